Background: an optimization exercise with open tools, aiming at a short achievable clock period and few clock cycles. Do not read the settings as production practice. RTL that was checked went through simulation tests only; none was proved equivalent to the original. Order is by start time. A run may have started before the one above it ended, and the first run may already hold edits. Not every run is shown, and edits may drop behaviour that the tests do not exercise. Only the layout flow was run in runs 4, 7, 9, 11 to 15, 19 to 22 and 24; the RTL was not checked for function there. Power is estimated from default activity; no workload was simulated.

$ cat flow/design.v
module pc(
    input clk,
    input reset,
    input pcwrite,
    input [7:0] next_pc,
    output reg [7:0] pc
);
    always @ (posedge clk or posedge reset) begin
        if (reset) begin
            pc <= 8'b0;
        end
        else if (pcwrite) begin
            pc <= next_pc;
        end
    end
endmodule
module IF_ID (
    input clk,
    input reset,
    input [18:0] IF_instruction,
    input IF_IDwrite,
    input [7:0] IF_pc_plus_one,
    output reg [7:0] ID_pc_plus_one,
    output reg [18:0] ID_instruction,
    output reg ID_valid
);
    always @(posedge clk or posedge reset) begin
        if (reset) begin
            ID_valid <= 1'b0;
        end
        else if (IF_IDwrite) begin
            ID_valid <= 1'b1;
        end
    end
    always @(posedge clk) begin
        if (IF_IDwrite) begin
            ID_instruction <= IF_instruction;
            ID_pc_plus_one <= IF_pc_plus_one;
        end
    end
endmodule
module control(
    input [4:0] opcode,
    input hazard,
    output reg ID_branch,
    output reg ID_regwrite,
    output reg ID_memtoreg,
    output reg ID_memread,
    output reg ID_memwrite,
    output reg ID_alusrc,
    output reg ID_aluop,
    output reg ID_regdist,
    output reg ID_branchtype,
    output reg ID_push,
    output reg ID_pop,
    output reg ID_ret,
    output reg ID_jump
);
    always @(*) begin
        ID_branch = 1'b0;
        ID_regwrite = 1'b0;
        ID_memtoreg = 1'b0;
        ID_memread = 1'b0;
        ID_memwrite = 1'b0;
        ID_alusrc = 1'b0;
        ID_aluop = 1'b0;
        ID_regdist = 1'b0;
        ID_branchtype = 1'b0;
        ID_push = 1'b0;
        ID_pop = 1'b0;
        ID_ret = 1'b0;
        ID_jump = 1'b0;
        if (!hazard) begin
            case (opcode)
                5'd0: begin
                    ID_regdist = 1'b1;
                    ID_regwrite = 1'b1;
                end
                5'd1: begin
                    ID_regdist = 1'b1;
                    ID_regwrite = 1'b1;
                end
                5'd2: begin
                    ID_jump = 1'b1;
                end
                5'd3: begin
                    ID_branch = 1'b1;
                    ID_branchtype = 1'b0;
                end
                5'd4: begin
                    ID_branch = 1'b1;
                    ID_branchtype = 1'b1;
                end
                5'd5: begin
                    ID_push = 1'b1;
                    ID_jump = 1'b1;
                    ID_regdist = 1'b1;
                    ID_regwrite = 1'b1;
                    ID_alusrc = 1'b1;
                end
                5'd6: begin
                    ID_pop = 1'b1;
                    ID_ret = 1'b1;
                    ID_regdist = 1'b1;
                    ID_regwrite = 1'b1;
                    ID_alusrc = 1'b1;
                end
                5'd7: begin
                    ID_memread = 1'b1;
                    ID_memtoreg = 1'b1;
                    ID_regwrite = 1'b1;
                    ID_alusrc = 1'b1;
                end
                5'd8: begin
                    ID_memwrite = 1'b1;
                    ID_alusrc = 1'b1;
                end
                5'd9: begin
                    ID_regwrite = 1'b1;
                end
                5'd10: begin
                    ID_regwrite = 1'b1;
                    ID_alusrc = 1'b1;
                end
                default: begin
                end
            endcase
        end
    end
endmodule
module reg_file(
    input clk,
    input reset,
    input WB_regwrite,
    input ID_push,
    input ID_pop,
    input [2:0] rs1,
    input [2:0] rs2,
    input [2:0] ws,
    input [18:0] wd,
    output reg [18:0] ID_rd1,
    output reg [18:0] ID_rd2,
    output [2:0] sp
);
    integer i;
    reg [2:0] SP;
    reg [18:0] register_file[0:7];
    assign sp = SP;
    always @(*) begin
        if (WB_regwrite && (ws == rs1))
            ID_rd1 = wd;
        else
            ID_rd1 = register_file[rs1];
        if (WB_regwrite && (ws == rs2))
            ID_rd2 = wd;
        else
            ID_rd2 = register_file[rs2];
    end
    always @(posedge clk or posedge reset) begin
        if (reset) begin
            for (i=0;i<8;i=i+1) begin
                register_file[i] <= 19'd0;
            end
            SP <= 3'd7;
        end else begin
            if (WB_regwrite) begin
                register_file[ws] <= wd;
            end
            if (ID_push) begin
                SP <= SP - 3'd1;
            end
            else if (ID_pop) begin
                SP <= SP + 3'd1;
            end
        end
    end
endmodule
module comparator (
    input [18:0] ID_rd1,
    input [18:0] ID_rd2,
    output reg zero
);
    always @(*) begin
        if (ID_rd1 == ID_rd2) begin
            zero = 1'b1;
        end
        else begin
            zero = 1'b0;
        end
    end
endmodule
module ID_EX(
    input clk,
    input reset,
    input [4:0] ID_opcode,
    input ID_regwrite,
    input ID_memtoreg,
    input ID_memread,
    input ID_memwrite,
    input ID_alusrc,
    input ID_aluop,
    input ID_regdist,
    input [7:0] ID_immediate,
    input [2:0] ID_rs,
    input [2:0] ID_rt,
    input [2:0] ID_rd,
    input [18:0] ID_rd1,
    input [18:0] ID_rd2,
    output reg [4:0] EX_opcode,
    output reg EX_regwrite,
    output reg EX_memtoreg,
    output reg EX_memread,
    output reg EX_memwrite,
    output reg EX_alusrc,
    output reg EX_aluop,
    output reg EX_regdist,
    output reg [7:0] EX_immediate,
    output reg [2:0] EX_rs,
    output reg [2:0] EX_rt,
    output reg [2:0] EX_rd,
    output reg [18:0] EX_rd1,
    output reg [18:0] EX_rd2
);
    always @(posedge clk or posedge reset) begin
        if (reset) begin
            EX_regwrite <= 1'b0;
            EX_memread <= 1'b0;
            EX_memwrite <= 1'b0;
        end
        else begin
            EX_regwrite <= ID_regwrite;
            EX_memread <= ID_memread;
            EX_memwrite <= ID_memwrite;
        end
    end
    always @(posedge clk) begin
        EX_opcode <= ID_opcode;
        EX_memtoreg <= ID_memtoreg;
        EX_alusrc <= ID_alusrc;
        EX_aluop <= ID_aluop;
        EX_regdist <= ID_regdist;
        EX_immediate <= ID_immediate;
        EX_rs <= ID_rs;
        EX_rt <= ID_rt;
        EX_rd <= ID_rd;
        EX_rd1 <= ID_rd1;
        EX_rd2 <= ID_rd2;
    end
endmodule
module alu_mux(
    input [1:0] sel,
    input [18:0] EX_data,
    input [18:0] MEM_data,
    input [18:0] WB_data,
    output reg [18:0] in
);
    always @(*) begin
        case (sel)
            2'b00 : in = EX_data;
            2'b01 : in = MEM_data;
            2'b10 : in = WB_data;
            default: in = 19'd0;
        endcase
    end
endmodule
module alu_control (
    input [4:0] opcode,
    input [4:0] funct,
    output reg [4:0] operation
);
    always @(*) begin
        case (opcode)
            5'd0: operation = funct;
            5'd1: operation = funct;
            5'd9: operation = funct;
            5'd10: operation = 5'd12;
            5'd8: operation = 5'd12;
            5'd7: operation = 5'd12;
            5'd5: operation = 5'd12;
            5'd6: operation = 5'd12;
            default: operation = 5'd0;
        endcase
    end
endmodule
module alu (
    input [18:0] in1,
    input [18:0] in2,
    input [4:0] alu_ctrl,
    output reg [18:0] EX_out
);
    always @(*) begin
        case (alu_ctrl)
            5'd0: EX_out = in1 + in2;
            5'd1: EX_out = in1 - in2;
            5'd2: EX_out = in1 * in2;
            5'd3: EX_out = (in2 == 19'd0) ? 19'd0 : in1 / in2;
            5'd4: EX_out = in1 + 1;
            5'd5: EX_out = in1 - 1;
            5'd6: EX_out = in1 & in2;
            5'd7: EX_out = in1 | in2;
            5'd8: EX_out = in1 ^ in2;
            5'd9: EX_out = ~in1;
            5'd10: EX_out = in1 ^ 19'b0011001010111010110;  
            5'd11: EX_out = in1 ^ 19'b0011001010111010110;
            5'd12: EX_out = in2;
            default: EX_out = 19'd0;
        endcase
    end
endmodule
module EX_MEM (
    input clk,
    input reset,
    input EX_regwrite,
    input EX_memtoreg,
    input EX_memread,
    input EX_memwrite,
    input [18:0] EX_out,
    input [18:0] EX_wdata,
    input [2:0] EX_rd,
    output reg MEM_regwrite,
    output reg MEM_memtoreg,
    output reg MEM_memread,
    output reg MEM_memwrite,
    output reg [18:0] MEM_out,
    output reg [18:0] MEM_wdata,
    output reg [2:0] MEM_rd
);
    always @(posedge clk or posedge reset) begin
        if (reset) begin
            MEM_regwrite <= 1'b0;
            MEM_memread <= 1'b0;
            MEM_memwrite <= 1'b0;
        end
        else begin
            MEM_regwrite <= EX_regwrite;
            MEM_memread <= EX_memread;
            MEM_memwrite <= EX_memwrite;
        end
    end
    always @(posedge clk) begin
        MEM_memtoreg <= EX_memtoreg;
        MEM_out <= EX_out;
        MEM_wdata <= EX_wdata;
        MEM_rd <= EX_rd;
    end
endmodule
module MEM_WB (
    input clk,
    input reset,
    input MEM_regwrite,
    input MEM_memtoreg,
    input [18:0] MEM_rdata,
    input [18:0] MEM_out,
    input [2:0] MEM_rd,
    output reg WB_regwrite,
    output reg WB_memtoreg,
    output reg [18:0] WB_rdata,
    output reg [18:0] WB_out,
    output reg [2:0] WB_rd
);
always @(posedge clk or posedge reset) begin
    if (reset) begin
        WB_regwrite <= 1'b0;
    end
    else begin
        WB_regwrite <= MEM_regwrite;
    end
end
always @(posedge clk) begin
    WB_memtoreg <= MEM_memtoreg;
    WB_rdata <= MEM_rdata;
    WB_out <= MEM_out;
    WB_rd <= MEM_rd;
end
endmodule
module forwarding_unit (
    input [2:0] EX_rs,
	input [2:0] EX_rt,
	input [2:0] MEM_rd,
	input [2:0] WB_rd,
	input MEM_regwrite,
	input WB_regwrite,
	output reg [1:0] mux_in1,
	output reg [1:0] mux_in2
);
    always @ (*) begin
	    mux_in1 = 2'b00;
		mux_in2 = 2'b00;
		if ((MEM_rd == EX_rs) && (MEM_regwrite)) begin
		    mux_in1 =2'b01;
		end
		if ((MEM_rd == EX_rt) && (MEM_regwrite)) begin
		    mux_in2 =2'b01;
		end
		if (((WB_rd == EX_rs) && (WB_regwrite)) && ~((MEM_rd == EX_rs) && (MEM_regwrite))) begin
            mux_in1 = 2'b10;
        end
		if (((WB_rd == EX_rt) && (WB_regwrite)) && ~((MEM_rd == EX_rt) && (MEM_regwrite))) begin
            mux_in2 = 2'b10;
        end
	end 
endmodule
module hazard_detection(
    input reset,
    input EX_memread,
    input [2:0] EX_rt,
    input [2:0] ID_rt,
    input [2:0] ID_rs,
    input ID_reads_early,
    input [2:0] ID_ra1,
    input [2:0] ID_ra2,
    input EX_regwrite,
    input [2:0] EX_dest,
    input MEM_regwrite,
    input [2:0] MEM_rd,
    output reg hazard,
    output reg IF_IDwrite,
    output reg PCwrite
);
    wire early_hazard;
    assign early_hazard = ID_reads_early &&
        ((EX_regwrite && ((EX_dest == ID_ra1) || (EX_dest == ID_ra2))) ||
         (MEM_regwrite && ((MEM_rd == ID_ra1) || (MEM_rd == ID_ra2))));
    always @ (*) begin
        if (reset) begin
            hazard = 1'b0;
            IF_IDwrite = 1'b1;
            PCwrite = 1'b1;
        end
        else if ((EX_memread && ((EX_rt == ID_rt) || (EX_rt == ID_rs))) || early_hazard) begin
            hazard = 1'b1;
            IF_IDwrite = 1'b0;
            PCwrite = 1'b0;
        end
        else begin
            hazard = 1'b0;
            IF_IDwrite = 1'b1;
            PCwrite = 1'b1;
        end
    end
endmodule
module cpu(
    input clk,
    input reset,
    output [7:0] imem_addr,
    input [18:0] imem_data,
    output [7:0] dmem_addr,
    output [18:0] dmem_wdata,
    output dmem_we,
    input [18:0] dmem_rdata,
    output rf_we,
    output [2:0] rf_waddr,
    output [18:0] rf_wdata
);
    wire [7:0] ret_mux_pc;
    wire [7:0] pc;
    wire pcwrite;
    wire IF_IDwrite;
    wire hazard;
    wire WB_regwrite;
    pc pc_cpu (
        .clk(clk),
        .reset(reset),
        .pcwrite(pcwrite),
        .next_pc(ret_mux_pc),
        .pc(pc)
    );
    wire [18:0] IF_instruction;
    assign imem_addr = pc;
    assign IF_instruction = imem_data;
    wire [7:0] IF_pc_plus_one;
    assign IF_pc_plus_one = pc + 8'd1;
    wire [7:0] ID_pc_plus_one;
    wire [18:0] ID_instruction;
    wire ID_valid;
    wire branch_signal;
    IF_ID IF_ID_cpu (
        .clk(clk),
        .reset(reset),
        .IF_instruction(IF_instruction),
        .IF_IDwrite(IF_IDwrite),
        .IF_pc_plus_one(IF_pc_plus_one),
        .ID_pc_plus_one(ID_pc_plus_one),
        .ID_instruction(ID_instruction),
        .ID_valid(ID_valid)
    );
    wire ID_branch, ID_regwrite, ID_memtoreg, ID_memread, ID_memwrite, ID_alusrc, ID_aluop;
    wire ID_regdist, ID_branchtype, ID_push, ID_pop, ID_ret, ID_jump;
    control control_cpu(
        .opcode(ID_instruction[18:14]),
        .hazard(hazard | ~ID_valid),
        .ID_branch(ID_branch),
        .ID_regwrite(ID_regwrite),
        .ID_memtoreg(ID_memtoreg),
        .ID_memread(ID_memread),
        .ID_memwrite(ID_memwrite),
        .ID_alusrc(ID_alusrc),
        .ID_aluop(ID_aluop),
        .ID_regdist(ID_regdist),
        .ID_branchtype(ID_branchtype),
        .ID_push(ID_push),
        .ID_pop(ID_pop),
        .ID_ret(ID_ret),
        .ID_jump(ID_jump)
    );
    wire [18:0] wd;
    wire [18:0] ID_rd1, ID_rd2;
    wire [2:0] ws;
    wire [2:0] sp;
    wire ID_is_ret = (ID_instruction[18:14] == 5'd6);
    wire ID_is_call = (ID_instruction[18:14] == 5'd5);
    wire [2:0] ID_ra1 = ID_is_ret ? (sp + 3'd1) : ID_instruction[13:11];
    wire [2:0] ID_ra2 = ID_instruction[10:8];
    reg_file reg_file_cpu(
        .clk(clk),
        .reset(reset),
        .WB_regwrite(WB_regwrite),
        .ID_push(ID_push),
        .ID_pop(ID_pop),
        .rs1(ID_ra1),
        .rs2(ID_ra2),
        .ws(ws),
        .wd(wd),
        .ID_rd1(ID_rd1),
        .ID_rd2(ID_rd2),
        .sp(sp)
    );
    wire zero;
    comparator comparator_cpu(
        .ID_rd1(ID_rd1),
        .ID_rd2(ID_rd2),
        .zero(zero)
    );
    wire zero_flag;
    assign zero_flag = (ID_branchtype) ? ~zero : zero;
    assign branch_signal = ID_branch && zero_flag;
    wire [7:0] branch_mux_pc;
    assign branch_mux_pc = (branch_signal) ? ID_instruction[7:0] : IF_pc_plus_one;
    wire [7:0] jump_mux_pc;
    assign jump_mux_pc = (ID_jump) ? ID_instruction[7:0] : branch_mux_pc;
    assign ret_mux_pc = (ID_ret) ? ID_rd1[7:0] : jump_mux_pc;
    wire [7:0] ID_immediate = ID_is_call ? ID_pc_plus_one :
                              (ID_is_ret ? 8'd0 : ID_instruction[7:0]);
    wire [2:0] ID_rd = ID_is_call ? sp :
                       (ID_is_ret ? (sp + 3'd1) : ID_instruction[7:5]);
    wire EX_regwrite, EX_memtoreg, EX_memread, EX_memwrite, EX_alusrc, EX_aluop, EX_regdist;
    wire [7:0] EX_immediate;
    wire [2:0] EX_rs, EX_rt, EX_rd;
    wire [18:0] EX_rd1, EX_rd2;
    wire [4:0] EX_opcode;
    ID_EX ID_EX_cpu(
        .clk(clk),
        .reset(reset),
        .ID_opcode(ID_instruction[18:14]),
        .ID_regwrite(ID_regwrite),
        .ID_memtoreg(ID_memtoreg),
        .ID_memread(ID_memread),
        .ID_memwrite(ID_memwrite),
        .ID_alusrc(ID_alusrc),
        .ID_aluop(ID_aluop),
        .ID_regdist(ID_regdist),
        .ID_immediate(ID_immediate),
        .ID_rs(ID_instruction[13:11]),
        .ID_rt(ID_instruction[10:8]),
        .ID_rd(ID_rd),
        .ID_rd1(ID_rd1),
        .ID_rd2(ID_rd2),
        .EX_opcode(EX_opcode),
        .EX_regwrite(EX_regwrite),
        .EX_memtoreg(EX_memtoreg),
        .EX_memread(EX_memread),
        .EX_memwrite(EX_memwrite),
        .EX_alusrc(EX_alusrc),
        .EX_aluop(EX_aluop),
        .EX_regdist(EX_regdist),
        .EX_immediate(EX_immediate),
        .EX_rs(EX_rs),
        .EX_rt(EX_rt),
        .EX_rd(EX_rd),
        .EX_rd1(EX_rd1),
        .EX_rd2(EX_rd2)
    );
    wire [1:0] sel1, sel2;
    wire [18:0] in1, EX_in2_mux, in2;
    wire [18:0] MEM_out;
    alu_mux alu_mux_in1(
        .sel(sel1),
        .EX_data(EX_rd1),
        .MEM_data(MEM_out),
        .WB_data(wd),
        .in(in1)
    );
    alu_mux alu_mux_in2(
        .sel(sel2),
        .EX_data(EX_rd2),
        .MEM_data(MEM_out),
        .WB_data(wd),
        .in(EX_in2_mux)
    );
    wire [18:0] extended_EX_immediate;
    assign extended_EX_immediate = { 11'b0, EX_immediate};
    assign in2 = (EX_alusrc) ? extended_EX_immediate : EX_in2_mux;
    wire [4:0] alu_ctrl;
    alu_control alu_control_cpu(
        .opcode(EX_opcode),
        .funct(EX_immediate[4:0]),
        .operation(alu_ctrl)
    );
    wire [18:0] EX_out;
    alu alu_cpu(
        .in1(in1),
        .in2(in2),
        .alu_ctrl(alu_ctrl),
        .EX_out(EX_out)
    );
    wire [2:0] EX_rd_muxed;
    assign EX_rd_muxed = (EX_regdist) ? EX_rd : EX_rt;
    wire MEM_regwrite, MEM_memtoreg, MEM_memread, MEM_memwrite;
    wire [18:0] MEM_wdata;
    wire [2:0] MEM_rd;
    EX_MEM EX_MEM_cpu (
        .clk(clk),
        .reset(reset),
        .EX_regwrite(EX_regwrite),
        .EX_memtoreg(EX_memtoreg),
        .EX_memread(EX_memread),
        .EX_memwrite(EX_memwrite),
        .EX_out(EX_out),
        .EX_wdata(EX_in2_mux),
        .EX_rd(EX_rd_muxed),
        .MEM_regwrite(MEM_regwrite),
        .MEM_memtoreg(MEM_memtoreg),
        .MEM_memread(MEM_memread),
        .MEM_memwrite(MEM_memwrite),
        .MEM_out(MEM_out),
        .MEM_wdata(MEM_wdata),
        .MEM_rd(MEM_rd)
    );
    wire [18:0] MEM_rdata;
    assign dmem_addr = MEM_out[7:0];
    assign dmem_wdata = MEM_wdata;
    assign dmem_we = MEM_memwrite;
    assign MEM_rdata = dmem_rdata;
    wire WB_memtoreg;
    wire [18:0] WB_rdata, WB_out;
    wire [2:0] WB_rd;
    MEM_WB MEM_WB_cpu(
        .clk(clk),
        .reset(reset),
        .MEM_regwrite(MEM_regwrite),
        .MEM_memtoreg(MEM_memtoreg),
        .MEM_rdata(MEM_rdata),
        .MEM_out(MEM_out),
        .MEM_rd(MEM_rd),
        .WB_regwrite(WB_regwrite),
        .WB_memtoreg(WB_memtoreg),
        .WB_rdata(WB_rdata),
        .WB_out(WB_out),
        .WB_rd(WB_rd)
    );
    assign ws = WB_rd;
    assign wd = (WB_memtoreg) ? WB_rdata : WB_out;
    assign rf_we = WB_regwrite;
    assign rf_waddr = WB_rd;
    assign rf_wdata = wd;
    forwarding_unit forwarding_unit_cpu(
        .EX_rs(EX_rs),
        .EX_rt(EX_rt),
        .MEM_rd(MEM_rd),
        .WB_rd(WB_rd),
        .MEM_regwrite(MEM_regwrite),
        .WB_regwrite(WB_regwrite),
        .mux_in1(sel1),
        .mux_in2(sel2)
    );
    wire ID_reads_early = ID_valid && ((ID_instruction[18:14] == 5'd3) ||
                          (ID_instruction[18:14] == 5'd4) || ID_is_ret);
    hazard_detection hazard_detection_cpu(
        .reset(reset),
        .EX_memread(EX_memread),
        .EX_rt(EX_rt),
        .ID_rs(ID_instruction[13:11]),
        .ID_rt(ID_instruction[10:8]),
        .ID_reads_early(ID_reads_early),
        .ID_ra1(ID_ra1),
        .ID_ra2(ID_ra2),
        .EX_regwrite(EX_regwrite),
        .EX_dest(EX_rd_muxed),
        .MEM_regwrite(MEM_regwrite),
        .MEM_rd(MEM_rd),
        .hazard(hazard),
        .IF_IDwrite(IF_IDwrite),
        .PCwrite(pcwrite)
    );
endmodule
$ cat flow/run.sh
#!/bin/bash
# synth_recipe.tcl (not shown) runs the flow's synth.tcl, then flattens the netlist and writes it again
# the make line also repeats each setting of config.mk as NAME=value (left out here)
make -C /OpenROAD-flow-scripts/flow DESIGN_CONFIG=/design/flow/config.mk WORK_HOME=/design/flow/orfs CLKGATE_MAP_FILE= SYNTH_SCRIPT=/design/flow/synth_recipe.tcl finish
$ cat flow/config.mk
export PLATFORM = sky130hd
export DESIGN_NAME = cpu
export DESIGN_NICKNAME = cpu
export VERILOG_FILES = /design/flow/design.v
export SDC_FILE = /design/flow/constraint.sdc
export NUM_CORES = 4
export LEC_CHECK = 0
export CAP_MARGIN = 20
export CORE_MARGIN = 2
export CORE_UTILIZATION = 40
export SLEW_MARGIN = 20
$ cat flow/constraint.sdc
create_clock -name core_clock -period 38.0 [get_ports {clk}]
set_input_delay 7.6000 -clock core_clock [delete_from_list [all_inputs] [get_ports {clk}]]
set_output_delay 7.6000 -clock core_clock [all_outputs]
set_load 0.01 [all_outputs]
==> results_dict.tcl, run 1 <==
set metrics [dict create \
    async_reset_ff_share_pct 48.0 \
    area.sequential_sq_mm 0.00824 \
    wire_per_inst_um 24.0 \
    rrSetupSlack_ps 1640 \
    die_area_sq_mm 0.0863 \
    crit_top_cell "o21a_1" \
    cts_tree "done" \
    path_clk_slew_ps 80 \
    synth_edf_count 27 \
    r2r-start "MEM_WB_cpu.WB_rd[2]" \
    path_class "reg2reg" \
    max_slew_margin_pct 26.2 \
    critPathRequiredTime_ps 38450 \
    multi_input_area_sq_mm 0.0242 \
    synth_area_per_cell_sq_um 8.13 \
    worstMarginPinSlew_ps 1110 \
    num_vias 32600 \
    first_global_vias 31200 \
    first_iter_violations 3053 \
    critPathSlowestCell "dfxtp_4" \
    period_share_pct 95.7 \
    firstDrtPassIters 8 \
    grt_remaining_overflow 0 \
    port_buffers 98 \
    setup_viol 0 \
    antennaDiodeCount 0 \
    synth_area_sq_mm 0.0336 \
    num-fill-cells 8115 \
    synth_top_area_share_pct 12.4 \
    final_max_slew_viol_count 0 \
    drtAntennaViolNets 0 \
    worstSkewPairLatency_ps 600 \
    crit_path_max_fanout 8 \
    grt_pass1_wl_um 195000 \
    finClkSkew_ps 32.3 \
    design.core.area_sq_mm 0.0834 \
    ys.flop_type "dfrtp_1" \
    final_nets 4830 \
    synth_common_cells "nor2_1 (439), nand2_1 (394), inv_1 (331), ha_1 (319), o21ai_0 (309)" \
    critPathLaunch "MEM_WB_cpu.WB_rd[2]" \
    dp_hpwl_um 96000 \
    cts_buffers 41 \
    ys_warn_count 14 \
    reg2regPathDepth 189 \
    gp_congestion 0.995 \
    chipWidth_um 294 \
    rows 106 \
    startpoint_type "flip-flop" \
    clockBufferDepth 3 \
    cp-endpoint "EX_MEM_cpu.MEM_out[0]" \
    arrival_ps 36810 \
    grt_max_degree 77 \
    status "finished clean" \
    cp_slowest_stage_delay_ps 370 \
    area_delta_synth_final_pct 18.5 \
    synth.most_common_cell "nor2_1" \
    max_freq_mhz 27.5 \
    yosysSeqAreaShare_pct 24.5 \
    end_kind "flip-flop" \
    layout-drive-gt1-share_pct 15.2 \
    clock-sinks 354 \
    viasPerCell 5.97 \
    cap_violations 0 \
    synth.distinct_cells 98 \
    syn_inst 4131 \
    finalHoldViolCount 0 \
    worstHoldPathType "reg2reg" \
    synth-seq-cells 354 \
    antenna_found_initial 9 \
    synthTopCellsByArea "dfrtp_1 (12%), ha_1 (12%), dfxtp_1 (9.4%), fa_1 (7.4%), nor2_1 (4.9%)" \
    reg2reg_to "EX_MEM_cpu.MEM_out[0]" \
    grtUsageTotal_pct 29.5 \
    tns_ps 0 \
    synth_top_area_cell "dfrtp_1" \
    initial_core_util_pct 40.2 \
    ios 99 \
    drt_wl_total_um 131000 \
    clock-root-buffer "clkbuf_16" \
    die_y_um 294 \
    drc 0 \
    finalCriticalPeriod_ps 36360 \
    cts_max_level 2 \
]
final cells by class:
class | instances | area share [%]
Multi-Input combinational cell | 3213 | 60.8
Sequential cell | 354 | 20.7
Timing Repair Buffer | 397 | 8.41
Tap cell | 1080 | 3.40
Inverter | 340 | 3.22
Clock buffer | 55 | 2.91
Clock inverter | 21 | 0.538
per-layer routing:
metal,vias up,track usage [%],wire length [um]
li1,15100,-,-
met3,357,5.28,10700
met2,1467,48.4,60600
met5,-,0,44
met1,15700,37.7,53300
met4,6,13.7,6670
timing repair:
action                     4_1_cts  5_1_grt
cloned                           0        2
pin swaps                        9      135
setup endpoints to repair        1        2
setup buffers                    5       78
gates resized for setup         37      195
hold buffers                     0        0
per-stage QoR:
| stage | setup WS [ps] | instances | utilization [%] | hold slack, ps | cell area (sq um) |
|---|---|---|---|---|---|
| after global routing | -414 | 5460 | 47.7 | 332 | 39800 |
| after floorplan | 34.9 | 4131 | - | 310 | 33700 |
| after CTS | 10.5 | 5379 | 46.0 | 326 | 38400 |
| final | 1640 | 5460 | 47.7 | 327 | 39800 |
| after global placement | 120 | 5298 | 44.1 | 312 | 36800 |
| after detailed placement | -758 | 5298 | 44.1 | 312 | 36800 |
sequential cells by signal (all words and copies together), names as in the netlist, 5 cells and up, named ones only:
register,count
EX_MEM_cpu.MEM_out,19
EX_MEM_cpu.MEM_wdata,19
ID_EX_cpu.EX_immediate,8
ID_EX_cpu.EX_opcode,5
ID_EX_cpu.EX_rd1,19
ID_EX_cpu.EX_rd2,19
IF_ID_cpu.ID_instruction,19
IF_ID_cpu.ID_pc_plus_one,8
MEM_WB_cpu.WB_out,19
MEM_WB_cpu.WB_rdata,19
pc_cpu.pc,8
reg_file_cpu.register_file,152
cell families after synthesis:
group,count (synthesis),share of synthesized area (%)
simple gates,1301,17.5
fa+ha+maj,443,19.3
compound gates,1129,22.0
xor+xnor,189,5.03
mux,151,5.29
buf+inv,564,6.48
flops,354,24.5
worst min-delay path by stage:
stage | startpoint | to | slack (ps) | depth (start not counted)
2_1_floorplan | ID_EX_cpu.EX_memtoreg | EX_MEM_cpu.MEM_memtoreg | 310 | 0
3_3_place_gp | ID_EX_cpu.EX_memtoreg | EX_MEM_cpu.MEM_memtoreg | 310 | 0
3_5_place_dp | ID_EX_cpu.EX_memtoreg | EX_MEM_cpu.MEM_memtoreg | 310 | 0
4_1_cts | ID_EX_cpu.EX_memtoreg | EX_MEM_cpu.MEM_memtoreg | 330 | 0
5_1_grt | ID_EX_cpu.EX_memtoreg | EX_MEM_cpu.MEM_memtoreg | 330 | 0
6_report | EX_MEM_cpu.MEM_memtoreg | MEM_WB_cpu.WB_memtoreg | 330 | 0
placed cells by master, fill, tap and decap left out, types with 140 or more instances in the layout:
cell,synthesis,routed
xnor2_1,142,140
inv_1,331,326
dfxtp_1,157,148
ha_1,319,307
buf_4,11,281
dfrtp_1,167,167
a21oi_1,250,231
o21ai_0,309,273
nor2_1,439,430
nand2_1,394,392
critical path, delay by kind of cell, from the launching register on:
kind / cells / cell delay (ps)
adder cells (fa/ha/maj): 18 / 5110
AND/OR/NAND/NOR: 31 / 5040
XOR/XNOR: 1 / 210
AO/OA/AOI/OAI: 121 / 22190
flip-flops: 1 / 370
buffers and inverters: 9 / 1170
multiplexers: 9 / 2030
Testbench counts, summed over its fixed seeds: cycles 12,611.
Power of run 1 is left out: the tool's default activity adds up to more than one toggle a clock period on the data nets, which glitch-free logic cannot reach.
==> inputs of run 2 (changes only) <==
==> flow/design.v (replaced) <==
module cpu(
    input clk,
    input reset,
    output [7:0] imem_addr,
    input [18:0] imem_data,
    output [7:0] dmem_addr,
    output [18:0] dmem_wdata,
    output dmem_we,
    input [18:0] dmem_rdata,
    output rf_we,
    output [2:0] rf_waddr,
    output [18:0] rf_wdata
);
    localparam [18:0] KEY = 19'b0011001010111010110;
    reg [7:0] pc;
    reg [18:0] ir;
    reg ir_valid;
    reg [7:0] ir_pcp1;
    reg [2:0] sp;
    reg [18:0] rf [0:7];
    reg x_we, x_ld, x_st, x_div;
    reg [2:0] x_rd;
    reg [7:0] x_imm;
    reg [18:0] x_a, x_b, x_sd;
    reg x_fa, x_fb;
    reg [11:0] x_sel;      
    reg [1:0] dv_ph;
    reg [18:0] dv_r;
    reg w_we;
    reg [2:0] w_rd;
    reg [18:0] w_data;
    assign imem_addr = pc;
    assign dmem_addr = x_imm;
    assign dmem_we = x_st;
    assign dmem_wdata = x_sd;
    assign rf_we = w_we;
    assign rf_waddr = w_rd;
    assign rf_wdata = w_data;
    wire [18:0] a = x_fa ? w_data : x_a;
    wire [18:0] b = x_fb ? w_data : x_b;
    wire [22:0] bm [0:15];
    assign bm[0] = 23'd0;
    genvar g;
    generate
        for (g = 1; g < 16; g = g + 1) begin : g_mult
            assign bm[g] = b * g;
        end
    endgenerate
    wire b_zero = (b == 19'd0);
    wire lt1 = {4'd0, a} < {b, 4'd0};
    wire lt2 = {8'd0, a} < {b, 8'd0};
    wire lt3 = {12'd0, a} < {b, 12'd0};
    wire lt4 = {16'd0, a} < {b, 16'd0};
    wire [2:0] d0_top = b_zero ? 3'd0 : lt1 ? 3'd0 : lt2 ? 3'd1 : lt3 ? 3'd2 : lt4 ? 3'd3 : 3'd4;
    wire [18:0] d0_r = (d0_top == 3'd0) ? a : (d0_top == 3'd1) ? {4'd0, a[18:4]} :
                       (d0_top == 3'd2) ? {8'd0, a[18:8]} : (d0_top == 3'd3) ? {12'd0, a[18:12]} :
                       {16'd0, a[18:16]};
    reg [22:0] dm [1:15];       
    reg [18:0] dv_a;            
    reg [2:0] dv_i;             
    reg [18:0] dv_q;            
    function [22:0] dstep;      
        input [22:0] r;
        input [22:0] m1, m2, m3, m4, m5, m6, m7, m8, m9, m10, m11, m12, m13, m14, m15;
        reg [23:0] t [1:15];
        reg [15:0] ge;
        reg [3:0] dig;
        reg [18:0] rem;
        integer j;
        begin
            t[1] = {1'b0, r} - {1'b0, m1};   t[2] = {1'b0, r} - {1'b0, m2};
            t[3] = {1'b0, r} - {1'b0, m3};   t[4] = {1'b0, r} - {1'b0, m4};
            t[5] = {1'b0, r} - {1'b0, m5};   t[6] = {1'b0, r} - {1'b0, m6};
            t[7] = {1'b0, r} - {1'b0, m7};   t[8] = {1'b0, r} - {1'b0, m8};
            t[9] = {1'b0, r} - {1'b0, m9};   t[10] = {1'b0, r} - {1'b0, m10};
            t[11] = {1'b0, r} - {1'b0, m11}; t[12] = {1'b0, r} - {1'b0, m12};
            t[13] = {1'b0, r} - {1'b0, m13}; t[14] = {1'b0, r} - {1'b0, m14};
            t[15] = {1'b0, r} - {1'b0, m15};
            ge[0] = 1'b1;
            for (j = 1; j < 16; j = j + 1) ge[j] = !t[j][23];
            ge[0] = 1'b1;
            dig = 4'd0;
            rem = (ge[1] ? 19'd0 : r[18:0]);
            for (j = 1; j < 15; j = j + 1) begin
                dig = dig | ((ge[j] && !ge[j+1]) ? j[3:0] : 4'd0);
                rem = rem | ((ge[j] && !ge[j+1]) ? t[j][18:0] : 19'd0);
            end
            dig = dig | (ge[15] ? 4'd15 : 4'd0);
            rem = rem | (ge[15] ? t[15][18:0] : 19'd0);
            dstep = {dig, rem};
        end
    endfunction
    wire [22:0] s0 = dstep({4'd0, d0_r}, bm[1], bm[2], bm[3], bm[4], bm[5], bm[6], bm[7], bm[8],
                           bm[9], bm[10], bm[11], bm[12], bm[13], bm[14], bm[15]);
    reg [3:0] nib1, nib2;
    always @(*) begin
        case (dv_i)
            3'd0: nib1 = dv_a[3:0];
            3'd1: nib1 = dv_a[7:4];
            3'd2: nib1 = dv_a[11:8];
            default: nib1 = dv_a[15:12];
        endcase
        case (dv_i)
            3'd1: nib2 = dv_a[3:0];
            3'd2: nib2 = dv_a[7:4];
            default: nib2 = dv_a[11:8];
        endcase
    end
    wire [22:0] s1 = dstep({dv_r, nib1}, dm[1], dm[2], dm[3], dm[4], dm[5], dm[6], dm[7], dm[8],
                           dm[9], dm[10], dm[11], dm[12], dm[13], dm[14], dm[15]);
    wire [22:0] s2 = dstep({s1[18:0], nib2}, dm[1], dm[2], dm[3], dm[4], dm[5], dm[6], dm[7], dm[8],
                           dm[9], dm[10], dm[11], dm[12], dm[13], dm[14], dm[15]);
    wire dv_first = (dv_ph == 2'd0);
    wire dv_last = dv_first ? (d0_top == 3'd0) : (dv_i <= 3'd1);
    wire [18:0] div_res = dv_first ? (b_zero ? 19'd0 : {15'd0, s0[22:19]}) :
                          (dv_i == 3'd0) ? {dv_q[14:0], s1[22:19]} :
                          {dv_q[10:0], s1[22:19], s2[22:19]};
    wire x_hold = x_div && !dv_last;
    always @(posedge clk or posedge reset) begin
        if (reset) begin
            dv_ph <= 2'd0;
        end else if (x_div) begin
            dv_ph <= dv_last ? 2'd0 : 2'd1;
        end
    end
    integer mi;
    always @(posedge clk) begin
        if (x_div) begin
            if (dv_first) begin
                for (mi = 1; mi < 16; mi = mi + 1) dm[mi] <= bm[mi];
                dv_a <= a;
                dv_i <= d0_top - 3'd1;
                dv_r <= s0[18:0];
                dv_q <= {15'd0, s0[22:19]};
            end else begin
                dv_i <= dv_i - 3'd2;
                dv_r <= s2[18:0];
                dv_q <= {dv_q[10:0], s1[22:19], s2[22:19]};
            end
        end
    end
    wire [18:0] r_add = a + b;
    wire [18:0] r_sub = a - b;
    wire [18:0] r_mul = a * b;
    wire [18:0] r_inc = a + 19'd1;
    wire [18:0] r_dec = a - 19'd1;
    wire [18:0] x_fast =
        ({19{x_sel[0]}} & r_add) |
        ({19{x_sel[1]}} & r_sub) |
        ({19{x_sel[4]}} & r_inc) |
        ({19{x_sel[5]}} & r_dec) |
        ({19{x_sel[6]}} & (a & b)) |
        ({19{x_sel[7]}} & (a | b)) |
        ({19{x_sel[8]}} & (a ^ b)) |
        ({19{x_sel[9]}} & (~a)) |
        ({19{x_sel[10]}} & (a ^ KEY)) |
        ({19{x_sel[11]}} & b);
    wire [18:0] x_res = x_fast | ({19{x_sel[2]}} & r_mul);
    wire [4:0] op = ir[18:14];
    wire [2:0] f_rs = ir[13:11];
    wire [2:0] f_rt = ir[10:8];
    wire [7:0] f_imm = ir[7:0];
    wire [2:0] f_rd = ir[7:5];
    wire [4:0] f_fn = ir[4:0];
    wire d_art = ir_valid && (op == 5'd0 || op == 5'd1);
    wire d_cry = ir_valid && (op == 5'd9);
    wire d_jmp = ir_valid && (op == 5'd2);
    wire d_beq = ir_valid && (op == 5'd3);
    wire d_bne = ir_valid && (op == 5'd4);
    wire d_call = ir_valid && (op == 5'd5);
    wire d_ret = ir_valid && (op == 5'd6);
    wire d_ld = ir_valid && (op == 5'd7);
    wire d_st = ir_valid && (op == 5'd8);
    wire d_imm = ir_valid && (op == 5'd10);
    wire d_alu = d_art || d_cry;
    wire [2:0] sp1 = sp + 3'd1;
    wire [2:0] ra = d_ret ? sp1 : f_rs;
    wire [2:0] rb = f_rt;
    wire [18:0] rfa = (w_we && w_rd == ra) ? w_data : rf[ra];
    wire [18:0] rfb = (w_we && w_rd == rb) ? w_data : rf[rb];
    wire xa_hit = x_we && x_rd == ra;
    wire xb_hit = x_we && x_rd == rb;
    wire x_slow = x_ld || x_div || x_sel[2];    
    wire [18:0] va = xa_hit ? x_fast : rfa;
    wire [18:0] vb = xb_hit ? x_fast : rfb;
    wire use_a_early = d_beq || d_bne || d_ret;
    wire use_b_early = d_beq || d_bne || d_st;
    wire stall = x_hold || (x_slow && ((use_a_early && xa_hit) || (use_b_early && xb_hit)));
    wire eq = (va == vb);
    wire taken = d_jmp || d_call || (d_beq && eq) || (d_bne && !eq);
    wire [7:0] pcp1 = pc + 8'd1;
    wire [7:0] next_pc = d_ret ? va[7:0] : (taken ? f_imm : pcp1);
    wire d_we = d_alu || d_call || d_ret || d_ld || d_imm;
    wire [2:0] d_rd = d_call ? sp : (d_ret ? sp1 : (d_art ? f_rd : f_rt));
    wire d_useimm = !d_alu;
    wire [18:0] d_bval = d_call ? {11'd0, ir_pcp1} : (d_ret ? 19'd0 : {11'd0, f_imm});
    reg [11:0] d_sel;
    always @(*) begin
        d_sel = 12'd0;
        if (d_alu) begin
            case (f_fn)
                5'd0: d_sel[0] = 1'b1;
                5'd1: d_sel[1] = 1'b1;
                5'd2: d_sel[2] = 1'b1;
                5'd3: d_sel[3] = 1'b1;
                5'd4: d_sel[4] = 1'b1;
                5'd5: d_sel[5] = 1'b1;
                5'd6: d_sel[6] = 1'b1;
                5'd7: d_sel[7] = 1'b1;
                5'd8: d_sel[8] = 1'b1;
                5'd9: d_sel[9] = 1'b1;
                5'd10: d_sel[10] = 1'b1;
                5'd11: d_sel[10] = 1'b1;
                5'd12: d_sel[11] = 1'b1;
                default: d_sel = 12'd0;
            endcase
        end else if (d_imm || d_call || d_ret) begin
            d_sel[11] = 1'b1;
        end
    end
    integer i;
    always @(posedge clk or posedge reset) begin
        if (reset) begin
            pc <= 8'd0;
            ir_valid <= 1'b0;
            sp <= 3'd7;
            x_we <= 1'b0; x_ld <= 1'b0; x_st <= 1'b0; x_div <= 1'b0;
            w_we <= 1'b0;
            for (i = 0; i < 8; i = i + 1) rf[i] <= 19'd0;
        end else begin
            if (w_we) rf[w_rd] <= w_data;
            w_we <= x_we && !x_hold;
            if (!x_hold) begin
                x_we <= d_we && !stall;
                x_ld <= d_ld && !stall;
                x_st <= d_st && !stall;
                x_div <= d_alu && (f_fn == 5'd3) && !stall;
            end
            if (!stall) begin
                pc <= next_pc;
                ir_valid <= 1'b1;
                if (d_call) sp <= sp - 3'd1;
                else if (d_ret) sp <= sp1;
            end
        end
    end
    always @(posedge clk) begin
        w_rd <= x_rd;
        w_data <= x_ld ? dmem_rdata : (x_div ? div_res : x_res);
        if (!x_hold) begin
            x_rd <= d_rd;
            x_imm <= f_imm;
            x_a <= rfa;
            x_b <= d_useimm ? d_bval : rfb;
            x_fa <= xa_hit && d_alu;
            x_fb <= xb_hit && d_alu;
            x_sd <= vb;
            x_sel <= d_sel;
        end
        if (!stall) begin
            ir <= imem_data;
            ir_pcp1 <= pcp1;
        end
    end
endmodule
==> results_dict.tcl, run 2 <==
set metrics [dict create \
    wire_per_inst_um 34.6 \
    path_class "reg2reg" \
    status "finished clean" \
    finClkSkew_ps 66.1 \
    first_global_vias 83800 \
    path_clk_slew_ps 70 \
    p_per_area_mw_per_mm2 86.7 \
    grt_use_met2_pct 65.2 \
    ys_warn_count 6 \
    ios 99 \
    final_nets 11800 \
    switching_share_pct 57.9 \
    ys.flop_type "edfxtp_1" \
    worstMarginPinSlew_ps 1250 \
    synth_area_sq_mm 0.0840 \
    synth.most_common_cell "ha_1" \
    drtAntennaViolNets 0 \
    startpoint_type "flip-flop" \
    die_y_um 462 \
    critPathSlowestCell "o31ai_1" \
    p_switching_mw 4.64 \
    final_cell_mix "ha_1 (1203), inv_1 (915), a21oi_1 (751)" \
    syn_inst 10200 \
    design.core.area_sq_mm 0.209 \
    final_max_slew_viol_count 0 \
    synth_top_area_share_pct 17.9 \
    finalHoldViolCount 0 \
    grt_remaining_overflow 0 \
    synth_edf_count 320 \
    port_buffers 98 \
    post-cts-setup-buffers 0 \
    dp_hpwl_um 372000 \
    p_leak_nw 41.7 \
    num-fill-cells 20800 \
    cts_tree "done" \
    setup_viol 0 \
    viasPerCell 6.54 \
    peakVddDrop_mv 0.0934 \
    seq_power_share_pct 10.5 \
    largest-register "dm" \
    synth_top_area_cell "ha_1" \
    placed_cell_area_sq_mm 0.0903 \
    cap_violations 0 \
    top_usage_layer "met2" \
    grt_util_met3_pct 9.61 \
    crit_path_max_fanout 12 \
    end_kind "flip-flop" \
    num_vias 86700 \
    cp_slowest_stage_delay_ps 830 \
    finish.instance_area_sq_mm 0.0925 \
    grt_use_met1_pct 48.6 \
    grtUsageTotal_pct 41.2 \
    finalCriticalPeriod_ps 12360 \
    rsz0062_at_grt "false" \
    first_iter_violations 9470 \
    final_common_cell "ha_1" \
    critPathRequiredTime_ps 38420 \
    antenna_found_initial 35 \
    rrSetupSlack_ps 25640 \
    tns_ps 0 \
    firstDrtPassIters 8 \
    cts_buffers 59 \
    max_slew_margin_pct 16.1 \
    drc 0 \
    comb_power_share_pct 81.5 \
    rows 168 \
    arrival_ps 12780 \
    clockBufferDepth 3 \
    hold_buffers 0 \
    synthTopCellsByArea "ha_1 (18%), edfxtp_1 (11%), xnor2_1 (5.7%), fa_1 (5.6%), dfrtp_1 (5.0%)" \
    crit_top_cell "nor2_1" \
    period_share_pct 32.5 \
    max_freq_mhz 80.9 \
    chipWidth_um 462 \
    cts_resized 0 \
    gp_congestion 1.06 \
    layout-drive-gt1-share_pct 7.67 \
    worstSkewPairLatency_ps 750 \
    synth.distinct_cells 117 \
    yosysSeqAreaShare_pct 17.3 \
    internal_power_mw 3.38 \
    grt_max_degree 72 \
    die_area_sq_mm 0.214 \
    drt_wl_total_um 459000 \
    synth_area_per_cell_sq_um 8.27 \
    initial_core_util_pct 40.2 \
    cts_max_level 2 \
    clock-root-buffer "clkbuf_16" \
    area_delta_synth_final_pct 10.1 \
    synth-seq-cells 523 \
    clock-sinks 523 \
    worstHoldPathType "reg2reg" \
    largest_reg_flops 159 \
    synth_common_cells "ha_1 (1203), inv_1 (916), a21oi_1 (753), nand2_1 (711), nor2_1 (695)" \
    power_frac_clock_pct 8.1 \
    async_reset_ff_share_pct 32.5 \
    reg_top3 "dm (159), rf (152)" \
    grt_pass1_wl_um 633000 \
]
-- run 2: cell count changes after synthesis, sizes merged, moves of 292 or more --
cell,before,now
xnor2,142,549
a21o,60,352
a21oi,250,753
nand2,394,711
ha,319,1203
edfxtp,27,320
inv,334,917
-- run 2: per-layer routing --
metal	part of all wire, %	vias to the layer above	wire length, um
li1	-	37900	-
met1	37	42500	172000
met2	44	4870	202000
met3	9.5	1349	43600
met4	8.9	22	40900
met5	0.030	-	136
-- run 2: worst paths after layout --
check	from	to	cells after the start
worst max-delay path	dv_i[0]	dv_r[16]	34
worst min-delay path	x_rd[0]	w_rd[0]	0
worst max register to register	dv_i[0]	dv_r[16]	34
worst min register to register	x_rd[0]	w_rd[0]	0
max in group asynchronous	reset	dv_ph[0]	4
min in group asynchronous	reset	rf[2][12]	2
-- run 2: final cells by class --
cell class | instances | area [sq um] | share of cell area, %
antenna | 20 | 50.0 | 0.0541
clock buffer | 62 | 1520 | 1.64
clock inverter | 50 | 619 | 0.670
inverter | 930 | 3500 | 3.78
multi-input combinational | 8422 | 65300 | 70.6
sequential | 523 | 14500 | 15.7
tap | 2805 | 3510 | 3.79
timing repair buffer | 431 | 3480 | 3.76
-- run 2: cell families (layout without fill, tap and decap cells) --
family	Yosys count	in the layout	share of synthesized area, %
multiplexers	288	288	3.80
XOR/XNOR	813	813	8.47
adder cells (fa/ha/maj)	1438	1438	23.5
flip-flops	523	523	17.3
other	0	20	0
buffers and inverters	1218	1473	5.51
AO/OA/AOI/OAI	3241	3241	26.0
AND/OR/NAND/NOR	2642	2642	15.4
-- run 2: power groups by stage --
stage / Clock, mW / Combinational (mW) / Sequential, mW
3_3_place_gp: 0 / 6.25 / 0.842
5_1_grt: 0.670 / 6.89 / 0.846
2_1_floorplan: 0 / 3.93 / 0.809
3_5_place_dp: 0 / 6.28 / 0.844
6_report: 0.648 / 6.53 / 0.839
4_1_cts: 0.653 / 6.32 / 0.834
-- run 2: per-stage QoR --
step	util [%]	total power, mW	instances	worst slack [ps]	hold slack [ps]
floorplan	-	4.74	10200	25800	433
global placement	43.2	7.09	13100	25920	472
detailed placement	43.2	7.12	13100	25910	476
CTS	44.2	7.81	13200	25850	492
global route	44.2	8.41	13200	25320	512
finish	44.2	8.02	13200	25640	501
-- run 2: worst max-delay path, delay by kind of cell (launching register included) --
kind / cells / cell delay (ps)
AOI/OAI and AO/OA: 17 / 5920
and+or+nand+nor: 9 / 2860
buffers and inverters: 6 / 2040
DFF: 1 / 600
adders and majority gates: 2 / 580
Testbench counts for the RTL of run 2, summed over its fixed seeds: cycles 12,128.
==> inputs of run 3 (changes only) <==
==> flow/flow/run.sh (new file) <==
#!/bin/bash
# The standard layout (standard.sh), with timing repair asked to leave
# a setup margin, so that it sizes and buffers the critical paths.
set -euo pipefail
bash standard.sh SETUP_SLACK_MARGIN=28 TNS_END_PERCENT=100 finish > standard_flow.log 2>&1
==> flow/standard.sh (new file) <==
#!/bin/bash
# synth_recipe.tcl (not shown) runs the flow's synth.tcl, then flattens the netlist and writes it again
# the make line also repeats each setting of config.mk as NAME=value (left out here)
make -C /OpenROAD-flow-scripts/flow DESIGN_CONFIG=/design/flow/config.mk WORK_HOME=/design/flow/orfs CLKGATE_MAP_FILE= SYNTH_SCRIPT=/design/flow/synth_recipe.tcl "${@:-finish}"
removed: flow/run.sh
==> results_dict.tcl, run 3 <==
set metrics [dict create \
    status "finished clean" \
    finalCriticalPeriod_ps 9970 \
    gp_congestion 1.05 \
    critPathRequiredTime_ps 38460 \
    startpoint_type "flip-flop" \
    rsz0062_at_grt "true" \
    total_power_mw 8.21 \
    ys_warn_count 6 \
    viasPerCell 6.56 \
    hold_end "w_rd[1]" \
    finalHoldViolCount 0 \
    peakVddDrop_mv 0.0766 \
    synth_area_sq_mm 0.0840 \
    wire_per_inst_um 34.9 \
    holdCritStartpoint "x_rd[1]" \
    layout-drive-gt1-share_pct 8.75 \
    path_clk_slew_ps 70 \
    first_iter_violations 10100 \
    drtAntennaViolNets 0 \
    tns_ps 0 \
    chipWidth_um 462 \
    synthXorXnorAreaFrac_pct 8.47 \
    final_max_slew_viol_count 0 \
    setup_viol 0 \
    max_freq_mhz 100 \
    num_vias 87100 \
    cts_max_level 2 \
    worstSkewPairLatency_ps 760 \
    rrSetupSlack_ps 28030 \
    port_buffers 98 \
    cts_buffers 60 \
    crit_path_max_fanout 18 \
    internal_power_mw 3.45 \
    reg2regPathDepth 33 \
    holdPathStages 0 \
    final_nets 11900 \
    clock-root-buffer "clkbuf_16" \
    switching_share_pct 57.9 \
    path_class "reg2reg" \
    max_slew_margin_pct 15.8 \
    first_global_vias 84700 \
    drc 0 \
    largest_reg_flops 159 \
    async_reset_ff_share_pct 32.5 \
    ios 99 \
    comb_power_share_pct 81.9 \
    initial_core_util_pct 40.2 \
    ys.flop_type "edfxtp_1" \
    synth_top_area_share_pct 17.9 \
    synth-seq-cells 523 \
    syn_inst 10200 \
    synth_edf_count 320 \
    num-fill-cells 20700 \
    cap_violations 0 \
    p_leak_nw 42.0 \
    p_switching_mw 4.76 \
    firstDrtPassIters 9 \
    synth_compound_area_share_pct 26.0 \
    synthMuxAreaShare_pct 3.80 \
    r2r-start "x_fb" \
    p_per_area_mw_per_mm2 87.9 \
    post-route-util_pct 44.7 \
    rows 168 \
    grt_pass1_wl_um 638000 \
    die_area_sq_mm 0.214 \
    end_kind "flip-flop" \
    synth_simple_gate_area_share_pct 15.4 \
    synth_common_cells "ha_1 (1203), inv_1 (916), a21oi_1 (753), nand2_1 (711), nor2_1 (695)" \
    synthTopCellsByArea "ha_1 (18%), edfxtp_1 (11%), xnor2_1 (5.7%), fa_1 (5.6%), dfrtp_1 (5.0%)" \
    largest-register "dm" \
    seq_power_share_pct 10.1 \
    synth-adder-area-share_pct 23.5 \
    synth_top_area_cell "ha_1" \
    worstHoldPathType "reg2reg" \
    reg_top3 "dm (159), rf (152)" \
    synth_area_per_cell_sq_um 8.27 \
    power_frac_clock_pct 8.0 \
    grt_max_degree 149 \
    grtUsageTotal_pct 41.6 \
    worstMarginPinSlew_ps 1260 \
    area_delta_synth_final_pct 11.1 \
    die_y_um 462 \
    yosysSeqAreaShare_pct 17.3 \
    period_share_pct 26.2 \
    design.core.area_sq_mm 0.209 \
    drt_wl_total_um 464000 \
    antenna_found_initial 41 \
    synth.most_common_cell "ha_1" \
    clockBufferDepth 3 \
    cts_tree "done" \
    synth_top_family_by_area "compound AO/OA/AOI/OAI gates" \
    arrival_ps 10440 \
    critPathSlowestCell "xnor2_2" \
    crit_top_cell "buf_4" \
    clock-sinks 523 \
    dp_hpwl_um 373000 \
    synth.distinct_cells 117 \
    final_cell_mix "ha_1 (1202), inv_1 (906), a21oi_1 (746)" \
    finClkSkew_ps 58.6 \
    reg2reg_to "dv_r[17]" \
    grt_remaining_overflow 0 \
    cp_slowest_stage_delay_ps 590 \
    final_common_cell "ha_1" \
]
-- run 3: how the worst max path moves through the flow --
stage,endpoint,start
global route,dv_r[10],x_fa
global placement,dv_r[0],dv_i[0]
floorplan,dv_ph[0],reset
CTS,dv_r[10],x_fb
finish,dv_r[17],x_fb
detailed placement,dv_r[14],x_fa
-- run 3: logic make-up (layout without fill, tap and decap cells) --
group / Yosys count / in the layout
compound gates: 3241 / 3241
simple gates: 2642 / 2642
fa+ha+maj: 1438 / 1438
buf+inv: 1218 / 1512
xor+xnor: 813 / 813
flops: 523 / 523
mux: 288 / 288
other cells: 0 / 16
-- run 3: timing repair --
| action | CTS | global route |
|---|---|---|
| hold buffers | 0 | 0 |
| pin swaps | 6 | 6 |
| gates resized for setup | 67 | 71 |
| setup endpoints to repair | 27 | 28 |
| buffers inserted | 22 | 13 |
-- run 3: per-layer routing --
| layer | share of wire [%] | GRT usage, % | vias up |
|---|---|---|---|
| met5 | 0.043 | 0 | - |
| met4 | 9.4 | 32.1 | 30 |
| met3 | 9.7 | 10.0 | 1519 |
| met2 | 44 | 65.9 | 5015 |
| met1 | 37 | 48.4 | 42500 |
| li1 | - | - | 38000 |
-- run 3: worst max-delay path: cells and delay by family, from the launching register on --
| family | cells | cell delay [ps] |
|---|---|---|
| compound gates | 15 | 3960 |
| buf+inv | 8 | 1830 |
| fa+ha+maj | 4 | 1770 |
| simple gates | 4 | 880 |
| xor+xnor | 1 | 590 |
| flops | 1 | 460 |
| mux | 1 | 130 |
-- run 3: cell type report --
class                           instances  area [sq um]  share of cell area (%)
Sequential cell                       523         14500                    15.6
Antenna cell                           16          40.0                  0.0429
Inverter                              930          3530                    3.78
Timing Repair Buffer                  468          3800                    4.07
Multi-Input combinational cell       8422         65800                    70.5
Clock inverter                         41           532                   0.569
Clock buffer                           73          1610                    1.73
Tap cell                             2805          3510                    3.76
-- run 3: through the flow --
stage / setup WS, ps / std cells / cell area, sq um / hold WS (ps)
finish: 28030 / 13300 / 93400 / 485
global route: 27970 / 13300 / 93400 / 504
CTS: 28010 / 13200 / 92900 / 479
detailed placement: 26030 / 13100 / 90300 / 467
global placement: 25700 / 13100 / 90300 / 476
floorplan: 28230 / 10200 / 84000 / 433
-- run 3: power groups by stage --
stage	Clock, mW	Sequential (mW)	Combinational (mW)
final	0.655	0.830	6.73
after global placement	0	0.832	6.31
after global routing	0.676	0.837	7.07
after floorplan	0	0.809	3.93
after CTS	0.660	0.825	6.42
after detailed placement	0	0.834	6.33
==> inputs of run 4 (changes only) <==
==> flow/design.v (replaced) <==
module cpu(
    input clk,
    input reset,
    output [7:0] imem_addr,
    input [18:0] imem_data,
    output [7:0] dmem_addr,
    output [18:0] dmem_wdata,
    output dmem_we,
    input [18:0] dmem_rdata,
    output rf_we,
    output [2:0] rf_waddr,
    output [18:0] rf_wdata
);
    localparam [18:0] KEY = 19'b0011001010111010110;
    reg [7:0] pc;           
    reg [7:0] pcn;          
    reg [18:0] ir;
    reg ir_valid;
    reg [7:0] ir_pcp1;
    reg [2:0] sp;
    reg [18:0] rf [0:7];
    reg [7:0] rz;           
    reg x_we, x_ld, x_st, x_div;
    reg [2:0] x_rd;
    reg [7:0] x_imm;
    reg [18:0] x_a, x_b, x_sd;
    reg x_fa, x_fb;
    reg [11:0] x_sel;       
    reg x_mul;
    reg [7:0] w_oh;         
    reg [18:0] w_data;
    reg o_we;
    reg [2:0] o_rd;
    reg [18:0] o_data;
    assign imem_addr = pc;
    assign dmem_addr = x_imm;
    assign dmem_we = x_st;
    assign dmem_wdata = x_sd;
    assign rf_we = o_we;
    assign rf_waddr = o_rd;
    assign rf_wdata = o_data;
    wire [18:0] a = x_fa ? w_data : x_a;
    wire [18:0] b = x_fb ? w_data : x_b;
    reg dv_busy;                
    reg [18:0] dv_a, dv_b, dv_r, dv_q;
    reg [20:0] dv_b3;
    reg [3:0] dv_i;             
    function [20:0] dstep;      
        input [20:0] r;
        input [18:0] d;
        input [20:0] d3;
        reg [21:0] t1, t2, t3;
        begin
            t1 = {1'b0, r} - {3'b0, d};
            t2 = {1'b0, r} - {2'b0, d, 1'b0};
            t3 = {1'b0, r} - {1'b0, d3};
            if (!t3[21]) dstep = {2'd3, t3[18:0]};
            else if (!t2[21]) dstep = {2'd2, t2[18:0]};
            else if (!t1[21]) dstep = {2'd1, t1[18:0]};
            else dstep = {2'd0, r[18:0]};
        end
    endfunction
    wire b_zero = (b == 19'd0);
    wire [20:0] b3 = {2'b0, b} + {1'b0, b, 1'b0};
    wire [9:1] lt;
    genvar g;
    generate
        for (g = 1; g < 10; g = g + 1) begin : g_lt
            assign lt[g] = {{(2*g){1'b0}}, a} < {b, {(2*g){1'b0}}};
        end
    endgenerate
    wire dv_fast = b_zero || lt[1];
    wire [20:0] f0 = dstep({2'b0, a}, b, b3);
    wire [18:0] q_fast = b_zero ? 19'd0 : {17'd0, f0[20:19]};
    reg [3:0] nd;               
    always @(*) begin
        nd = 4'd9;
        if (lt[9]) nd = 4'd8;
        if (lt[8]) nd = 4'd7;
        if (lt[7]) nd = 4'd6;
        if (lt[6]) nd = 4'd5;
        if (lt[5]) nd = 4'd4;
        if (lt[4]) nd = 4'd3;
        if (lt[3]) nd = 4'd2;
        if (lt[2]) nd = 4'd1;
    end
    wire [18:0] a_top = a >> {nd, 1'b0};
    wire [20:0] s0 = dstep({2'b0, a_top}, b, b3);
    wire [18:0] dv_sh = dv_a >> {dv_i, 1'b0};
    wire [20:0] s1 = dstep({dv_r, dv_sh[1:0]}, dv_b, dv_b3);
    wire [18:0] dv_sh2 = dv_a >> {dv_i - 4'd1, 1'b0};
    wire [20:0] s2 = dstep({s1[18:0], dv_sh2[1:0]}, dv_b, dv_b3);
    wire dv_last = (dv_i <= 4'd1);
    wire [18:0] q_slow = (dv_i == 4'd0) ? {dv_q[16:0], s1[20:19]} : {dv_q[14:0], s1[20:19], s2[20:19]};
    wire [18:0] div_res = dv_busy ? q_slow : q_fast;
    wire x_hold = x_div && (dv_busy ? !dv_last : !dv_fast);
    always @(posedge clk or posedge reset) begin
        if (reset) begin
            dv_busy <= 1'b0;
        end else begin
            dv_busy <= x_hold;
        end
    end
    always @(posedge clk) begin
        if (!dv_busy) begin
            dv_a <= a;
            dv_b <= b;
            dv_b3 <= b3;
            dv_i <= nd - 4'd1;
            dv_r <= s0[18:0];
            dv_q <= {17'd0, s0[20:19]};
        end else begin
            dv_i <= dv_i - 4'd2;
            dv_r <= s2[18:0];
            dv_q <= {dv_q[14:0], s1[20:19], s2[20:19]};
        end
    end
    wire [18:0] r_mul = a * b;
    wire [18:0] x_fast =
        ({19{x_sel[0]}} & (a + b)) |
        ({19{x_sel[1]}} & (a - b)) |
        ({19{x_sel[4]}} & (a + 19'd1)) |
        ({19{x_sel[5]}} & (a - 19'd1)) |
        ({19{x_sel[6]}} & (a & b)) |
        ({19{x_sel[7]}} & (a | b)) |
        ({19{x_sel[8]}} & (a ^ b)) |
        ({19{x_sel[9]}} & (~a)) |
        ({19{x_sel[10]}} & (a ^ KEY)) |
        ({19{x_sel[11]}} & b);
    wire [18:0] x_out = x_ld ? dmem_rdata :
                        x_div ? div_res :
                        (x_fast | ({19{x_sel[2]}} & r_mul));
    wire x_wr = x_we && !x_hold;
    wire [4:0] op = ir[18:14];
    wire [2:0] f_rs = ir[13:11];
    wire [2:0] f_rt = ir[10:8];
    wire [7:0] f_imm = ir[7:0];
    wire [2:0] f_rd = ir[7:5];
    wire [4:0] f_fn = ir[4:0];
    wire d_art = ir_valid && (op == 5'd0 || op == 5'd1);
    wire d_cry = ir_valid && (op == 5'd9);
    wire d_jmp = ir_valid && (op == 5'd2);
    wire d_beq = ir_valid && (op == 5'd3);
    wire d_bne = ir_valid && (op == 5'd4);
    wire d_call = ir_valid && (op == 5'd5);
    wire d_ret = ir_valid && (op == 5'd6);
    wire d_ld = ir_valid && (op == 5'd7);
    wire d_st = ir_valid && (op == 5'd8);
    wire d_imm = ir_valid && (op == 5'd10);
    wire d_alu = d_art || d_cry;
    wire [2:0] sp1 = sp + 3'd1;
    wire [2:0] ra = d_ret ? sp1 : f_rs;
    wire [2:0] rb = f_rt;
    wire [18:0] rfa = w_oh[ra] ? w_data : (rz[ra] ? 19'd0 : rf[ra]);
    wire [18:0] rfb = w_oh[rb] ? w_data : (rz[rb] ? 19'd0 : rf[rb]);
    wire xa_hit = x_we && x_rd == ra;
    wire xb_hit = x_we && x_rd == rb;
    wire x_slow = x_ld || x_div || x_mul;
    wire [18:0] va = xa_hit ? x_fast : rfa;
    wire [18:0] vb = xb_hit ? x_fast : rfb;
    wire use_a_early = d_beq || d_bne || d_ret;
    wire use_b_early = d_beq || d_bne || d_st;
    wire stall = x_hold || (x_slow && ((use_a_early && xa_hit) || (use_b_early && xb_hit)));
    wire eq = (va == vb);
    wire taken = d_jmp || d_call || (d_beq && eq) || (d_bne && !eq);
    wire [7:0] next_pc = d_ret ? va[7:0] : (taken ? f_imm : pcn);
    wire [7:0] next_pcn = d_ret ? va[7:0] + 8'd1 : (taken ? f_imm + 8'd1 : pcn + 8'd1);
    wire d_we = d_alu || d_call || d_ret || d_ld || d_imm;
    wire [2:0] d_rd = d_call ? sp : (d_ret ? sp1 : (d_art ? f_rd : f_rt));
    wire d_useimm = !d_alu;
    wire [18:0] d_bval = d_call ? {11'd0, ir_pcp1} : (d_ret ? 19'd0 : {11'd0, f_imm});
    reg [11:0] d_sel;
    always @(*) begin
        d_sel = 12'd0;
        if (d_alu) begin
            case (f_fn)
                5'd0: d_sel[0] = 1'b1;
                5'd1: d_sel[1] = 1'b1;
                5'd2: d_sel[2] = 1'b1;
                5'd3: d_sel[3] = 1'b1;
                5'd4: d_sel[4] = 1'b1;
                5'd5: d_sel[5] = 1'b1;
                5'd6: d_sel[6] = 1'b1;
                5'd7: d_sel[7] = 1'b1;
                5'd8: d_sel[8] = 1'b1;
                5'd9: d_sel[9] = 1'b1;
                5'd10: d_sel[10] = 1'b1;
                5'd11: d_sel[10] = 1'b1;
                5'd12: d_sel[11] = 1'b1;
                default: d_sel = 12'd0;
            endcase
        end else if (d_imm || d_call || d_ret) begin
            d_sel[11] = 1'b1;
        end
    end
    integer i;
    always @(posedge clk or posedge reset) begin
        if (reset) begin
            pc <= 8'd0;
            pcn <= 8'd1;
            ir_valid <= 1'b0;
            sp <= 3'd7;
            rz <= 8'hff;
            x_we <= 1'b0; x_ld <= 1'b0; x_st <= 1'b0; x_div <= 1'b0;
            w_oh <= 8'd0;
            o_we <= 1'b0;
        end else begin
            rz <= rz & ~w_oh;
            w_oh <= x_wr ? (8'd1 << x_rd) : 8'd0;
            o_we <= x_wr;
            if (!x_hold) begin
                x_we <= d_we && !stall;
                x_ld <= d_ld && !stall;
                x_st <= d_st && !stall;
                x_div <= d_alu && (f_fn == 5'd3) && !stall;
            end
            if (!stall) begin
                pc <= next_pc;
                pcn <= next_pcn;
                ir_valid <= 1'b1;
                if (d_call) sp <= sp - 3'd1;
                else if (d_ret) sp <= sp1;
            end
        end
    end
    always @(posedge clk) begin
        for (i = 0; i < 8; i = i + 1)
            if (w_oh[i]) rf[i] <= w_data;
        w_data <= x_out;
        if (x_wr) begin
            o_rd <= x_rd;
            o_data <= x_out;
        end
        if (!x_hold) begin
            x_rd <= d_rd;
            x_imm <= f_imm;
            x_a <= rfa;
            x_b <= d_useimm ? d_bval : rfb;
            x_fa <= xa_hit && d_alu;
            x_fb <= xb_hit && d_alu;
            x_sd <= vb;
            x_sel <= d_sel;
            x_mul <= d_alu && (f_fn == 5'd2);
        end
        if (!stall) begin
            ir <= imem_data;
            ir_pcp1 <= pcn;
        end
    end
endmodule
==> flow/flow/run.sh (replaced) <==
#!/bin/bash
# The standard layout (standard.sh), with timing repair asked to leave
# a setup margin, so that it sizes and buffers the critical paths.
set -euo pipefail
bash standard.sh SETUP_SLACK_MARGIN=29.5 TNS_END_PERCENT=100 finish > standard_flow.log 2>&1
==> results_dict.tcl, run 4 <==
set metrics [dict create \
    status "finished clean" \
    peakVddDrop_mv 0.0849 \
    cts_max_level 2 \
    final_nets 5659 \
    synth_top_area_share_pct 23.8 \
    die_y_um 333 \
    path_class "reg2out" \
    grt_remaining_overflow 0 \
    synth-seq-cells 453 \
    grt_use_met1_pct 42.4 \
    drt_wl_total_um 170000 \
    rsz0062_at_grt "true" \
    rrSetupSlack_ps 29570 \
    synthMuxAreaShare_pct 4.97 \
    synth_simple_gate_area_share_pct 14.2 \
    reg_top3 "rf (152), dv_b3 (21)" \
    clock-root-buffer "clkbuf_16" \
    critPathRequiredTime_ps 30400 \
    synth-adder-area-share_pct 20.4 \
    synth_common_cells "ha_1 (489), inv_1 (422), nand2_1 (404), nor2_1 (402), edfxtp_1 (342)" \
    largest-register "rf" \
    num_vias 39500 \
    final_cell_mix "ha_1 (481), inv_1 (416), nand2_1 (401)" \
    synthXorXnorAreaFrac_pct 5.24 \
    finalHoldViolCount 0 \
    initial_core_util_pct 40.3 \
    cp_slowest_stage_delay_ps 550 \
    wire_per_inst_um 26.4 \
    largest_reg_flops 152 \
    finClkSkew_ps 42.3 \
    ys_warn_count 2 \
    worstHoldPathType "reg2reg" \
    setup_viol 0 \
    grt_pass1_wl_um 246000 \
    tns_ps 0 \
    max_freq_mhz 111 \
    drtAntennaViolNets 0 \
    max_slew_margin_pct 24.8 \
    holdCritStartpoint "pcn[5]" \
    grt_max_degree 73 \
    finish.instance_area_sq_mm 0.0501 \
    clockBufferDepth 3 \
    synth_edf_count 342 \
    hold_buffers 0 \
    cpLargestDelayFamily "flip-flops" \
    async_reset_ff_share_pct 9.27 \
    layout-drive-gt1-share_pct 14.3 \
    final_common_cell "ha_1" \
    grt_util_met3_pct 5.01 \
    die_area_sq_mm 0.111 \
    drc 0 \
    worstSkewPairLatency_ps 690 \
    path_cells "buf_2" \
    period_share_pct 23.7 \
    critPathSlowestCell "edfxtp_1" \
    cts_tree "done" \
    final_max_slew_viol_count 0 \
    firstDrtPassIters 7 \
    antenna_found_initial 7 \
    worstMarginPinSlew_ps 1110 \
    port_buffers 98 \
    first_iter_violations 5136 \
    synth_compound_area_share_pct 19.9 \
    crit_path_max_fanout 1 \
    synth_area_per_cell_sq_um 9.10 \
    placed_cells_incl_taps 6191 \
    cap_violations 0 \
    synth_area_sq_mm 0.0432 \
    fin_cells 6450 \
    finalCriticalPeriod_ps 9010 \
    synth_top_area_cell "edfxtp_1" \
    end_kind "output port" \
    placed_cell_area_sq_mm 0.0463 \
    ys.flop_type "edfxtp_1" \
    p_leak_nw 21.0 \
    r2r-start "dv_i[0]" \
    cp.buffers_inverters 1 \
    grt_use_met2_pct 43.4 \
    yosysSeqAreaShare_pct 29.4 \
    syn_inst 4750 \
    dp_hpwl_um 121000 \
    rows 120 \
    p_per_area_mw_per_mm2 89.3 \
    cts_buffers 53 \
    synth.distinct_cells 102 \
    synth_top_family_by_area "adder cells" \
    clock-sinks 453 \
    arrival_ps 1410 \
    ios 99 \
    top_usage_layer "met2" \
    critPathLaunch "x_sd[17]" \
    path_clk_slew_ps 60 \
    synth.most_common_cell "ha_1" \
    first_global_vias 37200 \
    design.core.area_sq_mm 0.107 \
    startpoint_type "flip-flop" \
    synthTopCellsByArea "edfxtp_1 (24%), ha_1 (14%), fa_1 (6.3%), xnor2_1 (4.0%), inv_1 (3.7%)" \
    viasPerCell 6.12 \
    chipWidth_um 333 \
    area_delta_synth_final_pct 15.8 \
    gp_congestion 0.970 \
    grtUsageTotal_pct 29.5 \
]
==> run 4: cell count changes in the layout (fill, tap and decap cells not counted), moves of 135 or more <==
cell and change:
nand2_1 -307, dfrtp_1 -135, xnor2_1 -351, inv_1 -490
ha_1 -721, xor2_1 -204, nor2_1 -296, o21ai_0 -366
a21o_1 -288, a21oi_1 -468
==> run 4: per-stage QoR <==
step	hold slack, ps	power [mW]	utilization (%)	worst slack, ps
2_1_floorplan	424	2.59	-	29520
3_3_place_gp	454	3.28	43.2	27920
3_5_place_dp	455	3.28	43.2	27800
4_1_cts	470	4.07	45.4	28990
5_1_grt	494	4.77	46.7	28950
6_report	472	4.47	46.7	28990
==> run 4: path summary, 6_finish.rpt <==
kind | cells past startpoint | endpoint
hold / removal | 0 | ir_pcp1[5]
min in group asynchronous | 2 | pc[0]
hold reg to reg | 0 | ir_pcp1[5]
setup / recovery | 1 | dmem_wdata[17]
max in group asynchronous | 3 | rz[5]
setup reg to reg | 43 | w_data[0]
==> run 4: repair_timing <==
action,CTS,global route
gates cloned,1,8
setup endpoints to repair,96,94
pin swaps,16,77
buffers inserted,60,82
resized for setup,332,183
==> run 4: layer usage <==
layer	part of all wire (%)	wire, um	vias to the layer above
li1	-	-	17700
met1	43	72900	19100
met2	42	71400	2290
met3	10	17700	425
met4	4.9	8300	0
met5	0	0	-
==> run 4: layout make-up <==
type | instances | area (sq um)
clock inverters | 26 | 294
fillers | 10200 | 57100
flip-flops and latches | 453 | 12700
inverters | 442 | 1690
diodes | 7 | 17.5
repair buffers | 384 | 3140
multi-input cells | 3661 | 28900
well taps | 1403 | 1760
clock buffers | 74 | 1580
==> run 4: cell families (layout without fill, tap and decap cells) <==
logic type                 after synthesis  count (layout)
AOI/OAI and AO/OA                     1283            1285
other                                    1              13
DFF                                    453             453
adders and majority gates              624             624
buffers and inverters                  643             926
muxes                                  182             182
xor gates and xnor gates               257             257
and+or+nand+nor                       1307            1307
==> run 4: where the power goes <==
part / total (mW) / internal [mW] / switching (mW) / leakage (nW)
clock: 0.548 / 0.316 / 0.233 / 0.916
combinational: 3.25 / 1.42 / 1.84 / 15.5
sequential: 0.670 / 0.604 / 0.0664 / 4.59
==> inputs of run 5 (changes only) <==
--- a/flow/design.v
+++ b/flow/design.v
@@ -26,3 +26,2 @@
     reg [18:0] x_a, x_b, x_sd;
-    reg x_fa, x_fb;
     reg [11:0] x_sel;       
@@ -41,4 +40,4 @@
     assign rf_wdata = o_data;
-    wire [18:0] a = x_fa ? w_data : x_a;
-    wire [18:0] b = x_fb ? w_data : x_b;
+    wire [18:0] a = x_a;
+    wire [18:0] b = x_b;
     reg dv_busy;                
@@ -228,15 +227,11 @@
             if (w_oh[i]) rf[i] <= w_data;
-        w_data <= x_out;
-        if (x_wr) begin
-            o_rd <= x_rd;
-            o_data <= x_out;
-        end
+        if (x_wr) w_data <= x_out;
+        o_rd <= x_rd;
+        o_data <= x_out;
+        x_imm <= f_imm;
+        x_sd <= vb;
         if (!x_hold) begin
             x_rd <= d_rd;
-            x_imm <= f_imm;
-            x_a <= rfa;
-            x_b <= d_useimm ? d_bval : rfb;
-            x_fa <= xa_hit && d_alu;
-            x_fb <= xb_hit && d_alu;
-            x_sd <= vb;
+            x_a <= xa_hit ? x_out : rfa;
+            x_b <= d_useimm ? d_bval : (xb_hit ? x_out : rfb);
             x_sel <= d_sel;
==> results_dict.tcl, run 5 <==
set metrics [dict create \
    status "finished clean" \
    synth.distinct_cells 112 \
    synth_area_per_cell_sq_um 9.00 \
    path_clk_slew_ps 60 \
    largest_reg_flops 152 \
    firstDrtPassIters 8 \
    synth-seq-cells 451 \
    fin_cells 6351 \
    final_common_cell "ha_1" \
    synth_top_area_cell "edfxtp_1" \
    finalCriticalPeriod_ps 8830 \
    largest-register "rf" \
    arrival_ps 1230 \
    syn_inst 4771 \
    worstMarginPinSlew_ps 1080 \
    startpoint_type "flip-flop" \
    synth_area_sq_mm 0.0429 \
    cpLargestDelayFamily "flip-flops" \
    yosysSeqAreaShare_pct 28.8 \
    grt_max_degree 58 \
    first_iter_violations 3911 \
    async_reset_ff_share_pct 9.31 \
    cp.buffers_inverters 1 \
    die_area_sq_mm 0.110 \
    cap_violations 0 \
    cts_max_level 2 \
    setup_viol 0 \
    viasPerCell 6.03 \
    final_cell_mix "ha_1 (484), inv_1 (434), nor2_1 (377)" \
    grtUsageTotal_pct 29.0 \
    initial_core_util_pct 40.2 \
    port_buffers 98 \
    cts_buffers 53 \
    critPathSlowestCell "dfrtp_2" \
    final_max_slew_viol_count 0 \
    finish.instance_area_sq_mm 0.0488 \
    path_class "reg2out" \
    finClkSkew_ps 61.3 \
    synthTopCellsByArea "edfxtp_1 (22%), ha_1 (14%), fa_1 (6.3%), dfxtp_1 (4.6%), xnor2_1 (3.9%)" \
    drtAntennaViolNets 0 \
    path_cells "buf_6" \
    ios 99 \
    end_kind "output port" \
    max_slew_margin_pct 27.2 \
    area_delta_synth_final_pct 13.6 \
    placed_cell_area_sq_mm 0.0458 \
    ys.flop_type "edfxtp_1" \
    grt_pass1_wl_um 242000 \
    synth_common_cells "ha_1 (489), inv_1 (443), nor2_1 (384), nand2_1 (376), a21oi_1 (311)" \
    worstHoldPathType "reg2reg" \
    drc 0 \
    antenna_found_initial 4 \
    rsz0062_at_grt "true" \
    max_freq_mhz 113 \
    clockBufferDepth 3 \
    layout-drive-gt1-share_pct 12.1 \
    synth.most_common_cell "ha_1" \
    drt_wl_total_um 164000 \
    antennaDiodeCount 0 \
    chipWidth_um 332 \
    clock-sinks 451 \
    post-route-util_pct 45.7 \
    dp_hpwl_um 119000 \
    synth_edf_count 310 \
    tns_ps 0 \
    clock-root-buffer "clkbuf_16" \
    placed_cells_incl_taps 6184 \
    crit_path_max_fanout 2 \
    period_share_pct 23.2 \
    critPathRequiredTime_ps 30400 \
    rows 120 \
    gp_congestion 0.984 \
    grt_remaining_overflow 0 \
    final_nets 5567 \
    finalHoldViolCount 0 \
    wire_per_inst_um 25.8 \
    reg_top3 "rf (152), dv_b3 (21)" \
    worstSkewPairLatency_ps 680 \
    synth_top_area_share_pct 21.7 \
    die_y_um 332 \
    first_global_vias 37300 \
    num_vias 38300 \
    ys_warn_count 2 \
    cp_slowest_stage_delay_ps 450 \
    cts_tree "done" \
    design.core.area_sq_mm 0.107 \
]
run 5: cell count changes after synthesis, moves of 14 or more:
cell      previous run  this run
a21boi_0            67        38
a21o_1              65       109
a31oi_1             34        50
buf_2               23        37
dfxtp_1             69        99
edfxtp_1           342       310
inv_1              422       443
nand2_1            404       376
nor2_1             402       384
o21a_1              75        53
o221ai_1            34        11
o41ai_1             19         5
run 5: timing repair:
| item | CTS | global route |
|---|---|---|
| cloned | 1 | 5 |
| gates resized for setup | 340 | 142 |
| hold buffers | 0 | 0 |
| pin swaps | 4 | 30 |
| buffers inserted | 22 | 38 |
| setup endpoints to repair | 92 | 99 |
run 5: final cells by class:
type                    count  area, sq um
clock buffers              71         1530
clock inverters            29          354
fillers                 10300        58000
inverters                 449         1710
multi-input cells        3657        28500
flip-flops and latches    451        12400
well taps                1403         1760
repair buffers            290         2540
repair inverters            1         5.00
run 5: kinds of logic (layout without fill, tap and decap cells):
| logic type | count (synthesis) | after routing | synth area share [%] |
|---|---|---|---|
| xor gates and xnor gates | 251 | 251 | 5.14 |
| adders and majority gates | 624 | 624 | 20.5 |
| DFF | 451 | 451 | 28.8 |
| muxes | 162 | 162 | 4.50 |
| and+or+nand+nor | 1306 | 1307 | 14.5 |
| AOI/OAI and AO/OA | 1307 | 1307 | 20.4 |
| other | 1 | 6 | 0.00873 |
| buffers and inverters | 669 | 840 | 6.11 |
run 5: through the flow:
step / setup WS [ps] / hold slack (ps)
2_1_floorplan: 29530 / 387
3_3_place_gp: 28120 / 454
3_5_place_dp: 28090 / 461
4_1_cts: 29130 / 475
5_1_grt: 29120 / 490
6_report: 29170 / 471
run 5: final timing paths:
kind	start	to	slack [ps]	depth (start not counted)
max	x_st	dmem_we	29170	1
min	pcn[5]	ir_pcp1[5]	470	0
max reg2reg	dv_i[0]	x_b[0]	29770	36
min reg2reg	pcn[5]	ir_pcp1[5]	470	0
max in group asynchronous	reset	pcn[0]	30170	3
min in group asynchronous	reset	o_we	7260	2
run 5: layer usage:
metal | GRT usage, % | share of wire (%)
met1 | 36.8 | 40
met2 | 46.8 | 45
met3 | 5.23 | 8.8
met4 | 15.5 | 6.1
met5 | 0 | 0.023
Testbench counts for the RTL of run 5, summed over its fixed seeds: cycles 12,300.
Power of run 5 is not shown: the default activity estimate is doubtful for this run.
==> inputs of run 6 (changes only) <==
==> flow/flow/run.sh (replaced) <==
#!/bin/bash
# The standard layout (standard.sh), with timing repair asked to leave
# a setup margin, so that it sizes and buffers the critical paths.
set -euo pipefail
bash standard.sh SETUP_SLACK_MARGIN=31 TNS_END_PERCENT=100 MATCH_CELL_FOOTPRINT=0 CORE_UTILIZATION=55 CTS_CLUSTER_SIZE=30 CTS_CLUSTER_DIAMETER=100 finish > standard_flow.log 2>&1
==> results_dict.tcl, run 6 <==
set metrics [dict create \
    status "finished clean" \
    final_cell_mix "ha_1 (463), inv_1 (412), nand2_1 (358)" \
    hold_end "ir_pcp1[4]" \
    clockBufferDepth 3 \
    arrival_ps 1200 \
    clock-root-buffer "clkbuf_16" \
    path_clk_slew_ps 120 \
    area.sequential_sq_mm 0.0124 \
    largest-register "rf" \
    drc 0 \
    finalCriticalPeriod_ps 8800 \
    synthTopCellsByArea "edfxtp_1 (22%), ha_1 (14%), fa_1 (6.3%), dfxtp_1 (4.6%), xnor2_1 (3.9%)" \
    worstSkewPairLatency_ps 660 \
    synth_top_area_cell "edfxtp_1" \
    num-fill-cells 6471 \
    critPathLaunch "x_st" \
    die_area_sq_mm 0.0803 \
    finalHoldViolCount 0 \
    yosysSeqAreaShare_pct 28.8 \
    path_class "reg2out" \
    first_global_vias 38200 \
    final_nets 5705 \
    largest_reg_flops 152 \
    final_max_slew_viol_count 0 \
    synth_area_per_cell_sq_um 9.00 \
    ys.flop_type "edfxtp_1" \
    rrSetupSlack_ps 30000 \
    synth.distinct_cells 112 \
    ys_warn_count 2 \
    drtAntennaViolNets 0 \
    startpoint_type "flip-flop" \
    finClkSkew_ps 61.9 \
    clock-sinks 451 \
    cts_buffers 24 \
    reg_top3 "rf (152), dv_b3 (21)" \
    design.core.area_sq_mm 0.0773 \
    cts_max_level 1 \
    synth_area_sq_mm 0.0429 \
    multi_input_area_sq_mm 0.0302 \
    cp_slowest_stage_delay_ps 410 \
    chipWidth_um 283 \
    final_common_cell "ha_1" \
    syn_inst 4771 \
    rsz0062_at_grt "true" \
    cts_tree "done" \
    synth_edf_count 310 \
    async_reset_ff_share_pct 9.31 \
    grt_remaining_overflow 0 \
    area_delta_synth_final_pct 18.8 \
    die_y_um 283 \
    worstHoldPathType "reg2reg" \
    synth.most_common_cell "ha_1" \
    dp_hpwl_um 120000 \
    cap_violations 0 \
    gp_congestion 1.02 \
    synth_common_cells "ha_1 (489), inv_1 (443), nor2_1 (384), nand2_1 (376), a21oi_1 (311)" \
    grtUsageTotal_pct 40.7 \
    max_freq_mhz 114 \
    drt_wl_total_um 171000 \
    layout-drive-gt1-share_pct 19.9 \
    reg2reg_to "x_b[0]" \
    setup_viol 0 \
    end_kind "output port" \
    synth-seq-cells 451 \
    grt_max_degree 58 \
    period_share_pct 23.2 \
    worstMarginPinSlew_ps 1300 \
    wire_per_inst_um 28.1 \
    synth_top_area_share_pct 21.7 \
    port_buffers 98 \
    max_slew_margin_pct 12.7 \
    critPathSlowestCell "dfrtp_1" \
    holdPathStages 0 \
    critPathRequiredTime_ps 30400 \
    cp.buffers_inverters 1 \
    initial_core_util_pct 55.5 \
    ios 99 \
    path_cells "clkbuf_2" \
    num_vias 40100 \
    reg2regPathDepth 38 \
    viasPerCell 6.57 \
    cpLargestDelayFamily "flip-flops" \
    rows 102 \
    grt_pass1_wl_um 247000 \
    antenna_found_initial 3 \
    first_iter_violations 4859 \
    tns_ps 0 \
    crit_path_max_fanout 2 \
    firstDrtPassIters 8 \
    holdCritStartpoint "pcn[4]" \
    r2r-start "dv_i[0]" \
]
==> run 6: cell counts after synthesis <==
Identical to the previous run, type by type.
==> run 6: how the worst max path moves through the flow <==
stage / depth (start not counted) / slack (ps) / end
CTS: 1 / 29170 / imem_addr[0]
finish: 1 / 29200 / dmem_we
floorplan: 8 / 29580 / x_b[1]
global placement: 35 / 28550 / dv_r[10]
global route: 1 / 29170 / imem_addr[0]
detailed placement: 35 / 28380 / dv_r[8]
==> run 6: logic make-up after synthesis <==
group	count (synthesis)	synth area share [%]
AOI/OAI and AO/OA	1307	20.4
xor gates and xnor gates	251	5.14
adders and majority gates	624	20.5
buffers and inverters	669	6.11
DFF	451	28.8
muxes	162	4.50
other	1	0.00873
and+or+nand+nor	1306	14.5
==> run 6: timing repair <==
item                       CTS  global route
cloned                      13             5
pin swaps                  141           123
setup endpoints to repair  244           234
buffers inserted           138            87
hold buffers                 0             0
gates resized for setup    696           170
==> run 6: per-stage QoR <==
| step | util [%] | instance area (sq um) | worst slack [ps] | instances | hold slack (ps) |
|---|---|---|---|---|---|
| after floorplan | - | 43800 | 29580 | 4776 | 387 |
| after global placement | 59.4 | 45900 | 28550 | 5812 | 457 |
| after detailed placement | 59.4 | 45900 | 28380 | 5812 | 456 |
| after CTS | 64.0 | 49500 | 29170 | 6007 | 481 |
| after global routing | 65.9 | 51000 | 29170 | 6099 | 491 |
| final | 65.9 | 51000 | 29200 | 6102 | 481 |
==> run 6: layout make-up <==
type / count / share of cell area, %
diodes: 3 / 0.0147
well taps: 1040 / 2.55
inverters: 449 / 3.50
repair inverters: 7 / 0.103
clock buffers: 31 / 1.23
flip-flops and latches: 451 / 24.4
multi-input cells: 3660 / 59.1
repair buffers: 448 / 8.63
clock inverters: 13 / 0.486
==> run 6: metal layers <==
metal	vias to the layer above	track usage (%)	wire, um
li1	17700	-	-
met4	2	25.3	14100
met5	-	0	8
met3	709	6.42	16300
met1	19300	51.5	64400
met2	2418	65.5	76400
Power of run 6 is not shown: the default activity estimate is doubtful for this run.
==> inputs of run 7 (changes only) <==
--- a/flow/design.v
+++ b/flow/design.v
@@ -43,52 +43,73 @@
     reg dv_busy;                
-    reg [18:0] dv_a, dv_b, dv_r, dv_q;
-    reg [20:0] dv_b3;
-    reg [3:0] dv_i;             
-    function [20:0] dstep;      
-        input [20:0] r;
-        input [18:0] d;
-        input [20:0] d3;
-        reg [21:0] t1, t2, t3;
-        begin
-            t1 = {1'b0, r} - {3'b0, d};
-            t2 = {1'b0, r} - {2'b0, d, 1'b0};
-            t3 = {1'b0, r} - {1'b0, d3};
-            if (!t3[21]) dstep = {2'd3, t3[18:0]};
-            else if (!t2[21]) dstep = {2'd2, t2[18:0]};
-            else if (!t1[21]) dstep = {2'd1, t1[18:0]};
-            else dstep = {2'd0, r[18:0]};
-        end
-    endfunction
+    reg [18:0] dv_a, dv_r, dv_q;
+    reg [2:0] dv_i;             
+    reg [22:0] dm [1:15];       
+    genvar g;
     wire b_zero = (b == 19'd0);
     wire [20:0] b3 = {2'b0, b} + {1'b0, b, 1'b0};
-    wire [9:1] lt;
-    genvar g;
+    wire [21:0] f1 = {3'b0, a} - {3'b0, b};
+    wire [21:0] f2 = {3'b0, a} - {2'b0, b, 1'b0};
+    wire [21:0] f3 = {3'b0, a} - {1'b0, b3};
+    wire [1:0] f_dig = !f3[21] ? 2'd3 : !f2[21] ? 2'd2 : !f1[21] ? 2'd1 : 2'd0;
+    wire [18:0] b_any;          
+    assign b_any[18] = b[18];
     generate
-        for (g = 1; g < 10; g = g + 1) begin : g_lt
-            assign lt[g] = {{(2*g){1'b0}}, a} < {b, {(2*g){1'b0}}};
+        for (g = 0; g < 18; g = g + 1) begin : g_bany
+            assign b_any[g] = b[g] | b_any[g+1];
         end
     endgenerate
-    wire dv_fast = b_zero || lt[1];
-    wire [20:0] f0 = dstep({2'b0, a}, b, b3);
-    wire [18:0] q_fast = b_zero ? 19'd0 : {17'd0, f0[20:19]};
-    reg [3:0] nd;               
-    always @(*) begin
-        nd = 4'd9;
-        if (lt[9]) nd = 4'd8;
-        if (lt[8]) nd = 4'd7;
-        if (lt[7]) nd = 4'd6;
-        if (lt[6]) nd = 4'd5;
-        if (lt[5]) nd = 4'd4;
-        if (lt[4]) nd = 4'd3;
-        if (lt[3]) nd = 4'd2;
-        if (lt[2]) nd = 4'd1;
-    end
-    wire [18:0] a_top = a >> {nd, 1'b0};
-    wire [20:0] s0 = dstep({2'b0, a_top}, b, b3);
-    wire [18:0] dv_sh = dv_a >> {dv_i, 1'b0};
-    wire [20:0] s1 = dstep({dv_r, dv_sh[1:0]}, dv_b, dv_b3);
-    wire [18:0] dv_sh2 = dv_a >> {dv_i - 4'd1, 1'b0};
-    wire [20:0] s2 = dstep({s1[18:0], dv_sh2[1:0]}, dv_b, dv_b3);
-    wire dv_last = (dv_i <= 4'd1);
-    wire [18:0] q_slow = (dv_i == 4'd0) ? {dv_q[16:0], s1[20:19]} : {dv_q[14:0], s1[20:19], s2[20:19]};
+    wire [18:2] a_ok;
+    generate
+        for (g = 2; g < 19; g = g + 1) begin : g_aok
+            assign a_ok[g] = !a[g] || b_any[g-1];
+        end
+    endgenerate
+    wire dv_fast = b_zero || (&a_ok);
+    wire [18:0] q_fast = b_zero ? 19'd0 : {17'd0, f_dig};
+    wire [4:1] lt;
+    generate
+        for (g = 1; g < 5; g = g + 1) begin : g_lt
+            assign lt[g] = {{(4*g){1'b0}}, a} < {b, {(4*g){1'b0}}};
+        end
+    endgenerate
+    wire [2:0] nd = lt[1] ? 3'd0 : lt[2] ? 3'd1 : lt[3] ? 3'd2 : lt[4] ? 3'd3 : 3'd4;
+    function [22:0] hstep;      
+        input [22:0] r;
+        input [344:0] m;        
+        reg [23:0] t;
+        reg [15:0] ge;
+        reg [18:0] rem;
+        reg [3:0] dig;
+        reg [18:0] d [0:15];
+        integer j;
+        begin
+            ge[0] = 1'b1;
+            d[0] = r[18:0];
+            for (j = 1; j < 16; j = j + 1) begin
+                t = {1'b0, r} - {1'b0, m[23*j-1 -: 23]};
+                ge[j] = !t[23];
+                d[j] = t[18:0];
+            end
+            rem = 19'd0;
+            dig = 4'd0;
+            for (j = 0; j < 15; j = j + 1)
+                if (ge[j] && !ge[j+1]) begin
+                    rem = rem | d[j];
+                    dig = dig | j[3:0];
+                end
+            if (ge[15]) begin
+                rem = rem | d[15];
+                dig = dig | 4'd15;
+            end
+            hstep = {dig, rem};
+        end
+    endfunction
+    wire [344:0] dmv = {dm[15], dm[14], dm[13], dm[12], dm[11], dm[10], dm[9], dm[8],
+                        dm[7], dm[6], dm[5], dm[4], dm[3], dm[2], dm[1]};
+    wire [18:0] dv_sh = dv_a >> {dv_i, 2'b0};
+    wire [22:0] s1 = hstep({dv_r, dv_sh[3:0]}, dmv);
+    wire [18:0] dv_sh2 = dv_a >> {dv_i - 3'd1, 2'b0};
+    wire [22:0] s2 = hstep({s1[18:0], dv_sh2[3:0]}, dmv);
+    wire dv_last = (dv_i <= 3'd1);
+    wire [18:0] q_slow = (dv_i == 3'd0) ? {dv_q[14:0], s1[22:19]} : {dv_q[10:0], s1[22:19], s2[22:19]};
     wire [18:0] div_res = dv_busy ? q_slow : q_fast;
@@ -102,14 +123,14 @@
     end
+    integer mi;
     always @(posedge clk) begin
         if (!dv_busy) begin
+            for (mi = 1; mi < 16; mi = mi + 1) dm[mi] <= b * mi;
             dv_a <= a;
-            dv_b <= b;
-            dv_b3 <= b3;
-            dv_i <= nd - 4'd1;
-            dv_r <= s0[18:0];
-            dv_q <= {17'd0, s0[20:19]};
+            dv_i <= nd;
+            dv_r <= a >> {nd + 3'd1, 2'b0};     
+            dv_q <= 19'd0;
         end else begin
-            dv_i <= dv_i - 4'd2;
+            dv_i <= dv_i - 3'd2;
             dv_r <= s2[18:0];
-            dv_q <= {dv_q[14:0], s1[20:19], s2[20:19]};
+            dv_q <= {dv_q[10:0], s1[22:19], s2[22:19]};
         end
==> flow/flow/run.sh (replaced) <==
#!/bin/bash
# The standard layout (standard.sh), with timing repair asked to leave
# a setup margin, so that it sizes and buffers the critical paths.
set -euo pipefail
bash standard.sh SETUP_SLACK_MARGIN=30.5 TNS_END_PERCENT=100 MATCH_CELL_FOOTPRINT=0 CORE_UTILIZATION=55 finish > standard_flow.log 2>&1
==> results_dict.tcl, run 7 <==
set metrics [dict create \
    status "finished clean" \
    synth_top_family_by_area "adder cells" \
    arrival_ps 1260 \
    cts_tree "done" \
    worstSkewPairLatency_ps 730 \
    ys.flop_type "edfxtp_1" \
    synth_edf_count 430 \
    synth_compound_area_share_pct 23.9 \
    critPathRequiredTime_ps 30400 \
    die_area_sq_mm 0.133 \
    largest_reg_flops 159 \
    cp.buffers_inverters 1 \
    viasPerCell 7.00 \
    largest-register "dm" \
    clock-root-buffer "clkbuf_16" \
    hold_buffers 0 \
    antenna_found_initial 22 \
    syn_inst 8267 \
    synth_top_area_share_pct 18.0 \
    synth_simple_gate_area_share_pct 14.8 \
    grt_max_degree 73 \
    cp_slowest_stage_delay_ps 400 \
    setup_viol 0 \
    synth_top_area_cell "edfxtp_1" \
    grt_remaining_overflow 0 \
    drtAntennaViolNets 0 \
    cap_violations 0 \
    end_kind "output port" \
    worstHoldPathType "reg2reg" \
    tns_ps 0 \
    finalHoldViolCount 0 \
    grtUsageTotal_pct 48.6 \
    die_y_um 365 \
    wire_per_inst_um 32.2 \
    period_share_pct 23.3 \
    path_cells "clkbuf_2" \
    synthMuxAreaShare_pct 2.05 \
    finClkSkew_ps 81.2 \
    path_class "reg2out" \
    clockBufferDepth 3 \
    max_slew_margin_pct 19.2 \
    synth.most_common_cell "ha_1" \
    yosysSeqAreaShare_pct 22.2 \
    num_vias 73500 \
    synthTopCellsByArea "edfxtp_1 (18%), ha_1 (17%), fa_1 (6.8%), xnor2_1 (5.3%), inv_1 (4.2%)" \
    finalCriticalPeriod_ps 8860 \
    async_reset_ff_share_pct 7.39 \
    ys_warn_count 5 \
    design.core.area_sq_mm 0.129 \
    first_global_vias 72200 \
    drc 0 \
    synth_common_cells "ha_1 (998), inv_1 (810), nand2_1 (597), nor2_1 (574), a21oi_1 (563)" \
    worstMarginPinSlew_ps 1200 \
    synth-adder-area-share_pct 24.2 \
    rows 132 \
    firstDrtPassIters 9 \
    first_iter_violations 9992 \
    synthXorXnorAreaFrac_pct 7.08 \
    area_delta_synth_final_pct 18.8 \
    synth-seq-cells 568 \
    cpLargestDelayFamily "flip-flops" \
    gp_congestion 1.10 \
    startpoint_type "flip-flop" \
    final_common_cell "ha_1" \
    chipWidth_um 365 \
    cts_buffers 57 \
    layout-drive-gt1-share_pct 16.6 \
    clock-sinks 568 \
    synth_area_per_cell_sq_um 8.68 \
    drt_wl_total_um 338000 \
    critPathSlowestCell "dfrtp_1" \
    crit_path_max_fanout 2 \
    dp_hpwl_um 246000 \
    final_max_slew_viol_count 0 \
    path_clk_slew_ps 70 \
    synth.distinct_cells 122 \
    ios 99 \
    max_freq_mhz 113 \
    grt_pass1_wl_um 474000 \
    rsz0062_at_grt "true" \
    cts_max_level 2 \
    synth_area_sq_mm 0.0717 \
    port_buffers 98 \
    initial_core_util_pct 55.4 \
    final_nets 9982 \
    reg_top3 "dm (159), rf (152)" \
    final_cell_mix "ha_1 (937), inv_1 (785), nand2_1 (575)" \
]
## run 7: cell types whose count changed after synthesis, moves of 148 or more
| cell | previous run | this run |
|---|---|---|
| inv_1 | 443 | 810 |
| a21oi_1 | 311 | 563 |
| o21ai_0 | 249 | 410 |
| a21o_1 | 109 | 257 |
| nand2_1 | 376 | 597 |
| xnor2_1 | 190 | 432 |
| ha_1 | 489 | 998 |
| nor2_1 | 384 | 574 |
## run 7: logic make-up (layout without fill, tap and decap cells)
family | count (synthesis) | count (layout)
AO/OA/AOI/OAI | 2493 | 2493
AND/OR/NAND/NOR | 2186 | 2186
adder cells (fa/ha/maj) | 1243 | 1243
buffers and inverters | 1076 | 1557
XOR/XNOR | 580 | 580
flip-flops | 568 | 568
multiplexers | 121 | 121
other | 0 | 8
## run 7: through the flow
stage | hold slack, ps | area (sq um) | utilization (%) | cells | setup WS, ps
after floorplan | 346 | 72900 | - | 8267 | 29630
after global placement | 449 | 76400 | 59.0 | 10000 | 27130
after detailed placement | 446 | 76400 | 59.0 | 10000 | 26960
after CTS | 467 | 82100 | 63.4 | 10300 | 29130
after global routing | 503 | 85200 | 65.8 | 10500 | 29100
final | 476 | 85200 | 65.8 | 10500 | 29140
## run 7: cell type report
type	count	area (sq um)
Clock inverter	37	407
Multi-Input combinational cell	6623	55600
Timing Repair Buffer	628	6280
Clock buffer	71	1590
Sequential cell	568	16000
Tap cell	1742	2180
Inverter	821	3160
Fill cell	10500	44300
Antenna cell	8	20.0
## run 7: final timing paths
path / startpoint / end / slack [ps] / cells after the start
min reg2reg: dv_q[2] / dv_q[10] / 480 / 1
max reg2reg: dv_i[0] / x_b[3] / 29180 / 33
min: dv_q[2] / dv_q[10] / 480 / 1
max in group asynchronous: reset / pcn[0] / 30620 / 3
min in group asynchronous: reset / dv_busy / 7160 / 3
max: pc[4] / imem_addr[4] / 29140 / 1
## run 7: layer usage
metal | routed length [um] | GRT usage (%)
met5 | 130 | 0.327
met4 | 41200 | 46.1
met3 | 38600 | 12.6
met2 | 146000 | 75.9
met1 | 112000 | 53.7
## run 7: repair_timing
action,CTS,global route
setup buffers,184,143
pin swaps,209,234
gates resized for setup,829,355
endpoints found under the setup margin,240,175
cloned,3,10
hold endpoints to repair,0,0
Power of run 7 is not shown: default switching activity piles up to over one toggle a cycle in this logic, so the estimate is an artifact.
==> inputs of run 8 (changes only) <==
==> flow/design.v: back to that of run 5 <==
==> results_dict.tcl, run 8 <==
set metrics [dict create \
    synth_top_area_share_pct 21.7 \
    cap_violations 0 \
    synth_top_area_cell "edfxtp_1" \
    wire_per_inst_um 28.3 \
    antennaDiodeCount 0 \
    cts_max_level 2 \
    antenna_found_initial 6 \
    reg_top3 "rf (152), dv_b3 (21)" \
    status "finished clean" \
    grt_pass1_wl_um 251000 \
    critPathSlowestCell "dfrtp_1" \
    dp_hpwl_um 121000 \
    worstSkewPairLatency_ps 640 \
    largest_reg_flops 152 \
    finish.instance_area_sq_mm 0.0519 \
    finalWorstSetupSlack_ps 29250 \
    final_cell_mix "ha_1 (474), inv_1 (415), nor2_1 (359), nand2_1 (359), edfxtp_1 (310)" \
    initial_core_util_pct 55.5 \
    finClkSkew_ps 43.6 \
    synth_area_per_cell_sq_um 9.00 \
    cpLargestDelayFamily "flip-flops" \
    die_y_um 283 \
    critPathRequiredTime_ps 30400 \
    end_kind "output port" \
    synth_area_sq_mm 0.0429 \
    first_iter_violations 5140 \
    clockBufferDepth 3 \
    final_max_slew_viol_count 0 \
    ys_warn_count 2 \
    async_reset_ff_share_pct 9.31 \
    yosysSeqAreaShare_pct 28.8 \
    num_vias 40300 \
    finalHoldViolCount 0 \
    syn_inst 4771 \
    chipWidth_um 283 \
    placed_cell_area_sq_mm 0.0457 \
    crit_path_max_fanout 2 \
    grtUsageTotal_pct 41.8 \
    clock-sinks 451 \
    synth.most_common_cell "ha_1" \
    viasPerCell 6.54 \
    max_slew_margin_pct 25.2 \
    path_cells "clkbuf_2" \
    tns_ps 0 \
    rsz0062_at_grt "true" \
    synth_edf_count 310 \
    drtAntennaViolNets 0 \
    firstDrtPassIters 6 \
    synth-seq-cells 451 \
    final_common_cell "ha_1" \
    largest-register "rf" \
    die_area_sq_mm 0.0803 \
    gp_congestion 1.03 \
    synthTopCellsByArea "edfxtp_1 (22%), ha_1 (14%), fa_1 (6.3%), dfxtp_1 (4.6%), xnor2_1 (3.9%)" \
    layout-drive-gt1-share_pct 20.3 \
    drt_wl_total_um 174000 \
    cp_slowest_stage_delay_ps 400 \
    first_global_vias 38400 \
    port_buffers 98 \
    startpoint_type "flip-flop" \
    finalCriticalPeriod_ps 8750 \
    cts_tree "done" \
    final_nets 5753 \
    path_clk_slew_ps 60 \
    grt_max_degree 58 \
    design.core.area_sq_mm 0.0773 \
    period_share_pct 23.0 \
    rows 102 \
    max_freq_mhz 114 \
    arrival_ps 1150 \
    num-fill-cells 6359 \
    post-route-util_pct 67.1 \
    clock-root-buffer "clkbuf_16" \
    drc 0 \
    dp_slack_ps 28260 \
    cp.buffers_inverters 1 \
    worstHoldPathType "reg2reg" \
    worstMarginPinSlew_ps 1110 \
    synth.distinct_cells 112 \
    synth_common_cells "ha_1 (489), inv_1 (443), nor2_1 (384), nand2_1 (376), a21oi_1 (311)" \
    area_delta_synth_final_pct 20.9 \
    path_class "reg2out" \
    cts_buffers 52 \
    setup_viol 0 \
    hold_buffers 0 \
    ys.flop_type "edfxtp_1" \
    grt_remaining_overflow 0 \
    ios 99 \
]
-- run 8: kinds of logic after synthesis --
group           after synthesis  share of synthesized area, %
compound gates             1307                          20.4
xor+xnor                    251                          5.14
fa+ha+maj                   624                          20.5
buf+inv                     669                          6.11
flops                       451                          28.8
mux                         162                          4.50
other cells                   1                       0.00873
simple gates               1306                          14.5
-- run 8: metal layers --
layer  vias up  track usage [%]  part of all wire, %
li1      17800                -                    -
met1     19300             52.1                   37
met2      2467             64.2                   43
met3       738             10.1                   11
met4         6             28.6                  8.8
met5         -                0                0.025
-- run 8: timing repair --
item,CTS,global route
buffers inserted,136,105
pin swaps,110,146
resized for setup,663,260
gates cloned,13,4
setup endpoints to repair,239,183
-- run 8: final timing paths --
kind / from / cells after the start / slack (ps) / endpoint
hold reg to reg: pcn[3] / 0 / 480 / ir_pcp1[3]
setup reg to reg: dv_i[0] / 39 / 30380 / x_b[0]
max in group asynchronous: reset / 3 / 30540 / rz[7]
min in group asynchronous: reset / 2 / 7220 / pcn[5]
hold / removal: pcn[3] / 0 / 480 / ir_pcp1[3]
setup / recovery: x_st / 1 / 29250 / dmem_we
-- run 8: area by class of cell --
cell class / instances / area [sq um] / area share (%)
repair buffers: 472 / 4640 / 8.95
clock buffers: 74 / 1510 / 2.91
multi-input cells: 3658 / 30000 / 57.7
clock inverters: 23 / 253 / 0.487
inverters: 449 / 1780 / 3.44
well taps: 1040 / 1300 / 2.51
flip-flops and latches: 451 / 12400 / 23.9
repair inverters: 5 / 35.0 / 0.0675
-- run 8: per-stage QoR --
stage,std cells,hold slack [ps]
CTS,6063,472
global placement,5817,453
finish,6172,476
detailed placement,5817,459
global route,6172,486
floorplan,4776,387
-- run 8: worst reg2reg max path: cells and delay by family, from the launching register on --
family,cells,cell delay (ps)
buf+inv,5,510
simple gates,5,790
mux,3,970
flops,1,390
compound gates,23,3970
fa+ha+maj,3,750
Testbench counts for the RTL of run 8, summed over its fixed seeds: cycles 12,300.
Power of run 8 is not shown: the default activity estimate is doubtful for this run.
==> inputs of run 9 (changes only) <==
--- a/flow/design.v
+++ b/flow/design.v
@@ -43,54 +43,84 @@
     reg dv_busy;                
-    reg [18:0] dv_a, dv_b, dv_r, dv_q;
-    reg [20:0] dv_b3;
-    reg [3:0] dv_i;             
-    function [20:0] dstep;      
-        input [20:0] r;
-        input [18:0] d;
-        input [20:0] d3;
-        reg [21:0] t1, t2, t3;
-        begin
-            t1 = {1'b0, r} - {3'b0, d};
-            t2 = {1'b0, r} - {2'b0, d, 1'b0};
-            t3 = {1'b0, r} - {1'b0, d3};
-            if (!t3[21]) dstep = {2'd3, t3[18:0]};
-            else if (!t2[21]) dstep = {2'd2, t2[18:0]};
-            else if (!t1[21]) dstep = {2'd1, t1[18:0]};
-            else dstep = {2'd0, r[18:0]};
-        end
-    endfunction
+    reg [18:0] dv_r, dv_q;
+    reg [19:0] dv_a;            
+    reg [2:0] dv_i;             
+    reg [22:0] dm [1:15];       
+    genvar g;
     wire b_zero = (b == 19'd0);
     wire [20:0] b3 = {2'b0, b} + {1'b0, b, 1'b0};
-    wire [9:1] lt;
-    genvar g;
-    generate
-        for (g = 1; g < 10; g = g + 1) begin : g_lt
-            assign lt[g] = {{(2*g){1'b0}}, a} < {b, {(2*g){1'b0}}};
-        end
-    endgenerate
-    wire dv_fast = b_zero || lt[1];
-    wire [20:0] f0 = dstep({2'b0, a}, b, b3);
-    wire [18:0] q_fast = b_zero ? 19'd0 : {17'd0, f0[20:19]};
-    reg [3:0] nd;               
-    always @(*) begin
-        nd = 4'd9;
-        if (lt[9]) nd = 4'd8;
-        if (lt[8]) nd = 4'd7;
-        if (lt[7]) nd = 4'd6;
-        if (lt[6]) nd = 4'd5;
-        if (lt[5]) nd = 4'd4;
-        if (lt[4]) nd = 4'd3;
-        if (lt[3]) nd = 4'd2;
-        if (lt[2]) nd = 4'd1;
-    end
-    wire [18:0] a_top = a >> {nd, 1'b0};
-    wire [20:0] s0 = dstep({2'b0, a_top}, b, b3);
-    wire [18:0] dv_sh = dv_a >> {dv_i, 1'b0};
-    wire [20:0] s1 = dstep({dv_r, dv_sh[1:0]}, dv_b, dv_b3);
-    wire [18:0] dv_sh2 = dv_a >> {dv_i - 4'd1, 1'b0};
-    wire [20:0] s2 = dstep({s1[18:0], dv_sh2[1:0]}, dv_b, dv_b3);
-    wire dv_last = (dv_i <= 4'd1);
-    wire [18:0] q_slow = (dv_i == 4'd0) ? {dv_q[16:0], s1[20:19]} : {dv_q[14:0], s1[20:19], s2[20:19]};
-    wire [18:0] div_res = dv_busy ? q_slow : q_fast;
-    wire x_hold = x_div && (dv_busy ? !dv_last : !dv_fast);
+    wire [21:0] f1 = {3'b0, a} - {3'b0, b};
+    wire [21:0] f2 = {3'b0, a} - {2'b0, b, 1'b0};
+    wire [21:0] f3 = {3'b0, a} - {1'b0, b3};
+    wire [1:0] f_dig = !f3[21] ? 2'd3 : !f2[21] ? 2'd2 : !f1[21] ? 2'd1 : 2'd0;
+    wire [18:0] b_any;          
+    assign b_any[18] = b[18];
+    generate
+        for (g = 0; g < 18; g = g + 1) begin : g_bany
+            assign b_any[g] = b[g] | b_any[g+1];
+        end
+    endgenerate
+    wire [18:2] a_ok;
+    generate
+        for (g = 2; g < 19; g = g + 1) begin : g_aok
+            assign a_ok[g] = !a[g] || b_any[g-1];
+        end
+    endgenerate
+    wire dv_fast = b_zero || (&a_ok);
+    wire [18:0] q_fast = b_zero ? 19'd0 : {17'd0, f_dig};
+    wire [4:1] lt;
+    generate
+        for (g = 1; g < 5; g = g + 1) begin : g_lt
+            assign lt[g] = {{(4*g){1'b0}}, a} < {b, {(4*g){1'b0}}};
+        end
+    endgenerate
+    wire [2:0] nd = lt[1] ? 3'd0 : lt[2] ? 3'd1 : lt[3] ? 3'd2 : lt[4] ? 3'd3 : 3'd4;
+    wire [18:0] da, db;
+    wire [4:1] dlt;
+    generate
+        for (g = 1; g < 5; g = g + 1) begin : g_dlt
+            assign dlt[g] = {{(4*g){1'b0}}, da} < {db, {(4*g){1'b0}}};
+        end
+    endgenerate
+    wire [2:0] dnd = dlt[1] ? 3'd0 : dlt[2] ? 3'd1 : dlt[3] ? 3'd2 : dlt[4] ? 3'd3 : 3'd4;
+    reg x_pre;                  
+    function [22:0] hstep;      
+        input [22:0] r;
+        input [344:0] m;        
+        reg [23:0] t;
+        reg [15:0] ge;
+        reg [18:0] rem;
+        reg [3:0] dig;
+        reg [18:0] d [0:15];
+        integer j;
+        begin
+            ge[0] = 1'b1;
+            d[0] = r[18:0];
+            for (j = 1; j < 16; j = j + 1) begin
+                t = {1'b0, r} - {1'b0, m[23*j-1 -: 23]};
+                ge[j] = !t[23];
+                d[j] = t[18:0];
+            end
+            rem = 19'd0;
+            dig = 4'd0;
+            for (j = 0; j < 15; j = j + 1)
+                if (ge[j] && !ge[j+1]) begin
+                    rem = rem | d[j];
+                    dig = dig | j[3:0];
+                end
+            if (ge[15]) begin
+                rem = rem | d[15];
+                dig = dig | 4'd15;
+            end
+            hstep = {dig, rem};
+        end
+    endfunction
+    wire [344:0] dmv = {dm[15], dm[14], dm[13], dm[12], dm[11], dm[10], dm[9], dm[8],
+                        dm[7], dm[6], dm[5], dm[4], dm[3], dm[2], dm[1]};
+    wire [22:0] s1 = hstep({dv_r, dv_a[19:16]}, dmv);
+    wire [22:0] s2 = hstep({s1[18:0], dv_a[15:12]}, dmv);
+    wire dv_last = (dv_i <= 3'd1);
+    wire [18:0] q_slow = (dv_i == 3'd0) ? {dv_q[14:0], s1[22:19]} : {dv_q[10:0], s1[22:19], s2[22:19]};
+    wire dv_run = dv_busy || x_pre;
+    wire [18:0] div_res = dv_run ? q_slow : q_fast;
+    wire x_hold = x_div && (dv_run ? !dv_last : !dv_fast);
     always @(posedge clk or posedge reset) begin
@@ -102,14 +132,21 @@
     end
+    integer mi;
     always @(posedge clk) begin
-        if (!dv_busy) begin
-            dv_a <= a;
-            dv_b <= b;
-            dv_b3 <= b3;
-            dv_i <= nd - 4'd1;
-            dv_r <= s0[18:0];
-            dv_q <= {17'd0, s0[20:19]};
+        if (!x_hold) begin
+            for (mi = 1; mi < 16; mi = mi + 1) dm[mi] <= db * mi;
+            dv_a <= {1'b0, da} << {3'd4 - dnd, 2'b0};
+            dv_i <= dnd;
+            dv_r <= da >> {dnd + 3'd1, 2'b0};   
+            dv_q <= 19'd0;
+        end else if (!dv_run) begin
+            for (mi = 1; mi < 16; mi = mi + 1) dm[mi] <= b * mi;
+            dv_a <= {1'b0, a} << {3'd4 - nd, 2'b0};
+            dv_i <= nd;
+            dv_r <= a >> {nd + 3'd1, 2'b0};
+            dv_q <= 19'd0;
         end else begin
-            dv_i <= dv_i - 4'd2;
+            dv_i <= dv_i - 3'd2;
+            dv_a <= dv_a << 8;
             dv_r <= s2[18:0];
-            dv_q <= {dv_q[14:0], s1[20:19], s2[20:19]};
+            dv_q <= {dv_q[10:0], s1[22:19], s2[22:19]};
         end
@@ -157,2 +194,4 @@
     wire x_slow = x_ld || x_div || x_mul;
+    assign da = rfa;
+    assign db = rfb;
     wire [18:0] va = xa_hit ? x_fast : rfa;
@@ -238,2 +277,3 @@
             x_mul <= d_alu && (f_fn == 5'd2);
+            x_pre <= d_alu && (f_fn == 5'd3) && !xa_hit && !xb_hit && (rfb != 19'd0);
         end
==> results_dict.tcl, run 9 <==
set metrics [dict create \
    status "finished clean" \
    worstHoldPathType "reg2reg" \
    num_vias 85000 \
    placed_cell_area_sq_mm 0.0862 \
    crit_path_max_fanout 2 \
    end_kind "output port" \
    synthTopCellsByArea "ha_1 (19%), edfxtp_1 (15%), fa_1 (8.2%), xnor2_1 (5.3%), a21oi_1 (5.0%)" \
    syn_inst 9650 \
    first_iter_violations 10600 \
    synth_edf_count 412 \
    initial_core_util_pct 55.4 \
    synth_area_sq_mm 0.0817 \
    drt_wl_total_um 394000 \
    viasPerCell 6.95 \
    antenna_found_initial 26 \
    cts_tree "done" \
    rsz0062_at_grt "true" \
    ys.flop_type "edfxtp_1" \
    port_buffers 98 \
    drtAntennaViolNets 0 \
    final_max_slew_viol_count 0 \
    cp.buffers_inverters 1 \
    finalHoldViolCount 0 \
    synth.most_common_cell "ha_1" \
    die_y_um 389 \
    synth_area_per_cell_sq_um 8.46 \
    finalCriticalPeriod_ps 8900 \
    gp_congestion 1.12 \
    clock-sinks 570 \
    startpoint_type "flip-flop" \
    hold_buffers 0 \
    drc 0 \
    firstDrtPassIters 10 \
    max_freq_mhz 112 \
    path_cells "buf_6" \
    finClkSkew_ps 78.1 \
    chipWidth_um 389 \
    r2r-start "dm[14][2]" \
    ys_warn_count 5 \
    grt_pass1_wl_um 557000 \
    path_class "reg2out" \
    max_slew_margin_pct 12.9 \
    first_global_vias 83400 \
    worstMarginPinSlew_ps 1290 \
    largest-register "dm" \
    synth-seq-cells 570 \
    dp_slack_ps 26820 \
    final_common_cell "ha_1" \
    finalWorstSetupSlack_ps 29100 \
    synth_common_cells "ha_1 (1214), inv_1 (968), a21oi_1 (814), nand2_1 (735), nor2_1 (728)" \
    rows 141 \
    path_clk_slew_ps 70 \
    area_delta_synth_final_pct 18.8 \
    async_reset_ff_share_pct 7.37 \
    dp_hpwl_um 288000 \
    die_area_sq_mm 0.152 \
    design.core.area_sq_mm 0.147 \
    holdCritStartpoint "dv_a[4]" \
    cts_max_level 2 \
    ios 99 \
    finish.instance_area_sq_mm 0.0970 \
    cts_buffers 60 \
    clockBufferDepth 3 \
    cpLargestDelayFamily "flip-flops" \
    arrival_ps 1300 \
    final_cell_mix "ha_1 (1144), inv_1 (922), a21oi_1 (719)" \
    grtUsageTotal_pct 50.2 \
    layout-drive-gt1-share_pct 16.7 \
    cp_slowest_stage_delay_ps 420 \
    reg_top3 "dm (159), rf (152), dv_a (20)" \
    num-fill-cells 12100 \
    grt_max_degree 108 \
    clock-root-buffer "clkbuf_16" \
    yosysSeqAreaShare_pct 19.3 \
    synth.distinct_cells 121 \
    final_nets 11800 \
    cap_violations 0 \
    largest_reg_flops 159 \
    critPathRequiredTime_ps 30400 \
    grt_remaining_overflow 0 \
    synth_top_area_cell "ha_1" \
    critPathSlowestCell "dfrtp_1" \
    tns_ps 0 \
    critPathLaunch "pc[5]" \
    synth_top_area_share_pct 18.6 \
    period_share_pct 23.4 \
    wire_per_inst_um 32.3 \
    setup_viol 0 \
    worstSkewPairLatency_ps 750 \
]
[run 9: changes by cell type after synthesis, sizes merged, moves of 162 or more]
cell   change
nor2     +342
o21ai    +247
inv      +524
ha       +725
xor2     +162
nand2    +358
fa       +199
xnor2    +306
a21oi    +504
[run 9: cells by family (layout without fill, tap and decap cells)]
family          after synthesis  in the layout  synth area share (%)
xor+xnor                    719            719                  7.73
buf+inv                    1268           1893                  5.95
flops                       570            570                  19.3
mux                         154            154                  2.20
fa+ha+maj                  1548           1548                  26.8
other cells                   0             16                     0
simple gates               2545           2546                  14.9
compound gates             2846           2846                  23.2
[run 9: cell type report]
type / count / area, sq um / area share, %
multi-input cells: 7813 / 65100 / 67.1
clock inverters: 41 / 442 / 0.455
clock buffers: 73 / 1700 / 1.75
repair buffers: 798 / 7620 / 7.86
inverters: 981 / 3850 / 3.97
diodes: 16 / 40.0 / 0.0413
well taps: 1930 / 2410 / 2.49
flip-flops and latches: 570 / 15800 / 16.3
[run 9: final timing paths]
path,to,slack [ps],cells past startpoint
worst max-delay path,imem_addr[5],29100,1
worst min-delay path,dv_a[12],430,2
worst max register to register,x_b[0],29690,37
worst min register to register,dv_a[12],430,2
max in group asynchronous,rz[1],30680,3
min in group asynchronous,pc[0],7120,3
[run 9: timing repair]
action,in CTS,in global routing
cloned,11,2
resized for setup,1156,280
endpoints found under the setup margin,302,215
pin swaps,263,187
buffers inserted,338,107
hold endpoints to repair,0,0
[run 9: layer usage]
| metal | wire length [um] | share of wire, % | track usage (%) |
|---|---|---|---|
| met5 | 165 | 0.042 | 0 |
| met4 | 50100 | 13 | 49.7 |
| met3 | 46500 | 12 | 14.3 |
| met1 | 130000 | 33 | 54.9 |
| met2 | 167000 | 42 | 77.3 |
[run 9: through the flow]
| step | utilization (%) | hold slack, ps | cells |
|---|---|---|---|
| 5_1_grt | 65.8 | 431 | 12200 |
| 3_3_place_gp | 58.4 | 425 | 11600 |
| 4_1_cts | 64.3 | 429 | 12100 |
| 3_5_place_dp | 58.4 | 421 | 11600 |
| 6_report | 65.8 | 434 | 12200 |
| 2_1_floorplan | - | 346 | 9650 |
Power of run 9 is not shown: default switching activity piles up to over one toggle a cycle in this logic, so the estimate is an artifact.
==> inputs of run 10 (changes only) <==
--- a/flow/design.v
+++ b/flow/design.v
@@ -199,3 +199,3 @@
     wire use_a_early = d_beq || d_bne || d_ret;
-    wire use_b_early = d_beq || d_bne || d_st;
+    wire use_b_early = d_beq || d_bne;
     wire stall = x_hold || (x_slow && ((use_a_early && xa_hit) || (use_b_early && xb_hit)));
@@ -270,3 +270,3 @@
         x_imm <= f_imm;
-        x_sd <= vb;
+        x_sd <= xb_hit ? x_out : rfb;
         if (!x_hold) begin
==> flow/flow/run.sh (replaced) <==
#!/bin/bash
# The standard layout (standard.sh), with timing repair asked to leave
# a setup margin, so that it sizes and buffers the critical paths.
set -euo pipefail
bash standard.sh SETUP_SLACK_MARGIN=30.5 TNS_END_PERCENT=100 MATCH_CELL_FOOTPRINT=0 CORE_UTILIZATION=70 finish > standard_flow.log 2>&1
==> results_dict.tcl, run 10 <==
set metrics [dict create \
    dp_hpwl_um 284000 \
    synth_top_area_share_pct 18.5 \
    initial_core_util_pct 70.6 \
    synth.most_common_cell "ha_1" \
    synth.distinct_cells 115 \
    cts_max_level 2 \
    clockBufferDepth 3 \
    grt_max_degree 90 \
    grt_remaining_overflow 1 \
    cts_buffers 59 \
    synth_edf_count 412 \
    synth_top_area_cell "ha_1" \
    syn_inst 9739 \
    async_reset_ff_share_pct 7.37 \
    status "aborted with a tool error" \
    stop_error "[ERROR GRT-0116] Global routing finished with congestion. Check the congestion regions in the DRC Viewer." \
    ys_warn_count 5 \
    die_y_um 346 \
    synthTopCellsByArea "ha_1 (19%), edfxtp_1 (15%), fa_1 (8.2%), xnor2_1 (5.5%), a21oi_1 (4.9%)" \
    ys.flop_type "edfxtp_1" \
    yosysSeqAreaShare_pct 19.2 \
    clock-root-buffer "clkbuf_16" \
    synth_area_sq_mm 0.0819 \
    port_buffers 98 \
    synth_area_per_cell_sq_um 8.41 \
    haltStage "global routing" \
    gp_congestion 1.28 \
    chipWidth_um 346 \
    synth_common_cells "ha_1 (1214), inv_1 (1043), a21oi_1 (803), nor2_1 (736), nand2_1 (676)" \
    rows 125 \
    ios 99 \
    clock-sinks 570 \
    grt_pass1_wl_um 631000 \
    synth-seq-cells 570 \
    grtUsageTotal_pct 71.6 \
    first_global_vias 93900 \
]
## run 10: cell types whose count changed after synthesis, sizes merged, moves of 22 or more
cell,previous run,this run
a21boi,75,107
mux2i,113,82
xor2,223,173
clkbuf,205,230
nor2b,156,121
o2111ai,31,59
inv,970,1048
nand2,735,678
xnor2,496,518
## run 10: what timing repair did
action	CTS
buffers inserted	207
hold buffers	0
gates cloned	8
setup endpoints to repair	339
pin swaps	164
resized for setup	1036
## run 10: cell families after synthesis
kind of cell	synth area share [%]
AOI/OAI and AO/OA	23.7
and+or+nand+nor	14.8
DFF	19.2
adders and majority gates	26.7
muxes	1.87
xor gates and xnor gates	7.39
buffers and inverters	6.33
## run 10: layer usage
metal / overflow / GRT usage (%)
met5: 0 / 33.8
met4: 0 / 65.7
met3: 0 / 54.4
met2: 0 / 87.9
met1: 1 / 74.5
## run 10: how the worst max path moves through the flow
stage                  start            to  slack, ps
2_1_floorplan  dmem_rdata[5]        x_b[5]      29500
3_3_place_gp        dm[1][1]        x_b[3]      27200
3_5_place_dp        dm[1][1]        x_b[3]      27140
4_1_cts                pc[0]  imem_addr[0]      29150
## run 10: stage by stage
step                hold WS, ps  instances  utilization, %  instance area [sq um]  worst slack (ps)
floorplan                   346       9739               -                  82300             29500
global placement            418      11300            73.9                  85800             27200
detailed placement          428      11300            73.9                  85800             27140
CTS                         443      11600            79.7                  92400             29150
Testbench counts for the RTL of run 10, summed over its fixed seeds: cycles 12,022.
==> inputs of run 11 (changes only) <==
--- a/flow/design.v
+++ b/flow/design.v
@@ -43,82 +43,73 @@
     reg dv_busy;                
-    reg [18:0] dv_r, dv_q;
+    reg [18:0] dv_b, dv_r, dv_q;
     reg [19:0] dv_a;            
-    reg [2:0] dv_i;             
-    reg [22:0] dm [1:15];       
-    genvar g;
+    reg [20:0] dv_b3;
+    reg [3:0] dv_i;             
+    function [20:0] dstep;      
+        input [20:0] r;
+        input [18:0] d;
+        input [20:0] d3;
+        reg [21:0] t1, t2, t3;
+        begin
+            t1 = {1'b0, r} - {3'b0, d};
+            t2 = {1'b0, r} - {2'b0, d, 1'b0};
+            t3 = {1'b0, r} - {1'b0, d3};
+            if (!t3[21]) dstep = {2'd3, t3[18:0]};
+            else if (!t2[21]) dstep = {2'd2, t2[18:0]};
+            else if (!t1[21]) dstep = {2'd1, t1[18:0]};
+            else dstep = {2'd0, r[18:0]};
+        end
+    endfunction
     wire b_zero = (b == 19'd0);
     wire [20:0] b3 = {2'b0, b} + {1'b0, b, 1'b0};
-    wire [21:0] f1 = {3'b0, a} - {3'b0, b};
-    wire [21:0] f2 = {3'b0, a} - {2'b0, b, 1'b0};
-    wire [21:0] f3 = {3'b0, a} - {1'b0, b3};
-    wire [1:0] f_dig = !f3[21] ? 2'd3 : !f2[21] ? 2'd2 : !f1[21] ? 2'd1 : 2'd0;
-    wire [18:0] b_any;          
-    assign b_any[18] = b[18];
+    wire [9:1] lt;
+    genvar g;
     generate
-        for (g = 0; g < 18; g = g + 1) begin : g_bany
-            assign b_any[g] = b[g] | b_any[g+1];
+        for (g = 1; g < 10; g = g + 1) begin : g_lt
+            assign lt[g] = {{(2*g){1'b0}}, a} < {b, {(2*g){1'b0}}};
         end
     endgenerate
-    wire [18:2] a_ok;
+    wire dv_fast = b_zero || lt[1];
+    wire [20:0] f0 = dstep({2'b0, a}, b, b3);
+    wire [18:0] q_fast = b_zero ? 19'd0 : {17'd0, f0[20:19]};
+    reg [3:0] nd;               
+    always @(*) begin
+        nd = 4'd9;
+        if (lt[9]) nd = 4'd8;
+        if (lt[8]) nd = 4'd7;
+        if (lt[7]) nd = 4'd6;
+        if (lt[6]) nd = 4'd5;
+        if (lt[5]) nd = 4'd4;
+        if (lt[4]) nd = 4'd3;
+        if (lt[3]) nd = 4'd2;
+        if (lt[2]) nd = 4'd1;
+    end
+    wire [18:0] a_top = a >> {nd, 1'b0};
+    wire [20:0] s0 = dstep({2'b0, a_top}, b, b3);
+    wire [18:0] da, db;
+    wire [9:1] dlt;
     generate
-        for (g = 2; g < 19; g = g + 1) begin : g_aok
-            assign a_ok[g] = !a[g] || b_any[g-1];
+        for (g = 1; g < 10; g = g + 1) begin : g_dlt
+            assign dlt[g] = {{(2*g){1'b0}}, da} < {db, {(2*g){1'b0}}};
         end
     endgenerate
-    wire dv_fast = b_zero || (&a_ok);
-    wire [18:0] q_fast = b_zero ? 19'd0 : {17'd0, f_dig};
-    wire [4:1] lt;
-    generate
-        for (g = 1; g < 5; g = g + 1) begin : g_lt
-            assign lt[g] = {{(4*g){1'b0}}, a} < {b, {(4*g){1'b0}}};
-        end
-    endgenerate
-    wire [2:0] nd = lt[1] ? 3'd0 : lt[2] ? 3'd1 : lt[3] ? 3'd2 : lt[4] ? 3'd3 : 3'd4;
-    wire [18:0] da, db;
-    wire [4:1] dlt;
-    generate
-        for (g = 1; g < 5; g = g + 1) begin : g_dlt
-            assign dlt[g] = {{(4*g){1'b0}}, da} < {db, {(4*g){1'b0}}};
-        end
-    endgenerate
-    wire [2:0] dnd = dlt[1] ? 3'd0 : dlt[2] ? 3'd1 : dlt[3] ? 3'd2 : dlt[4] ? 3'd3 : 3'd4;
+    reg [3:0] dnd;              
+    always @(*) begin
+        dnd = 4'd9;
+        if (dlt[9]) dnd = 4'd8;
+        if (dlt[8]) dnd = 4'd7;
+        if (dlt[7]) dnd = 4'd6;
+        if (dlt[6]) dnd = 4'd5;
+        if (dlt[5]) dnd = 4'd4;
+        if (dlt[4]) dnd = 4'd3;
+        if (dlt[3]) dnd = 4'd2;
+        if (dlt[2]) dnd = 4'd1;
+        if (dlt[1]) dnd = 4'd0;
+    end
     reg x_pre;                  
-    function [22:0] hstep;      
-        input [22:0] r;
-        input [344:0] m;        
-        reg [23:0] t;
-        reg [15:0] ge;
-        reg [18:0] rem;
-        reg [3:0] dig;
-        reg [18:0] d [0:15];
-        integer j;
-        begin
-            ge[0] = 1'b1;
-            d[0] = r[18:0];
-            for (j = 1; j < 16; j = j + 1) begin
-                t = {1'b0, r} - {1'b0, m[23*j-1 -: 23]};
-                ge[j] = !t[23];
-                d[j] = t[18:0];
-            end
-            rem = 19'd0;
-            dig = 4'd0;
-            for (j = 0; j < 15; j = j + 1)
-                if (ge[j] && !ge[j+1]) begin
-                    rem = rem | d[j];
-                    dig = dig | j[3:0];
-                end
-            if (ge[15]) begin
-                rem = rem | d[15];
-                dig = dig | 4'd15;
-            end
-            hstep = {dig, rem};
-        end
-    endfunction
-    wire [344:0] dmv = {dm[15], dm[14], dm[13], dm[12], dm[11], dm[10], dm[9], dm[8],
-                        dm[7], dm[6], dm[5], dm[4], dm[3], dm[2], dm[1]};
-    wire [22:0] s1 = hstep({dv_r, dv_a[19:16]}, dmv);
-    wire [22:0] s2 = hstep({s1[18:0], dv_a[15:12]}, dmv);
-    wire dv_last = (dv_i <= 3'd1);
-    wire [18:0] q_slow = (dv_i == 3'd0) ? {dv_q[14:0], s1[22:19]} : {dv_q[10:0], s1[22:19], s2[22:19]};
     wire dv_run = dv_busy || x_pre;
+    wire [20:0] s1 = dstep({dv_r, dv_a[19:18]}, dv_b, dv_b3);
+    wire [20:0] s2 = dstep({s1[18:0], dv_a[17:16]}, dv_b, dv_b3);
+    wire dv_last = (dv_i <= 4'd1);
+    wire [18:0] q_slow = (dv_i == 4'd0) ? {dv_q[16:0], s1[20:19]} : {dv_q[14:0], s1[20:19], s2[20:19]};
     wire [18:0] div_res = dv_run ? q_slow : q_fast;
@@ -132,21 +123,22 @@
     end
-    integer mi;
     always @(posedge clk) begin
         if (!x_hold) begin
-            for (mi = 1; mi < 16; mi = mi + 1) dm[mi] <= db * mi;
-            dv_a <= {1'b0, da} << {3'd4 - dnd, 2'b0};
+            dv_a <= {1'b0, da} << {4'd9 - dnd, 1'b0};
+            dv_b <= db;
+            dv_b3 <= {2'b0, db} + {1'b0, db, 1'b0};
             dv_i <= dnd;
-            dv_r <= da >> {dnd + 3'd1, 2'b0};   
+            dv_r <= da >> {dnd + 4'd1, 1'b0};   
             dv_q <= 19'd0;
         end else if (!dv_run) begin
-            for (mi = 1; mi < 16; mi = mi + 1) dm[mi] <= b * mi;
-            dv_a <= {1'b0, a} << {3'd4 - nd, 2'b0};
-            dv_i <= nd;
-            dv_r <= a >> {nd + 3'd1, 2'b0};
-            dv_q <= 19'd0;
+            dv_a <= {1'b0, a} << {4'd10 - nd, 1'b0};
+            dv_b <= b;
+            dv_b3 <= b3;
+            dv_i <= nd - 4'd1;
+            dv_r <= s0[18:0];
+            dv_q <= {17'd0, s0[20:19]};
         end else begin
-            dv_i <= dv_i - 3'd2;
-            dv_a <= dv_a << 8;
+            dv_i <= dv_i - 4'd2;
+            dv_a <= dv_a << 4;
             dv_r <= s2[18:0];
-            dv_q <= {dv_q[10:0], s1[22:19], s2[22:19]};
+            dv_q <= {dv_q[14:0], s1[20:19], s2[20:19]};
         end
==> flow/flow/run.sh (replaced) <==
#!/bin/bash
# The standard layout (standard.sh), with timing repair asked to leave
# a setup margin, so that it sizes and buffers the critical paths.
set -euo pipefail
bash standard.sh SETUP_SLACK_MARGIN=30.5 TNS_END_PERCENT=100 MATCH_CELL_FOOTPRINT=0 CORE_UTILIZATION=55 finish > standard_flow.log 2>&1
==> results_dict.tcl, run 11 <==
set metrics [dict create \
    clock-sinks 453 \
    num-fill-cells 7605 \
    internal_power_mw 2.39 \
    period_share_pct 23.3 \
    cpLargestDelayFamily "flip-flops" \
    cts_max_level 2 \
    synth-seq-cells 453 \
    cp.buffers_inverters 1 \
    top_layer "met5" \
    largest_reg_flops 152 \
    worstSkewPairLatency_ps 670 \
    critPathRequiredTime_ps 30400 \
    status "finished clean" \
    synth_edf_count 292 \
    final_common_cell "ha_1" \
    wl_met2_um 87700 \
    rows 109 \
    end_kind "output port" \
    synthTopCellsByArea "edfxtp_1 (18%), ha_1 (15%), fa_1 (5.6%), dfxtp_1 (4.9%), a21oi_1 (4.1%)" \
    firstDrtPassIters 10 \
    placed_cells_incl_taps 6815 \
    whs_ps 458 \
    startpoint_type "flip-flop" \
    wl_met3_um 26200 \
    layout-drive-gt1-share_pct 17.3 \
    num_vias 47900 \
    antenna_found_initial 25 \
    finClkSkew_ps 66.6 \
    synth.most_common_cell "ha_1" \
    cp_slowest_stage_delay_ps 460 \
    clockBufferDepth 3 \
    async_reset_ff_share_pct 9.27 \
    total_power_mw 4.91 \
    grt_max_degree 61 \
    power_frac_clock_pct 10.7 \
    cts_buffers 50 \
    synth_top_area_cell "edfxtp_1" \
    wl_met1_um 78500 \
    r2r-start "x_a[2]" \
    dp_hpwl_um 151000 \
    synth_area_sq_mm 0.0486 \
    p_switching_mw 2.52 \
    critPathSlowestCell "dfxtp_4" \
    worstMarginPinSlew_ps 1150 \
    path_clk_slew_ps 60 \
    ys_warn_count 2 \
    reg_top3 "rf (152), dv_b3 (21), dv_a (20)" \
    ys.flop_type "edfxtp_1" \
    yosysSeqAreaShare_pct 25.1 \
    final_nets 6699 \
    grt_remaining_overflow 0 \
    syn_inst 5652 \
    setup_viol 0 \
    tns_ps 0 \
    finalCriticalPeriod_ps 8850 \
    p_leak_nw 24.5 \
    cts_tree "done" \
    grt_pass1_wl_um 302000 \
    synth_area_per_cell_sq_um 8.60 \
    design.core.area_sq_mm 0.0880 \
    die_area_sq_mm 0.0907 \
    area_delta_synth_final_pct 17.4 \
    port_buffers 98 \
    switching_share_pct 51.3 \
    comb_power_share_pct 76.1 \
    drtAntennaViolNets 0 \
    finalHoldViolCount 0 \
    gp_congestion 1.05 \
    chipWidth_um 301 \
    initial_core_util_pct 55.2 \
    largest-register "rf" \
    final_max_slew_viol_count 0 \
    p_per_area_mw_per_mm2 86.0 \
    synth_top_area_share_pct 18.0 \
    first_iter_violations 6331 \
    hold_buffers 0 \
    ios 99 \
    arrival_ps 1250 \
    fin_cells 7138 \
    final_cell_mix "ha_1 (593), nand2_1 (456), nor2_1 (439), inv_1 (439), a21oi_1 (346)" \
    wire_per_inst_um 29.6 \
    critPathLaunch "x_sd[8]" \
    first_global_vias 44800 \
    worstHoldPathType "reg2reg" \
    drt_wl_total_um 212000 \
    rsz0062_at_grt "true" \
    cap_violations 0 \
    die_y_um 301 \
    path_class "reg2out" \
    clock-root-buffer "clkbuf_16" \
    crit_path_max_fanout 2 \
    peakVddDrop_mv 0.234 \
    drc 0 \
    max_freq_mhz 113 \
    synth.distinct_cells 115 \
    path_cells "buf_6" \
    seq_power_share_pct 13.2 \
    holdCritStartpoint "dv_a[1]" \
    grtUsageTotal_pct 45.3 \
    max_slew_margin_pct 22.7 \
    synth_common_cells "ha_1 (600), inv_1 (478), nand2_1 (460), nor2_1 (452), a21oi_1 (397)" \
    viasPerCell 6.71 \
]
==> run 11: cell types whose count changed after synthesis, sizes merged, moves of 172 or more <==
cell	change
a21oi	-408
xnor2	-329
o21ai	-172
nand2	-217
nor2	-287
inv	-566
fa	-198
ha	-614
==> run 11: final cells by class <==
type	count	area (sq um)	share of cell area, %
Antenna cell	8	20.0	0.0351
Inverter	498	2000	3.51
Timing Repair Buffer	482	4460	7.82
Clock inverter	33	404	0.708
Timing Repair inverter	5	35.0	0.0614
Clock buffer	61	1370	2.41
Multi-Input combinational cell	4433	35000	61.3
Tap cell	1165	1460	2.55
Sequential cell	453	12300	21.6
==> run 11: metrics by stage <==
stage          instance area [sq um]  setup slack (ps)  util [%]
2_1_floorplan                  49000             29580         -
5_1_grt                        57000             29160      64.8
6_report                       57100             29150      64.9
3_3_place_gp                   51700             28760      58.7
4_1_cts                        55400             29170      63.0
3_5_place_dp                   51700             28750      58.7
==> run 11: what timing repair did <==
action                     CTS  global route
pin swaps                   59            89
setup endpoints to repair  271           229
resized for setup          637           214
hold endpoints to repair     0             0
cloned                       7             6
setup buffers              102           106
==> run 11: final timing paths <==
| kind | end | slack, ps | cells past startpoint |
|---|---|---|---|
| min in group asynchronous | x_st | 7160 | 2 |
| min | dv_a[5] | 460 | 1 |
| max in group asynchronous | rz[6] | 30540 | 2 |
| max reg2reg | x_b[17] | 30430 | 31 |
| min reg2reg | dv_a[5] | 460 | 1 |
| max | dmem_wdata[8] | 29150 | 1 |
==> run 11: cells by family (layout without fill, tap and decap cells) <==
kind of cell             after synthesis  in the layout  share of synthesized area (%)
AO/OA/AOI/OAI                       1637           1639                           22.8
XOR/XNOR                             262            262                           4.72
adder cells (fa/ha/maj)              736            736                           21.1
buffers and inverters                774           1079                           6.18
flip-flops                           453            453                           25.1
multiplexers                         167            167                           4.16
other                                  1             14                        0.00772
AND/OR/NAND/NOR                     1622           1623                           15.9
==> run 11: routing by layer <==
| layer | vias to the layer above | global-route usage (%) |
|---|---|---|
| li1 | 21100 | - |
| met1 | 22700 | 56.5 |
| met2 | 3166 | 66.1 |
| met3 | 876 | 14.6 |
| met4 | 28 | 32.0 |
| met5 | - | 0 |
==> run 11: power by group through the flow <==
stage	registers, mW	logic, mW	clock network [mW]
after floorplan	0.643	2.37	0
after global placement	0.659	3.27	0
after detailed placement	0.658	3.30	0
after CTS	0.649	3.46	0.524
after global routing	0.652	4.06	0.545
final	0.650	3.73	0.524
==> inputs of run 12 (changes only) <==
==> flow/flow/run.sh (replaced) <==
#!/bin/bash
# The standard layout (standard.sh), with timing repair asked to leave
# a setup margin, so that it sizes and buffers the critical paths.
set -euo pipefail
bash standard.sh SETUP_SLACK_MARGIN=30.5 TNS_END_PERCENT=100 MATCH_CELL_FOOTPRINT=0 CORE_UTILIZATION=62 finish > standard_flow.log 2>&1
==> results_dict.tcl, run 12 <==
set metrics [dict create \
    initial_core_util_pct 62.7 \
    wl_met3_um 31600 \
    synth_edf_count 292 \
    arrival_ps 1220 \
    viasPerCell 7.05 \
    max_slew_margin_pct 11.4 \
    rsz0062_at_grt "true" \
    firstDrtPassIters 7 \
    critPathLaunch "pc[5]" \
    setup_viol 0 \
    antenna_found_initial 14 \
    num_vias 48900 \
    synthTopCellsByArea "edfxtp_1 (18%), ha_1 (15%), fa_1 (5.6%), dfxtp_1 (4.9%), a21oi_1 (4.1%)" \
    worstHoldPathType "reg2reg" \
    final_max_slew_viol_count 0 \
    cpLargestDelayFamily "flip-flops" \
    synth_area_per_cell_sq_um 8.60 \
    synth.most_common_cell "ha_1" \
    die_y_um 284 \
    critPathRequiredTime_ps 30400 \
    reg_top3 "rf (152), dv_b3 (21), dv_a (20)" \
    path_cells "buf_6" \
    drtAntennaViolNets 0 \
    tns_ps 0 \
    peakVddDrop_mv 0.167 \
    ys_warn_count 2 \
    end_kind "output port" \
    fin_cells 6942 \
    worstMarginPinSlew_ps 1320 \
    startpoint_type "flip-flop" \
    final_cell_mix "ha_1 (593), nand2_1 (457), inv_1 (449)" \
    gp_congestion 1.05 \
    first_iter_violations 7590 \
    first_global_vias 46100 \
    clockBufferDepth 3 \
    grtUsageTotal_pct 50.2 \
    final_common_cell "ha_1" \
    p_leak_nw 24.2 \
    dp_hpwl_um 149000 \
    finalHoldViolCount 0 \
    die_area_sq_mm 0.0806 \
    synth-seq-cells 453 \
    yosysSeqAreaShare_pct 25.1 \
    holdCritStartpoint "dv_a[4]" \
    design.core.area_sq_mm 0.0775 \
    cts_max_level 2 \
    finalCriticalPeriod_ps 8820 \
    finClkSkew_ps 47.0 \
    largest-register "rf" \
    wire_per_inst_um 30.2 \
    synth_common_cells "ha_1 (600), inv_1 (478), nand2_1 (460), nor2_1 (452), a21oi_1 (397)" \
    clock-root-buffer "clkbuf_16" \
    synth_top_area_cell "edfxtp_1" \
    worstSkewPairLatency_ps 640 \
    cts_buffers 48 \
    critPathSlowestCell "dfrtp_2" \
    synth.distinct_cells 115 \
    area_delta_synth_final_pct 15.3 \
    rows 102 \
    p_per_area_mw_per_mm2 87.5 \
    ys.flop_type "edfxtp_1" \
    path_clk_slew_ps 60 \
    layout-drive-gt1-share_pct 15.5 \
    synth_area_sq_mm 0.0486 \
    cp.buffers_inverters 1 \
    wl_met2_um 85000 \
    grt_max_degree 67 \
    total_power_mw 4.90 \
    crit_path_max_fanout 2 \
    async_reset_ff_share_pct 9.27 \
    status "finished clean" \
    final_nets 6632 \
    grt_pass1_wl_um 302000 \
    cap_violations 0 \
    drt_wl_total_um 210000 \
    path_class "reg2out" \
    clock-sinks 453 \
    synth_top_area_share_pct 18.0 \
    ios 99 \
    top_layer "met5" \
    drc 0 \
    period_share_pct 23.2 \
    cts_tree "done" \
    placed_cells_incl_taps 6691 \
    wl_met1_um 72600 \
    largest_reg_flops 152 \
    grt_remaining_overflow 0 \
    syn_inst 5652 \
    chipWidth_um 284 \
    max_freq_mhz 113 \
    r2r-start "x_b[3]" \
    cp_slowest_stage_delay_ps 460 \
    port_buffers 98 \
]
[run 12: tightest hold or removal path, stage by stage (launching register included)]
cell	delay [ps]
dfxtp_1	310
a21oi_1	50
o221ai_1	70
[run 12: area by class of cell]
cell class / count / area [sq um]
Clock buffer: 66 / 1360
Fill cell: 5996 / 21500
Timing Repair Buffer: 417 / 3900
Multi-Input combinational cell: 4433 / 34800
Timing Repair inverter: 5 / 35.0
Inverter: 498 / 1960
Tap cell: 1040 / 1300
Sequential cell: 453 / 12300
Clock inverter: 22 / 324
Antenna cell: 8 / 20.0
[run 12: cell families (layout without fill, tap and decap cells)]
logic type | Yosys count | in the layout | share of synthesized area, %
other | 1 | 14 | 0.00772
AOI/OAI and AO/OA | 1637 | 1638 | 22.8
buffers and inverters | 774 | 1008 | 6.18
and+or+nand+nor | 1622 | 1624 | 15.9
adders and majority gates | 736 | 736 | 21.1
muxes | 167 | 167 | 4.16
xor gates and xnor gates | 262 | 262 | 4.72
DFF | 453 | 453 | 25.1
[run 12: what timing repair did]
item                                    in CTS  in global routing
endpoints found under the setup margin     277                227
pin swaps                                   53                 56
gates resized for setup                    563                194
hold buffers                                 0                  0
gates cloned                                 5                  6
buffers inserted                            77                 67
[run 12: metal layers]
metal	vias to the layer above	GRT usage [%]
met5	-	0.179
met2	3837	72.1
met1	23100	61.2
met3	1087	18.2
met4	16	38.4
li1	20900	-
[run 12: stage by stage]
stage | setup WS (ps) | util (%) | hold WS (ps) | area, sq um
after floorplan | 29580 | - | 346 | 49000
after global placement | 28820 | 66.5 | 441 | 51500
after detailed placement | 28820 | 66.5 | 448 | 51500
after CTS | 29160 | 70.6 | 466 | 54700
after global routing | 29180 | 72.3 | 480 | 56000
final | 29180 | 72.3 | 464 | 56000
[run 12: worst paths after layout]
path	to	slack, ps	cells after the start
setup / recovery	imem_addr[5]	29180	1
setup reg to reg	x_b[17]	30420	32
min in group asynchronous	ir_valid	7180	2
max in group asynchronous	rz[3]	30550	3
hold / removal	dv_a[8]	460	2
hold reg to reg	dv_a[8]	460	2
[run 12: power breakdown]
group	total (mW)	switching (mW)	internal [mW]	leakage, nW
combinational	3.73	2.25	1.48	18.9
clock	0.515	0.220	0.295	0.819
sequential	0.656	0.0661	0.590	4.40
total	4.90	2.53	2.37	24.2
==> inputs of run 13 (changes only) <==
==> flow/flow/run.sh (replaced) <==
#!/bin/bash
# The standard layout (standard.sh), with timing repair asked to leave
# a setup margin, so that it sizes and buffers the critical paths, and a clock
# tree with smaller sink clusters.
set -euo pipefail
bash standard.sh SETUP_SLACK_MARGIN=30.5 TNS_END_PERCENT=100 MATCH_CELL_FOOTPRINT=0 CORE_UTILIZATION=55 "CTS_ARGS=-sink_clustering_enable -repair_clock_nets -sink_clustering_size 16 -sink_clustering_max_diameter 50 -balance_levels" finish > standard_flow.log 2>&1
==> results_dict.tcl, run 13 <==
set metrics [dict create \
    status "finished clean" \
    chipWidth_um 301 \
    finalHoldViolCount 0 \
    first_iter_violations 6445 \
    final_common_cell "ha_1" \
    grt_pass1_wl_um 301000 \
    synth-adder-area-share_pct 21.1 \
    rrSetupSlack_ps 30480 \
    hold_end "dv_a[5]" \
    clock-root-buffer "clkbuf_16" \
    placed_cell_area_sq_mm 0.0517 \
    synthMuxAreaShare_pct 4.16 \
    drtAntennaViolNets 0 \
    synth_compound_area_share_pct 22.8 \
    top_usage_layer "met2" \
    holdCritStartpoint "dv_a[1]" \
    worstSkewPairLatency_ps 680 \
    cts_tree "done" \
    synth_edf_count 292 \
    grt_max_degree 61 \
    grt_remaining_overflow 0 \
    cap_violations 0 \
    reg_top3 "rf (152), dv_b3 (21), dv_a (20)" \
    ys.flop_type "edfxtp_1" \
    firstDrtPassIters 9 \
    yosysSeqAreaShare_pct 25.1 \
    final_cell_mix "ha_1 (592), nand2_1 (456), inv_1 (439)" \
    hold_buffers 0 \
    ys_warn_count 2 \
    port_buffers 98 \
    path_class "reg2out" \
    crit_path_max_fanout 1 \
    ios 99 \
    power_frac_clock_pct 11.3 \
    async_reset_ff_share_pct 9.27 \
    num_vias 48000 \
    dp_hpwl_um 151000 \
    viasPerCell 6.74 \
    switching_share_pct 51.6 \
    p_leak_nw 24.5 \
    critPathLaunch "x_sd[8]" \
    clockBufferDepth 3 \
    wire_per_inst_um 29.7 \
    drt_wl_total_um 212000 \
    die_area_sq_mm 0.0907 \
    synth.most_common_cell "ha_1" \
    peakVddDrop_mv 0.232 \
    die_y_um 301 \
    synth_area_sq_mm 0.0486 \
    synth_top_area_share_pct 18.0 \
    p_per_area_mw_per_mm2 86.8 \
    synth-seq-cells 453 \
    worstHoldPathType "reg2reg" \
    startpoint_type "flip-flop" \
    final_nets 6686 \
    synth_area_per_cell_sq_um 8.60 \
    finalCriticalPeriod_ps 8850 \
    design.core.area_sq_mm 0.0880 \
    finClkSkew_ps 87.3 \
    max_freq_mhz 113 \
    post-route-util_pct 64.9 \
    antenna_found_initial 17 \
    cp_slowest_stage_delay_ps 460 \
    tns_ps 0 \
    max_slew_margin_pct 24.0 \
    p_switching_mw 2.56 \
    grt_use_met1_pct 57.2 \
    worstMarginPinSlew_ps 1130 \
    cpLargestDelayFamily "flip-flops" \
    r2r-start "x_a[2]" \
    internal_power_mw 2.40 \
    layout-drive-gt1-share_pct 17.2 \
    reg2regPathDepth 31 \
    whs_ps 457 \
    grt_util_met3_pct 13.4 \
    cp.buffers_inverters 1 \
    path_clk_slew_ps 70 \
    synth_top_family_by_area "compound AO/OA/AOI/OAI gates" \
    end_kind "output port" \
    rows 109 \
    synth.distinct_cells 115 \
    finish.instance_area_sq_mm 0.0571 \
    final_max_slew_viol_count 0 \
    largest-register "rf" \
    synth_simple_gate_area_share_pct 15.9 \
    rsz0062_at_grt "true" \
    setup_viol 0 \
    synth_common_cells "ha_1 (600), inv_1 (478), nand2_1 (460), nor2_1 (452), a21oi_1 (397)" \
    comb_power_share_pct 75.6 \
    critPathRequiredTime_ps 30400 \
    critPathSlowestCell "dfxtp_4" \
    cts_max_level 2 \
    first_global_vias 44600 \
    path_cells "buf_6" \
    largest_reg_flops 152 \
    synthXorXnorAreaFrac_pct 4.72 \
    drc 0 \
    seq_power_share_pct 13.1 \
    grtUsageTotal_pct 45.2 \
    period_share_pct 23.3 \
    initial_core_util_pct 55.2 \
    synth_top_area_cell "edfxtp_1" \
    cts_buffers 55 \
    holdPathStages 1 \
    syn_inst 5652 \
    grt_use_met2_pct 66.3 \
    area_delta_synth_final_pct 17.6 \
    arrival_ps 1250 \
    clock-sinks 453 \
    gp_congestion 1.05 \
    synthTopCellsByArea "edfxtp_1 (18%), ha_1 (15%), fa_1 (5.6%), dfxtp_1 (4.9%), a21oi_1 (4.1%)" \
    reg2reg_to "x_b[17]" \
]
run 13: worst register-to-register path, delay by kind of cell, from the launching register on:
family	cells	cell delay (ps)
compound gates	14	2500
buf+inv	6	830
fa+ha+maj	8	3010
simple gates	1	160
flops	1	320
mux	1	130
xor+xnor	1	280
run 13: cell families (layout without fill, tap and decap cells):
logic type,Yosys count,in the layout
AND/OR/NAND/NOR,1622,1623
AO/OA/AOI/OAI,1637,1639
other,1,11
multiplexers,167,167
XOR/XNOR,262,262
adder cells (fa/ha/maj),736,736
flip-flops,453,453
buffers and inverters,774,1071
run 13: cell type report:
type                            instances  area (sq um)
Antenna cell                            5          12.5
Clock buffer                           65          1500
Clock inverter                         39           489
Fill cell                            7569         30800
Inverter                              498          2000
Multi-Input combinational cell       4433         35000
Sequential cell                       453         12300
Tap cell                             1165          1460
Timing Repair Buffer                  464          4340
Timing Repair inverter                  5          32.5
run 13: routing by layer:
metal  up-vias  wire length [um]  part of all wire (%)
met5         -               124                 0.059
met1     22900             79200                    37
met4        20             18700                   8.8
li1      21100                 -                     -
met3       870             25800                    12
met2      3161             88000                    42
run 13: power by group through the flow:
stage	combinational [mW]	clock, mW	sequential (mW)
4_1_cts	3.46	0.562	0.650
3_3_place_gp	3.27	0	0.659
3_5_place_dp	3.30	0	0.658
2_1_floorplan	2.37	0	0.643
5_1_grt	4.06	0.581	0.652
6_report	3.75	0.560	0.650
run 13: how the worst max path moves through the flow:
| stage | cells after the start | to | slack (ps) |
|---|---|---|---|
| 2_1_floorplan | 4 | x_b[7] | 29580 |
| 5_1_grt | 1 | dmem_wdata[8] | 29150 |
| 4_1_cts | 1 | dmem_wdata[8] | 29150 |
| 6_report | 1 | dmem_wdata[8] | 29150 |
| 3_3_place_gp | 6 | x_b[1] | 28760 |
| 3_5_place_dp | 6 | x_b[1] | 28750 |
run 13: timing repair:
action,CTS,global route
cloned,6,8
setup endpoints to repair,271,241
setup buffers,95,94
pin swaps,57,85
resized for setup,630,211
run 13: stage by stage:
| stage | total power [mW] | setup WS [ps] | instances |
|---|---|---|---|
| after floorplan | 3.02 | 29580 | 5657 |
| after detailed placement | 3.95 | 28750 | 6815 |
| final | 4.96 | 29150 | 7127 |
| after global routing | 5.30 | 29150 | 7122 |
| after global placement | 3.92 | 28760 | 6814 |
| after CTS | 4.67 | 29150 | 7020 |
==> inputs of run 14 (changes only) <==
==> flow/flow/run.sh (replaced) <==
#!/bin/bash
# The standard layout (standard.sh), with timing repair asked to leave
# a setup margin, so that it sizes and buffers the critical paths.
set -euo pipefail
bash standard.sh SETUP_SLACK_MARGIN=30.5 TNS_END_PERCENT=100 MATCH_CELL_FOOTPRINT=0 CORE_UTILIZATION=55 GPL_TIMING_DRIVEN=1 finish > standard_flow.log 2>&1
==> results_dict.tcl, run 14 <==
set metrics [dict create \
    cts_tree "done" \
    synth.most_common_cell "ha_1" \
    final_max_slew_viol_count 0 \
    path_class "reg2out" \
    async_reset_ff_share_pct 9.27 \
    synthTopCellsByArea "edfxtp_1 (18%), ha_1 (15%), fa_1 (5.6%), dfxtp_1 (4.9%), a21oi_1 (4.1%)" \
    syn_inst 5652 \
    chipWidth_um 301 \
    synth_area_sq_mm 0.0486 \
    cap_violations 0 \
    wire_per_inst_um 29.6 \
    worstSkewPairLatency_ps 670 \
    drt_wl_total_um 212000 \
    p_per_area_mw_per_mm2 86.0 \
    first_iter_violations 6331 \
    reg2reg_to "x_b[17]" \
    antenna_found_initial 25 \
    arrival_ps 1250 \
    hold_buffers 0 \
    viasPerCell 6.71 \
    final_cell_mix "ha_1 (593), nand2_1 (456), nor2_1 (439), inv_1 (439), a21oi_1 (346)" \
    rsz0062_at_grt "true" \
    finalHoldViolCount 0 \
    grt_max_degree 61 \
    rrSetupSlack_ps 30430 \
    ios 99 \
    holdPathStages 1 \
    switching_share_pct 51.3 \
    p_leak_nw 24.5 \
    peakVddDrop_mv 0.234 \
    synth_top_area_share_pct 18.0 \
    internal_power_mw 2.39 \
    dp_hpwl_um 151000 \
    reg_top3 "rf (152), dv_b3 (21), dv_a (20)" \
    cts_max_level 2 \
    ys.flop_type "edfxtp_1" \
    synth-seq-cells 453 \
    seq_power_share_pct 13.2 \
    synth_top_area_cell "edfxtp_1" \
    path_cells "buf_6" \
    largest_reg_flops 152 \
    yosysSeqAreaShare_pct 25.1 \
    synth_area_per_cell_sq_um 8.60 \
    worstMarginPinSlew_ps 1150 \
    grtUsageTotal_pct 45.3 \
    power_frac_clock_pct 10.7 \
    startpoint_type "flip-flop" \
    cp_slowest_stage_delay_ps 460 \
    first_global_vias 44800 \
    clock-sinks 453 \
    clock-root-buffer "clkbuf_16" \
    ys_warn_count 2 \
    p_switching_mw 2.52 \
    worst-path-stages 1 \
    design.core.area_sq_mm 0.0880 \
    end_kind "output port" \
    r2r-start "x_a[2]" \
    final_common_cell "ha_1" \
    rows 109 \
    post-route-util_pct 64.9 \
    die_area_sq_mm 0.0907 \
    finalCriticalPeriod_ps 8850 \
    hold_end "dv_a[5]" \
    max_freq_mhz 113 \
    holdCritStartpoint "dv_a[1]" \
    crit_path_max_fanout 2 \
    max_slew_margin_pct 22.7 \
    clockBufferDepth 3 \
    num_vias 47900 \
    grt_pass1_wl_um 302000 \
    cpLargestDelayFamily "flip-flops" \
    worstHoldPathType "reg2reg" \
    layout-drive-gt1-share_pct 17.3 \
    grt_remaining_overflow 0 \
    comb_power_share_pct 76.1 \
    largest-register "rf" \
    reg2regPathDepth 31 \
    period_share_pct 23.3 \
    drc 0 \
    firstDrtPassIters 10 \
    critPathRequiredTime_ps 30400 \
    area_delta_synth_final_pct 17.4 \
    critPathSlowestCell "dfxtp_4" \
    synth_common_cells "ha_1 (600), inv_1 (478), nand2_1 (460), nor2_1 (452), a21oi_1 (397)" \
    final_nets 6699 \
    port_buffers 98 \
    status "finished clean" \
    synth.distinct_cells 115 \
    die_y_um 301 \
    cts_buffers 50 \
    cp.buffers_inverters 1 \
    tns_ps 0 \
    finClkSkew_ps 66.6 \
    initial_core_util_pct 55.2 \
    setup_viol 0 \
    drtAntennaViolNets 0 \
    path_clk_slew_ps 60 \
    synth_edf_count 292 \
    gp_congestion 1.05 \
]
[run 14: cell counts after synthesis]
No cell type changed its count.
[run 14: area by class of cell]
class                      count  area, sq um
clock inverter                33          404
inverter                     498         2000
fill                        7605        30900
clock buffer                  61         1370
tap                         1165         1460
timing repair buffer         482         4460
timing repair inverter         5         35.0
sequential                   453        12300
antenna                        8         20.0
multi-input combinational   4433        35000
[run 14: through the flow]
| stage | area, sq um | hold slack (ps) | instances | worst slack, ps | power, mW |
|---|---|---|---|---|---|
| 2_1_floorplan | 49000 | 346 | 5657 | 29580 | 3.02 |
| 6_report | 57100 | 458 | 7138 | 29150 | 4.91 |
| 5_1_grt | 57000 | 474 | 7130 | 29160 | 5.26 |
| 3_3_place_gp | 51700 | 436 | 6814 | 28760 | 3.92 |
| 4_1_cts | 55400 | 459 | 7018 | 29170 | 4.63 |
| 3_5_place_dp | 51700 | 444 | 6815 | 28750 | 3.95 |
[run 14: timing repair]
action / in CTS / in global routing
gates cloned: 7 / 6
pin swaps: 59 / 89
resized for setup: 637 / 214
endpoints found under the setup margin: 271 / 229
buffers inserted: 102 / 106
[run 14: cells by family (layout without fill, tap and decap cells)]
family                     Yosys count  after routing  share of synthesized area [%]
AOI/OAI and AO/OA                 1637           1639                           22.8
xor gates and xnor gates           262            262                           4.72
adders and majority gates          736            736                           21.1
buffers and inverters              774           1079                           6.18
DFF                                453            453                           25.1
muxes                              167            167                           4.16
other                                1             14                        0.00772
and+or+nand+nor                   1622           1623                           15.9
[run 14: worst max-delay path by stage]
stage                        from       endpoint
finish                    x_sd[8]  dmem_wdata[8]
global route              x_sd[8]  dmem_wdata[8]
CTS                       x_sd[8]  dmem_wdata[8]
detailed placement  dmem_rdata[1]         x_b[1]
global placement    dmem_rdata[1]         x_b[1]
floorplan           dmem_rdata[7]         x_b[7]
[run 14: power groups by stage]
stage	clock network (mW)	logic, mW	registers [mW]
after floorplan	0	2.37	0.643
after global placement	0	3.27	0.659
final	0.524	3.73	0.650
after detailed placement	0	3.30	0.658
after CTS	0.524	3.46	0.649
after global routing	0.545	4.06	0.652
[run 14: metal layers]
metal | track usage (%) | routed length [um] | vias to the layer above
met2 | 66.1 | 87700 | 3166
met3 | 14.6 | 26200 | 876
li1 | - | - | 21100
met1 | 56.5 | 78500 | 22700
met4 | 32.0 | 18700 | 28
met5 | 0 | 305 | -
==> inputs of run 15 (changes only) <==
==> flow/flow/run.sh (replaced) <==
#!/bin/bash
# The standard layout (standard.sh), with timing repair asked to leave
# a setup margin, so that it sizes and buffers the critical paths, and a clock
# tree with smaller sink clusters.
set -euo pipefail
bash standard.sh SETUP_SLACK_MARGIN=30.5 TNS_END_PERCENT=100 MATCH_CELL_FOOTPRINT=0 CORE_UTILIZATION=55 "CTS_ARGS=-sink_clustering_enable -repair_clock_nets -sink_clustering_levels 1 -sink_clustering_size 30 -sink_clustering_max_diameter 120" finish > standard_flow.log 2>&1
==> results_dict.tcl, run 15 <==
set metrics [dict create \
    final_cell_mix "ha_1 (592), nand2_1 (456), inv_1 (439)" \
    grt_max_degree 61 \
    startpoint_type "flip-flop" \
    rsz0062_at_grt "true" \
    antenna_found_initial 19 \
    finalCriticalPeriod_ps 8850 \
    clock-sinks 453 \
    largest-register "rf" \
    first_iter_violations 6327 \
    area_delta_synth_final_pct 15.0 \
    cts_buffers 22 \
    critPathSlowestCell "dfxtp_4" \
    clock-root-buffer "clkbuf_16" \
    synth_top_area_cell "edfxtp_1" \
    path_cells "buf_6" \
    finalHoldViolCount 0 \
    synth-seq-cells 453 \
    final_common_cell "ha_1" \
    wl_met2_um 86800 \
    grt_pass1_wl_um 300000 \
    critPathRequiredTime_ps 30400 \
    whs_ps 470 \
    p_per_area_mw_per_mm2 83.8 \
    cpLargestDelayFamily "flip-flops" \
    cap_violations 0 \
    async_reset_ff_share_pct 9.27 \
    synth_common_cells "ha_1 (600), inv_1 (478), nand2_1 (460), nor2_1 (452), a21oi_1 (397)" \
    top_layer "met5" \
    peakVddDrop_mv 0.232 \
    synth_area_per_cell_sq_um 8.60 \
    firstDrtPassIters 7 \
    largest_reg_flops 152 \
    chipWidth_um 301 \
    drtAntennaViolNets 0 \
    synthTopCellsByArea "edfxtp_1 (18%), ha_1 (15%), fa_1 (5.6%), dfxtp_1 (4.9%), a21oi_1 (4.1%)" \
    first_global_vias 44200 \
    cp.buffers_inverters 1 \
    grtUsageTotal_pct 44.9 \
    finClkSkew_ps 72.9 \
    gp_congestion 1.05 \
    cts_tree "done" \
    wl_met1_um 78800 \
    setup_viol 0 \
    wire_per_inst_um 29.7 \
    grt_remaining_overflow 0 \
    max_freq_mhz 113 \
    die_area_sq_mm 0.0907 \
    arrival_ps 1250 \
    design.core.area_sq_mm 0.0880 \
    status "finished clean" \
    wl_met3_um 25100 \
    cp_slowest_stage_delay_ps 480 \
    clockBufferDepth 3 \
    syn_inst 5652 \
    synth_edf_count 292 \
    reg_top3 "rf (152), dv_b3 (21), dv_a (20)" \
    synth_area_sq_mm 0.0486 \
    total_power_mw 4.68 \
    yosysSeqAreaShare_pct 25.1 \
    drc 0 \
    viasPerCell 6.73 \
    synth.most_common_cell "ha_1" \
    num_vias 47600 \
    final_nets 6655 \
    path_class "reg2out" \
    synth.distinct_cells 115 \
    synth_top_area_share_pct 18.0 \
    path_clk_slew_ps 120 \
    worstHoldPathType "reg2reg" \
    end_kind "output port" \
    max_slew_margin_pct 21.5 \
    p_leak_nw 24.0 \
    drt_wl_total_um 210000 \
    tns_ps 0 \
    dp_hpwl_um 151000 \
    initial_core_util_pct 55.2 \
    rows 109 \
    worstSkewPairLatency_ps 650 \
    port_buffers 98 \
    layout-drive-gt1-share_pct 16.2 \
    worstMarginPinSlew_ps 1170 \
    ys.flop_type "edfxtp_1" \
    ys_warn_count 2 \
    die_y_um 301 \
    ios 99 \
    crit_path_max_fanout 2 \
    cts_max_level 1 \
    period_share_pct 23.3 \
    final_max_slew_viol_count 0 \
]
==> run 15: cell counts after synthesis <==
No cell type changed its count.
==> run 15: repair_timing <==
| item | in CTS | in global routing |
|---|---|---|
| pin swaps | 57 | 72 |
| gates resized for setup | 628 | 210 |
| hold buffers | 0 | 0 |
| endpoints found under the setup margin | 271 | 238 |
| cloned | 7 | 8 |
| setup buffers | 86 | 103 |
==> run 15: area by class of cell <==
cell class | instances | area [sq um]
Multi-Input combinational cell | 4434 | 34900
Timing Repair Buffer | 465 | 4350
Timing Repair inverter | 5 | 35.0
Clock buffer | 32 | 598
Tap cell | 1165 | 1460
Clock inverter | 8 | 154
Sequential cell | 453 | 12300
Antenna cell | 6 | 15.0
Inverter | 498 | 2000
Fill cell | 7738 | 32100
==> run 15: routing by layer <==
layer	vias up	track usage, %
li1	21000	-
met1	22600	57.0
met2	3118	65.5
met3	852	12.8
met4	24	31.7
met5	-	0
==> run 15: cell families after synthesis <==
family	share of synthesized area, %
other	0.00772
xor gates and xnor gates	4.72
AOI/OAI and AO/OA	22.8
and+or+nand+nor	15.9
muxes	4.16
DFF	25.1
adders and majority gates	21.1
buffers and inverters	6.18
==> run 15: path summary, 6_finish.rpt <==
path                          from            end  slack, ps  cells past startpoint
max                        x_sd[8]  dmem_wdata[8]      29150                      1
min                        dv_a[1]        dv_a[5]        470                      1
max reg2reg                 x_b[5]        x_b[17]      30420                     31
min reg2reg                dv_a[1]        dv_a[5]        470                      1
max in group asynchronous    reset         pcn[0]      30530                      2
min in group asynchronous    reset       ir_valid       7130                      2
==> run 15: where the power goes <==
| group | switching [mW] | total [mW] | internal (mW) |
|---|---|---|---|
| logic | 2.23 | 3.73 | 1.50 |
| clock network | 0.186 | 0.306 | 0.120 |
| registers | 0.0608 | 0.649 | 0.589 |
==> run 15: through the flow <==
| step | setup slack [ps] | cells | area, sq um | utilization (%) |
|---|---|---|---|---|
| 2_1_floorplan | 29580 | 5657 | 49000 | - |
| 3_3_place_gp | 28760 | 6814 | 51700 | 58.7 |
| 3_5_place_dp | 28750 | 6815 | 51700 | 58.7 |
| 4_1_cts | 29160 | 6948 | 54200 | 61.6 |
| 5_1_grt | 29150 | 7060 | 55900 | 63.5 |
| 6_report | 29150 | 7066 | 55900 | 63.5 |
==> inputs of run 16 (changes only) <==
==> flow/design.v: back to that of run 10 <==
==> flow/flow/run.sh (replaced) <==
#!/bin/bash
# The standard layout (standard.sh), with timing repair asked to leave
# a setup margin, so that it sizes and buffers the critical paths.
set -euo pipefail
bash standard.sh SETUP_SLACK_MARGIN=30.5 TNS_END_PERCENT=100 MATCH_CELL_FOOTPRINT=0 CORE_UTILIZATION=55 finish > standard_flow.log 2>&1
==> results_dict.tcl, run 16 <==
set metrics [dict create \
    status "finished clean" \
    antenna_found_initial 34 \
    synth_edf_count 412 \
    cpLargestDelayFamily "flip-flops" \
    synth_common_cells "ha_1 (1214), inv_1 (1043), a21oi_1 (803), nor2_1 (736), nand2_1 (676)" \
    synth_top_area_cell "ha_1" \
    cts_max_level 3 \
    clock-root-buffer "clkbuf_16" \
    cp_slowest_stage_delay_ps 430 \
    grtUsageTotal_pct 53.2 \
    rows 141 \
    synth.distinct_cells 115 \
    worstHoldPathType "reg2reg" \
    clock-sinks 570 \
    die_y_um 390 \
    gp_congestion 1.11 \
    arrival_ps 1350 \
    synth.most_common_cell "ha_1" \
    yosysSeqAreaShare_pct 19.2 \
    final_common_cell "ha_1" \
    syn_inst 9739 \
    grt_max_degree 172 \
    worstMarginPinSlew_ps 1360 \
    layout-drive-gt1-share_pct 17.3 \
    synth-seq-cells 570 \
    synth_top_area_share_pct 18.5 \
    dp_hpwl_um 305000 \
    cap_violations 0 \
    setup_viol 0 \
    ios 99 \
    final_nets 11900 \
    final_max_slew_viol_count 0 \
    holdCritStartpoint "dv_a[2]" \
    wire_per_inst_um 34.0 \
    r2r-start "dm[14][2]" \
    first_global_vias 84800 \
    drc 0 \
    path_cells "buf_6" \
    cts_buffers 71 \
    finalHoldViolCount 0 \
    num_vias 87300 \
    finClkSkew_ps 105 \
    firstDrtPassIters 8 \
    critPathSlowestCell "dfrtp_1" \
    period_share_pct 23.5 \
    cts_tree "done" \
    first_iter_violations 12100 \
    clockBufferDepth 3 \
    tns_ps 0 \
    viasPerCell 7.09 \
    worstSkewPairLatency_ps 760 \
    crit_path_max_fanout 2 \
    synth_area_per_cell_sq_um 8.41 \
    ys.flop_type "edfxtp_1" \
    cp.buffers_inverters 1 \
    max_slew_margin_pct 9.09 \
    area_delta_synth_final_pct 19.5 \
    largest-register "dm" \
    synth_area_sq_mm 0.0819 \
    drtAntennaViolNets 0 \
    chipWidth_um 390 \
    grt_remaining_overflow 0 \
    critPathRequiredTime_ps 30400 \
    synthTopCellsByArea "ha_1 (19%), edfxtp_1 (15%), fa_1 (8.2%), xnor2_1 (5.5%), a21oi_1 (4.9%)" \
    port_buffers 98 \
    initial_core_util_pct 55.4 \
    critPathLaunch "x_st" \
    die_area_sq_mm 0.152 \
    ys_warn_count 5 \
    design.core.area_sq_mm 0.148 \
    async_reset_ff_share_pct 7.37 \
    end_kind "output port" \
    rsz0062_at_grt "true" \
    grt_pass1_wl_um 586000 \
    reg_top3 "dm (159), rf (152), dv_a (20)" \
    max_freq_mhz 112 \
    drt_wl_total_um 419000 \
    finalCriticalPeriod_ps 8950 \
    final_cell_mix "ha_1 (1175), inv_1 (1001), nor2_1 (698)" \
    largest_reg_flops 159 \
    startpoint_type "flip-flop" \
    path_clk_slew_ps 60 \
    path_class "reg2out" \
]
-- run 16: cell count changes after synthesis, moves of 55 or more --
cell / delta
a21oi_1: +406
edfxtp_1: +120
nand2_1: +216
nor2_1: +284
o21ai_0: +185
fa_1: +198
ha_1: +614
inv_1: +565
o21bai_1: +128
nor3_1: +90
xnor2_1: +329
a21o_1: +160
xor2_1: +100
a21boi_0: +55
-- run 16: worst paths after layout --
| kind | end | slack (ps) | depth (start not counted) |
|---|---|---|---|
| worst max-delay path | dmem_we | 29050 | 1 |
| min in group asynchronous | pcn[2] | 7190 | 2 |
| worst min-delay path | dv_a[10] | 440 | 2 |
| worst min register to register | dv_a[10] | 440 | 2 |
| worst max register to register | x_a[3] | 29650 | 39 |
| max in group asynchronous | sp[1] | 30520 | 3 |
-- run 16: repair_timing --
| item | in CTS | in global routing |
|---|---|---|
| setup buffers | 268 | 162 |
| gates cloned | 8 | 3 |
| endpoints found under the setup margin | 343 | 252 |
| resized for setup | 1180 | 430 |
| hold buffers | 0 | 0 |
| pin swaps | 244 | 270 |
-- run 16: cell families after synthesis --
kind of cell	Yosys count	share of synthesized area (%)
AOI/OAI and AO/OA	2924	23.7
and+or+nand+nor	2513	14.8
adders and majority gates	1548	26.7
buffers and inverters	1357	6.33
xor gates and xnor gates	691	7.39
DFF	570	19.2
muxes	136	1.87
-- run 16: cell type report --
class                           instances  area (sq um)
Inverter                             1058          4130
Fill cell                           12000         49900
Timing Repair inverter                  3          22.5
Clock inverter                         35           480
Multi-Input combinational cell       7812         65200
Antenna cell                           13          32.5
Tap cell                             1930          2410
Timing Repair Buffer                  802          7700
Sequential cell                       570         15900
Clock buffer                           95          2020
-- run 16: metrics by stage --
step | instances | cell area [sq um] | worst slack [ps] | hold slack (ps) | utilization (%)
final | 12300 | 97900 | 29050 | 441 | 66.2
after global routing | 12300 | 97900 | 29060 | 483 | 66.2
after global placement | 11700 | 86600 | 27460 | 431 | 58.6
after detailed placement | 11700 | 86600 | 27210 | 432 | 58.6
after floorplan | 9739 | 82300 | 29500 | 346 | -
after CTS | 12100 | 94800 | 29060 | 446 | 64.1
-- run 16: metal layers --
layer | wire (um) | global-route usage (%) | part of all wire [%]
met1 | 133000 | 55.7 | 32
met2 | 174000 | 79.8 | 42
met3 | 55600 | 20.5 | 13
met4 | 55900 | 54.7 | 13
met5 | 206 | 0.670 | 0.049
Testbench counts for the RTL of run 16, summed over its fixed seeds: cycles 12,022.
Power of run 16 is left out: the tool's default activity adds up to more than one toggle a clock period on the data nets, which glitch-free logic cannot reach.
==> inputs of run 17 (changes only) <==
--- a/flow/design.v
+++ b/flow/design.v
@@ -44,11 +44,10 @@
     reg [18:0] dv_r, dv_q;
-    reg [19:0] dv_a;            
+    reg [20:0] dv_a;            
     reg [2:0] dv_i;             
-    reg [22:0] dm [1:15];       
+    reg [21:0] dv_m1, dv_m2, dv_m3, dv_m4, dv_m5, dv_m6, dv_m7;
     genvar g;
     wire b_zero = (b == 19'd0);
-    wire [20:0] b3 = {2'b0, b} + {1'b0, b, 1'b0};
     wire [21:0] f1 = {3'b0, a} - {3'b0, b};
     wire [21:0] f2 = {3'b0, a} - {2'b0, b, 1'b0};
-    wire [21:0] f3 = {3'b0, a} - {1'b0, b3};
+    wire [21:0] f3 = {3'b0, a} - ({3'b0, b} + {2'b0, b, 1'b0});
     wire [1:0] f_dig = !f3[21] ? 2'd3 : !f2[21] ? 2'd2 : !f1[21] ? 2'd1 : 2'd0;
@@ -69,56 +68,47 @@
     wire [18:0] q_fast = b_zero ? 19'd0 : {17'd0, f_dig};
-    wire [4:1] lt;
-    generate
-        for (g = 1; g < 5; g = g + 1) begin : g_lt
-            assign lt[g] = {{(4*g){1'b0}}, a} < {b, {(4*g){1'b0}}};
-        end
-    endgenerate
-    wire [2:0] nd = lt[1] ? 3'd0 : lt[2] ? 3'd1 : lt[3] ? 3'd2 : lt[4] ? 3'd3 : 3'd4;
+    function [2:0] ndig;
+        input [18:0] x, y;
+        begin
+            if ({3'd0, x} < {y, 3'd0}) ndig = 3'd0;
+            else if ({6'd0, x} < {y, 6'd0}) ndig = 3'd1;
+            else if ({9'd0, x} < {y, 9'd0}) ndig = 3'd2;
+            else if ({12'd0, x} < {y, 12'd0}) ndig = 3'd3;
+            else if ({15'd0, x} < {y, 15'd0}) ndig = 3'd4;
+            else if ({18'd0, x} < {y, 18'd0}) ndig = 3'd5;
+            else ndig = 3'd6;
+        end
+    endfunction
+    function [24:0] ostep;      
+        input [21:0] r;
+        input [21:0] m1, m2, m3, m4, m5, m6, m7;
+        reg [22:0] t1, t2, t3, t4, t5, t6, t7;
+        reg [7:0] ge;
+        begin
+            t1 = {1'b0, r} - {1'b0, m1};
+            t2 = {1'b0, r} - {1'b0, m2};
+            t3 = {1'b0, r} - {1'b0, m3};
+            t4 = {1'b0, r} - {1'b0, m4};
+            t5 = {1'b0, r} - {1'b0, m5};
+            t6 = {1'b0, r} - {1'b0, m6};
+            t7 = {1'b0, r} - {1'b0, m7};
+            ge = {!t7[22], !t6[22], !t5[22], !t4[22], !t3[22], !t2[22], !t1[22], 1'b1};
+            ostep = ({25{ge[0] & !ge[1]}} & {3'd0, r}) |
+                    ({25{ge[1] & !ge[2]}} & {3'd1, t1[21:0]}) |
+                    ({25{ge[2] & !ge[3]}} & {3'd2, t2[21:0]}) |
+                    ({25{ge[3] & !ge[4]}} & {3'd3, t3[21:0]}) |
+                    ({25{ge[4] & !ge[5]}} & {3'd4, t4[21:0]}) |
+                    ({25{ge[5] & !ge[6]}} & {3'd5, t5[21:0]}) |
+                    ({25{ge[6] & !ge[7]}} & {3'd6, t6[21:0]}) |
+                    ({25{ge[7]}} & {3'd7, t7[21:0]});
+        end
+    endfunction
+    wire [2:0] nd = ndig(a, b);
     wire [18:0] da, db;
-    wire [4:1] dlt;
-    generate
-        for (g = 1; g < 5; g = g + 1) begin : g_dlt
-            assign dlt[g] = {{(4*g){1'b0}}, da} < {db, {(4*g){1'b0}}};
-        end
-    endgenerate
-    wire [2:0] dnd = dlt[1] ? 3'd0 : dlt[2] ? 3'd1 : dlt[3] ? 3'd2 : dlt[4] ? 3'd3 : 3'd4;
+    wire [2:0] dnd = ndig(da, db);
     reg x_pre;                  
-    function [22:0] hstep;      
-        input [22:0] r;
-        input [344:0] m;        
-        reg [23:0] t;
-        reg [15:0] ge;
-        reg [18:0] rem;
-        reg [3:0] dig;
-        reg [18:0] d [0:15];
-        integer j;
-        begin
-            ge[0] = 1'b1;
-            d[0] = r[18:0];
-            for (j = 1; j < 16; j = j + 1) begin
-                t = {1'b0, r} - {1'b0, m[23*j-1 -: 23]};
-                ge[j] = !t[23];
-                d[j] = t[18:0];
-            end
-            rem = 19'd0;
-            dig = 4'd0;
-            for (j = 0; j < 15; j = j + 1)
-                if (ge[j] && !ge[j+1]) begin
-                    rem = rem | d[j];
-                    dig = dig | j[3:0];
-                end
-            if (ge[15]) begin
-                rem = rem | d[15];
-                dig = dig | 4'd15;
-            end
-            hstep = {dig, rem};
-        end
-    endfunction
-    wire [344:0] dmv = {dm[15], dm[14], dm[13], dm[12], dm[11], dm[10], dm[9], dm[8],
-                        dm[7], dm[6], dm[5], dm[4], dm[3], dm[2], dm[1]};
-    wire [22:0] s1 = hstep({dv_r, dv_a[19:16]}, dmv);
-    wire [22:0] s2 = hstep({s1[18:0], dv_a[15:12]}, dmv);
+    wire dv_run = dv_busy || x_pre;
+    wire [24:0] s1 = ostep({dv_r, dv_a[20:18]}, dv_m1, dv_m2, dv_m3, dv_m4, dv_m5, dv_m6, dv_m7);
+    wire [24:0] s2 = ostep({s1[18:0], dv_a[17:15]}, dv_m1, dv_m2, dv_m3, dv_m4, dv_m5, dv_m6, dv_m7);
     wire dv_last = (dv_i <= 3'd1);
-    wire [18:0] q_slow = (dv_i == 3'd0) ? {dv_q[14:0], s1[22:19]} : {dv_q[10:0], s1[22:19], s2[22:19]};
-    wire dv_run = dv_busy || x_pre;
+    wire [18:0] q_slow = (dv_i == 3'd0) ? {dv_q[15:0], s1[24:22]} : {dv_q[12:0], s1[24:22], s2[24:22]};
     wire [18:0] div_res = dv_run ? q_slow : q_fast;
@@ -132,15 +122,17 @@
     end
-    integer mi;
+    wire [18:0] sa = x_hold ? a : da;      
+    wire [18:0] sb = x_hold ? b : db;
+    wire [2:0] snd = x_hold ? nd : dnd;
     always @(posedge clk) begin
-        if (!x_hold) begin
-            for (mi = 1; mi < 16; mi = mi + 1) dm[mi] <= db * mi;
-            dv_a <= {1'b0, da} << {3'd4 - dnd, 2'b0};
-            dv_i <= dnd;
-            dv_r <= da >> {dnd + 3'd1, 2'b0};   
-            dv_q <= 19'd0;
-        end else if (!dv_run) begin
-            for (mi = 1; mi < 16; mi = mi + 1) dm[mi] <= b * mi;
-            dv_a <= {1'b0, a} << {3'd4 - nd, 2'b0};
-            dv_i <= nd;
-            dv_r <= a >> {nd + 3'd1, 2'b0};
+        if (!x_hold || !dv_run) begin
+            dv_m1 <= {3'b0, sb};
+            dv_m2 <= {2'b0, sb, 1'b0};
+            dv_m3 <= {3'b0, sb} + {2'b0, sb, 1'b0};
+            dv_m4 <= {1'b0, sb, 2'b0};
+            dv_m5 <= {3'b0, sb} + {1'b0, sb, 2'b0};
+            dv_m6 <= {2'b0, sb, 1'b0} + {1'b0, sb, 2'b0};
+            dv_m7 <= {sb, 3'b0} - {3'b0, sb};
+            dv_a <= {2'b0, sa} << (5'd18 - {2'b0, snd} - {1'b0, snd, 1'b0});
+            dv_i <= snd;
+            dv_r <= sa >> ({2'b0, snd} + {1'b0, snd, 1'b0} + 5'd3);    
             dv_q <= 19'd0;
@@ -148,5 +140,5 @@
             dv_i <= dv_i - 3'd2;
-            dv_a <= dv_a << 8;
+            dv_a <= dv_a << 6;
             dv_r <= s2[18:0];
-            dv_q <= {dv_q[10:0], s1[22:19], s2[22:19]};
+            dv_q <= {dv_q[12:0], s1[24:22], s2[24:22]};
         end
==> flow/flow/run.sh (replaced) <==
#!/bin/bash
# The standard layout (standard.sh), with timing repair asked to leave
# a setup margin, so that it sizes and buffers the critical paths.
set -euo pipefail
bash standard.sh SETUP_SLACK_MARGIN=30.5 TNS_END_PERCENT=100 MATCH_CELL_FOOTPRINT=0 CORE_UTILIZATION=62 finish > standard_flow.log 2>&1
==> results_dict.tcl, run 17 <==
set metrics [dict create \
    status "finished clean" \
    die_area_sq_mm 0.0870 \
    worstMarginPinSlew_ps 1290 \
    final_common_cell "ha_1" \
    final_nets 7103 \
    synthTopCellsByArea "edfxtp_1 (19%), ha_1 (15%), fa_1 (5.9%), dfxtp_1 (4.5%), xnor2_1 (4.1%)" \
    initial_core_util_pct 62.7 \
    period_share_pct 23.2 \
    cap_violations 0 \
    finalCriticalPeriod_ps 8810 \
    hold_end "dv_a[9]" \
    end_kind "output port" \
    r2r-start "dv_m6[2]" \
    cp.buffers_inverters 1 \
    drtAntennaViolNets 0 \
    wire_per_inst_um 28.5 \
    reg2regPathDepth 27 \
    dp_slack_ps 27480 \
    tns_ps 0 \
    rows 106 \
    ios 99 \
    hold_buffers 0 \
    synth_top_area_share_pct 19.0 \
    startpoint_type "flip-flop" \
    grtUsageTotal_pct 47.5 \
    synth_area_per_cell_sq_um 8.73 \
    synth_area_sq_mm 0.0525 \
    design.core.area_sq_mm 0.0837 \
    critPathRequiredTime_ps 30400 \
    largest-register "rf" \
    holdCritStartpoint "dv_a[3]" \
    port_buffers 98 \
    clockBufferDepth 3 \
    clock-sinks 492 \
    worstSkewPairLatency_ps 700 \
    largest_reg_flops 152 \
    synth-seq-cells 492 \
    die_y_um 295 \
    placed_cell_area_sq_mm 0.0554 \
    synth.distinct_cells 115 \
    multi_input_area_sq_mm 0.0382 \
    grt_remaining_overflow 0 \
    critPathSlowestCell "dfrtp_1" \
    first_global_vias 50200 \
    setup_viol 0 \
    drt_wl_total_um 213000 \
    chipWidth_um 295 \
    top_layer "met5" \
    cpLargestDelayFamily "flip-flops" \
    num_vias 52600 \
    cts_buffers 54 \
    synth_common_cells "ha_1 (629), inv_1 (542), nor2_1 (487), nand2_1 (476), a21oi_1 (381)" \
    finalWorstSetupSlack_ps 29190 \
    wl_met1_um 72700 \
    path_cells "buf_6" \
    syn_inst 6010 \
    cp_slowest_stage_delay_ps 400 \
    yosysSeqAreaShare_pct 25.5 \
    layout-drive-gt1-share_pct 16.4 \
    antenna_found_initial 8 \
    finClkSkew_ps 102 \
    ys_warn_count 2 \
    max_slew_margin_pct 13.6 \
    path_clk_slew_ps 60 \
    async_reset_ff_share_pct 8.54 \
    worstHoldPathType "reg2reg" \
    firstDrtPassIters 8 \
    placed_cells_incl_taps 7144 \
    rrSetupSlack_ps 30010 \
    first_iter_violations 6350 \
    num-fill-cells 6312 \
    final_cell_mix "ha_1 (617), inv_1 (505), nor2_1 (466), nand2_1 (466), edfxtp_1 (332)" \
    synth_edf_count 332 \
    crit_path_max_fanout 2 \
    finalHoldViolCount 0 \
    max_freq_mhz 113 \
    ys.flop_type "edfxtp_1" \
    final_max_slew_viol_count 0 \
    dp_hpwl_um 155000 \
    reg2reg_to "x_b[2]" \
    arrival_ps 1210 \
    viasPerCell 7.04 \
    holdPathStages 2 \
    synth.most_common_cell "ha_1" \
    rsz0062_at_grt "true" \
    gp_congestion 1.07 \
    finish.instance_area_sq_mm 0.0613 \
    fin_cells 7463 \
    cts_max_level 2 \
    area_delta_synth_final_pct 16.8 \
    grt_pass1_wl_um 310000 \
    synth_top_area_cell "edfxtp_1" \
    clock-root-buffer "clkbuf_16" \
    wl_met2_um 91300 \
    drc 0 \
    path_class "reg2out" \
    grt_max_degree 70 \
    cts_tree "done" \
    area.sequential_sq_mm 0.0135 \
    wl_met3_um 26200 \
]
## run 17: cell types whose count changed after synthesis, sizes merged, moves of 80 or more
| cell | delta |
|---|---|
| o21ai | -197 |
| o21bai | -110 |
| ha | -585 |
| edfxtp | -80 |
| nor2 | -252 |
| inv | -505 |
| fa | -178 |
| a21oi | -425 |
| a21o | -108 |
| nand2 | -202 |
| xnor2 | -275 |
## run 17: kinds of logic (layout without fill, tap and decap cells)
| family | after synthesis | after routing | share of synthesized area [%] |
|---|---|---|---|
| AO/OA/AOI/OAI | 1738 | 1738 | 22.9 |
| AND/OR/NAND/NOR | 1711 | 1712 | 15.7 |
| buffers and inverters | 792 | 1105 | 5.90 |
| adder cells (fa/ha/maj) | 789 | 789 | 21.0 |
| flip-flops | 492 | 492 | 25.5 |
| XOR/XNOR | 344 | 344 | 5.78 |
| multiplexers | 144 | 144 | 3.23 |
| other | 0 | 5 | 0 |
## run 17: how the worst max path moves through the flow
stage | startpoint | endpoint | cells past startpoint
2_1_floorplan | dmem_rdata[17] | x_b[17] | 4
5_1_grt | pc[6] | imem_addr[6] | 1
6_report | x_st | dmem_we | 1
3_5_place_dp | dv_m5[1] | x_b[0] | 29
4_1_cts | x_st | dmem_we | 1
3_3_place_gp | dv_m5[1] | x_b[0] | 29
## run 17: area by class of cell
| cell class | count | share of cell area (%) |
|---|---|---|
| antenna | 5 | 0.0204 |
| clock buffer | 77 | 2.44 |
| clock inverter | 25 | 0.555 |
| inverter | 553 | 3.58 |
| multi-input combinational | 4727 | 62.3 |
| sequential | 492 | 22.0 |
| tap | 1134 | 2.31 |
| timing repair buffer | 445 | 6.79 |
| timing repair inverter | 5 | 0.0571 |
## run 17: per-stage QoR
| stage | util (%) | hold slack (ps) |
|---|---|---|
| floorplan | - | 346 |
| detailed placement | 66.2 | 418 |
| finish | 73.3 | 435 |
| global placement | 66.1 | 415 |
| CTS | 71.2 | 436 |
| global route | 73.3 | 480 |
## run 17: what timing repair did
item | in CTS | in global routing
gates cloned | 6 | 2
buffers inserted | 108 | 96
gates resized for setup | 711 | 228
endpoints found under the setup margin | 291 | 234
hold endpoints to repair | 0 | 0
pin swaps | 86 | 117
## run 17: metal layers
metal / track usage [%] / up-vias
met2: 73.3 / 4020
met4: 39.3 / 8
li1: - / 22500
met5: 0.222 / -
met1: 55.9 / 24700
met3: 12.2 / 1322
Testbench counts for the RTL of run 17, summed over its fixed seeds: cycles 12,057.
Power of run 17 is left out for the same reason.
==> inputs of run 18 (changes only) <==
==> flow/flow/run.sh (replaced) <==
#!/bin/bash
# The standard layout (standard.sh), with timing repair asked to leave
# a setup margin, so that it sizes and buffers the critical paths.
set -euo pipefail
bash standard.sh SETUP_SLACK_MARGIN=30.5 TNS_END_PERCENT=100 MATCH_CELL_FOOTPRINT=0 CORE_UTILIZATION=62 CTS_BUF_LIST=sky130_fd_sc_hd__clkbuf_8 finish > standard_flow.log 2>&1
==> results_dict.tcl, run 18 <==
set metrics [dict create \
    synthTopCellsByArea "edfxtp_1 (19%), ha_1 (15%), fa_1 (5.9%), dfxtp_1 (4.5%), xnor2_1 (4.1%)" \
    post-route-util_pct 73.9 \
    final_nets 7144 \
    synth_area_sq_mm 0.0525 \
    multi_input_area_sq_mm 0.0384 \
    num_vias 53000 \
    critPathSlowestCell "dfrtp_1" \
    clock-root-buffer "clkbuf_8" \
    drtAntennaViolNets 0 \
    synth.most_common_cell "ha_1" \
    max_slew_margin_pct 15.6 \
    synth_edf_count 332 \
    largest_reg_flops 152 \
    clock-sinks 492 \
    critPathRequiredTime_ps 30400 \
    first_iter_violations 6783 \
    design.core.area_sq_mm 0.0837 \
    grt_remaining_overflow 0 \
    synth-seq-cells 492 \
    worstSkewPairLatency_ps 760 \
    finalCriticalPeriod_ps 8890 \
    wire_per_inst_um 28.7 \
    cap_violations 0 \
    first_global_vias 50400 \
    die_y_um 295 \
    area_delta_synth_final_pct 17.8 \
    chipWidth_um 295 \
    startpoint_type "flip-flop" \
    num-fill-cells 6275 \
    layout-drive-gt1-share_pct 17.7 \
    worstMarginPinSlew_ps 1260 \
    syn_inst 6010 \
    end_kind "output port" \
    drc 0 \
    fin_cells 7528 \
    synth.distinct_cells 115 \
    path_clk_slew_ps 70 \
    cts_max_level 3 \
    dp_hpwl_um 155000 \
    cpLargestDelayFamily "flip-flops" \
    die_area_sq_mm 0.0870 \
    rows 106 \
    crit_path_max_fanout 2 \
    port_buffers 98 \
    grt_max_degree 70 \
    area.sequential_sq_mm 0.0135 \
    period_share_pct 23.4 \
    ys.flop_type "edfxtp_1" \
    path_class "reg2out" \
    grt_pass1_wl_um 312000 \
    cp.buffers_inverters 1 \
    status "finished clean" \
    placed_cells_incl_taps 7144 \
    worstHoldPathType "reg2reg" \
    setup_viol 0 \
    finClkSkew_ps 75.3 \
    viasPerCell 7.04 \
    cp_slowest_stage_delay_ps 410 \
    final_cell_mix "ha_1 (619), inv_1 (524), nand2_1 (465)" \
    hold_buffers 0 \
    tns_ps 0 \
    final_max_slew_viol_count 0 \
    path_cells "buf_6" \
    final_common_cell "ha_1" \
    cts_tree "done" \
    rsz0062_at_grt "true" \
    cts_buffers 86 \
    async_reset_ff_share_pct 8.54 \
    arrival_ps 1290 \
    synth_common_cells "ha_1 (629), inv_1 (542), nor2_1 (487), nand2_1 (476), a21oi_1 (381)" \
    clockBufferDepth 3 \
    gp_congestion 1.07 \
    largest-register "rf" \
    initial_core_util_pct 62.7 \
    firstDrtPassIters 9 \
    drt_wl_total_um 216000 \
    synth_area_per_cell_sq_um 8.73 \
    grtUsageTotal_pct 47.8 \
    synth_top_area_share_pct 19.0 \
    ys_warn_count 2 \
    whs_ps 394 \
    yosysSeqAreaShare_pct 25.5 \
    finalHoldViolCount 0 \
    synth_top_area_cell "edfxtp_1" \
    ios 99 \
    antenna_found_initial 11 \
    max_freq_mhz 112 \
]
[run 18: cell types whose count changed in the layout (fill, tap and decap cells not counted), sizes merged]
cell and delta:
clkinv +9, buf +7, clkinvlp +2, inv +22, clkbuf +25, clkdlybuf4s50 +1, dlymetal6s2s -1
[run 18: what timing repair did]
item	CTS	global route
setup endpoints to repair	278	252
buffers inserted	111	97
gates resized for setup	705	304
pin swaps	85	134
hold endpoints to repair	0	0
cloned	7	6
[run 18: final timing paths]
| path | start | to | depth (start not counted) | slack, ps |
|---|---|---|---|---|
| max in group asynchronous | reset | pc[7] | 2 | 30590 |
| setup / recovery | pc[1] | imem_addr[1] | 1 | 29110 |
| setup reg to reg | dv_m6[2] | x_b[2] | 28 | 30140 |
| hold reg to reg | dv_a[3] | dv_a[9] | 2 | 390 |
| min in group asynchronous | reset | w_oh[7] | 2 | 7090 |
| hold / removal | dv_a[3] | dv_a[9] | 2 | 390 |
[run 18: cell type report]
cell class	instances	share of cell area, %
diodes	5	0.0202
clock buffers	100	2.23
clock inverters	58	0.712
inverters	553	3.57
multi-input cells	4727	62.1
flip-flops and latches	492	21.8
well taps	1134	2.29
repair buffers	454	7.19
repair inverters	5	0.0486
[run 18: cells by family after synthesis]
logic type | share of synthesized area [%]
AOI/OAI and AO/OA | 22.9
and+or+nand+nor | 15.7
buffers and inverters | 5.90
adders and majority gates | 21.0
DFF | 25.5
xor gates and xnor gates | 5.78
muxes | 3.23
[run 18: stage by stage]
stage | area, sq um | setup slack [ps]
after detailed placement | 55400 | 27480
after global routing | 61800 | 29110
after CTS | 59600 | 29110
after floorplan | 52800 | 29490
after global placement | 55300 | 27450
final | 61800 | 29110
[run 18: layer usage]
metal,GRT usage [%],wire length [um],up-vias,part of all wire (%)
met5,0.776,63,-,0.029
met4,39.6,22800,12,11
met3,12.6,27200,1370,13
met2,73.5,92800,4015,43
met1,56.0,73400,24900,34
li1,-,-,22700,-
Power of run 18 is left out for the same reason.
==> inputs of run 19 (changes only) <==
--- a/flow/design.v
+++ b/flow/design.v
@@ -240,2 +240,3 @@
             o_we <= x_wr;
+            x_st <= d_st && !stall;
             if (!x_hold) begin
@@ -243,7 +244,6 @@
                 x_ld <= d_ld && !stall;
-                x_st <= d_st && !stall;
                 x_div <= d_alu && (f_fn == 5'd3) && !stall;
             end
+            pc <= stall ? pcn - 8'd1 : next_pc;
             if (!stall) begin
-                pc <= next_pc;
                 pcn <= next_pcn;
==> flow/flow/run.sh (replaced) <==
#!/bin/bash
# The standard layout (standard.sh), with timing repair asked to leave
# a setup margin, so that it sizes and buffers the critical paths.
set -euo pipefail
bash standard.sh SETUP_SLACK_MARGIN=30.5 TNS_END_PERCENT=100 MATCH_CELL_FOOTPRINT=0 CORE_UTILIZATION=62 finish > standard_flow.log 2>&1
==> results_dict.tcl, run 19 <==
set metrics [dict create \
    cts_buffers 54 \
    synth_common_cells "ha_1 (630), inv_1 (534), nor2_1 (497), nand2_1 (424), a21oi_1 (398)" \
    num_vias 54200 \
    largest-register "rf" \
    grt_max_degree 64 \
    synth_edf_count 332 \
    setup_viol 0 \
    status "finished clean" \
    finalWorstSetupSlack_ps 29150 \
    initial_core_util_pct 62.3 \
    cts_max_level 2 \
    synth_top_area_share_pct 18.9 \
    critPathSlowestCell "dfrtp_1" \
    final_nets 7208 \
    synth.most_common_cell "ha_1" \
    final_common_cell "ha_1" \
    synth.distinct_cells 114 \
    hold_buffers 0 \
    drt_wl_total_um 229000 \
    max_slew_margin_pct 16.1 \
    worstMarginPinSlew_ps 1240 \
    syn_inst 6032 \
    finClkSkew_ps 87.8 \
    synth_area_sq_mm 0.0529 \
    die_y_um 296 \
    chipWidth_um 296 \
    rows 107 \
    firstDrtPassIters 10 \
    area_delta_synth_final_pct 19.3 \
    clockBufferDepth 3 \
    die_area_sq_mm 0.0876 \
    final_max_slew_viol_count 0 \
    first_iter_violations 8030 \
    dp_hpwl_um 161000 \
    layout-drive-gt1-share_pct 18.5 \
    cts_tree "done" \
    path_cells "buf_6" \
    cp_slowest_stage_delay_ps 430 \
    synthTopCellsByArea "edfxtp_1 (19%), ha_1 (15%), fa_1 (5.9%), dfxtp_1 (4.5%), xnor2_1 (4.3%)" \
    critPathRequiredTime_ps 30400 \
    post-route-util_pct 74.3 \
    area.sequential_sq_mm 0.0135 \
    grt_remaining_overflow 0 \
    grt_pass1_wl_um 322000 \
    clock-root-buffer "clkbuf_16" \
    port_buffers 98 \
    final_cell_mix "ha_1 (616), inv_1 (496), nor2_1 (470)" \
    tns_ps 0 \
    cpLargestDelayFamily "flip-flops" \
    startpoint_type "flip-flop" \
    ys_warn_count 2 \
    worstHoldPathType "reg2reg" \
    ios 99 \
    drtAntennaViolNets 0 \
    multi_input_area_sq_mm 0.0388 \
    ys.flop_type "edfxtp_1" \
    num-fill-cells 6258 \
    grtUsageTotal_pct 49.5 \
    wire_per_inst_um 30.2 \
    cap_violations 0 \
    synth_area_per_cell_sq_um 8.77 \
    clock-sinks 492 \
    cp.buffers_inverters 1 \
    max_freq_mhz 113 \
    finalHoldViolCount 0 \
    arrival_ps 1250 \
    placed_cell_area_sq_mm 0.0559 \
    end_kind "output port" \
    yosysSeqAreaShare_pct 25.3 \
    path_clk_slew_ps 60 \
    path_class "reg2out" \
    dp_slack_ps 27880 \
    crit_path_max_fanout 1 \
    finish.instance_area_sq_mm 0.0631 \
    viasPerCell 7.15 \
    largest_reg_flops 152 \
    antenna_found_initial 12 \
    gp_congestion 1.06 \
    worstSkewPairLatency_ps 680 \
    period_share_pct 23.3 \
    finalCriticalPeriod_ps 8850 \
    synth_top_area_cell "edfxtp_1" \
    design.core.area_sq_mm 0.0849 \
    synth-seq-cells 492 \
    rsz0062_at_grt "true" \
    drc 0 \
    first_global_vias 50400 \
    async_reset_ff_share_pct 8.54 \
]
run 19: changes by cell type after synthesis, sizes merged, moves of 15 or more:
cell / delta
nand2: -51
a22oi: +27
o21ai: +32
xnor2: +15
nor3: -23
a21o: +15
and2: -17
a221oi: -34
a31oi: -20
a21oi: +18
o211ai: +23
run 19: layout make-up:
type                    instances  area share, %
diodes                          3         0.0119
clock buffers                  73           2.38
clock inverters                29          0.524
inverters                     549           3.53
multi-input cells            4740           61.6
flip-flops and latches        492           21.4
well taps                    1144           2.27
repair buffers                544           8.33
repair inverters                1        0.00793
run 19: timing repair:
action                                  4_1_cts  5_1_grt
cloned                                        9        8
resized for setup                           749      291
pin swaps                                   103      147
buffers inserted                            146      136
endpoints found under the setup margin      304      226
endpoints found under the hold margin         0        0
run 19: worst paths after layout:
kind,slack (ps),startpoint,end,cells past startpoint
max,29150,pc[7],imem_addr[7],1
min,430,dv_a[0],dv_a[6],2
max reg2reg,30180,dv_m7[0],x_b[1],33
min reg2reg,430,dv_a[0],dv_a[6],2
max in group asynchronous,30480,reset,rz[4],3
min in group asynchronous,7280,reset,x_div,3
run 19: logic make-up (layout without fill, tap and decap cells):
| logic type | after synthesis | in the layout | share of synthesized area [%] |
|---|---|---|---|
| mux | 162 | 162 | 3.88 |
| other cells | 0 | 3 | 0 |
| flops | 492 | 492 | 25.3 |
| fa+ha+maj | 792 | 792 | 20.9 |
| xor+xnor | 357 | 359 | 5.91 |
| buf+inv | 803 | 1196 | 5.89 |
| simple gates | 1630 | 1630 | 14.8 |
| compound gates | 1796 | 1797 | 23.2 |
run 19: per-stage QoR:
| step | instances | hold WS [ps] |
|---|---|---|
| 2_1_floorplan | 6032 | 343 |
| 3_3_place_gp | 7171 | 409 |
| 3_5_place_dp | 7171 | 427 |
| 4_1_cts | 7428 | 444 |
| 5_1_grt | 7572 | 466 |
| 6_report | 7575 | 435 |
run 19: metal layers:
layer | global-route usage, % | wire length (um) | vias to the layer above
met5 | 1.11 | 341 | -
met3 | 17.1 | 33900 | 1389
met4 | 35.9 | 22600 | 18
li1 | - | - | 22800
met2 | 72.3 | 93100 | 4577
met1 | 60.7 | 78900 | 25400
Power of run 19 is left out for the same reason.
==> inputs of run 20 (changes only) <==
==> flow/flow/run.sh (replaced) <==
#!/bin/bash
# The standard layout (standard.sh), with timing repair asked to leave
# a setup margin, so that it sizes and buffers the critical paths.
set -euo pipefail
bash standard.sh SETUP_SLACK_MARGIN=30.5 TNS_END_PERCENT=100 MATCH_CELL_FOOTPRINT=0 CORE_UTILIZATION=62 "CTS_ARGS=-sink_clustering_enable -repair_clock_nets -distance_between_buffers 600 -branching_point_buffers_distance 600" finish > standard_flow.log 2>&1
==> results_dict.tcl, run 20 <==
set metrics [dict create \
    status "finished clean" \
    chipWidth_um 296 \
    max_slew_margin_pct 16.1 \
    clock-root-buffer "clkbuf_16" \
    period_share_pct 23.3 \
    worstSkewPairLatency_ps 680 \
    clock-sinks 492 \
    synth_area_sq_mm 0.0529 \
    max_freq_mhz 113 \
    critPathSlowestCell "dfrtp_1" \
    worst-path-stages 1 \
    drtAntennaViolNets 0 \
    cp-endpoint "imem_addr[7]" \
    startpoint_type "flip-flop" \
    drt_wl_total_um 229000 \
    r2r-start "dv_m7[0]" \
    area.sequential_sq_mm 0.0135 \
    cts_buffers 54 \
    arrival_ps 1250 \
    hold_buffers 0 \
    synth.distinct_cells 114 \
    async_reset_ff_share_pct 8.54 \
    yosysSeqAreaShare_pct 25.3 \
    cts_tree "done" \
    design.core.area_sq_mm 0.0849 \
    synth.most_common_cell "ha_1" \
    first_iter_violations 8030 \
    ys_warn_count 2 \
    num_vias 54200 \
    synth_top_area_cell "edfxtp_1" \
    final_nets 7208 \
    synth_top_area_share_pct 18.9 \
    fin_cells 7575 \
    worstMarginPinSlew_ps 1240 \
    clockBufferDepth 3 \
    path_class "reg2out" \
    synthTopCellsByArea "edfxtp_1 (19%), ha_1 (15%), fa_1 (5.9%), dfxtp_1 (4.5%), xnor2_1 (4.3%)" \
    path_cells "buf_6" \
    cpLargestDelayFamily "flip-flops" \
    rows 107 \
    cap_violations 0 \
    final_common_cell "ha_1" \
    die_area_sq_mm 0.0876 \
    syn_inst 6032 \
    tns_ps 0 \
    worstHoldPathType "reg2reg" \
    grt_max_degree 64 \
    largest_reg_flops 152 \
    rrSetupSlack_ps 30180 \
    dp_hpwl_um 161000 \
    setup_viol 0 \
    die_y_um 296 \
    wire_per_inst_um 30.2 \
    synth_area_per_cell_sq_um 8.77 \
    final_max_slew_viol_count 0 \
    reg2regPathDepth 33 \
    area_delta_synth_final_pct 19.3 \
    port_buffers 98 \
    crit_path_max_fanout 1 \
    final_cell_mix "ha_1 (616), inv_1 (496), nor2_1 (470)" \
    synth-seq-cells 492 \
    ios 99 \
    gp_congestion 1.06 \
    initial_core_util_pct 62.3 \
    reg2reg_to "x_b[1]" \
    ys.flop_type "edfxtp_1" \
    grt_pass1_wl_um 322000 \
    cp.buffers_inverters 1 \
    grt_remaining_overflow 0 \
    viasPerCell 7.15 \
    finalCriticalPeriod_ps 8850 \
    placed_cells_incl_taps 7171 \
    synth_common_cells "ha_1 (630), inv_1 (534), nor2_1 (497), nand2_1 (424), a21oi_1 (398)" \
    end_kind "output port" \
    grtUsageTotal_pct 49.5 \
    num-fill-cells 6258 \
    synth_edf_count 332 \
    cts_max_level 2 \
    finClkSkew_ps 87.8 \
    layout-drive-gt1-share_pct 18.5 \
    drc 0 \
    antenna_found_initial 12 \
    largest-register "rf" \
    finalHoldViolCount 0 \
    firstDrtPassIters 10 \
    multi_input_area_sq_mm 0.0388 \
    cp_slowest_stage_delay_ps 430 \
    first_global_vias 50400 \
    critPathRequiredTime_ps 30400 \
    path_clk_slew_ps 60 \
    critPathLaunch "pc[7]" \
    rsz0062_at_grt "true" \
]
==> run 20: cell counts in the layout (fill, tap and decap cells not counted) <==
No cell type changed its count.
==> run 20: through the flow <==
step	hold slack, ps	util (%)	instance area (sq um)	setup slack (ps)
2_1_floorplan	343	-	53400	29480
3_3_place_gp	409	65.8	55900	28120
3_5_place_dp	427	65.8	55900	27880
4_1_cts	444	71.5	60700	29160
5_1_grt	466	74.3	63100	29150
6_report	435	74.3	63100	29150
==> run 20: how the worst min path moves through the flow <==
stage	startpoint	to	cells past startpoint
after detailed placement	dv_a[0]	dv_a[6]	2
after global placement	dv_a[5]	dv_a[11]	2
after floorplan	ir[1]	x_imm[1]	0
after global routing	dv_a[7]	dv_a[13]	1
after CTS	dv_a[0]	dv_a[6]	2
final	dv_a[0]	dv_a[6]	2
==> run 20: cell type report <==
| cell class | instances | share of cell area (%) |
|---|---|---|
| repair inverters | 1 | 0.00793 |
| well taps | 1144 | 2.27 |
| repair buffers | 544 | 8.33 |
| clock inverters | 29 | 0.524 |
| flip-flops and latches | 492 | 21.4 |
| diodes | 3 | 0.0119 |
| multi-input cells | 4740 | 61.6 |
| clock buffers | 73 | 2.38 |
| inverters | 549 | 3.53 |
==> run 20: logic make-up after synthesis <==
family / Yosys count / share of synthesized area [%]
compound gates: 1796 / 23.2
simple gates: 1630 / 14.8
buf+inv: 803 / 5.89
fa+ha+maj: 792 / 20.9
flops: 492 / 25.3
xor+xnor: 357 / 5.91
mux: 162 / 3.88
==> run 20: layer usage <==
layer	vias up	global-route usage (%)	part of all wire (%)
met4	18	35.9	9.9
met3	1389	17.1	15
met2	4577	72.3	41
li1	22800	-	-
met5	-	1.11	0.15
met1	25400	60.7	34
==> run 20: what timing repair did <==
| action | 4_1_cts | 5_1_grt |
|---|---|---|
| pin swaps | 103 | 147 |
| gates cloned | 9 | 8 |
| buffers inserted | 146 | 136 |
| endpoints found under the setup margin | 304 | 226 |
| gates resized for setup | 749 | 291 |
==> run 20: tightest hold or removal path: cells and delay by family (launching register included) <==
| family | cells | cell delay [ps] |
|---|---|---|
| and+or+nand+nor | 1 | 40 |
| DFF | 1 | 310 |
| AOI/OAI and AO/OA | 1 | 50 |
Power of run 20 is left out for the same reason.
==> inputs of run 21 (changes only) <==
--- a/flow/design.v
+++ b/flow/design.v
@@ -228,3 +228,2 @@
         if (reset) begin
-            pc <= 8'd0;
             pcn <= 8'd1;
@@ -233,5 +232,4 @@
             rz <= 8'hff;
-            x_we <= 1'b0; x_ld <= 1'b0; x_st <= 1'b0; x_div <= 1'b0;
+            x_we <= 1'b0; x_ld <= 1'b0; x_div <= 1'b0;
             w_oh <= 8'd0;
-            o_we <= 1'b0;
         end else begin
@@ -239,4 +237,2 @@
             w_oh <= x_wr ? (8'd1 << x_rd) : 8'd0;
-            o_we <= x_wr;
-            x_st <= d_st && !stall;
             if (!x_hold) begin
@@ -246,3 +242,2 @@
             end
-            pc <= stall ? pcn - 8'd1 : next_pc;
             if (!stall) begin
@@ -253,2 +248,13 @@
             end
+        end
+    end
+    always @(posedge clk) begin
+        if (reset) begin
+            pc <= 8'd0;
+            x_st <= 1'b0;
+            o_we <= 1'b0;
+        end else begin
+            pc <= stall ? pcn - 8'd1 : next_pc;
+            x_st <= d_st && !stall;
+            o_we <= x_wr;
         end
==> flow/flow/run.sh (replaced) <==
#!/bin/bash
# The standard layout (standard.sh), with timing repair asked to leave
# a setup margin, so that it sizes and buffers the critical paths.
set -euo pipefail
bash standard.sh SETUP_SLACK_MARGIN=30.5 TNS_END_PERCENT=100 MATCH_CELL_FOOTPRINT=0 CORE_UTILIZATION=62 SLEW_MARGIN=30 finish > standard_flow.log 2>&1
==> results_dict.tcl, run 21 <==
set metrics [dict create \
    status "finished clean" \
    initial_core_util_pct 62.7 \
    synth_common_cells "ha_1 (627), inv_1 (493), a21oi_1 (458), nor2_1 (449), nand2_1 (437)" \
    hold_buffers 0 \
    cts_max_level 2 \
    period_share_pct 23.2 \
    dp_slack_ps 27570 \
    cts_buffers 55 \
    cpLargestDelayFamily "flip-flops" \
    drt_wl_total_um 205000 \
    clock-root-buffer "clkbuf_16" \
    num_vias 49000 \
    worstMarginPinSlew_ps 1160 \
    wl_met1_um 70200 \
    clockBufferDepth 3 \
    post-route-util_pct 75.3 \
    drc 0 \
    final_cell_mix "ha_1 (611), inv_1 (456), nand2_1 (431)" \
    cp_slowest_stage_delay_ps 410 \
    first_global_vias 47400 \
    ys.flop_type "edfxtp_1" \
    ys_warn_count 2 \
    clock-sinks 492 \
    crit_path_max_fanout 1 \
    synth_edf_count 332 \
    cts_tree "done" \
    top_layer "met5" \
    firstDrtPassIters 11 \
    grt_remaining_overflow 0 \
    wl_met2_um 88200 \
    final_common_cell "ha_1" \
    startpoint_type "flip-flop" \
    synth-seq-cells 492 \
    num-fill-cells 5823 \
    path_class "reg2out" \
    grt_max_degree 83 \
    max_freq_mhz 113 \
    finalCriticalPeriod_ps 8820 \
    rsz0062_at_grt "true" \
    finClkSkew_ps 63.4 \
    rrSetupSlack_ps 29280 \
    drtAntennaViolNets 0 \
    dp_hpwl_um 141000 \
    wl_met3_um 26500 \
    max_slew_margin_pct 21.9 \
    die_area_sq_mm 0.0837 \
    largest_reg_flops 152 \
    chipWidth_um 289 \
    cap_violations 0 \
    synth_area_sq_mm 0.0505 \
    first_iter_violations 6454 \
    antenna_found_initial 5 \
    r2r-start "dv_m7[0]" \
    critPathRequiredTime_ps 30400 \
    design.core.area_sq_mm 0.0805 \
    final_nets 6878 \
    hold_end "dv_a[6]" \
    worstHoldPathType "reg2reg" \
    holdCritStartpoint "dv_a[0]" \
    arrival_ps 1220 \
    tns_ps 0 \
    holdPathStages 2 \
    die_y_um 289 \
    setup_viol 0 \
    final_max_slew_viol_count 0 \
    grt_pass1_wl_um 296000 \
    synth_top_area_share_pct 19.7 \
    syn_inst 5676 \
    synth.most_common_cell "ha_1" \
    ios 99 \
    grtUsageTotal_pct 47.5 \
    finalHoldViolCount 0 \
    gp_congestion 1.05 \
    path_clk_slew_ps 60 \
    reg2regPathDepth 47 \
    path_cells "buf_6" \
    critPathLaunch "x_sd[2]" \
    rows 104 \
    synth_top_area_cell "edfxtp_1" \
    reg2reg_to "x_b[1]" \
    critPathSlowestCell "dfxtp_4" \
    whs_ps 426 \
    synthTopCellsByArea "edfxtp_1 (20%), ha_1 (16%), fa_1 (6.1%), dfxtp_1 (5.1%), a21oi_1 (4.5%)" \
    worstSkewPairLatency_ps 680 \
    async_reset_ff_share_pct 6.50 \
    finalWorstSetupSlack_ps 29180 \
    end_kind "output port" \
    yosysSeqAreaShare_pct 26.4 \
    synth_area_per_cell_sq_um 8.89 \
    viasPerCell 6.84 \
    cp.buffers_inverters 1 \
    port_buffers 98 \
    area_delta_synth_final_pct 20.1 \
    synth.distinct_cells 120 \
    wire_per_inst_um 28.6 \
    layout-drive-gt1-share_pct 20.0 \
    largest-register "rf" \
]
==> run 21: cell types whose count changed after synthesis, moves of 22 or more <==
cell	before	now
o21ai_0	342	250
a21oi_1	398	458
nor2_1	497	449
o211ai_1	65	20
inv_1	534	493
a211oi_1	63	30
xor2_1	99	129
nor3_1	111	84
clkbuf_1	171	145
nand4_1	59	36
or3_1	41	19
==> run 21: how the worst max path moves through the flow <==
| stage | endpoint | slack, ps | cells after the start |
|---|---|---|---|
| floorplan | x_b[0] | 29360 | 7 |
| global placement | x_b[2] | 27570 | 47 |
| detailed placement | x_b[1] | 27570 | 48 |
| CTS | dmem_wdata[2] | 29190 | 1 |
| global route | x_b[1] | 28970 | 50 |
| finish | dmem_wdata[2] | 29180 | 1 |
==> run 21: final cells by class <==
| cell class | count | area [sq um] | share of cell area (%) |
|---|---|---|---|
| multi-input combinational | 4424 | 36300 | 60.0 |
| inverter | 516 | 2130 | 3.51 |
| clock buffer | 72 | 1600 | 2.63 |
| timing repair buffer | 566 | 5470 | 9.02 |
| sequential | 492 | 13400 | 22.2 |
| clock inverter | 32 | 293 | 0.483 |
| antenna | 3 | 7.51 | 0.0124 |
| timing repair inverter | 1 | 7.51 | 0.0124 |
| tap | 1060 | 1330 | 2.19 |
==> run 21: logic make-up after synthesis <==
family	count (synthesis)	synth area share [%]
compound gates	1612	21.3
flops	492	26.4
mux	151	3.85
simple gates	1490	13.8
xor+xnor	385	6.72
buf+inv	762	6.08
fa+ha+maj	784	21.7
==> run 21: repair_timing <==
item | 4_1_cts | 5_1_grt
resized for setup | 771 | 173
setup buffers | 231 | 84
pin swaps | 149 | 100
setup endpoints to repair | 305 | 222
gates cloned | 8 | 4
==> run 21: metal layers <==
| layer | track usage [%] | vias to the layer above |
|---|---|---|
| met5 | 0.114 | - |
| met2 | 72.3 | 3644 |
| met3 | 13.6 | 1086 |
| met1 | 56.5 | 23100 |
| met4 | 37.2 | 10 |
| li1 | - | 21200 |
==> run 21: through the flow <==
step / cell area (sq um) / cells
3_5_place_dp: 53600 / 6731
4_1_cts: 59100 / 7074
2_1_floorplan: 51300 / 5676
3_3_place_gp: 53600 / 6731
5_1_grt: 60600 / 7163
6_report: 60600 / 7166
Power of run 21 is left out for the same reason.
==> inputs of run 22 (changes only) <==
==> flow/flow/run.sh (replaced) <==
#!/bin/bash
# The standard layout (standard.sh), with timing repair asked to leave
# a setup margin, so that it sizes and buffers the critical paths.
set -euo pipefail
bash standard.sh SETUP_SLACK_MARGIN=30.5 TNS_END_PERCENT=100 MATCH_CELL_FOOTPRINT=0 CORE_UTILIZATION=62 finish > standard_flow.log 2>&1
==> results_dict.tcl, run 22 <==
set metrics [dict create \
    largest_reg_flops 152 \
    clock-sinks 492 \
    fin_cells 7126 \
    finClkSkew_ps 77.3 \
    end_kind "output port" \
    die_y_um 289 \
    period_share_pct 23.2 \
    rsz0062_at_grt "true" \
    yosysSeqAreaShare_pct 26.4 \
    layout-drive-gt1-share_pct 19.7 \
    critPathSlowestCell "dfxtp_4" \
    wire_per_inst_um 28.4 \
    final_cell_mix "ha_1 (612), inv_1 (455), nand2_1 (431)" \
    die_area_sq_mm 0.0837 \
    cts_buffers 56 \
    drtAntennaViolNets 0 \
    cts_max_level 2 \
    final_common_cell "ha_1" \
    design.core.area_sq_mm 0.0805 \
    synth-seq-cells 492 \
    largest-register "rf" \
    syn_inst 5676 \
    arrival_ps 1220 \
    initial_core_util_pct 62.7 \
    tns_ps 0 \
    placed_cells_incl_taps 6731 \
    async_reset_ff_share_pct 6.50 \
    critPathRequiredTime_ps 30400 \
    rows 104 \
    grt_pass1_wl_um 291000 \
    grt_max_degree 83 \
    drc 0 \
    area_delta_synth_final_pct 19.8 \
    first_global_vias 46900 \
    antenna_found_initial 0 \
    chipWidth_um 289 \
    final_nets 6837 \
    crit_path_max_fanout 1 \
    synth_top_area_share_pct 19.7 \
    max_slew_margin_pct 19.0 \
    firstDrtPassIters 9 \
    finalCriticalPeriod_ps 8820 \
    worstMarginPinSlew_ps 1210 \
    synth.distinct_cells 120 \
    synth_top_area_cell "edfxtp_1" \
    ys.flop_type "edfxtp_1" \
    viasPerCell 6.82 \
    synth.most_common_cell "ha_1" \
    synth_edf_count 332 \
    status "finished clean" \
    drt_wl_total_um 202000 \
    worstSkewPairLatency_ps 700 \
    cp_slowest_stage_delay_ps 410 \
    ys_warn_count 2 \
    synth_area_sq_mm 0.0505 \
    final_max_slew_viol_count 0 \
    first_iter_violations 6162 \
    cap_violations 0 \
    max_freq_mhz 113 \
    ios 99 \
    finish.instance_area_sq_mm 0.0605 \
    num_vias 48600 \
    gp_congestion 1.05 \
    finalHoldViolCount 0 \
    startpoint_type "flip-flop" \
    clockBufferDepth 3 \
    path_class "reg2out" \
    path_cells "buf_6" \
    cpLargestDelayFamily "flip-flops" \
    cts_tree "done" \
    cp.buffers_inverters 1 \
    synthTopCellsByArea "edfxtp_1 (20%), ha_1 (16%), fa_1 (6.1%), dfxtp_1 (5.1%), a21oi_1 (4.5%)" \
    setup_viol 0 \
    grtUsageTotal_pct 46.8 \
    worstHoldPathType "reg2reg" \
    grt_remaining_overflow 0 \
    post-route-util_pct 75.1 \
    dp_hpwl_um 141000 \
    path_clk_slew_ps 60 \
    placed_cell_area_sq_mm 0.0536 \
    port_buffers 98 \
    clock-root-buffer "clkbuf_16" \
    synth_area_per_cell_sq_um 8.89 \
    synth_common_cells "ha_1 (627), inv_1 (493), a21oi_1 (458), nor2_1 (449), nand2_1 (437)" \
]
## run 22: tightest hold or removal path, delay by kind of cell, from the launching register on
family / cells / cell delay, ps
flops: 1 / 310
simple gates: 2 / 90
## run 22: final cells by class
class                   count  area, sq um
repair buffers            525         5090
well taps                1060         1330
clock buffers              78         1690
clock inverters            28          389
flip-flops and latches    492        13400
inverters                 516         2130
fillers                  5787        20100
repair inverters            1         7.51
multi-input cells        4423        36400
diodes                      3         7.51
## run 22: what timing repair did
| item | 4_1_cts | 5_1_grt |
|---|---|---|
| endpoints found under the hold margin | 0 | 0 |
| pin swaps | 102 | 95 |
| hold buffers | 0 | 0 |
| setup endpoints to repair | 305 | 224 |
| setup buffers | 186 | 93 |
| gates cloned | 5 | 2 |
| gates resized for setup | 755 | 210 |
## run 22: cell families after synthesis
family	Yosys count	synth area share, %
muxes	151	3.85
and+or+nand+nor	1490	13.8
buffers and inverters	762	6.08
AOI/OAI and AO/OA	1612	21.3
DFF	492	26.4
xor gates and xnor gates	385	6.72
adders and majority gates	784	21.7
## run 22: final timing paths
path                       cells past startpoint  slack [ps]  startpoint       endpoint
setup / recovery                               1       29180     x_sd[2]  dmem_wdata[2]
hold / removal                                 2         430     dv_a[0]        dv_a[6]
setup reg to reg                              48       29380    dv_m7[0]        dv_r[2]
hold reg to reg                                2         430     dv_a[0]        dv_a[6]
max in group asynchronous                      3       30710       reset         pcn[0]
min in group asynchronous                      3        7070       reset           x_we
## run 22: metal layers
layer,vias up,global-route usage [%],share of wire [%]
met1,23000,55.8,35
met3,1083,12.8,12
met2,3384,71.3,43
met4,2,37.0,10
met5,-,0.625,0.032
li1,21100,-,-
## run 22: through the flow
stage	setup slack, ps	hold slack, ps
2_1_floorplan	29360	343
3_3_place_gp	27570	401
3_5_place_dp	27420	416
4_1_cts	29200	431
5_1_grt	29100	461
6_report	29180	425
Power of run 22 is left out for the same reason.
==> inputs of run 23 (changes only) <==
--- a/flow/design.v
+++ b/flow/design.v
@@ -186,6 +186,6 @@
     wire x_slow = x_ld || x_div || x_mul;
-    assign da = rfa;
-    assign db = rfb;
     wire [18:0] va = xa_hit ? x_fast : rfa;
     wire [18:0] vb = xb_hit ? x_fast : rfb;
+    assign da = va;
+    assign db = vb;
     wire use_a_early = d_beq || d_bne || d_ret;
@@ -275,3 +275,3 @@
             x_mul <= d_alu && (f_fn == 5'd2);
-            x_pre <= d_alu && (f_fn == 5'd3) && !xa_hit && !xb_hit && (rfb != 19'd0);
+            x_pre <= d_alu && (f_fn == 5'd3) && !(x_slow && (xa_hit || xb_hit)) && (vb != 19'd0);
         end
==> results_dict.tcl, run 23 <==
set metrics [dict create \
    die_area_sq_mm 0.0863 \
    clock-sinks 492 \
    viasPerCell 7.21 \
    worst-path-stages 1 \
    worstSkewPairLatency_ps 660 \
    grt_remaining_overflow 0 \
    synthMuxAreaShare_pct 3.04 \
    max_slew_margin_pct 9.90 \
    cpLargestDelayFamily "flip-flops" \
    cts_max_level 2 \
    worstMarginPinSlew_ps 1340 \
    finalHoldViolCount 0 \
    first_iter_violations 8381 \
    startpoint_type "flip-flop" \
    largest_reg_flops 152 \
    drt_wl_total_um 230000 \
    clockBufferDepth 3 \
    finish.instance_area_sq_mm 0.0625 \
    cp_slowest_stage_delay_ps 400 \
    crit_path_max_fanout 1 \
    ys_warn_count 2 \
    holdPathStages 2 \
    firstDrtPassIters 12 \
    finClkSkew_ps 61.4 \
    path_cells "buf_6" \
    setup_viol 0 \
    path_clk_slew_ps 70 \
    yosysSeqAreaShare_pct 25.6 \
    cp.buffers_inverters 1 \
    ys.flop_type "edfxtp_1" \
    syn_inst 6003 \
    cap_violations 0 \
    holdCritStartpoint "dv_a[1]" \
    synth.most_common_cell "ha_1" \
    final_nets 7193 \
    synth_area_sq_mm 0.0521 \
    period_share_pct 23.1 \
    end_kind "output port" \
    synth-adder-area-share_pct 21.2 \
    synth_edf_count 332 \
    synth-seq-cells 492 \
    initial_core_util_pct 62.4 \
    synth_simple_gate_area_share_pct 16.0 \
    r2r-start "dv_m1[3]" \
    finalWorstSetupSlack_ps 29220 \
    synthTopCellsByArea "edfxtp_1 (19%), ha_1 (15%), fa_1 (6.0%), dfxtp_1 (4.9%), xnor2_1 (4.2%)" \
    critPathSlowestCell "dfxtp_4" \
    critPathRequiredTime_ps 30400 \
    cts_buffers 53 \
    drtAntennaViolNets 0 \
    final_common_cell "ha_1" \
    first_global_vias 51100 \
    synth_top_area_share_pct 19.1 \
    arrival_ps 1180 \
    async_reset_ff_share_pct 6.50 \
    synth_compound_area_share_pct 22.7 \
    dp_hpwl_um 159000 \
    clock-root-buffer "clkbuf_16" \
    finalCriticalPeriod_ps 8780 \
    rsz0062_at_grt "true" \
    port_buffers 98 \
    dp_slack_ps 28310 \
    rows 106 \
    grtUsageTotal_pct 50.7 \
    reg2regPathDepth 27 \
    fin_cells 7495 \
    synth_top_area_cell "edfxtp_1" \
    placed_cell_area_sq_mm 0.0548 \
    synth_area_per_cell_sq_um 8.67 \
    final_max_slew_viol_count 0 \
    largest-register "rf" \
    layout-drive-gt1-share_pct 19.1 \
    worstHoldPathType "reg2reg" \
    wire_per_inst_um 30.7 \
    antenna_found_initial 11 \
    die_y_um 294 \
    status "finished clean" \
    design.core.area_sq_mm 0.0834 \
    tns_ps 0 \
    synthXorXnorAreaFrac_pct 5.70 \
    chipWidth_um 294 \
    critPathLaunch "o_data[18]" \
    synth.distinct_cells 111 \
    max_freq_mhz 114 \
    area_delta_synth_final_pct 20.1 \
    num_vias 54000 \
    gp_congestion 1.08 \
    ios 99 \
    drc 0 \
    synth_common_cells "ha_1 (633), inv_1 (518), nor2_1 (480), nand2_1 (474), a21oi_1 (414)" \
    placed_cells_incl_taps 7078 \
    synth_top_family_by_area "compound AO/OA/AOI/OAI gates" \
    final_cell_mix "ha_1 (612), inv_1 (475), nand2_1 (453)" \
    grt_pass1_wl_um 325000 \
    num-fill-cells 6065 \
    path_class "reg2out" \
    cts_tree "done" \
    grt_max_degree 69 \
]
[run 23: cell count changes in the layout (fill, tap and decap cells not counted), moves of 20 or more]
| cell | delta |
|---|---|
| inv_1 | +20 |
| a21oi_2 | -35 |
| nand4_1 | +26 |
| nor2_1 | +28 |
| or3_1 | +31 |
| nor3_1 | +55 |
| o21ai_0 | +80 |
| xor2_1 | -41 |
| o211ai_1 | +41 |
| and3_1 | +25 |
| a22oi_1 | -39 |
| nand2_1 | +22 |
[run 23: final timing paths]
check	endpoint	slack (ps)
max in group asynchronous	x_div	30690
worst max-delay path	rf_wdata[18]	29220
worst min register to register	dv_a[7]	400
min in group asynchronous	w_oh[6]	6980
worst min-delay path	dv_a[7]	400
worst max register to register	x_b[0]	30170
[run 23: cells by family after synthesis]
| family | after synthesis |
|---|---|
| AO/OA/AOI/OAI | 1747 |
| XOR/XNOR | 339 |
| adder cells (fa/ha/maj) | 789 |
| buffers and inverters | 771 |
| flip-flops | 492 |
| multiplexers | 131 |
| AND/OR/NAND/NOR | 1734 |
[run 23: per-layer routing]
| layer | part of all wire, % | vias to the layer above | track usage, % |
|---|---|---|---|
| li1 | - | 22600 | - |
| met1 | 33 | 25200 | 57.2 |
| met2 | 42 | 4583 | 76.4 |
| met3 | 14 | 1561 | 17.5 |
| met4 | 11 | 10 | 44.2 |
| met5 | 0.088 | - | 0.113 |
[run 23: layout make-up]
| cell class | instances | area [sq um] | area share, % |
|---|---|---|---|
| Inverter | 533 | 2170 | 3.47 |
| Timing Repair Buffer | 535 | 5130 | 8.20 |
| Multi-Input combinational cell | 4746 | 38500 | 61.6 |
| Tap cell | 1080 | 1350 | 2.16 |
| Clock inverter | 36 | 482 | 0.770 |
| Timing Repair inverter | 3 | 17.5 | 0.0280 |
| Sequential cell | 492 | 13500 | 21.5 |
| Clock buffer | 62 | 1380 | 2.21 |
| Antenna cell | 8 | 20.0 | 0.0320 |
[run 23: what timing repair did]
action,in CTS,in global routing
setup endpoints to repair,291,236
hold buffers,0,0
buffers inserted,148,144
resized for setup,801,313
gates cloned,10,8
pin swaps,77,121
[run 23: worst min-delay path, cell delays in order, from the launching register on]
cell	delay (ps)
dfxtp_1	300
nand2_1	40
o31ai_1	50
[run 23: per-stage QoR]
stage	hold WS (ps)	utilization, %
floorplan	346	-
global placement	405	65.7
detailed placement	416	65.7
CTS	391	71.9
global route	411	74.9
finish	403	75.0
Testbench counts for the RTL of run 23, summed over its fixed seeds: cycles 12,033.
Power of run 23 is left out for the same reason.
==> inputs of run 24 (changes only) <==
--- a/flow/design.v
+++ b/flow/design.v
@@ -80,2 +80,53 @@
     endfunction
+    function [22:0] ksub;
+        input [21:0] x, y;
+        reg [21:0] g, p, gn, pn;
+        reg [22:0] c;
+        integer i, d;
+        begin
+            g = x & ~y;
+            p = x ^ ~y;
+            for (d = 1; d < 22; d = d * 2) begin
+                gn = g;
+                pn = p;
+                for (i = d; i < 22; i = i + 1) begin
+                    gn[i] = g[i] | (p[i] & g[i-d]);
+                    pn[i] = p[i] & p[i-d];
+                end
+                g = gn;
+                p = pn;
+            end
+            c[0] = 1'b1;
+            for (i = 0; i < 22; i = i + 1) c[i+1] = g[i] | p[i];
+            ksub = {c[22], (x ^ ~y) ^ c[21:0]};
+        end
+    endfunction
+    function [21:0] kadd;
+        input [21:0] x, y;
+        reg [21:0] g, p, gn, pn;
+        integer i, d;
+        begin
+            g = x & y;
+            p = x ^ y;
+            for (d = 1; d < 22; d = d * 2) begin
+                gn = g;
+                pn = p;
+                for (i = d; i < 22; i = i + 1) begin
+                    gn[i] = g[i] | (p[i] & g[i-d]);
+                    pn[i] = p[i] & p[i-d];
+                end
+                g = gn;
+                p = pn;
+            end
+            kadd = (x ^ y) ^ {g[20:0], 1'b0};
+        end
+    endfunction
+    function [21:0] ksub22;
+        input [21:0] x, y;
+        reg [22:0] t;
+        begin
+            t = ksub(x, y);
+            ksub22 = t[21:0];
+        end
+    endfunction
     function [24:0] ostep;      
@@ -86,10 +137,10 @@
         begin
-            t1 = {1'b0, r} - {1'b0, m1};
-            t2 = {1'b0, r} - {1'b0, m2};
-            t3 = {1'b0, r} - {1'b0, m3};
-            t4 = {1'b0, r} - {1'b0, m4};
-            t5 = {1'b0, r} - {1'b0, m5};
-            t6 = {1'b0, r} - {1'b0, m6};
-            t7 = {1'b0, r} - {1'b0, m7};
-            ge = {!t7[22], !t6[22], !t5[22], !t4[22], !t3[22], !t2[22], !t1[22], 1'b1};
+            t1 = ksub(r, m1);
+            t2 = ksub(r, m2);
+            t3 = ksub(r, m3);
+            t4 = ksub(r, m4);
+            t5 = ksub(r, m5);
+            t6 = ksub(r, m6);
+            t7 = ksub(r, m7);
+            ge = {t7[22], t6[22], t5[22], t4[22], t3[22], t2[22], t1[22], 1'b1};
             ostep = ({25{ge[0] & !ge[1]}} & {3'd0, r}) |
@@ -129,7 +180,7 @@
             dv_m2 <= {2'b0, sb, 1'b0};
-            dv_m3 <= {3'b0, sb} + {2'b0, sb, 1'b0};
+            dv_m3 <= kadd({3'b0, sb}, {2'b0, sb, 1'b0});
             dv_m4 <= {1'b0, sb, 2'b0};
-            dv_m5 <= {3'b0, sb} + {1'b0, sb, 2'b0};
-            dv_m6 <= {2'b0, sb, 1'b0} + {1'b0, sb, 2'b0};
-            dv_m7 <= {sb, 3'b0} - {3'b0, sb};
+            dv_m5 <= kadd({3'b0, sb}, {1'b0, sb, 2'b0});
+            dv_m6 <= kadd({2'b0, sb, 1'b0}, {1'b0, sb, 2'b0});
+            dv_m7 <= ksub22({sb, 3'b0}, {3'b0, sb});
             dv_a <= {2'b0, sa} << (5'd18 - {2'b0, snd} - {1'b0, snd, 1'b0});
==> results_dict.tcl, run 24 <==
set metrics [dict create \
    status "finished clean" \
    grt_max_degree 66 \
    viasPerCell 7.20 \
    dp_hpwl_um 153000 \
    grtUsageTotal_pct 48.8 \
    first_global_vias 49600 \
    drc 0 \
    port_buffers 98 \
    final_nets 7105 \
    ys_warn_count 2 \
    rsz0062_at_grt "true" \
    top_layer "met5" \
    synth_edf_count 332 \
    grt_remaining_overflow 0 \
    finalHoldViolCount 0 \
    wl_met2_um 91900 \
    finClkSkew_ps 60.4 \
    drtAntennaViolNets 0 \
    die_area_sq_mm 0.0844 \
    area_delta_synth_final_pct 23.9 \
    arrival_ps 1210 \
    startpoint_type "flip-flop" \
    synth_top_area_share_pct 19.6 \
    die_y_um 290 \
    yosysSeqAreaShare_pct 26.2 \
    clock-root-buffer "clkbuf_16" \
    setup_viol 0 \
    synth_common_cells "ha_1 (641), inv_1 (490), nand2_1 (460), nor2_1 (430), a21oi_1 (381)" \
    worstHoldPathType "reg2reg" \
    grt_pass1_wl_um 311000 \
    fin_cells 7403 \
    synth.distinct_cells 110 \
    gp_congestion 1.05 \
    wl_met1_um 75000 \
    hold_buffers 0 \
    clock-sinks 492 \
    dp_slack_ps 28160 \
    initial_core_util_pct 62.3 \
    cp_slowest_stage_delay_ps 400 \
    final_common_cell "ha_1" \
    finalWorstSetupSlack_ps 29190 \
    final_max_slew_viol_count 0 \
    tns_ps 0 \
    synth.most_common_cell "ha_1" \
    synth_area_sq_mm 0.0509 \
    whs_ps 429 \
    crit_path_max_fanout 1 \
    final_cell_mix "ha_1 (598), nand2_1 (454), buf_4 (443)" \
    reg_top3 "rf (152), dv_m7 (22)" \
    synthTopCellsByArea "edfxtp_1 (20%), ha_1 (16%), fa_1 (5.8%), dfxtp_1 (5.0%), xnor2_1 (3.8%)" \
    finalCriticalPeriod_ps 8810 \
    critPathSlowestCell "dfxtp_4" \
    synth-seq-cells 492 \
    antenna_found_initial 10 \
    path_cells "buf_6" \
    cts_tree "done" \
    ys.flop_type "edfxtp_1" \
    period_share_pct 23.2 \
    firstDrtPassIters 13 \
    synth_area_per_cell_sq_um 8.80 \
    wl_met3_um 32800 \
    placed_cells_incl_taps 6831 \
    cts_buffers 55 \
    worstSkewPairLatency_ps 700 \
    design.core.area_sq_mm 0.0817 \
    largest_reg_flops 152 \
    cp.buffers_inverters 1 \
    drt_wl_total_um 222000 \
    first_iter_violations 7832 \
    async_reset_ff_share_pct 6.50 \
    cap_violations 0 \
    synth_top_area_cell "edfxtp_1" \
    layout-drive-gt1-share_pct 23.0 \
    syn_inst 5783 \
    max_slew_margin_pct 20.8 \
    path_clk_slew_ps 70 \
    largest-register "rf" \
    worstMarginPinSlew_ps 1180 \
    clockBufferDepth 3 \
    path_class "reg2out" \
    wire_per_inst_um 30.0 \
    chipWidth_um 290 \
    ios 99 \
    end_kind "output port" \
    max_freq_mhz 114 \
    rows 105 \
    cpLargestDelayFamily "flip-flops" \
    num_vias 53300 \
    critPathRequiredTime_ps 30400 \
    cts_max_level 2 \
]
==> run 24: cell count changes in the layout (fill, tap and decap cells not counted), sizes merged, moves of 24 or more <==
cell | previous run | this run
o21bai | 40 | 16
o21ai | 345 | 291
nor2 | 482 | 433
buf | 510 | 656
nor3 | 151 | 111
a21o | 153 | 123
xnor2 | 252 | 224
inv | 500 | 472
a21oi | 414 | 382
nand3 | 106 | 149
==> run 24: final cells by class <==
cell class / count / area, sq um
Sequential cell: 492 / 13400
Clock buffer: 66 / 1560
Fill cell: 5552 / 18600
Tap cell: 1070 / 1340
Inverter: 499 / 2090
Timing Repair Buffer: 681 / 6440
Clock inverter: 38 / 430
Antenna cell: 9 / 22.5
Timing Repair inverter: 2 / 12.5
Multi-Input combinational cell: 4546 / 37700
==> run 24: worst paths after layout <==
path / from / endpoint / slack, ps / depth (start not counted)
worst max register to register: dv_m7[0] / x_b[0] / 29950 / 37
worst min register to register: dv_a[0] / dv_a[6] / 430 / 2
min in group asynchronous: reset / pcn[7] / 6960 / 2
worst max-delay path: x_sd[3] / dmem_wdata[3] / 29190 / 1
max in group asynchronous: reset / sp[0] / 30610 / 4
worst min-delay path: dv_a[0] / dv_a[6] / 430 / 2
==> run 24: timing repair <==
| action | 4_1_cts | 5_1_grt |
|---|---|---|
| pin swaps | 113 | 187 |
| buffers inserted | 227 | 212 |
| cloned | 12 | 8 |
| endpoints found under the setup margin | 301 | 212 |
| resized for setup | 929 | 322 |
==> run 24: logic make-up (layout without fill, tap and decap cells) <==
logic type / after synthesis / in the layout / synth area share [%]
DFF: 492 / 492 / 26.2
other: 0 / 9 / 0
buffers and inverters: 752 / 1286 / 5.69
AOI/OAI and AO/OA: 1615 / 1615 / 21.7
adders and majority gates: 788 / 788 / 21.5
muxes: 123 / 123 / 3.09
xor gates and xnor gates: 321 / 322 / 5.52
and+or+nand+nor: 1692 / 1698 / 16.2
==> run 24: worst register-to-register path, delay by kind of cell, from the launching register on <==
family                   cells  cell delay [ps]
AO/OA/AOI/OAI               18             3960
adder cells (fa/ha/maj)      2              370
buffers and inverters        9             1370
flip-flops                   1              500
AND/OR/NAND/NOR              8             1620
==> run 24: layer usage <==
metal | GRT usage [%] | up-vias
met2 | 72.7 | 4589
met1 | 58.5 | 25000
met3 | 17.2 | 1472
met5 | 1.47 | -
met4 | 35.2 | 16
li1 | - | 22200
==> run 24: through the flow <==
step                instance area (sq um)  utilization (%)
finish                              63100             77.2
global route                        63100             77.2
CTS                                 59900             73.3
detailed placement                  53700             65.7
global placement                    53700             65.7
floorplan                           51400                -
Power of run 24 is left out for the same reason.

## afterwards: timing with drivers on the ports
The results above use ideal ports. As a check the final layouts listed here were re-extracted and re-timed, cells and wires unchanged. Step 1 sets driving cells, clkbuf_16 on the clock port and buf_2 on the other inputs (assumed; they add their load-dependent delay and slew). Step 2 moves the port delays by t, midway between the first and last clock arrival at a register: inputs arrive t later, outputs are due t later. That takes back most of the time a late clock gives input paths. Three values: ideal ports, drivers, drivers and shift; two values: the first two.
run	shift t [ns]	setup slack, ns	worst setup path after step 2	cell pins on the clock port's net
run 1	0.635	1.638 / 1.638 / 1.638	register to register	1
run 2	0.797	25.645 / 25.645 / 25.645	register to register	1
run 3	0.824	28.025 / 27.966 / 28.025	register to register	1
run 4	0.726	28.994 / 28.932 / 29.050	input to register	1
run 5	0.709	29.169 / 29.105 / 28.793	input to register	1
run 6	0.698	29.199 / 29.131 / 29.216	input to register	1
run 7	0.766	29.138 / 29.057 / 28.818	input to register	1
run 8	0.696	29.253 / 29.181 / 29.132	input to register	1
run 9	0.799	29.096 / 29.006 / 29.149	input to register	1
run 11	0.715	29.148 / 29.070 / 29.267	input to register	1
run 12	0.684	29.177 / 29.111 / 29.260	input to register	1
run 13	0.706	29.146 / 29.074 / 29.290	input to register	1
run 14	0.715	29.148 / 29.070 / 29.267	input to register	1
run 15	0.682	29.151 / 29.084 / 29.290	input to register	1
run 16	0.796	29.052 / 28.960 / 28.974	input to register	1
run 17	0.721	29.188 / 29.111 / 29.191	input to register	1
run 18	0.795	29.110 / 29.035 / 29.213	input to register	1
run 19	0.714	29.152 / 29.072 / 29.216	input to register	1
run 20	0.714	29.152 / 29.072 / 29.216	input to register	1
run 21	0.730	29.177 / 29.099 / 28.830	input to register	1
run 22	0.734	29.176 / 29.099 / 28.799	input to register	1
run 23	0.710	29.220 / 29.144 / 29.110	input to register	1
run 24	0.744	29.194 / 29.124 / 29.316	input to register	1
After both steps every run listed still meets setup and hold. For run 22, which loses most, drivers alone change the setup slack by -0.077 ns; drivers and shift together by -0.377 ns.
